What follows belongs to an exercise in optimizing a design on an open flow for small area; a production flow would make more cautious choices. Where RTL was checked, it was by simulation tests only, not by an equivalence proof against the original. The runs stand in the order in which they began. Some may have run side by side, so a run need not build on the results above it, and the first need not be the original design. The series may have gaps, and a smaller design here may also do less where the tests do not look. For run 1, only the layout was checked, not whether the RTL still works. Power is estimated from default activity; no workload was simulated.

===== flow/config.mk =====
export PLATFORM = sky130hd
export DESIGN_NAME = clock
export DESIGN_NICKNAME = clock
export VERILOG_FILES = /design/flow/design.v
export SDC_FILE = /design/flow/constraint.sdc
export NUM_CORES = 4
export LEC_CHECK = 0
export CAP_MARGIN = 20
export CORE_MARGIN = 2
export CORE_UTILIZATION = 40
export SLEW_MARGIN = 20

===== flow/run.sh =====
#!/bin/bash
# synth_recipe.tcl (not shown) runs the flow's synth.tcl, then flattens the netlist and writes it again
# the make line also repeats each setting of config.mk as NAME=value (left out here)
make -C /OpenROAD-flow-scripts/flow DESIGN_CONFIG=/design/flow/config.mk WORK_HOME=/design/flow/orfs CLKGATE_MAP_FILE= SYNTH_SCRIPT=/design/flow/synth_recipe.tcl finish

===== flow/design.v =====
module clk_div(
    input clk,
    input rst,
    output reg tick_1hz
    );
    parameter CLK_FREQ = 1000; 
    reg [31:0] cnt; 
    always @(posedge clk or posedge rst) begin
        if (rst) begin
            cnt <= 0;
            tick_1hz <= 0;
        end 
        else begin
            if (cnt >= CLK_FREQ - 1) begin
                cnt <= 0;
                tick_1hz <= 1;
            end 
            else begin
                cnt <= cnt + 1;
                tick_1hz <= 0; 
            end
        end
    end
endmodule
module time_counter(
    input clk,
    input rst,
    input tick_1hz,
    input adjust,    
    input up,        
    input up_ten,    
    output reg [3:0] cur_h_ten, cur_h_one,
    output reg [3:0] cur_m_ten, cur_m_one,
    output reg [3:0] cur_s_ten, cur_s_one,
    output reg [1:0] adjust_mode,
    output reg led4, led6, led8
    );
    reg prev_adjust, prev_up, prev_up_ten;
    wire adjust_pulse, up_pulse, up_ten_pulse;
    always @(posedge clk) begin
        prev_adjust <= adjust;
        prev_up     <= up;
        prev_up_ten <= up_ten;
    end
    assign adjust_pulse = adjust & (~prev_adjust);
    assign up_pulse     = up & (~prev_up);
    assign up_ten_pulse = up_ten & (~prev_up_ten);
    always @(posedge clk or posedge rst) begin
        if(rst) adjust_mode <= 0;
        else if(adjust_pulse) begin
            if(adjust_mode >= 3) adjust_mode <= 0;
            else adjust_mode <= adjust_mode + 1;
        end
    end
    always @(*) begin
        case(adjust_mode)
            2'd0: {led4, led6, led8} = 3'b111;  
            2'd1: {led4, led6, led8} = 3'b001;  
            2'd2: {led4, led6, led8} = 3'b010;  
            2'd3: {led4, led6, led8} = 3'b100;  
            default: {led4, led6, led8} = 3'b111;
        endcase
    end
    always @(posedge clk or posedge rst) begin
        if(rst) begin
            {cur_h_ten, cur_h_one} <= 0;
            {cur_m_ten, cur_m_one} <= 0;
            {cur_s_ten, cur_s_one} <= 0;
        end
        else begin
            if(adjust_mode == 0 && tick_1hz) begin
                if(cur_s_one == 9) begin
                    cur_s_one <= 0;
                    if(cur_s_ten == 5) begin
                        cur_s_ten <= 0;
                        if(cur_m_one == 9) begin
                            cur_m_one <= 0;
                            if(cur_m_ten == 5) begin
                                cur_m_ten <= 0;
                                if(cur_h_ten == 2 && cur_h_one == 3) begin
                                    cur_h_ten <= 0; cur_h_one <= 0;
                                end else if(cur_h_one == 9) begin
                                    cur_h_one <= 0; cur_h_ten <= cur_h_ten + 1;
                                end else begin
                                    cur_h_one <= cur_h_one + 1;
                                end
                            end else cur_m_ten <= cur_m_ten + 1;
                        end else cur_m_one <= cur_m_one + 1;
                    end else cur_s_ten <= cur_s_ten + 1;
                end else cur_s_one <= cur_s_one + 1;
            end
            else if(up_pulse) begin
                case(adjust_mode)
                    2'd1: begin  
                        if(cur_s_one == 9) begin
                             cur_s_one <= 0;
                             if(cur_s_ten == 5) cur_s_ten <= 0;
                              else cur_s_ten <= cur_s_ten + 1;
                        end else cur_s_one <= cur_s_one + 1;
                    end
                    2'd2: begin  
                        if(cur_m_one == 9) begin
                             cur_m_one <= 0;
                             if(cur_m_ten == 5) cur_m_ten <= 0; 
                             else cur_m_ten <= cur_m_ten + 1;
                        end else cur_m_one <= cur_m_one + 1;
                    end
                    2'd3: begin  
                        if(cur_h_ten == 2 && cur_h_one == 3) begin
                            cur_h_ten <= 0; cur_h_one <= 0;
                        end else if(cur_h_one == 9) begin
                            cur_h_one <= 0; cur_h_ten <= cur_h_ten + 1;
                        end else begin
                            cur_h_one <= cur_h_one + 1;
                        end
                    end
                endcase
            end
            else if(up_ten_pulse) begin
                case(adjust_mode)
                    2'd1: begin 
                        if(cur_s_ten >= 5) cur_s_ten <= 0;
                        else cur_s_ten <= cur_s_ten + 1;
                    end
                    2'd2: begin 
                        if(cur_m_ten >= 5) cur_m_ten <= 0;
                        else cur_m_ten <= cur_m_ten + 1;
                    end
                    2'd3: begin 
                        if(cur_h_ten == 2) begin
                            cur_h_ten <= 0;
                            cur_h_one <= cur_h_one + 6;
                        end
                        else if(cur_h_ten == 1 && cur_h_one >= 4) begin
                            cur_h_ten <= 0;
                            cur_h_one <= cur_h_one - 4;
                        end
                        else begin
                            cur_h_ten <= cur_h_ten + 1;
                        end
                    end
                endcase
            end
        end
    end
endmodule
module time_converter(
    input [3:0] h_ten, h_one, 
    input world_clock, h24,
    input usa, england, spain,
    output reg [3:0] disp_h_ten, disp_h_one,
    output reg am, pm
    );
    integer k_time;  
    integer w_time;  
    always @(*) begin
        k_time = h_ten * 10 + h_one;
        w_time = k_time; 
        if (world_clock) begin
            if (usa) begin      
                w_time = k_time - 14;
                if (w_time < 0) w_time = w_time + 24; 
            end
            else if (england) begin 
                w_time = k_time - 9;
                if (w_time < 0) w_time = w_time + 24;
            end
            else if (spain) begin   
                w_time = k_time - 8;
                if (w_time < 0) w_time = w_time + 24;
            end
        end
        am = 0; 
        pm = 0;
        if (h24 || world_clock) begin
        end
        else begin
            if (w_time < 12) begin
                am = 1; pm = 0;
                if (w_time == 0) w_time = 12;
            end
            else begin
                am = 0; pm = 1;
                if (w_time > 12) w_time = w_time - 12;
            end
        end
        disp_h_ten = w_time / 10;
        disp_h_one = w_time % 10;
    end
endmodule
module stopwatch(
    input clk, rst,
    input enable_mode, 
    input btn_start,
    input btn_reset,
    output reg [3:0] m_ten, m_one,
    output reg [3:0] s_ten, s_one,
    output reg [3:0] ms_ten, ms_one,
    output reg [3:0] lap_m10, lap_m1,
    output reg [3:0] lap_s10, lap_s1,
    output reg [3:0] lap_ms10, lap_ms1
    );
reg [18:0] cnt_div;
    wire tick_10ms;
    assign tick_10ms = (cnt_div == 10 - 1);
    always @(posedge clk or posedge rst) begin
        if(rst) cnt_div <= 0;
        else if(tick_10ms) cnt_div <= 0;
        else cnt_div <= cnt_div + 1;
    end
    reg prev_start, prev_reset;
    wire start_pulse = btn_start & ~prev_start;
    wire reset_pulse = btn_reset & ~prev_reset;
    always @(posedge clk) begin
        prev_start <= btn_start;
        prev_reset <= btn_reset;
    end
    reg running; 
    always @(posedge clk or posedge rst) begin
        if(rst) begin
            {m_ten, m_one, s_ten, s_one, ms_ten, ms_one} <= 0;
            {lap_m10, lap_m1, lap_s10, lap_s1, lap_ms10, lap_ms1} <= 0;
            running <= 0;
        end
        else if(enable_mode) begin 
            if(start_pulse) begin
                running <= ~running;
                if (running) begin
                    lap_m10 <= m_ten; lap_m1 <= m_one;
                    lap_s10 <= s_ten; lap_s1 <= s_one;
                    lap_ms10 <= ms_ten; lap_ms1 <= ms_one;
                end
            end
            if(reset_pulse) begin
                running <= 0;
                {m_ten, m_one, s_ten, s_one, ms_ten, ms_one} <= 0;
                {lap_m10, lap_m1, lap_s10, lap_s1, lap_ms10, lap_ms1} <= 0;
            end
            if(running && tick_10ms) begin
                if(ms_one == 9) begin
                    ms_one <= 0;
                    if(ms_ten == 9) begin
                        ms_ten <= 0;
                        if(s_one == 9) begin
                            s_one <= 0;
                            if(s_ten == 5) begin
                                s_ten <= 0;
                                if(m_one == 9) begin
                                    m_one <= 0;
                                    if(m_ten == 5) m_ten <= 0;
                                    else m_ten <= m_ten + 1;
                                end else m_one <= m_one + 1;
                            end else s_ten <= s_ten + 1;
                        end else s_one <= s_one + 1;
                    end else ms_ten <= ms_ten + 1;
                end else ms_one <= ms_one + 1;
            end
        end
    end
endmodule
module timer(
    input clk, rst,
    input enable_mode,
    input btn_start,
    input btn_min,
    input btn_sec,
    input btn_clear,
    input btn_stop_alarm,
    output reg [3:0] tm_m10, tm_m1,
    output reg [3:0] tm_s10, tm_s1,
    output reg [3:0] set_m10, set_m1,
    output reg [3:0] set_s10, set_s1,
    output reg alarm_on
    );
    reg [31:0] cnt;
    wire tick_1hz;
    parameter CLK_FREQ = 1000;
    assign tick_1hz = (cnt == CLK_FREQ - 1);
    always @(posedge clk or posedge rst) begin
        if(rst) cnt <= 0;
        else if(cnt >= CLK_FREQ - 1) cnt <= 0; 
        else cnt <= cnt + 1;
    end
    reg prev_start, prev_min, prev_sec, prev_clear, prev_stop;
    wire start_pulse = btn_start & ~prev_start;
    wire min_pulse   = btn_min   & ~prev_min;
    wire sec_pulse   = btn_sec   & ~prev_sec;
    wire clear_pulse = btn_clear & ~prev_clear;
    wire stop_pulse  = btn_stop_alarm & ~prev_stop;
    always @(posedge clk) begin
        prev_start <= btn_start; prev_min <= btn_min; prev_sec <= btn_sec;
        prev_clear <= btn_clear; prev_stop <= btn_stop_alarm;
    end
    reg running; 
    wire is_zero = (tm_m10==0 && tm_m1==0 && tm_s10==0 && tm_s1==0);
    always @(posedge clk or posedge rst) begin
        if(rst) begin
            {tm_m10, tm_m1, tm_s10, tm_s1} <= 0;
            {set_m10, set_m1, set_s10, set_s1} <= 0;
            running <= 0; alarm_on <= 0;
        end
        else if(enable_mode) begin
            if (alarm_on && stop_pulse) begin 
                alarm_on <= 0; 
                running <= 0; 
            end
            else if (clear_pulse) begin
                {tm_m10, tm_m1, tm_s10, tm_s1} <= 0;
                {set_m10, set_m1, set_s10, set_s1} <= 0;
                running <= 0; alarm_on <= 0;
            end
            else if(!running && !alarm_on) begin
                if(min_pulse) begin 
                    if(tm_m1 == 9) begin 
                        tm_m1<=0; tm_m10<=tm_m10+1; 
                        set_m1<=0; set_m10<=set_m10+1; 
                    end 
                    else begin 
                        tm_m1 <= tm_m1 + 1;
                        set_m1 <= set_m1 + 1;          
                    end
                end
                if(sec_pulse) begin 
                    if(tm_s10 == 5) begin
                        tm_s10 <= 0; 
                        set_s10 <= 0;                  
                    end 
                    else begin
                        tm_s10 <= tm_s10 + 1;
                        set_s10 <= set_s10 + 1;        
                    end
                    tm_s1 <= 0; set_s1 <= 0; 
                end
            end
            if(start_pulse && !alarm_on && !is_zero) running <= ~running;
            if(running && tick_1hz) begin
                if(is_zero) begin 
                    running <= 0; 
                    alarm_on <= 1; 
                end
                else begin
                    if(tm_s1 == 0) begin
                        tm_s1 <= 9;
                        if(tm_s10 == 0) begin
                            tm_s10 <= 5;
                            if(tm_m1 == 0) begin
                                tm_m1 <= 9;
                                if(tm_m10 > 0) tm_m10 <= tm_m10 - 1;
                            end else tm_m1 <= tm_m1 - 1;
                        end else tm_s10 <= tm_s10 - 1;
                    end else tm_s1 <= tm_s1 - 1;
                end
            end
        end
        else begin 
            alarm_on <= 0; 
            running <= 0; 
        end
    end
endmodule
module alarm(
    input clk, rst,
    input enable_set,
    input btn_min,
    input btn_hour,
    input btn_stop,
    input btn_toggle,
    input btn_clear,
    input [3:0] cur_h_ten, cur_h_one,
    input [3:0] cur_m_ten, cur_m_one,
    input [3:0] cur_s_ten, cur_s_one,
    output reg [3:0] al_h_ten, al_h_one,
    output reg [3:0] al_m_ten, al_m_one,
    output reg alarm_trigger, 
    output reg alarm_enabled  
    );
    reg prev_min, prev_hour, prev_stop, prev_toggle, prev_clear;
    wire min_pulse    = btn_min    & ~prev_min;
    wire hour_pulse   = btn_hour   & ~prev_hour;
    wire stop_pulse   = btn_stop   & ~prev_stop;
    wire toggle_pulse = btn_toggle & ~prev_toggle;
    wire clear_pulse  = btn_clear  & ~prev_clear;
    always @(posedge clk) begin
        prev_min    <= btn_min;
        prev_hour   <= btn_hour;
        prev_stop   <= btn_stop;
        prev_toggle <= btn_toggle;
        prev_clear  <= btn_clear;
    end
    always @(posedge clk or posedge rst) begin
        if(rst) begin
            {al_h_ten, al_h_one, al_m_ten, al_m_one} <= 0;
            alarm_enabled <= 0; 
        end
        else begin
            if (toggle_pulse) alarm_enabled <= ~alarm_enabled;
            if(enable_set) begin
                if(clear_pulse) begin
                    {al_h_ten, al_h_one, al_m_ten, al_m_one} <= 0;
                end
                if(min_pulse) begin 
                    if(al_m_one == 9) begin al_m_one <= 0;
                    if(al_m_ten == 5) al_m_ten <= 0; 
                    else al_m_ten <= al_m_ten + 1; end 
                    else al_m_one <= al_m_one + 1;
                end
                if(hour_pulse) begin 
                     if(al_h_ten == 2 && al_h_one == 3) begin al_h_ten <= 0;
                     al_h_one <= 0; end 
                     else if(al_h_one == 9) begin al_h_one <= 0;
                     al_h_ten <= al_h_ten + 1; end 
                     else al_h_one <= al_h_one + 1;
                end
            end
        end
    end
    reg is_ringing; 
    always @(posedge clk or posedge rst) begin
        if (rst) is_ringing <= 0;
        else begin
            if (!alarm_enabled || (is_ringing && stop_pulse)) is_ringing <= 0;
            else if (alarm_enabled && !enable_set && !is_ringing) begin
                if ({cur_h_ten, cur_h_one, cur_m_ten, cur_m_one} == {al_h_ten, al_h_one, al_m_ten, al_m_one} &&
                    cur_s_ten == 0 && cur_s_one == 0) is_ringing <= 1; 
            end
        end
    end
    always @(*) alarm_trigger = is_ringing;
endmodule
module display_controller(
    input clk,
    input rst, 
    input [3:0] h_ten, h_one, 
    input [3:0] m_ten, m_one, 
    input [3:0] s_ten, s_one,
    input world_clock, use_alarm,
    input usa, england, spain,
    output reg [7:0] seg_com,  
    output reg [7:0] seg_data, 
    output reg [7:0] seg7
    );
    reg [19:0] seg_clk_div;
    wire seg_scan_clk;
    assign seg_scan_clk = seg_clk_div[1]; 
    always @(posedge clk or posedge rst) begin
        if (rst) seg_clk_div <= 0;
        else seg_clk_div <= seg_clk_div + 1;
    end
    reg [2:0] seg_scan_cnt;
    wire seg_scan_en = (seg_clk_div[1:0] == 2'b01);
    always @(posedge clk or posedge rst) begin
        if (rst) seg_scan_cnt <= 0;
        else if (seg_scan_en) begin
            if (seg_scan_cnt == 5) seg_scan_cnt <= 0;
            else seg_scan_cnt <= seg_scan_cnt + 1;
        end
    end
    reg [3:0] current_digit;
    always @(*) begin
        seg_data = 8'b1111_1111; 
        case (seg_scan_cnt)
            3'd0: begin
                seg_com = 8'b1101_1111; 
                current_digit = h_ten;
            end
            3'd1: begin
                seg_com = 8'b1110_1111;
                current_digit = h_one;
            end
            3'd2: begin
                seg_com = 8'b1111_0111;
                current_digit = m_ten;
            end
            3'd3: begin
                seg_com = 8'b1111_1011; 
                current_digit = m_one;
            end
            3'd4: begin
                seg_com = 8'b1111_1101; 
                current_digit = s_ten;
            end
            3'd5: begin
                seg_com = 8'b1111_1110; 
                current_digit = s_one;
            end
            default: begin
                seg_com = 8'b1111_1111;
                current_digit = 4'd0;
            end
        endcase
        case (current_digit)
            4'h0: seg_data[6:0] = ~7'b100_0000;
            4'h1: seg_data[6:0] = ~7'b111_1001;
            4'h2: seg_data[6:0] = ~7'b010_0100;
            4'h3: seg_data[6:0] = ~7'b011_0000;
            4'h4: seg_data[6:0] = ~7'b001_1001;
            4'h5: seg_data[6:0] = ~7'b001_0010;
            4'h6: seg_data[6:0] = ~7'b000_0010;
            4'h7: seg_data[6:0] = ~7'b111_1000;
            4'h8: seg_data[6:0] = ~7'b000_0000;
            4'h9: seg_data[6:0] = ~7'b001_0000;
            default: seg_data[6:0] = 7'b000_0000;
        endcase
        if (seg_scan_cnt == 3'd1 || seg_scan_cnt == 3'd3) 
             seg_data[7] = 1'b1;
        else 
             seg_data[7] = 1'b0;
    end 
    always @(posedge clk or posedge rst) begin
        if(rst) seg7 <= 8'b0000_0000; 
        else begin
            if(world_clock) begin
                if(usa)      
                    seg7 <= 8'b0011_1110; 
                else if(england) 
                    seg7 <= 8'b0111_1001; 
                else if(spain)   
                    seg7 <= 8'b0110_1101; 
                else 
                    seg7 <= 8'b0000_0000; 
            end
            else 
                seg7 <= 8'b0000_0000;
        end
    end
endmodule
module lcd_controller(
    input clk, rst,     
    input h24, world_clock,
    input sw_stopwatch, sw_timer, sw_alarm_set,
    input alarm_enabled,
    input usa, england, spain, 
    input [3:0] stp_m10, stp_m1, stp_s10, stp_s1, stp_ms10, stp_ms1,
    input [3:0] set_m10, set_m1, set_s10, set_s1,
    input [3:0] al_h10, al_h1, al_m10, al_m1,
    output reg LCD_RS, LCD_RW, LCD_E,
    output reg [7:0] LCD_DATA
    );
    reg [31:0] lcd_clk_div;
    wire lcd_tick;
    assign lcd_tick = (lcd_clk_div == 3 - 1);
    always @(posedge clk or posedge rst) begin
        if (rst) lcd_clk_div <= 0;
        else if (lcd_tick) lcd_clk_div <= 0;
        else lcd_clk_div <= lcd_clk_div + 1;
    end
    always @(posedge clk or posedge rst) begin
        if (rst) LCD_E <= 0;
        else if (lcd_clk_div < 1) LCD_E <= 1; 
        else LCD_E <= 0;
    end
    reg [7:0] lcd_state;
    reg [7:0] lcd_data_reg;
    reg lcd_rs_reg;
    reg [4:0] char_idx; 
    always @(posedge clk or posedge rst) begin
        if (rst) begin
            lcd_state <= 0;
            LCD_RW <= 0; LCD_RS <= 0; LCD_DATA <= 8'h00;
            char_idx <= 0;
            lcd_rs_reg <= 0; lcd_data_reg <= 8'h00;
        end 
        else begin
            if (lcd_tick) begin 
                case (lcd_state)
                    0:  begin lcd_rs_reg <= 0; lcd_data_reg <= 8'h38; lcd_state <= 1; end 
                    1:  begin lcd_state <= 2; end 
                    2:  begin lcd_rs_reg <= 0; lcd_data_reg <= 8'h38; lcd_state <= 3; end 
                    3:  begin lcd_state <= 4; end
                    4:  begin lcd_rs_reg <= 0; lcd_data_reg <= 8'h0C; lcd_state <= 5; end 
                    5:  begin lcd_state <= 6; end
                    6:  begin lcd_rs_reg <= 0; lcd_data_reg <= 8'h01; lcd_state <= 7; end 
                    7:  begin lcd_state <= 8; end
                    8:  begin lcd_rs_reg <= 0; lcd_data_reg <= 8'h06; lcd_state <= 9; end 
                    9:  begin lcd_state <= 10; end
                    10: begin lcd_rs_reg <= 0; lcd_data_reg <= 8'h80; char_idx <= 0; lcd_state <= 11; end 
                    11: begin 
                        lcd_rs_reg <= 1;
                        if (sw_stopwatch) begin
                            case(char_idx)
                                0: lcd_data_reg <= "M"; 1: lcd_data_reg <= "O"; 2: lcd_data_reg <= "D"; 3: lcd_data_reg <= "E";
                                4: lcd_data_reg <= " "; 5: lcd_data_reg <= ":"; 6: lcd_data_reg <= " ";
                                7: lcd_data_reg <= "S"; 8: lcd_data_reg <= "T"; 9: lcd_data_reg <= "O"; 10: lcd_data_reg <= "P"; 
                                11: lcd_data_reg <= "W"; 12: lcd_data_reg <= "A"; 13: lcd_data_reg <= "T"; 14: lcd_data_reg <= "C"; 15: lcd_data_reg <= "H";
                            endcase
                        end
                        else if (sw_timer) begin
                            case(char_idx)
                                0: lcd_data_reg <= "M"; 1: lcd_data_reg <= "O"; 2: lcd_data_reg <= "D"; 3: lcd_data_reg <= "E";
                                4: lcd_data_reg <= " "; 5: lcd_data_reg <= ":"; 6: lcd_data_reg <= " ";
                                7: lcd_data_reg <= "T"; 8: lcd_data_reg <= "I"; 9: lcd_data_reg <= "M"; 10: lcd_data_reg <= "E"; 
                                11: lcd_data_reg <= "R"; 12: lcd_data_reg <= " "; 13: lcd_data_reg <= " "; 14: lcd_data_reg <= " "; 15: lcd_data_reg <= " ";
                            endcase
                        end
                        else if (sw_alarm_set) begin
                            case(char_idx)
                                0: lcd_data_reg <= "A"; 1: lcd_data_reg <= "L"; 2: lcd_data_reg <= "A"; 3: lcd_data_reg <= "R"; 
                                4: lcd_data_reg <= "M"; 5: lcd_data_reg <= " "; 6: lcd_data_reg <= "S"; 7: lcd_data_reg <= "E"; 
                                8: lcd_data_reg <= "T"; 9: lcd_data_reg <= " "; 10: lcd_data_reg <= ":"; 11: lcd_data_reg <= " "; 
                                12: lcd_data_reg <= (alarm_enabled) ? "O" : "O";
                                13: lcd_data_reg <= (alarm_enabled) ? "N" : "F";
                                14: lcd_data_reg <= (alarm_enabled) ? " " : "F";
                                15: lcd_data_reg <= " ";
                            endcase
                        end
                        else begin
                            case(char_idx)
                                0: lcd_data_reg <= "M"; 1: lcd_data_reg <= "O"; 2: lcd_data_reg <= "D"; 3: lcd_data_reg <= "E";
                                4: lcd_data_reg <= " "; 5: lcd_data_reg <= ":"; 6: lcd_data_reg <= " ";
                                7: lcd_data_reg <= (h24) ? "2" : "1";
                                8: lcd_data_reg <= (h24) ? "4" : "2"; 
                                9: lcd_data_reg <= "H"; 
                                10: lcd_data_reg <= " "; 11: lcd_data_reg <= "T"; 12: lcd_data_reg <= "Y"; 13: lcd_data_reg <= "P"; 14: lcd_data_reg <= "E"; 15: lcd_data_reg <= " ";
                            endcase
                        end
                        if(char_idx < 15) char_idx <= char_idx + 1;
                        else lcd_state <= 12;
                    end
                    12: begin lcd_rs_reg <= 0; lcd_data_reg <= 8'hC0; char_idx <= 0; lcd_state <= 13; end 
                    13: begin
                        lcd_rs_reg <= 1;
                        if (sw_stopwatch) begin
                            case(char_idx)
                                0: lcd_data_reg <= "L"; 1: lcd_data_reg <= "A"; 2: lcd_data_reg <= "P"; 
                                3: lcd_data_reg <= " "; 4: lcd_data_reg <= ":"; 5: lcd_data_reg <= " ";
                                6: lcd_data_reg <= stp_m10 + "0"; 7: lcd_data_reg <= stp_m1 + "0";
                                8: lcd_data_reg <= ":";  
                                9: lcd_data_reg <= stp_s10 + "0"; 10: lcd_data_reg <= stp_s1 + "0";
                                11: lcd_data_reg <= ":";  
                                12: lcd_data_reg <= stp_ms10 + "0"; 13: lcd_data_reg <= stp_ms1 + "0";
                                14: lcd_data_reg <= " "; 15: lcd_data_reg <= " ";
                            endcase
                        end
                        else if (sw_timer) begin
                            case(char_idx)
                                0: lcd_data_reg <= "S"; 1: lcd_data_reg <= "E"; 2: lcd_data_reg <= "T"; 
                                3: lcd_data_reg <= " "; 4: lcd_data_reg <= ":"; 5: lcd_data_reg <= " ";
                                6: lcd_data_reg <= set_m10 + "0"; 7: lcd_data_reg <= set_m1 + "0";
                                8: lcd_data_reg <= ":";
                                9: lcd_data_reg <= set_s10 + "0"; 10: lcd_data_reg <= set_s1 + "0";
                                default: lcd_data_reg <= " "; 
                            endcase
                        end
                        else if (sw_alarm_set) begin
                            case(char_idx)
                                0: lcd_data_reg <= "T"; 1: lcd_data_reg <= "I"; 2: lcd_data_reg <= "M"; 3: lcd_data_reg <= "E"; 
                                4: lcd_data_reg <= " "; 5: lcd_data_reg <= ":"; 6: lcd_data_reg <= " ";
                                7: lcd_data_reg <= al_h10 + "0"; 8: lcd_data_reg <= al_h1 + "0";
                                9: lcd_data_reg <= ":";
                                10: lcd_data_reg <= al_m10 + "0"; 11: lcd_data_reg <= al_m1 + "0";
                                default: lcd_data_reg <= " ";
                            endcase
                        end
                        else begin
                            case(char_idx)
                                0: lcd_data_reg <= "Z"; 1: lcd_data_reg <= "O"; 2: lcd_data_reg <= "N"; 3: lcd_data_reg <= "E";
                                4: lcd_data_reg <= " "; 5: lcd_data_reg <= ":"; 6: lcd_data_reg <= " ";
                                default: begin
                                    if (world_clock && usa) begin
                                        case(char_idx)
                                            7: lcd_data_reg <= "U"; 8: lcd_data_reg <= "S"; 9: lcd_data_reg <= "A"; 10: lcd_data_reg <= " "; 
                                            11: lcd_data_reg <= "("; 12: lcd_data_reg <= "N"; 13: lcd_data_reg <= "Y"; 14: lcd_data_reg <= ")"; 15: lcd_data_reg <= " ";
                                        endcase
                                    end
                                    else if (world_clock && england) begin
                                        case(char_idx)
                                            7: lcd_data_reg <= "U"; 8: lcd_data_reg <= "K"; 9: lcd_data_reg <= " "; 10: lcd_data_reg <= "("; 
                                            11: lcd_data_reg <= "L"; 12: lcd_data_reg <= "O"; 13: lcd_data_reg <= "N"; 14: lcd_data_reg <= ")"; 15: lcd_data_reg <= " ";
                                        endcase
                                    end
                                    else if (world_clock && spain) begin
                                        case(char_idx)
                                            7: lcd_data_reg <= "S"; 8: lcd_data_reg <= "P"; 9: lcd_data_reg <= "A"; 10: lcd_data_reg <= "I"; 
                                            11: lcd_data_reg <= "N"; 12: lcd_data_reg <= " "; 13: lcd_data_reg <= " "; 14: lcd_data_reg <= " "; 15: lcd_data_reg <= " ";
                                        endcase
                                    end
                                    else begin
                                        case(char_idx)
                                            7: lcd_data_reg <= "K"; 8: lcd_data_reg <= "O"; 9: lcd_data_reg <= "R"; 10: lcd_data_reg <= "E"; 
                                            11: lcd_data_reg <= "A"; 12: lcd_data_reg <= " "; 13: lcd_data_reg <= " "; 14: lcd_data_reg <= " "; 15: lcd_data_reg <= " ";
                                        endcase
                                    end
                                end
                            endcase
                        end
                        if(char_idx < 15) char_idx <= char_idx + 1; 
                        else lcd_state <= 14; 
                    end
                    14: begin lcd_rs_reg <= 0; lcd_data_reg <= 8'h02; lcd_state <= 15; end 
                    15: begin lcd_state <= 10; end 
                    default: lcd_state <= 0;
                endcase
                LCD_RS <= lcd_rs_reg;
                LCD_DATA <= lcd_data_reg;
                LCD_RW <= 0; 
            end
        end
    end
endmodule
module clock(
    input clk,
    input rst,
    input adjust, up, up_ten,
    input h24, world_clock,
    input usa, england, spain,
    input sw_stopwatch,
    input sw_timer,
    input sw_alarm_set,
    input btn_stp_start,
    input btn_stp_reset,
    input btn_alarm_toggle,
    input btn_alarm_stop,
    output [7:0] seg_data, seg_com, seg7,
    output am, pm,
    output led4, led6, led8, 
    output LCD_RS, LCD_RW, LCD_E,
    output [7:0] LCD_DATA,
    output [3:0] rgb_r,
    output piezo_out 
    );
    wire tick_1hz;
    wire [1:0] adjust_mode;
    wire [3:0] cur_h_ten, cur_h_one, cur_m_ten, cur_m_one, cur_s_ten, cur_s_one;
    wire [3:0] disp_h_ten, disp_h_one; 
    wire [3:0] stp_m10, stp_m1, stp_s10, stp_s1, stp_ms10, stp_ms1;
    wire [3:0] stp_run_m10, stp_run_m1, stp_run_s10, stp_run_s1, stp_run_ms10, stp_run_ms1;
    wire [3:0] stp_lap_m10, stp_lap_m1, stp_lap_s10, stp_lap_s1, stp_lap_ms10, stp_lap_ms1;
    wire [3:0] tm_m10, tm_m1, tm_s10, tm_s1;
    wire [3:0] tm_set_m10, tm_set_m1, tm_set_s10, tm_set_s1;
    wire timer_alarm_on; 
    wire [3:0] al_h10, al_h1, al_m10, al_m1;
    wire real_alarm_trig; 
    wire alarm_is_on;     
    reg [3:0] final_h_ten, final_h_one, final_m_ten, final_m_one, final_s_ten, final_s_one;
    clk_div u_clk_div( .clk(clk), .rst(rst), .tick_1hz(tick_1hz) );
    time_counter u_counter(
        .clk(clk), .rst(rst), .tick_1hz(tick_1hz),
        .adjust( adjust & ~sw_stopwatch & ~sw_timer & ~sw_alarm_set ), 
        .up(     up     & ~sw_stopwatch & ~sw_timer & ~sw_alarm_set ), 
        .up_ten( up_ten & ~sw_stopwatch & ~sw_timer & ~sw_alarm_set ),
        .cur_h_ten(cur_h_ten), .cur_h_one(cur_h_one),
        .cur_m_ten(cur_m_ten), .cur_m_one(cur_m_one),
        .cur_s_ten(cur_s_ten), .cur_s_one(cur_s_one),
        .adjust_mode(adjust_mode),
        .led4(led4), .led6(led6), .led8(led8) 
    );
    time_converter u_converter(
        .h_ten(cur_h_ten), .h_one(cur_h_one),
        .world_clock(world_clock), .h24(h24),
        .usa(usa), .england(england), .spain(spain),
        .disp_h_ten(disp_h_ten), .disp_h_one(disp_h_one),
        .am(am), .pm(pm)
    );
    stopwatch u_stopwatch(
        .clk(clk), .rst(rst),
        .enable_mode(sw_stopwatch),
        .btn_start(btn_stp_start), .btn_reset(btn_stp_reset),
        .m_ten(stp_run_m10), .m_one(stp_run_m1),
        .s_ten(stp_run_s10), .s_one(stp_run_s1),
        .ms_ten(stp_run_ms10), .ms_one(stp_run_ms1),
        .lap_m10(stp_lap_m10), .lap_m1(stp_lap_m1),
        .lap_s10(stp_lap_s10), .lap_s1(stp_lap_s1),
        .lap_ms10(stp_lap_ms10), .lap_ms1(stp_lap_ms1)
    );
   timer u_timer(
        .clk(clk), .rst(rst),
        .enable_mode(sw_timer),
        .btn_start(adjust),
        .btn_min(up_ten),
        .btn_sec(up),
        .btn_clear(btn_stp_reset),
        .btn_stop_alarm(btn_alarm_stop),
        .tm_m10(tm_m10), .tm_m1(tm_m1), 
        .tm_s10(tm_s10), .tm_s1(tm_s1),
        .set_m10(tm_set_m10), .set_m1(tm_set_m1), 
        .set_s10(tm_set_s10),
        .set_s1(tm_set_s1),
        .alarm_on(timer_alarm_on)
    );
    alarm u_alarm(
        .clk(clk), .rst(rst),
        .enable_set(sw_alarm_set), 
        .btn_min(up),              
        .btn_hour(up_ten),         
        .btn_stop(btn_alarm_stop),     
        .btn_toggle(btn_alarm_toggle), 
        .btn_clear(btn_stp_reset),     
        .cur_h_ten(cur_h_ten), .cur_h_one(cur_h_one),
        .cur_m_ten(cur_m_ten), .cur_m_one(cur_m_one),
        .cur_s_ten(cur_s_ten), .cur_s_one(cur_s_one),
        .al_h_ten(al_h10), .al_h_one(al_h1),
        .al_m_ten(al_m10), .al_m_one(al_m1),
        .alarm_trigger(real_alarm_trig),
        .alarm_enabled(alarm_is_on) 
    );
    always @(*) begin
        if (sw_stopwatch) begin 
            final_h_ten = stp_run_m10;  final_h_one = stp_run_m1;
            final_m_ten = stp_run_s10;  final_m_one = stp_run_s1;
            final_s_ten = stp_run_ms10; final_s_one = stp_run_ms1;
        end
        else if (sw_timer) begin
            final_h_ten = 0;        final_h_one = 0;
            final_m_ten = tm_m10;   final_m_one = tm_m1;
            final_s_ten = tm_s10;   final_s_one = tm_s1;
        end
        else if (sw_alarm_set) begin
            final_h_ten = al_h10;   final_h_one = al_h1; 
            final_m_ten = al_m10;   final_m_one = al_m1;
            final_s_ten = 0;        final_s_one = 0;
        end
        else begin
            final_h_ten = disp_h_ten; final_h_one = disp_h_one;
            final_m_ten = cur_m_ten;  final_m_one = cur_m_one;
            final_s_ten = cur_s_ten;  final_s_one = cur_s_one;
        end
    end
    reg [15:0] piezo_cnt;
    reg piezo_wave;
    always @(posedge clk or posedge rst) begin
        if(rst) begin piezo_cnt <= 0; piezo_wave <= 0; end
        else begin
            piezo_wave <= ~piezo_wave; 
        end
    end
    assign piezo_out = (timer_alarm_on | real_alarm_trig) ? piezo_wave : 1'b0;
    reg [8:0] blink_cnt; 
    always @(posedge clk or posedge rst) begin
        if(rst) blink_cnt <= 0; else blink_cnt <= blink_cnt + 1;
    end
    wire blink_sig = blink_cnt[8]; 
    wire blink_red = (timer_alarm_on | real_alarm_trig) ? blink_sig : 1'b0; 
    assign rgb_r = {blink_red, blink_red, blink_red, blink_red}; 
    display_controller u_display(
        .clk(clk), .rst(rst),
        .h_ten(final_h_ten), .h_one(final_h_one),
        .m_ten(final_m_ten), .m_one(final_m_one),
        .s_ten(final_s_ten), .s_one(final_s_one),
        .world_clock(world_clock), .use_alarm(1'b0),
        .usa(usa), .england(england), .spain(spain),
        .seg_com(seg_com), .seg_data(seg_data), .seg7(seg7)
    );
    lcd_controller u_lcd(
        .clk(clk), .rst(rst),
        .h24(h24), .world_clock(world_clock),
        .sw_stopwatch(sw_stopwatch),
        .sw_timer(sw_timer),
        .sw_alarm_set(sw_alarm_set), 
        .alarm_enabled(alarm_is_on), 
        .usa(usa), .england(england), .spain(spain),
        .stp_m10(stp_lap_m10), .stp_m1(stp_lap_m1),
        .stp_s10(stp_lap_s10), .stp_s1(stp_lap_s1),
        .stp_ms10(stp_lap_ms10), .stp_ms1(stp_lap_ms1),
        .set_m10(tm_set_m10), .set_m1(tm_set_m1),
        .set_s10(tm_set_s10), .set_s1(tm_set_s1),
        .al_h10(al_h10), .al_h1(al_h1),
        .al_m10(al_m10), .al_m1(al_m1),
        .LCD_RS(LCD_RS), .LCD_RW(LCD_RW),
        .LCD_E(LCD_E), .LCD_DATA(LCD_DATA)
    );
endmodule

===== flow/constraint.sdc =====
create_clock -name core_clock -period 20.0 [get_ports {clk}]
set_input_delay 4.0000 -clock core_clock [delete_from_list [all_inputs] [get_ports {clk}]]
set_output_delay 4.0000 -clock core_clock [all_outputs]
set_load 0.01 [all_outputs]

==> qor.csv, run 1 <==
stage;metric;value;unit
run_status;outcome;timing/DRC/antenna clean;
detailed_routing;drt_first_iter_violations;1927;
clock_network;cts_resized;0;
grt;grt_use_total;23.80;%
worst_setup_path;slowest_delay;0.89;ns
placement;dpl.cell_count;3191;
placement;dp_hpwl;46.92;mm
die;coreArea;51410;µm²
synthesis;syn-cell-area;20880;µm²
worst_setup_path;path_buf_inv;5;
detailed_routing;vias_per_cell;5.957;
die;ios;62;
detailed_routing;vias;19396;
worst_setup_path;crit_path_top_delay_cell;clkdlybuf4s50_1;
pwr;power_density;124.4;nW/µm²
worst_setup_path;crit_type;in -> out;
synthesis;yosys_warnings;9;
clock_network;cts_sinks;297;
placement;port_buffers;57;
pwr;p_total;0.002908;W
clock_network;clk_latency;0.58;ns
die;rows;83;
run;maxCapViolCount;0;
synthesis;synthArstFlopShare;96.63;%
grt;overflow;0;
clock_network;cts_root_buf;clkbuf_16;
sta;fin_skew;0.02702;ns
synthesis;yosysSeqAreaShare;35.36;%
synthesis;synth_cell_types;118;
sta;fin_setup_tns;0;ns
grt;grt_pass1_wl;103.2;mm
sta;worst_slew_pin_slew;1.067;ns
die;die_h;232.4;µm
synthesis;synthCells;2508;
cells_and_area;reg.largest.list;u_clk_div.cnt x32, u_lcd.lcd_clk_div x32, u_timer.cnt x32;
grt;grt_max_degree;133;
synthesis;synth_ff_type;dfrtp_1;
sta;timing.final.ws_setup;1.610;ns
synthesis;syn_area_per_cell;8.323;µm²
sta;min_period_over_period;91.95;%
detailed_routing;wire_per_inst;19.69;µm
worst_setup_path;worstPathMaxFanout;19;
detailed_routing;drc;0;
worst_setup_path;cpLargestDelayFamily;compound AO/OA/AOI/OAI gates;
die;die_area;54030;µm²
worst_setup_path;worstPathArrival;14.39;ns
worst_setup_path;setup.worst_path.end_class;output pin;
synthesis;synth_edf_count;0;
synthesis;synth_top_area_cell;dfrtp_1;
sta;fmax;54.38;MHz
hold_path;holdCritPathClass;reg -> reg;
clock_network;cts_buffers;36;
worst_setup_path;crit_path_start_kind;input port;
pwr;vdd_drop_max;0.1546;mV
sta;slew_viol_final;0;
sta;grt_setup_unrepaired;no;
placement;dpl_worst_slack;1.890;ns
clock_network;cts_max_path_buffers;3;
synthesis;synth_area_leaders;dfrtp_1 (34%), nand2_1 (5.8%), ha_1 (5.0%), o21ai_0 (4.8%), nor2_1 (3.9%);
pwr;leakagePower;9.603;nW
cells_and_area;nNetsFinal;2652;
clock_network;ctsHoldBuffers;0;
sta;hold_viol;0;
sta;setup_violations;0;
clock_network;post-cts-setup-buffer-count;0;
clock_network;path_clk_slew;0.06;ns
synthesis;synth.most_common_cell;nand2_1;
grt;grt_pass1_vias;18601;
clock_network;h-tree-depth;2;
grt;antenna_found_initial;0;
cells_and_area;drive_gt1_share;6.910;%
die;initial_utilization;40.61;%
clock_network;cts_tree;yes;
die;die_w;232.4;µm
worst_setup_path;crit_required;16.00;ns
cells_and_area;n_antenna_cell;0;
detailed_routing;drtPass1Iterations;6;
cells_and_area;layout.cells.non_filler;3256;
worst_setup_path;rrSetupSlack;14.70;ns
detailed_routing;routed_wl;64.10;mm
sta;slew_headroom;28.36;%
placement;routabilityCongestion;0.9956;
cells_and_area;area_growth;12.04;%
synthesis;synth_top_area_share;34.40;%
synthesis;netlist_top_cells_count;nand2_1 (320), dfrtp_1 (287), nor2_1 (219);
synthesis;ys_ff_latch;297;
sta;fin_crit;18.39;ns
detailed_routing;ant_nets;0;
[final timing paths]
check                             startpoint                     to  cells after the start
min reg2reg                       piezo_wave             piezo_wave                      1
max in group asynchronous                rst  u_lcd.lcd_clk_div[18]                      4
min in group asynchronous                rst      u_timer.tm_s10[0]                      2
max reg2reg                u_lcd.char_idx[2]  u_lcd.lcd_data_reg[0]                     11
min                               piezo_wave             piezo_wave                      1
max                                      usa            seg_data[4]                     38
[where the power goes]
group	internal (W)	switching (W)	leakage, nW
registers	0.000646	0.0000774	3.79
logic	0.000564	0.000934	5.20
clock network	0.000418	0.000268	0.615
total	0.00163	0.00128	9.60
[logic make-up after synthesis]
group | Yosys count | share of synthesized area (%)
AND/OR/NAND/NOR | 1051 | 24.71
AO/OA/AOI/OAI | 666 | 21.84
flip-flops | 297 | 35.36
buffers and inverters | 223 | 4.357
XOR/XNOR | 132 | 5.880
adder cells (fa/ha/maj) | 86 | 5.227
multiplexers | 51 | 2.595
other | 2 | 0.03598
[area by class of cell]
class | count | area (µm²)
clock inverters | 9 | 156.4
repair buffers | 85 | 774.5
multi-input cells | 2034 | 12760
well taps | 680 | 850.8
clock buffers | 56 | 1097
flip-flops and latches | 297 | 7382
inverters | 95 | 364.1
fillers | 5099 | 28020
[stage by stage]
step / util [%] / cell area [µm²] / hold WS [ns]
floorplan: - / 21050 / 0.3828
global placement: 43.05 / 22130 / 0.3922
detailed placement: 43.05 / 22130 / 0.3918
CTS: 45.49 / 23380 / 0.4002
global route: 45.50 / 23390 / 0.4377
finish: 45.50 / 23390 / 0.3993
[metal layers]
metal / vias to the layer above / track usage (%) / share of wire (%)
li1: 9177 / - / -
met1: 9396 / 31.64 / 44
met2: 679 / 39.18 / 47
met3: 144 / 3.627 / 6.1
met4: 0 / 8.654 / 3.4
met5: - / 0 / 0
[placed cells by master (no fill, tap or decap), drive strengths merged, types with 23 or more instances in the layout]
cell / instances
dfrtp: 287
clkbuf: 56
nor4: 45
nor2b: 35
conb: 48
a21oi: 115
nand3: 121
a22oi: 29
nor3: 66
mux2i: 26
a31oi: 37
o22ai: 23
xor2: 41
buf: 30
ha: 84
o21ai: 213
o31ai: 30
and3: 31
mux2: 25
nand2: 321
nand4: 52
clkdlybuf4s50: 55
nor2: 221
xnor2: 88
and2: 36
nand2b: 30
inv: 92
==> inputs of run 2 (changes only) <==
==> flow/design.v (replaced) <==
module clock(
    input clk,
    input rst,
    input adjust, up, up_ten,
    input h24, world_clock,
    input usa, england, spain,
    input sw_stopwatch,
    input sw_timer,
    input sw_alarm_set,
    input btn_stp_start,
    input btn_stp_reset,
    input btn_alarm_toggle,
    input btn_alarm_stop,
    output [7:0] seg_data, seg_com, seg7,
    output am, pm,
    output led4, led6, led8,
    output LCD_RS, LCD_RW, LCD_E,
    output [7:0] LCD_DATA,
    output [3:0] rgb_r,
    output piezo_out
    );
    reg [8:0] b;
    reg [2:0] d0, d1, d2;
    reg [1:0] t;             
    wire d0_4 = (d0 == 3'd4);
    wire d1_4 = (d1 == 3'd4);
    wire d2_4 = (d2 == 3'd4);
    always @(posedge clk or posedge rst) begin
        if (rst) begin
            b <= 0; d0 <= 0; d1 <= 0; d2 <= 0; t <= 0;
        end else begin
            b <= b + 1'b1;
            d0 <= d0_4 ? 3'd0 : d0 + 1'b1;
            if (d0_4) d1 <= d1_4 ? 3'd0 : d1 + 1'b1;
            if (d0_4 && d1_4) d2 <= d2_4 ? 3'd0 : d2 + 1'b1;
            t <= {t[1] ^ t[0], ~t[0] | t[1]};
        end
    end
    wire tick_999 = (b[2:0] == 3'd7) && d0_4 && d1_4 && d2_4;
    wire tick_1hz = (b[2:0] == 3'd0) && (d0 == 0) && (d1 == 0) && (d2 == 0) && (t != 2'b00);
    wire tick_10ms = b[0] && d0_4;
    wire lcd_tick = (t == 2'b10);
    assign LCD_E = (t == 2'b01);
    wire nomode = ~sw_stopwatch & ~sw_timer & ~sw_alarm_set;
    reg p_adj, p_up, p_upt, p_sst, p_srs, p_atg, p_ast, p_nm;
    always @(posedge clk) begin
        p_adj <= adjust; p_up <= up; p_upt <= up_ten;
        p_sst <= btn_stp_start; p_srs <= btn_stp_reset;
        p_atg <= btn_alarm_toggle; p_ast <= btn_alarm_stop;
        p_nm <= nomode;
    end
    wire adj_p = adjust & ~p_adj;
    wire up_p = up & ~p_up;
    wire upt_p = up_ten & ~p_upt;
    wire sst_p = btn_stp_start & ~p_sst;
    wire srs_p = btn_stp_reset & ~p_srs;
    wire atg_p = btn_alarm_toggle & ~p_atg;
    wire ast_p = btn_alarm_stop & ~p_ast;
    wire tc_adj_p = adjust & nomode & ~(p_adj & p_nm);
    wire tc_up_p = up & nomode & ~(p_up & p_nm);
    wire tc_upt_p = up_ten & nomode & ~(p_upt & p_nm);
    reg [1:0] adjust_mode;
    reg [1:0] h10; reg [3:0] h1;
    reg [2:0] m10; reg [3:0] m1;
    reg [2:0] s10; reg [3:0] s1;
    always @(posedge clk or posedge rst) begin
        if (rst) adjust_mode <= 0;
        else if (tc_adj_p) adjust_mode <= adjust_mode + 1'b1;
    end
    assign {led4, led6, led8} = (adjust_mode == 2'd1) ? 3'b001 :
                                (adjust_mode == 2'd2) ? 3'b010 :
                                (adjust_mode == 2'd3) ? 3'b100 : 3'b111;
    wire h_wrap = (h10 == 2'd2) && (h1 == 4'd3);
    always @(posedge clk or posedge rst) begin
        if (rst) begin
            h10 <= 0; h1 <= 0; m10 <= 0; m1 <= 0; s10 <= 0; s1 <= 0;
        end else begin
            if (adjust_mode == 0 && tick_1hz) begin
                if (s1 == 9) begin
                    s1 <= 0;
                    if (s10 == 5) begin
                        s10 <= 0;
                        if (m1 == 9) begin
                            m1 <= 0;
                            if (m10 == 5) begin
                                m10 <= 0;
                                if (h_wrap) begin h10 <= 0; h1 <= 0; end
                                else if (h1 == 9) begin h1 <= 0; h10 <= h10 + 1'b1; end
                                else h1 <= h1 + 1'b1;
                            end else m10 <= m10 + 1'b1;
                        end else m1 <= m1 + 1'b1;
                    end else s10 <= s10 + 1'b1;
                end else s1 <= s1 + 1'b1;
            end
            else if (tc_up_p) begin
                case (adjust_mode)
                    2'd1: begin
                        if (s1 == 9) begin
                            s1 <= 0;
                            if (s10 == 5) s10 <= 0; else s10 <= s10 + 1'b1;
                        end else s1 <= s1 + 1'b1;
                    end
                    2'd2: begin
                        if (m1 == 9) begin
                            m1 <= 0;
                            if (m10 == 5) m10 <= 0; else m10 <= m10 + 1'b1;
                        end else m1 <= m1 + 1'b1;
                    end
                    2'd3: begin
                        if (h_wrap) begin h10 <= 0; h1 <= 0; end
                        else if (h1 == 9) begin h1 <= 0; h10 <= h10 + 1'b1; end
                        else h1 <= h1 + 1'b1;
                    end
                    default: ;
                endcase
            end
            else if (tc_upt_p) begin
                case (adjust_mode)
                    2'd1: if (s10 >= 5) s10 <= 0; else s10 <= s10 + 1'b1;
                    2'd2: if (m10 >= 5) m10 <= 0; else m10 <= m10 + 1'b1;
                    2'd3: begin
                        if (h10 == 2'd2) begin h10 <= 0; h1 <= h1 + 4'd6; end
                        else if (h10 == 2'd1 && h1 >= 4) begin h10 <= 0; h1 <= h1 - 4'd4; end
                        else h10 <= h10 + 1'b1;
                    end
                    default: ;
                endcase
            end
        end
    end
    reg [4:0] w;
    reg [3:0] dh10, dh1;
    reg am_r, pm_r;
    always @(*) begin
        w = h10 * 5'd10 + h1;
        if (world_clock) begin
            if (usa) w = (w < 14) ? w + 5'd10 : w - 5'd14;
            else if (england) w = (w < 9) ? w + 5'd15 : w - 5'd9;
            else if (spain) w = (w < 8) ? w + 5'd16 : w - 5'd8;
        end
        am_r = 0; pm_r = 0;
        if (!(h24 || world_clock)) begin
            if (w < 12) begin
                am_r = 1;
                if (w == 0) w = 12;
            end else begin
                pm_r = 1;
                if (w > 12) w = w - 5'd12;
            end
        end
        dh10 = (w >= 20) ? 4'd2 : (w >= 10) ? 4'd1 : 4'd0;
        dh1 = (w >= 20) ? w - 5'd20 : (w >= 10) ? w - 5'd10 : w;
    end
    assign am = am_r;
    assign pm = pm_r;
    reg sw_run;
    reg [2:0] sm10; reg [3:0] sm1; reg [2:0] ss10; reg [3:0] ss1; reg [3:0] sc10, sc1;
    reg [2:0] lm10; reg [3:0] lm1; reg [2:0] ls10; reg [3:0] ls1; reg [3:0] lc10, lc1;
    always @(posedge clk or posedge rst) begin
        if (rst) begin
            {sm10, sm1, ss10, ss1, sc10, sc1} <= 0;
            {lm10, lm1, ls10, ls1, lc10, lc1} <= 0;
            sw_run <= 0;
        end else if (sw_stopwatch) begin
            if (sst_p) begin
                sw_run <= ~sw_run;
                if (sw_run) begin
                    lm10 <= sm10; lm1 <= sm1; ls10 <= ss10; ls1 <= ss1; lc10 <= sc10; lc1 <= sc1;
                end
            end
            if (srs_p) begin
                sw_run <= 0;
                {sm10, sm1, ss10, ss1, sc10, sc1} <= 0;
                {lm10, lm1, ls10, ls1, lc10, lc1} <= 0;
            end
            if (sw_run && tick_10ms) begin
                if (sc1 == 9) begin
                    sc1 <= 0;
                    if (sc10 == 9) begin
                        sc10 <= 0;
                        if (ss1 == 9) begin
                            ss1 <= 0;
                            if (ss10 == 5) begin
                                ss10 <= 0;
                                if (sm1 == 9) begin
                                    sm1 <= 0;
                                    if (sm10 == 5) sm10 <= 0; else sm10 <= sm10 + 1'b1;
                                end else sm1 <= sm1 + 1'b1;
                            end else ss10 <= ss10 + 1'b1;
                        end else ss1 <= ss1 + 1'b1;
                    end else sc10 <= sc10 + 1'b1;
                end else sc1 <= sc1 + 1'b1;
            end
        end
    end
    reg [3:0] tm_m10, tm_m1; reg [2:0] tm_s10; reg [3:0] tm_s1;
    reg [3:0] set_m10, set_m1, set_s10;
    reg tm_run, tm_alarm;
    wire tm_zero = (tm_m10 == 0) && (tm_m1 == 0) && (tm_s10 == 0) && (tm_s1 == 0);
    always @(posedge clk or posedge rst) begin
        if (rst) begin
            {tm_m10, tm_m1, tm_s10, tm_s1} <= 0;
            {set_m10, set_m1, set_s10} <= 0;
            tm_run <= 0; tm_alarm <= 0;
        end else if (sw_timer) begin
            if (tm_alarm && ast_p) begin
                tm_alarm <= 0; tm_run <= 0;
            end else if (srs_p) begin
                {tm_m10, tm_m1, tm_s10, tm_s1} <= 0;
                {set_m10, set_m1, set_s10} <= 0;
                tm_run <= 0; tm_alarm <= 0;
            end else if (!tm_run && !tm_alarm) begin
                if (upt_p) begin
                    if (tm_m1 == 9) begin
                        tm_m1 <= 0; tm_m10 <= tm_m10 + 1'b1;
                        set_m1 <= 0; set_m10 <= set_m10 + 1'b1;
                    end else begin
                        tm_m1 <= tm_m1 + 1'b1;
                        set_m1 <= set_m1 + 1'b1;
                    end
                end
                if (up_p) begin
                    if (tm_s10 == 5) begin
                        tm_s10 <= 0; set_s10 <= 0;
                    end else begin
                        tm_s10 <= tm_s10 + 1'b1; set_s10 <= set_s10 + 1'b1;
                    end
                    tm_s1 <= 0;
                end
            end
            if (adj_p && !tm_alarm && !tm_zero) tm_run <= ~tm_run;
            if (tm_run && tick_999) begin
                if (tm_zero) begin
                    tm_run <= 0; tm_alarm <= 1;
                end else begin
                    if (tm_s1 == 0) begin
                        tm_s1 <= 9;
                        if (tm_s10 == 0) begin
                            tm_s10 <= 5;
                            if (tm_m1 == 0) begin
                                tm_m1 <= 9;
                                if (tm_m10 != 0) tm_m10 <= tm_m10 - 1'b1;
                            end else tm_m1 <= tm_m1 - 1'b1;
                        end else tm_s10 <= tm_s10 - 1'b1;
                    end else tm_s1 <= tm_s1 - 1'b1;
                end
            end
        end else begin
            tm_alarm <= 0; tm_run <= 0;
        end
    end
    reg [1:0] ah10; reg [3:0] ah1; reg [2:0] am10; reg [3:0] am1;
    reg al_en, al_ring;
    always @(posedge clk or posedge rst) begin
        if (rst) begin
            {ah10, ah1, am10, am1} <= 0;
            al_en <= 0;
        end else begin
            if (atg_p) al_en <= ~al_en;
            if (sw_alarm_set) begin
                if (srs_p) {ah10, ah1, am10, am1} <= 0;
                if (up_p) begin
                    if (am1 == 9) begin
                        am1 <= 0;
                        if (am10 == 5) am10 <= 0; else am10 <= am10 + 1'b1;
                    end else am1 <= am1 + 1'b1;
                end
                if (upt_p) begin
                    if (ah10 == 2 && ah1 == 3) begin ah10 <= 0; ah1 <= 0; end
                    else if (ah1 == 9) begin ah1 <= 0; ah10 <= ah10 + 1'b1; end
                    else ah1 <= ah1 + 1'b1;
                end
            end
        end
    end
    always @(posedge clk or posedge rst) begin
        if (rst) al_ring <= 0;
        else begin
            if (!al_en || (al_ring && ast_p)) al_ring <= 0;
            else if (!sw_alarm_set && !al_ring) begin
                if (h10 == ah10 && h1 == ah1 && m10 == am10 && m1 == am1 && s10 == 0 && s1 == 0)
                    al_ring <= 1;
            end
        end
    end
    wire ringing = tm_alarm | al_ring;
    assign piezo_out = ringing & b[0];
    assign rgb_r = {4{ringing & b[8]}};
    reg [2:0] scan;
    always @(*) begin
        case ({t, b[2:0]})
            5'b00000: scan = 3'd0;
            5'b00001: scan = 3'd2;
            5'b00010: scan = 3'd5;
            5'b00011: scan = 3'd1;
            5'b00100: scan = 3'd3;
            5'b00101: scan = 3'd5;
            5'b00110: scan = 3'd2;
            5'b00111: scan = 3'd4;
            5'b01000: scan = 3'd4;
            5'b01001: scan = 3'd0;
            5'b01010: scan = 3'd3;
            5'b01011: scan = 3'd5;
            5'b01100: scan = 3'd1;
            5'b01101: scan = 3'd3;
            5'b01110: scan = 3'd0;
            5'b01111: scan = 3'd2;
            5'b10000: scan = 3'd2;
            5'b10001: scan = 3'd4;
            5'b10010: scan = 3'd1;
            5'b10011: scan = 3'd3;
            5'b10100: scan = 3'd5;
            5'b10101: scan = 3'd1;
            5'b10110: scan = 3'd4;
            5'b10111: scan = 3'd0;
            5'b11000: scan = 3'd0;
            5'b11001: scan = 3'd2;
            5'b11010: scan = 3'd5;
            5'b11011: scan = 3'd1;
            5'b11100: scan = 3'd3;
            5'b11101: scan = 3'd5;
            5'b11110: scan = 3'd2;
            5'b11111: scan = 3'd4;
            default: scan = 3'd0;
        endcase
    end
    reg [3:0] f_h10, f_h1, f_m10, f_m1, f_s10, f_s1;
    always @(*) begin
        if (sw_stopwatch) begin
            f_h10 = sm10; f_h1 = sm1; f_m10 = ss10; f_m1 = ss1; f_s10 = sc10; f_s1 = sc1;
        end else if (sw_timer) begin
            f_h10 = 0; f_h1 = 0; f_m10 = tm_m10; f_m1 = tm_m1; f_s10 = tm_s10; f_s1 = tm_s1;
        end else if (sw_alarm_set) begin
            f_h10 = ah10; f_h1 = ah1; f_m10 = am10; f_m1 = am1; f_s10 = 0; f_s1 = 0;
        end else begin
            f_h10 = dh10; f_h1 = dh1; f_m10 = m10; f_m1 = m1; f_s10 = s10; f_s1 = s1;
        end
    end
    reg [7:0] seg_com_r, seg_data_r;
    reg [3:0] digit;
    always @(*) begin
        case (scan)
            3'd0: begin seg_com_r = 8'b1101_1111; digit = f_h10; end
            3'd1: begin seg_com_r = 8'b1110_1111; digit = f_h1; end
            3'd2: begin seg_com_r = 8'b1111_0111; digit = f_m10; end
            3'd3: begin seg_com_r = 8'b1111_1011; digit = f_m1; end
            3'd4: begin seg_com_r = 8'b1111_1101; digit = f_s10; end
            default: begin seg_com_r = 8'b1111_1110; digit = f_s1; end
        endcase
        case (digit)
            4'h0: seg_data_r[6:0] = ~7'b100_0000;
            4'h1: seg_data_r[6:0] = ~7'b111_1001;
            4'h2: seg_data_r[6:0] = ~7'b010_0100;
            4'h3: seg_data_r[6:0] = ~7'b011_0000;
            4'h4: seg_data_r[6:0] = ~7'b001_1001;
            4'h5: seg_data_r[6:0] = ~7'b001_0010;
            4'h6: seg_data_r[6:0] = ~7'b000_0010;
            4'h7: seg_data_r[6:0] = ~7'b111_1000;
            4'h8: seg_data_r[6:0] = ~7'b000_0000;
            4'h9: seg_data_r[6:0] = ~7'b001_0000;
            default: seg_data_r[6:0] = 7'b000_0000;
        endcase
        seg_data_r[7] = (scan == 3'd1) || (scan == 3'd3);
    end
    assign seg_com = seg_com_r;
    assign seg_data = seg_data_r;
    reg [1:0] z;
    always @(posedge clk or posedge rst) begin
        if (rst) z <= 0;
        else if (!world_clock) z <= 0;
        else if (usa) z <= 2'b01;
        else if (england) z <= 2'b10;
        else if (spain) z <= 2'b11;
        else z <= 0;
    end
    assign seg7 = {1'b0, z[1], z[1] | z[0], z[1] ^ z[0], z[1] | z[0], z[0], z[0] & ~z[1], z[1]};
    reg [5:0] s;
    reg [5:0] dreg;      
    reg [5:0] ld;        
    reg [7:0] ch;        
    wire [3:0] idx = s[3:0];
    always @(*) begin
        ch = 8'h00;
        if (!s[5]) begin
            case (s[3:0])
                4'd0, 4'd2: ch = 8'h38;
                4'd4: ch = 8'h0C;
                4'd6: ch = 8'h01;
                4'd8: ch = 8'h06;
                4'd10: ch = 8'h80;
                4'd12: ch = 8'hC0;
                4'd14: ch = 8'h02;
                default: ch = 8'h00;
            endcase
        end else if (!s[4]) begin
            if (sw_stopwatch) begin
                case (idx)
                    0: ch = "M"; 1: ch = "O"; 2: ch = "D"; 3: ch = "E";
                    4: ch = " "; 5: ch = ":"; 6: ch = " ";
                    7: ch = "S"; 8: ch = "T"; 9: ch = "O"; 10: ch = "P";
                    11: ch = "W"; 12: ch = "A"; 13: ch = "T"; 14: ch = "C"; 15: ch = "H";
                endcase
            end else if (sw_timer) begin
                case (idx)
                    0: ch = "M"; 1: ch = "O"; 2: ch = "D"; 3: ch = "E";
                    4: ch = " "; 5: ch = ":"; 6: ch = " ";
                    7: ch = "T"; 8: ch = "I"; 9: ch = "M"; 10: ch = "E";
                    11: ch = "R"; 12: ch = " "; 13: ch = " "; 14: ch = " "; 15: ch = " ";
                endcase
            end else if (sw_alarm_set) begin
                case (idx)
                    0: ch = "A"; 1: ch = "L"; 2: ch = "A"; 3: ch = "R";
                    4: ch = "M"; 5: ch = " "; 6: ch = "S"; 7: ch = "E";
                    8: ch = "T"; 9: ch = " "; 10: ch = ":"; 11: ch = " ";
                    12: ch = "O";
                    13: ch = al_en ? "N" : "F";
                    14: ch = al_en ? " " : "F";
                    15: ch = " ";
                endcase
            end else begin
                case (idx)
                    0: ch = "M"; 1: ch = "O"; 2: ch = "D"; 3: ch = "E";
                    4: ch = " "; 5: ch = ":"; 6: ch = " ";
                    7: ch = h24 ? "2" : "1";
                    8: ch = h24 ? "4" : "2";
                    9: ch = "H";
                    10: ch = " "; 11: ch = "T"; 12: ch = "Y"; 13: ch = "P"; 14: ch = "E"; 15: ch = " ";
                endcase
            end
        end else begin
            if (sw_stopwatch) begin
                case (idx)
                    0: ch = "L"; 1: ch = "A"; 2: ch = "P";
                    3: ch = " "; 4: ch = ":"; 5: ch = " ";
                    6: ch = {5'b00110, lm10}; 7: ch = {4'b0011, lm1};
                    8: ch = ":";
                    9: ch = {5'b00110, ls10}; 10: ch = {4'b0011, ls1};
                    11: ch = ":";
                    12: ch = {4'b0011, lc10}; 13: ch = {4'b0011, lc1};
                    14: ch = " "; 15: ch = " ";
                endcase
            end else if (sw_timer) begin
                case (idx)
                    0: ch = "S"; 1: ch = "E"; 2: ch = "T";
                    3: ch = " "; 4: ch = ":"; 5: ch = " ";
                    6: ch = {4'b0011, set_m10}; 7: ch = {4'b0011, set_m1};
                    8: ch = ":";
                    9: ch = {4'b0011, set_s10}; 10: ch = "0";
                    default: ch = " ";
                endcase
            end else if (sw_alarm_set) begin
                case (idx)
                    0: ch = "T"; 1: ch = "I"; 2: ch = "M"; 3: ch = "E";
                    4: ch = " "; 5: ch = ":"; 6: ch = " ";
                    7: ch = {6'b001100, ah10}; 8: ch = {4'b0011, ah1};
                    9: ch = ":";
                    10: ch = {5'b00110, am10}; 11: ch = {4'b0011, am1};
                    default: ch = " ";
                endcase
            end else begin
                case (idx)
                    0: ch = "Z"; 1: ch = "O"; 2: ch = "N"; 3: ch = "E";
                    4: ch = " "; 5: ch = ":"; 6: ch = " ";
                    default: begin
                        if (world_clock && usa) begin
                            case (idx)
                                7: ch = "U"; 8: ch = "S"; 9: ch = "A"; 10: ch = " ";
                                11: ch = "("; 12: ch = "N"; 13: ch = "Y"; 14: ch = ")"; default: ch = " ";
                            endcase
                        end else if (world_clock && england) begin
                            case (idx)
                                7: ch = "U"; 8: ch = "K"; 9: ch = " "; 10: ch = "(";
                                11: ch = "L"; 12: ch = "O"; 13: ch = "N"; 14: ch = ")"; default: ch = " ";
                            endcase
                        end else if (world_clock && spain) begin
                            case (idx)
                                7: ch = "S"; 8: ch = "P"; 9: ch = "A"; 10: ch = "I";
                                11: ch = "N"; default: ch = " ";
                            endcase
                        end else begin
                            case (idx)
                                7: ch = "K"; 8: ch = "O"; 9: ch = "R"; 10: ch = "E";
                                11: ch = "A"; default: ch = " ";
                            endcase
                        end
                    end
                endcase
            end
        end
    end
    wire s_wr = s[5] | ~s[0];
    always @(posedge clk or posedge rst) begin
        if (rst) begin
            s <= 0; dreg <= 0; ld <= 0;
        end else if (lcd_tick) begin
            ld <= dreg;
            if (s_wr) dreg <= ch[5:0];
            if (s[5]) begin
                if (s[3:0] != 4'd15) s <= s + 1'b1;
                else s <= s[4] ? 6'd14 : 6'd12;
            end else if (s[3:0] == 4'd10) s <= 6'd32;
            else if (s[3:0] == 4'd12) s <= 6'd48;
            else if (s[3:0] == 4'd15) s <= 6'd10;
            else s <= s + 1'b1;
        end
    end
    wire cw2 = (s[5] && s[3:0] > 4'd1) || s == 6'd12 || s == 6'd14 || s == 6'd15 || s == 6'd48;
    assign LCD_DATA = {(s == 6'd33) || (s == 6'd49), (s == 6'd49) || (cw2 && !ld[5]), ld};
    assign LCD_RS = cw2;
    assign LCD_RW = 1'b0;
endmodule
--- a/flow/config.mk
+++ b/flow/config.mk
@@ -7,5 +7,6 @@
 export LEC_CHECK = 0
+export ABC_AREA = 1
 export CAP_MARGIN = 20
 export CORE_MARGIN = 2
-export CORE_UTILIZATION = 40
+export CORE_UTILIZATION = 65
 export SLEW_MARGIN = 20
==> run 2 against run 1 <==
Against the previous run:
- design area fell by 42%
- non-clock buffer count fell by 17
- register-to-register slack improved by 0.88 ns
- clock power fell by about 50%
- synthesized cell count fell by 32%
- largest cell class unchanged
- highest routed layer unchanged
==> qor.csv, run 2 <==
stage;metric;value;unit
run_status;outcome;timing/DRC/antenna clean;
sta;grt_setup_unrepaired;no;
clock_network;post-cts-setup-buffer-count;0;
detailed_routing;wire_per_inst;19.03;µm
synthesis;ys_ff_latch;159;
die;initial_utilization;65.70;%
grt;grt_pass1_vias;11849;
synthesis;synth.most_common_cell;nand2_1;
synthesis;synth_edf_count;0;
worst_setup_path;worstPathArrival;8.65;ns
sta;hold_viol;0;
die;die_area;19830;µm²
worst_setup_path;setup.worst_path.end_class;output pin;
clock_network;clk_latency;0.45;ns
pwr;p_sw_share;44.96;%
synthesis;synthCells;1705;
cells_and_area;nNetsFinal;1846;
pwr;leakagePower;6.491;nW
synthesis;syn_area_per_cell;7.135;µm²
sta;fin_skew;0.01521;ns
synthesis;synth_ff_type;dfrtp_1;
placement;port_buffers;57;
cells_and_area;largest_reg_flops;9;
worst_setup_path;crit_path_top_delay_cell;clkdlybuf4s50_1;
pwr;switching_power;0.0006214;W
clock_network;cts_root_buf;clkbuf_16;
sta;slew_viol_final;0;
pwr;internal-power;0.0007609;W
sta;fin_setup_tns;0;ns
cells_and_area;drive_gt1_share;5.518;%
grt;grt_max_degree;84;
synthesis;synth_top_area_share;31.06;%
cells_and_area;n_antenna_cell;0;
pwr;vdd_drop_max;0.07174;mV
worst_setup_path;crit_type;in -> out;
cells_and_area;regMostFlops;b;
worst_setup_path;worstPathMaxFanout;7;
grt;antenna_found_initial;0;
clock_network;cts_tree;yes;
detailed_routing;routed_wl;37.91;mm
pwr;power_density;102.2;nW/µm²
grt;grt_use_total;38.50;%
cells_and_area;final_cell_mix;nand2_1 (314), inv_1 (255), nor2_1 (159);
clock_network;h-tree-depth;4;
detailed_routing;vias_per_cell;6.340;
sta;fin_crit;12.65;ns
clock_network;ctsHoldBuffers;0;
cells_and_area;area_growth;11.19;%
sta;whs;0.4730;ns
synthesis;yosysSeqAreaShare;32.38;%
sta;worst_slew_pin_slew;1.055;ns
run;maxCapViolCount;0;
hold_path;holdCritPathClass;reg -> reg;
cells_and_area;final_common_cell;nand2_1;
synthesis;yosys_warnings;1;
sta;min_period_over_period;63.25;%
die;rows;50;
grt;grt_pass1_wl;60.84;mm
worst_setup_path;slowest_delay;0.62;ns
detailed_routing;drc;0;
grt;overflow;0;
die;die_w;140.8;µm
cells_and_area;n_fill_cell;1513;
synthesis;syn-cell-area;12170;µm²
synthesis;synthArstFlopShare;94.97;%
clock_network;cts_resized;0;
synthesis;synth_area_leaders;dfrtp_1 (31%), nand2_1 (9.7%), ha_1 (8.5%), inv_1 (7.9%), o21ai_0 (6.1%);
synthesis;netlist_top_cells_count;nand2_1 (314), inv_1 (256), nor2_1 (160);
pwr;seqPwrFrac;31.3;%
sta;fmax;79.05;MHz
detailed_routing;drt_first_iter_violations;1496;
placement;routabilityCongestion;1.070;
pwr;power_frac_comb;43.6;%
clock_network;path_clk_slew;0.08;ns
synthesis;synth_top_area_cell;dfrtp_1;
clock_network;cts_buffers;17;
worst_setup_path;crit_required;16.00;ns
worst_setup_path;cpMostUsedCell;nand2_1;
die;coreArea;18520;µm²
sta;slew_headroom;28.90;%
die;die_h;140.8;µm
clock_network;cts_sinks;159;
placement;dp_hpwl;27.62;mm
worst_setup_path;crit_path_start_kind;input port;
synthesis;synth_cell_types;63;
detailed_routing;ant_nets;0;
clock_network;cts_max_path_buffers;2;
die;ios;62;
sta;setup_violations;0;
detailed_routing;drtPass1Iterations;9;
detailed_routing;vias;12629;
pwr;power.share.clock;25.0;%
==> run 2: power groups by stage <==
stage | Sequential, W | Combinational (W) | Clock (W)
final | 0.000433 | 0.000603 | 0.000346
after global placement | 0.000434 | 0.000569 | 0
after CTS | 0.000430 | 0.000596 | 0.000345
after detailed placement | 0.000436 | 0.000587 | 0
after floorplan | 0.000412 | 0.000452 | 0
after global routing | 0.000438 | 0.000683 | 0.000356
==> run 2: area by class of cell <==
cell class,instances,area (µm²),area share [%]
Multi-Input combinational cell,1229,6990,51.68
Sequential cell,159,3939,29.12
Inverter,270,1022,7.557
Timing Repair Buffer,68,653.1,4.828
Clock buffer,17,425.4,3.145
Tap cell,234,292.8,2.164
Clock inverter,15,203.9,1.508
==> run 2: logic make-up after synthesis <==
logic type / synth area share (%)
AND/OR/NAND/NOR: 23.83
AO/OA/AOI/OAI: 21.90
buffers and inverters: 10.24
flip-flops: 32.38
adder cells (fa/ha/maj): 8.701
XOR/XNOR: 2.808
other: 0.06173
multiplexers: 0.08228
==> run 2: worst max-delay path: cells and delay by family <==
family	cells	cell delay, ns
AND/OR/NAND/NOR	23	1.92
adder cells (fa/ha/maj)	3	0.50
buffers and inverters	9	1.67
AO/OA/AOI/OAI	3	0.55
==> run 2: final timing paths <==
| kind | slack, ns | start | endpoint | depth (start not counted) |
|---|---|---|---|---|
| min in group asynchronous | 4.05 | rst | h10[0] | 2 |
| hold reg to reg | 0.47 | ld[1] | ld[1] | 2 |
| hold / removal | 0.47 | ld[1] | ld[1] | 2 |
| setup / recovery | 7.35 | england | seg_data[0] | 38 |
| setup reg to reg | 15.58 | s[3] | dreg[0] | 16 |
| max in group asynchronous | 14.53 | rst | ld[4] | 3 |
==> run 2: through the flow <==
| step | std cells | utilization (%) | area, µm² | power [W] | setup slack, ns |
|---|---|---|---|---|---|
| after floorplan | 1707 | - | 12170 | 0.0008642 | 9.034 |
| after global placement | 1960 | 69.65 | 12900 | 0.001003 | 7.546 |
| after detailed placement | 1960 | 69.65 | 12900 | 0.001023 | 7.409 |
| after CTS | 1992 | 73.05 | 13530 | 0.001371 | 7.396 |
| after global routing | 1992 | 73.05 | 13530 | 0.001477 | 6.884 |
| final | 1992 | 73.05 | 13530 | 0.001382 | 7.350 |
==> run 2: layer usage <==
layer | up-vias | wire length (µm) | track usage (%)
li1 | 5822 | - | -
met1 | 5887 | 15300 | 51.72
met2 | 775 | 17110 | 61.21
met3 | 145 | 3552 | 5.367
met4 | 0 | 1944 | 19.89
met5 | - | 0 | 0
==> inputs of run 3 (changes only) <==
==> flow/flow/run.sh (new file) <==
#!/bin/bash
set -euo pipefail
W=$(pwd)
F="$W/flow"

# ORFS's synth.tcl with the ABC script of the logic mapping replaced
sed 's#log_cmd abc {\*}$abc_args#log_cmd abc {*}[lreplace $abc_args 1 1 $::env(MY_ABC_SCRIPT)]#' \
    "$FLOW_HOME/scripts/synth.tcl" > "$W/synth_mod.tcl"
grep -q MY_ABC_SCRIPT "$W/synth_mod.tcl"
sed "s#source \$::env(SCRIPTS_DIR)/synth.tcl#source $W/synth_mod.tcl#" \
    "$W/synth_recipe.tcl" > "$W/my_synth.tcl"
grep -q synth_mod "$W/my_synth.tcl"
# The standard flow's layout command with that synthesis script
sed "s#SYNTH_SCRIPT=[^ ]*#SYNTH_SCRIPT=$W/my_synth.tcl ADDER_MAP_FILE= 'BUFFER_PORTS_ARGS=-buffer_cell sky130_fd_sc_hd__buf_1'#" \
    "$W/standard.sh" > "$W/my_standard.sh"
grep -q my_synth "$W/my_standard.sh"

export MY_ABC_SCRIPT="$F/area.abc"
bash "$W/my_standard.sh" > "$W/flow_make.log" 2>&1
test -f "$W/out/final.def"
==> flow/flow/area.abc (new file) <==
strash
ifraig
&get -n
&deepsyn -T 60
&put
dc2
dch -f
amap
topo
==> flow/standard.sh (new file) <==
#!/bin/bash
# synth_recipe.tcl (not shown) runs the flow's synth.tcl, then flattens the netlist and writes it again
# the make line also repeats each setting of config.mk as NAME=value (left out here)
make -C /OpenROAD-flow-scripts/flow DESIGN_CONFIG=/design/flow/config.mk WORK_HOME=/design/flow/orfs CLKGATE_MAP_FILE= SYNTH_SCRIPT=/design/flow/synth_recipe.tcl "${@:-finish}"
--- a/flow/config.mk
+++ b/flow/config.mk
@@ -11,2 +11,4 @@
 export CORE_UTILIZATION = 65
+export CTS_BUF_LIST = sky130_fd_sc_hd__clkbuf_4 sky130_fd_sc_hd__clkbuf_8
+export CTS_CLUSTER_SIZE = 10
 export SLEW_MARGIN = 20
removed: flow/run.sh
==> run 3 against run 2 <==
Against the previous run:
- still clean on timing, DRC and antenna
- critical path depth fell by 11
- non-clock buffer count shrank 7
- clock skew decreased by 0.0046 ns
- die area is 23% lower
==> qor.csv, run 3 <==
stage;metric;value;unit
worst_setup_path;setup.worst_path.end_class;output pin;
pwr;power_density;93.27;nW/µm²
die;die_w;123.4;µm
die;rows;43;
clock_network;cts_buffers;17;
synthesis;synthCells;1233;
die;die_area;15230;µm²
cells_and_area;largest_reg_flops;9;
worst_setup_path;cpMostUsedCell;nor2_1;
synthesis;synth_edf_count;0;
synthesis;syn-cell-area;9268;µm²
grt;overflow;0;
sta;grt_setup_unrepaired;no;
synthesis;yosys_warnings;1;
die;ios;62;
detailed_routing;drtPass1Iterations;9;
pwr;vdd_drop_max;0.07348;mV
synthesis;synth_top_area_cell;dfrtp_1;
detailed_routing;routed_wl;30.39;mm
detailed_routing;vias;10030;
sta;slew_viol_final;0;
worst_setup_path;crit_type;in -> out;
hold_path;holdCritPathClass;reg -> reg;
placement;dp_hpwl;22.87;mm
detailed_routing;drc;0;
grt;grt_pass1_vias;9055;
die;die_h;123.4;µm
detailed_routing;ant_nets;0;
die;initial_utilization;66.77;%
worst_setup_path;worstPathArrival;9.06;ns
clock_network;post-cts-setup-buffer-count;0;
clock_network;path_clk_slew;0.09;ns
synthesis;synth_ff_type;dfrtp_1;
grt;grt_max_degree;85;
detailed_routing;drt_first_iter_violations;1714;
cells_and_area;nNetsFinal;1323;
worst_setup_path;worstPathMaxFanout;6;
worst_setup_path;crit_path_start_kind;input port;
grt;grt_use_total;41.16;%
detailed_routing;vias_per_cell;6.691;
sta;fin_crit;13.06;ns
synthesis;yosysSeqAreaShare;42.50;%
placement;port_buffers;57;
die;coreArea;13880;µm²
synthesis;synth_cell_types;49;
synthesis;synthArstFlopShare;94.97;%
sta;min_period_over_period;65.32;%
cells_and_area;final_cell_mix;nor2_1 (264), clkinv_1 (193), dfrtp_1 (151);
sta;hold_viol;0;
cells_and_area;layout.cells.non_filler;1499;
grt;grt_pass1_wl;47.38;mm
placement;dpl.cell_count;1467;
clock_network;clk_latency;0.47;ns
detailed_routing;wire_per_inst;20.27;µm
sta;slew_headroom;25.72;%
sta;fmax;76.55;MHz
worst_setup_path;crit_required;16.00;ns
worst_setup_path;crit_path_top_delay_cell;a221oi_1;
clock_network;cts_resized;0;
clock_network;h-tree-depth;4;
run_status;outcome;timing/DRC/antenna clean;
synthesis;ys_ff_latch;159;
run;maxCapViolCount;0;
cells_and_area;n_fill_cell;1141;
sta;fin_skew;0.01062;ns
clock_network;ctsHoldBuffers;0;
cells_and_area;n_antenna_cell;0;
cells_and_area;final_common_cell;nor2_1;
clock_network;cts_tree;yes;
clock_network;cts_sinks;159;
cells_and_area;area_growth;8.640;%
worst_setup_path;slowest_delay;0.38;ns
cells_and_area;drive_gt1_share;2.805;%
sta;fin_setup_tns;0;ns
synthesis;syn_area_per_cell;7.516;µm²
synthesis;synth_top_area_share;40.77;%
grt;antenna_found_initial;0;
cells_and_area;regMostFlops;b;
synthesis;synth_area_leaders;dfrtp_1 (41%), nor2_1 (11%), clkinv_1 (7.9%), nand2_1 (5.3%), o21ai_0 (4.3%);
pwr;leakagePower;3.981;nW
placement;routabilityCongestion;1.081;
sta;setup_violations;0;
sta;whs;0.4598;ns
synthesis;netlist_top_cells_count;nor2_1 (264), clkinv_1 (194), dfrtp_1 (151);
synthesis;synth.most_common_cell;nor2_1;
sta;worst_slew_pin_slew;1.110;ns
clock_network;cts_max_path_buffers;2;
clock_network;cts_root_buf;clkbuf_8;
## run 3: changes by cell type after synthesis, sizes merged, moves of 30 or more
cell	before	now
o21ai	158	80
clkbuf	33	0
nand3	99	20
ha	83	0
clkinv	5	194
nand2	339	131
inv	265	0
nor2	163	264
xor2	31	1
a21oi	118	51
## run 3: where the power goes
group	leakage [nW]	switching [W]	total, W	internal, W
Sequential	2.02	0.0000561	0.000416	0.000360
Clock	0.187	0.000135	0.000242	0.000108
Combinational	1.77	0.000187	0.000280	0.0000931
Total	3.98	0.000378	0.000939	0.000561
## run 3: area by class of cell
type	count	area [µm²]	share of cell area, %
multi-input combinational	873	4541	45.10
timing repair buffer	61	244.0	2.423
inverter	194	733.2	7.282
tap	180	225.2	2.237
sequential	159	3939	39.12
clock buffer	20	262.8	2.610
clock inverter	12	123.9	1.230
## run 3: layer usage
layer	track usage, %	share of wire, %	vias up
li1	-	-	4507
met3	10.65	12	176
met5	0	0	-
met4	18.75	5.2	0
met1	54.88	39	4603
met2	63.19	44	744
## run 3: per-stage QoR
step | setup slack (ns) | instance area (µm²) | util [%] | power (W)
after floorplan | 8.087 | 9275 | - | 0.0006114
after global placement | 7.396 | 9682 | 69.75 | 0.0006827
after detailed placement | 7.048 | 9682 | 69.75 | 0.0006925
after CTS | 7.035 | 10070 | 72.53 | 0.0009289
after global routing | 6.336 | 10070 | 72.53 | 0.0009889
final | 6.937 | 10070 | 72.53 | 0.0009391
## run 3: final timing paths
check                      slack [ns]         from           to  cells past startpoint
max                              6.94  world_clock  seg_data[3]                     27
min                              0.46         b[8]         b[8]                      1
max reg2reg                     15.41        d0[0]    tm_m10[3]                     19
min reg2reg                      0.46         b[8]         b[8]                      1
max in group asynchronous       14.95          rst      sc10[3]                      3
min in group asynchronous        3.68          rst        h1[1]                      2
## run 3: worst max-delay path, delay by kind of cell
family	cells	cell delay, ns
AOI/OAI and AO/OA	11	2.43
and+or+nand+nor	10	1.66
buffers and inverters	6	0.98
## run 3: kinds of logic (layout without fill, tap and decap cells)
logic type	count (synthesis)	count (layout)	synth area share [%]
AO/OA/AOI/OAI	345	345	24.94
buffers and inverters	203	287	8.586
flip-flops	159	159	42.50
other	2	4	0.08103
AND/OR/NAND/NOR	523	523	23.80
XOR/XNOR	1	1	0.09452
==> inputs of run 4 (changes only) <==
--- a/flow/config.mk
+++ b/flow/config.mk
@@ -11,4 +11,3 @@
 export CORE_UTILIZATION = 65
-export CTS_BUF_LIST = sky130_fd_sc_hd__clkbuf_4 sky130_fd_sc_hd__clkbuf_8
-export CTS_CLUSTER_SIZE = 10
+export CTS_BUF_LIST = sky130_fd_sc_hd__clkbuf_8
 export SLEW_MARGIN = 20
==> run 4 against run 3 <==
Against the previous run:
- critical path depth is 3 higher
- total power is 2.3% lower
- design area is 1.3% higher
- largest power group unchanged
- highest routed layer unchanged
==> qor.csv, run 4 <==
stage;metric;value;unit
clock_network;cts_sinks;159;
synthesis;synth_top_area_share;40.43;%
synthesis;netlist_top_cells_count;nor2_1 (265), clkinv_1 (204), dfrtp_1 (151);
sta;fin_setup_tns;0;ns
worst_setup_path;worstPathMaxFanout;8;
die;coreArea;13990;µm²
synthesis;syn_area_per_cell;7.452;µm²
detailed_routing;vias_per_cell;6.610;
synthesis;yosys_warnings;1;
pwr;seqPwrFrac;44.7;%
cells_and_area;drive_gt1_share;2.906;%
worst_setup_path;crit_path_top_delay_cell;o21ai_0;
pwr;power_frac_comb;27.0;%
hold_path;holdCritStartpoint;d0[0];
synthesis;synth_top_area_cell;dfrtp_1;
placement;dp_hpwl;22.49;mm
run;maxCapViolCount;0;
cells_and_area;nNetsFinal;1346;
detailed_routing;vias;10060;
sta;fin_crit;13.68;ns
worst_setup_path;worstPathArrival;9.68;ns
clock_network;cts_resized;0;
hold_path;holdCritPathClass;reg -> reg;
sta;worst_slew_pin_slew;0.9950;ns
clock_network;cts_buffers;17;
synthesis;synth_ff_type;dfrtp_1;
worst_setup_path;cp-startpoint;world_clock;
pwr;internal-power;0.0005494;W
clock_network;path_clk_slew;0.11;ns
sta;min_period_over_period;68.42;%
pwr;leakagePower;3.979;nW
clock_network;clk_latency;0.50;ns
cells_and_area;final_cell_mix;nor2_1 (265), clkinv_1 (203), dfrtp_1 (151);
cells_and_area;largest_reg_flops;9;
die;die_area;15350;µm²
sta;hold_viol;0;
worst_setup_path;crit_path_start_kind;input port;
clock_network;ctsHoldBuffers;0;
detailed_routing;drtPass1Iterations;10;
detailed_routing;routed_wl;29.85;mm
clock_network;cts_max_path_buffers;2;
placement;port_buffers;57;
die;ios;62;
synthesis;syn-cell-area;9345;µm²
worst_setup_path;crit_type;in -> out;
cells_and_area;n_fill_cell;1110;
sta;fmax;73.08;MHz
pwr;power.share.clock;28.2;%
synthesis;synth.most_common_cell;nor2_1;
cells_and_area;regMostFlops;b;
grt;grt_use_total;40.60;%
die;rows;43;
synthesis;synth_cell_types;52;
clock_network;cts_tree;yes;
die;initial_utilization;66.81;%
pwr;power_density;89.92;nW/µm²
detailed_routing;ant_nets;0;
cells_and_area;fin_util;72.93;%
sta;slew_viol_final;0;
synthesis;synth_edf_count;0;
grt;grt_pass1_vias;8865;
detailed_routing;wire_per_inst;19.61;µm
detailed_routing;drt_first_iter_violations;1455;
pwr;vdd_drop_max;0.07396;mV
grt;antenna_found_initial;0;
sta;grt_setup_unrepaired;no;
synthesis;yosysSeqAreaShare;42.15;%
pwr;p_sw_share;40.11;%
clock_network;cts_root_buf;clkbuf_8;
sta;fin_skew;0.01667;ns
synthesis;synthArstFlopShare;94.97;%
worst_setup_path;setup.worst_path.end_class;output pin;
synthesis;synthCells;1254;
grt;overflow;0;
worst_setup_path;rr_startpoint;d0[0];
worst_setup_path;slowest_delay;0.63;ns
synthesis;synth_area_leaders;dfrtp_1 (40%), nor2_1 (11%), clkinv_1 (8.2%), nand2_1 (5.2%), o21ai_0 (4.7%);
worst_setup_path;crit_required;16.00;ns
cells_and_area;final_common_cell;nor2_1;
placement;routabilityCongestion;1.071;
grt;grt_pass1_wl;46.66;mm
clock_network;h-tree-depth;4;
cells_and_area;n_antenna_cell;0;
clock_network;post-cts-setup-buffer-count;0;
run_status;outcome;timing/DRC/antenna clean;
cells_and_area;area_growth;9.171;%
detailed_routing;drc;0;
synthesis;ys_ff_latch;159;
sta;setup_violations;0;
sta;slew_headroom;31.95;%
pwr;switching_power;0.0003680;W
grt;grt_max_degree;93;
die;die_w;123.9;µm
die;die_h;123.9;µm
[run 4: path summary, 6_finish.rpt]
path,to,slack (ns),cells after the start
setup / recovery,seg_data[1],6.32,30
hold / removal,d0[0],0.45,1
setup reg to reg,sm10[1],14.98,23
hold reg to reg,d0[0],0.45,1
max in group asynchronous,sc1[1],15.10,3
min in group asynchronous,adjust_mode[0],3.67,2
[run 4: area by class of cell]
| class | instances | area (µm²) | area share [%] |
|---|---|---|---|
| timing repair buffer | 63 | 259.0 | 2.539 |
| multi-input combinational | 884 | 4581 | 44.90 |
| sequential | 159 | 3939 | 38.61 |
| clock buffer | 18 | 247.7 | 2.428 |
| inverter | 204 | 770.7 | 7.555 |
| tap | 180 | 225.2 | 2.208 |
| clock inverter | 14 | 180.2 | 1.766 |
[run 4: power groups by stage]
stage | Clock (W) | Combinational, W | Sequential (W)
2_1_floorplan | 0 | 0.000184 | 0.000396
3_3_place_gp | 0 | 0.000236 | 0.000413
3_5_place_dp | 0 | 0.000240 | 0.000413
4_1_cts | 0.000258 | 0.000241 | 0.000407
5_1_grt | 0.000273 | 0.000276 | 0.000414
6_report | 0.000259 | 0.000248 | 0.000410
[run 4: worst max-delay path, delay by kind of cell]
| kind | cells | cell delay, ns |
|---|---|---|
| AO/OA/AOI/OAI | 11 | 2.90 |
| buffers and inverters | 8 | 1.20 |
| AND/OR/NAND/NOR | 11 | 1.56 |
[run 4: per-stage QoR]
step	cells	instance area, µm²	worst slack [ns]	power [W]	hold WS [ns]
global route	1522	10200	5.463	0.0009631	0.4715
detailed placement	1490	9774	6.468	0.0006531	0.4372
floorplan	1256	9353	7.604	0.0005796	0.4182
CTS	1522	10200	6.456	0.0009054	0.4515
global placement	1490	9774	6.771	0.0006487	0.4284
finish	1522	10200	6.316	0.0009174	0.4485
[run 4: logic make-up after synthesis]
kind of cell	share of synthesized area, %
other	0.08036
buffers and inverters	8.917
AO/OA/AOI/OAI	25.52
flip-flops	42.15
AND/OR/NAND/NOR	23.34
[run 4: metal layers]
| metal | wire length, µm | up-vias | global-route usage (%) | part of all wire (%) |
|---|---|---|---|---|
| li1 | - | 4584 | - | - |
| met1 | 11760 | 4582 | 55.86 | 39 |
| met2 | 12600 | 746 | 59.68 | 42 |
| met3 | 3901 | 148 | 11.13 | 13 |
| met4 | 1589 | 0 | 19.45 | 5.3 |
| met5 | 0 | - | 0 | 0 |
==> inputs of run 5 (changes only) <==
--- a/flow/design.v
+++ b/flow/design.v
@@ -62,3 +62,4 @@
     reg [1:0] adjust_mode;
-    reg [1:0] h10; reg [3:0] h1;
+    reg [4:0] hr;            
+    reg [4:0] ahr;           
     reg [2:0] m10; reg [3:0] m1;
@@ -72,6 +73,6 @@
                                 (adjust_mode == 2'd3) ? 3'b100 : 3'b111;
-    wire h_wrap = (h10 == 2'd2) && (h1 == 4'd3);
+    wire [4:0] hr_inc = (hr == 5'd23) ? 5'd0 : hr + 5'd1;
     always @(posedge clk or posedge rst) begin
         if (rst) begin
-            h10 <= 0; h1 <= 0; m10 <= 0; m1 <= 0; s10 <= 0; s1 <= 0;
+            hr <= 0; m10 <= 0; m1 <= 0; s10 <= 0; s1 <= 0;
         end else begin
@@ -86,5 +87,3 @@
                                 m10 <= 0;
-                                if (h_wrap) begin h10 <= 0; h1 <= 0; end
-                                else if (h1 == 9) begin h1 <= 0; h10 <= h10 + 1'b1; end
-                                else h1 <= h1 + 1'b1;
+                                hr <= hr_inc;
                             end else m10 <= m10 + 1'b1;
@@ -109,5 +108,3 @@
                     2'd3: begin
-                        if (h_wrap) begin h10 <= 0; h1 <= 0; end
-                        else if (h1 == 9) begin h1 <= 0; h10 <= h10 + 1'b1; end
-                        else h1 <= h1 + 1'b1;
+                        hr <= hr_inc;
                     end
@@ -120,7 +117,3 @@
                     2'd2: if (m10 >= 5) m10 <= 0; else m10 <= m10 + 1'b1;
-                    2'd3: begin
-                        if (h10 == 2'd2) begin h10 <= 0; h1 <= h1 + 4'd6; end
-                        else if (h10 == 2'd1 && h1 >= 4) begin h10 <= 0; h1 <= h1 - 4'd4; end
-                        else h10 <= h10 + 1'b1;
-                    end
+                    2'd3: hr <= (hr >= 5'd14) ? hr - 5'd14 : hr + 5'd10;
                     default: ;
@@ -130,2 +123,4 @@
     end
+    wire al_disp = sw_alarm_set;
+    wire [4:0] hx = al_disp ? ahr : hr;
     reg [4:0] w;
@@ -134,17 +129,11 @@
     always @(*) begin
-        w = h10 * 5'd10 + h1;
-        if (world_clock) begin
-            if (usa) w = (w < 14) ? w + 5'd10 : w - 5'd14;
-            else if (england) w = (w < 9) ? w + 5'd15 : w - 5'd9;
-            else if (spain) w = (w < 8) ? w + 5'd16 : w - 5'd8;
+        w = hx;
+        if (world_clock && !al_disp) begin
+            if (usa) w = (hx < 14) ? hx + 5'd10 : hx - 5'd14;
+            else if (england) w = (hx < 9) ? hx + 5'd15 : hx - 5'd9;
+            else if (spain) w = (hx < 8) ? hx + 5'd16 : hx - 5'd8;
         end
-        am_r = 0; pm_r = 0;
-        if (!(h24 || world_clock)) begin
-            if (w < 12) begin
-                am_r = 1;
-                if (w == 0) w = 12;
-            end else begin
-                pm_r = 1;
-                if (w > 12) w = w - 5'd12;
-            end
+        if (!(h24 || world_clock || al_disp)) begin
+            if (hx == 0) w = 12;
+            else if (hx > 12) w = hx - 5'd12;
         end
@@ -152,2 +141,4 @@
         dh1 = (w >= 20) ? w - 5'd20 : (w >= 10) ? w - 5'd10 : w;
+        am_r = !(h24 || world_clock) && (hr < 12);
+        pm_r = !(h24 || world_clock) && (hr >= 12);
     end
@@ -251,3 +242,3 @@
     end
-    reg [1:0] ah10; reg [3:0] ah1; reg [2:0] am10; reg [3:0] am1;
+    reg [2:0] am10; reg [3:0] am1;
     reg al_en, al_ring;
@@ -255,3 +246,3 @@
         if (rst) begin
-            {ah10, ah1, am10, am1} <= 0;
+            {ahr, am10, am1} <= 0;
             al_en <= 0;
@@ -260,3 +251,3 @@
             if (sw_alarm_set) begin
-                if (srs_p) {ah10, ah1, am10, am1} <= 0;
+                if (srs_p) {ahr, am10, am1} <= 0;
                 if (up_p) begin
@@ -268,5 +259,5 @@
                 if (upt_p) begin
-                    if (ah10 == 2 && ah1 == 3) begin ah10 <= 0; ah1 <= 0; end
-                    else if (ah1 == 9) begin ah1 <= 0; ah10 <= ah10 + 1'b1; end
-                    else ah1 <= ah1 + 1'b1;
+                    if (ahr == 5'd23) ahr <= 5'd0;
+                    else if (srs_p && dh1 != 4'd9) ahr <= dh1[3:0] + 5'd1;
+                    else ahr <= ahr + 5'd1;
                 end
@@ -280,3 +271,3 @@
             else if (!sw_alarm_set && !al_ring) begin
-                if (h10 == ah10 && h1 == ah1 && m10 == am10 && m1 == am1 && s10 == 0 && s1 == 0)
+                if (hr == ahr && m10 == am10 && m1 == am1 && s10 == 0 && s1 == 0)
                     al_ring <= 1;
@@ -333,3 +324,3 @@
         end else if (sw_alarm_set) begin
-            f_h10 = ah10; f_h1 = ah1; f_m10 = am10; f_m1 = am1; f_s10 = 0; f_s1 = 0;
+            f_h10 = dh10; f_h1 = dh1; f_m10 = am10; f_m1 = am1; f_s10 = 0; f_s1 = 0;
         end else begin
@@ -384,11 +375,10 @@
         if (!s[5]) begin
-            case (s[3:0])
-                4'd0, 4'd2: ch = 8'h38;
-                4'd4: ch = 8'h0C;
-                4'd6: ch = 8'h01;
-                4'd8: ch = 8'h06;
-                4'd10: ch = 8'h80;
-                4'd12: ch = 8'hC0;
-                4'd14: ch = 8'h02;
-                default: ch = 8'h00;
+            case (s[3:1])
+                3'd0, 3'd1: ch = 8'h38;
+                3'd2: ch = 8'h0C;
+                3'd3: ch = 8'h01;
+                3'd4: ch = 8'h06;
+                3'd5: ch = 8'h80;
+                3'd6: ch = 8'hC0;
+                default: ch = 8'h02;
             endcase
@@ -454,3 +444,3 @@
                     4: ch = " "; 5: ch = ":"; 6: ch = " ";
-                    7: ch = {6'b001100, ah10}; 8: ch = {4'b0011, ah1};
+                    7: ch = {4'b0011, dh10}; 8: ch = {4'b0011, dh1};
                     9: ch = ":";
--- a/flow/config.mk
+++ b/flow/config.mk
@@ -11,3 +11,4 @@
 export CORE_UTILIZATION = 65
-export CTS_BUF_LIST = sky130_fd_sc_hd__clkbuf_8
+export CTS_BUF_LIST = sky130_fd_sc_hd__clkbuf_4 sky130_fd_sc_hd__clkbuf_8
+export CTS_CLUSTER_SIZE = 10
 export SLEW_MARGIN = 20
==> run 5 against run 4 <==
Against the previous run:
- still clean
- non-clock buffer count grew 1
- clock skew rose by 0.00054 ns
- sequential share of layout area is 0.79 points higher
- setup slack better by 0.063 ns
- design area decreased by 3.3%
- routed wire length decreased by 1.9%
- via count down 4.0%
- flip-flop and latch count decreased by 2
- register-to-register slack worse by 0.20 ns
- cell count is 5.0% lower
- critical path depth unchanged
- critical path type unchanged
==> qor.csv, run 5 <==
stage;metric;value;unit
sta;worst_slew_pin_slew;1.079;ns
hold_path;min_to;d0[0];
clock_network;h-tree-depth;4;
pwr;power.share.clock;29.2;%
pwr;power_frac_comb;24.5;%
pwr;seqPwrFrac;46.3;%
clock_network;ctsHoldBuffers;0;
run;maxCapViolCount;0;
placement;dpl.cell_count;1414;
detailed_routing;drc;0;
synthesis;synth_top_family_by_area;compound AO/OA/AOI/OAI gates;
pwr;p_total;0.0008838;W
grt;overflow;0;
cells_and_area;area_growth;9.509;%
die;initial_utilization;65.70;%
grt;grt_max_degree;77;
worst_setup_path;rr_startpoint;hr[0];
detailed_routing;highest_layer;met4;
clock_network;clk_latency;0.50;ns
clock_network;path_clk_slew;0.10;ns
cells_and_area;nNetsFinal;1270;
synthesis;yosysSeqAreaShare;43.14;%
pwr;vdd_drop_max;0.07447;mV
grt;grt_use_total;41.60;%
detailed_routing;routed_wl;29.29;mm
placement;routabilityCongestion;1.044;
clock_network;post-cts-setup-buffer-count;0;
synthesis;synth_edf_count;0;
sta;hold_viol;0;
synthesis;synth-simple-area-share;22.24;%
synthesis;synth_xor_area_share;0;%
die;ios;62;
pwr;leakagePower;3.891;nW
clock_network;cts_max_path_buffers;2;
sta;fin_setup_tns;0;ns
cells_and_area;largest_reg_flops;9;
worst_setup_path;crit_path_start_kind;input port;
sta;fmax;73.42;MHz
placement;dpl-instance-area;9450;µm²
run_status;outcome;timing/DRC/antenna clean;
placement;port_buffers;57;
pwr;power_density;89.54;nW/µm²
synthesis;synthCells;1177;
worst_setup_path;reg2reg_depth;24;
synthesis;ys_ff_latch;157;
grt;grt_pass1_wl;47.10;mm
grt;grt_pass1_vias;9041;
sta;slew_viol_final;0;
synthesis;syn_area_per_cell;7.658;µm²
clock_network;cts_root_buf;clkbuf_8;
detailed_routing;wire_per_inst;20.26;µm
worst_setup_path;worstPathArrival;9.62;ns
sta;fin_skew;0.01720;ns
die;rows;43;
detailed_routing;ant_nets;0;
synthesis;synth_cell_types;49;
worst_setup_path;crit_required;16.00;ns
sta;fin_crit;13.62;ns
worst_setup_path;slowest_delay;0.51;ns
placement;dp_hpwl;22.01;mm
cells_and_area;final_common_cell;nor2_1;
die;die_h;121.8;µm
die;die_area;14830;µm²
clock_network;cts_resized;0;
sta;min_period_over_period;68.10;%
sta;slew_headroom;28.05;%
detailed_routing;vias;9656;
detailed_routing;drt_first_iter_violations;1696;
synthesis;yosys_warnings;1;
worst_setup_path;crit_path_top_delay_cell;a222oi_1;
synthesis;synth.most_common_cell;nor2_1;
die;die_w;121.8;µm
detailed_routing;wl_met1;11.32;mm
hold_path;holdCritStartpoint;d0[0];
die;coreArea;13720;µm²
synthesis;netlist_top_cells_count;nor2_1 (262), clkinv_1 (182), dfrtp_1 (149);
clock_network;cts_tree;yes;
detailed_routing;wl_met3;3.227;mm
synthesis;syn-cell-area;9014;µm²
cells_and_area;regMostFlops;b;
hold_path;holdCritPathClass;reg -> reg;
sta;grt_setup_unrepaired;no;
detailed_routing;vias_per_cell;6.678;
synthesis;synth_top_area_cell;dfrtp_1;
cells_and_area;n_antenna_cell;0;
detailed_routing;drtPass1Iterations;8;
synthesis;synthMuxAreaShare;0;%
synthesis;synth_top_area_share;41.37;%
hold_path;whs_path_depth;1;
clock_network;cts_sinks;157;
synthesis;synth_compound_area_share;26.21;%
cells_and_area;final_cell_mix;nor2_1 (261), clkinv_1 (181), dfrtp_1 (149);
cells_and_area;n_fill_cell;1101;
cells_and_area;drive_gt1_share;3.239;%
pwr;p_sw_share;38.29;%
pwr;internal-power;0.0005454;W
pwr;switching_power;0.0003384;W
cells_and_area;final_area;9871;µm²
worst_setup_path;rrSetupSlack;14.78;ns
worst_setup_path;cpMostUsedCell;nor2_1;
cells_and_area;layout.cells.non_filler;1446;
synthesis;synth_area_leaders;dfrtp_1 (41%), nor2_1 (11%), clkinv_1 (7.6%), nand2_1 (4.4%), o21ai_0 (4.1%);
synthesis;synthArstFlopShare;94.90;%
synthesis;synth_fa_ha_area_share;0;%
detailed_routing;routed-wl-met2;13.01;mm
worst_setup_path;reg2reg_to;dreg[1];
synthesis;synth_ff_type;dfrtp_1;
worst_setup_path;crit_type;in -> out;
grt;antenna_found_initial;0;
worst_setup_path;worstPathMaxFanout;8;
clock_network;cts_buffers;17;
sta;setup_violations;0;
worst_setup_path;setup.worst_path.end_class;output pin;
-- run 5: logic make-up after synthesis --
logic type             after synthesis
flip-flops                         157
buffers and inverters              191
AO/OA/AOI/OAI                      346
AND/OR/NAND/NOR                    481
other                                2
-- run 5: worst max-delay path, delay by kind of cell --
kind                   cells  cell delay (ns)
AO/OA/AOI/OAI             14             3.18
AND/OR/NAND/NOR           12             1.82
buffers and inverters      4             0.60
-- run 5: layout make-up --
type | count | area [µm²] | share of cell area [%]
well taps | 180 | 225.2 | 2.282
clock inverters | 14 | 176.4 | 1.787
repair buffers | 64 | 266.5 | 2.700
multi-input cells | 831 | 4384 | 44.42
inverters | 182 | 688.2 | 6.972
flip-flops and latches | 157 | 3889 | 39.40
clock buffers | 18 | 241.5 | 2.446
-- run 5: power by group through the flow --
stage	registers (W)	clock network, W	logic [W]
after global placement	0.000412	0	0.000204
final	0.000409	0.000258	0.000217
after floorplan	0.000396	0	0.000158
after detailed placement	0.000412	0	0.000210
after global routing	0.000414	0.000271	0.000241
after CTS	0.000406	0.000256	0.000212
-- run 5: routing by layer --
layer  vias to the layer above  GRT usage (%)
met5                         -              0
met4                         0          22.20
met3                       151          9.785
met2                       668          63.23
met1                      4465          55.52
li1                       4372              -
-- run 5: per-stage QoR --
step	setup WS, ns	hold WS (ns)	util [%]
5_1_grt	5.909	0.4709	71.95
2_1_floorplan	7.641	0.4182	-
6_report	6.379	0.4562	71.95
3_5_place_dp	6.625	0.4448	68.88
3_3_place_gp	7.026	0.4348	68.88
4_1_cts	6.617	0.4564	71.93
-- run 5: worst max path at each step --
stage	start	end	slack [ns]
floorplan	usa	seg_data[1]	7.64
global placement	world_clock	seg_data[1]	7.03
detailed placement	world_clock	seg_data[1]	6.63
CTS	world_clock	seg_data[1]	6.62
global route	world_clock	seg_data[1]	5.91
finish	world_clock	seg_data[1]	6.38
==> inputs of run 6 (changes only) <==
--- a/flow/design.v
+++ b/flow/design.v
@@ -24,5 +24,5 @@
     reg [1:0] t;             
-    wire d0_4 = (d0 == 3'd4);
-    wire d1_4 = (d1 == 3'd4);
-    wire d2_4 = (d2 == 3'd4);
+    wire d0_4 = d0[2];       
+    wire d1_4 = d1[2];
+    wire d2_4 = d2[2];
     always @(posedge clk or posedge rst) begin
@@ -73,3 +73,17 @@
                                 (adjust_mode == 2'd3) ? 3'b100 : 3'b111;
-    wire [4:0] hr_inc = (hr == 5'd23) ? 5'd0 : hr + 5'd1;
+    wire s1_9 = s1[3] & s1[0];
+    wire s10_5 = s10[2] & s10[0];
+    wire m1_9 = m1[3] & m1[0];
+    wire m10_5 = m10[2] & m10[0];
+    wire hr_23 = hr[4] & hr[2] & hr[1] & hr[0];
+    wire tk = (adjust_mode == 2'd0) & tick_1hz;
+    wire md1 = (adjust_mode == 2'd1), md2 = (adjust_mode == 2'd2), md3 = (adjust_mode == 2'd3);
+    wire u_one = tc_up_p;                  
+    wire u_ten = tc_upt_p & ~tc_up_p;      
+    wire inc_s1 = tk | (u_one & md1);
+    wire inc_s10 = (inc_s1 & s1_9) | (u_ten & md1);
+    wire inc_m1 = (tk & s1_9 & s10_5) | (u_one & md2);
+    wire inc_m10 = (inc_m1 & m1_9) | (u_ten & md2);
+    wire inc_hr = (tk & s1_9 & s10_5 & m1_9 & m10_5) | (u_one & md3);
+    wire add_hr = u_ten & md3;
     always @(posedge clk or posedge rst) begin
@@ -78,45 +92,8 @@
         end else begin
-            if (adjust_mode == 0 && tick_1hz) begin
-                if (s1 == 9) begin
-                    s1 <= 0;
-                    if (s10 == 5) begin
-                        s10 <= 0;
-                        if (m1 == 9) begin
-                            m1 <= 0;
-                            if (m10 == 5) begin
-                                m10 <= 0;
-                                hr <= hr_inc;
-                            end else m10 <= m10 + 1'b1;
-                        end else m1 <= m1 + 1'b1;
-                    end else s10 <= s10 + 1'b1;
-                end else s1 <= s1 + 1'b1;
-            end
-            else if (tc_up_p) begin
-                case (adjust_mode)
-                    2'd1: begin
-                        if (s1 == 9) begin
-                            s1 <= 0;
-                            if (s10 == 5) s10 <= 0; else s10 <= s10 + 1'b1;
-                        end else s1 <= s1 + 1'b1;
-                    end
-                    2'd2: begin
-                        if (m1 == 9) begin
-                            m1 <= 0;
-                            if (m10 == 5) m10 <= 0; else m10 <= m10 + 1'b1;
-                        end else m1 <= m1 + 1'b1;
-                    end
-                    2'd3: begin
-                        hr <= hr_inc;
-                    end
-                    default: ;
-                endcase
-            end
-            else if (tc_upt_p) begin
-                case (adjust_mode)
-                    2'd1: if (s10 >= 5) s10 <= 0; else s10 <= s10 + 1'b1;
-                    2'd2: if (m10 >= 5) m10 <= 0; else m10 <= m10 + 1'b1;
-                    2'd3: hr <= (hr >= 5'd14) ? hr - 5'd14 : hr + 5'd10;
-                    default: ;
-                endcase
-            end
+            if (inc_s1) s1 <= s1_9 ? 4'd0 : s1 + 1'b1;
+            if (inc_s10) s10 <= s10_5 ? 3'd0 : s10 + 1'b1;
+            if (inc_m1) m1 <= m1_9 ? 4'd0 : m1 + 1'b1;
+            if (inc_m10) m10 <= m10_5 ? 3'd0 : m10 + 1'b1;
+            if (inc_hr) hr <= hr_23 ? 5'd0 : hr + 5'd1;
+            else if (add_hr) hr <= (hr >= 5'd14) ? hr - 5'd14 : hr + 5'd10;
         end
@@ -167,13 +144,13 @@
             if (sw_run && tick_10ms) begin
-                if (sc1 == 9) begin
+                if (sc1[3] & sc1[0]) begin
                     sc1 <= 0;
-                    if (sc10 == 9) begin
+                    if (sc10[3] & sc10[0]) begin
                         sc10 <= 0;
-                        if (ss1 == 9) begin
+                        if (ss1[3] & ss1[0]) begin
                             ss1 <= 0;
-                            if (ss10 == 5) begin
+                            if (ss10[2] & ss10[0]) begin
                                 ss10 <= 0;
-                                if (sm1 == 9) begin
+                                if (sm1[3] & sm1[0]) begin
                                     sm1 <= 0;
-                                    if (sm10 == 5) sm10 <= 0; else sm10 <= sm10 + 1'b1;
+                                    if (sm10[2] & sm10[0]) sm10 <= 0; else sm10 <= sm10 + 1'b1;
                                 end else sm1 <= sm1 + 1'b1;
@@ -204,3 +181,3 @@
                 if (upt_p) begin
-                    if (tm_m1 == 9) begin
+                    if (tm_m1[3] & tm_m1[0]) begin
                         tm_m1 <= 0; tm_m10 <= tm_m10 + 1'b1;
@@ -213,3 +190,3 @@
                 if (up_p) begin
-                    if (tm_s10 == 5) begin
+                    if (tm_s10[2] & tm_s10[0]) begin
                         tm_s10 <= 0; set_s10 <= 0;
@@ -232,3 +209,3 @@
                                 tm_m1 <= 9;
-                                if (tm_m10 != 0) tm_m10 <= tm_m10 - 1'b1;
+                                tm_m10 <= tm_m10 - 1'b1;    
                             end else tm_m1 <= tm_m1 - 1'b1;
@@ -253,5 +230,5 @@
                 if (up_p) begin
-                    if (am1 == 9) begin
+                    if (am1[3] & am1[0]) begin
                         am1 <= 0;
-                        if (am10 == 5) am10 <= 0; else am10 <= am10 + 1'b1;
+                        if (am10[2] & am10[0]) am10 <= 0; else am10 <= am10 + 1'b1;
                     end else am1 <= am1 + 1'b1;
@@ -259,4 +236,4 @@
                 if (upt_p) begin
-                    if (ahr == 5'd23) ahr <= 5'd0;
-                    else if (srs_p && dh1 != 4'd9) ahr <= dh1[3:0] + 5'd1;
+                    if (ahr[4] & ahr[2] & ahr[1] & ahr[0]) ahr <= 5'd0;
+                    else if (srs_p && !(dh1[3] & dh1[0])) ahr <= dh1[3:0] + 5'd1;
                     else ahr <= ahr + 5'd1;
==> flow/flow/run.sh (replaced) <==
#!/bin/bash
set -euo pipefail
W=$(pwd)
F="$W/flow"

# ORFS's synth.tcl with the logic mapping (abc) replaced by my_abc_best
sed 's#log_cmd abc {\*}$abc_args#my_abc_best $abc_args#' \
    "$FLOW_HOME/scripts/synth.tcl" > "$W/synth_mod.tcl"
grep -q my_abc_best "$W/synth_mod.tcl"
sed "s#source \$::env(SCRIPTS_DIR)/synth.tcl#source $F/abc_best.tcl\nsource $W/synth_mod.tcl#" \
    "$W/synth_recipe.tcl" > "$W/my_synth.tcl"
grep -q synth_mod "$W/my_synth.tcl"
# The standard flow's layout command with that synthesis script
sed "s#SYNTH_SCRIPT=[^ ]*#SYNTH_SCRIPT=$W/my_synth.tcl ADDER_MAP_FILE= 'BUFFER_PORTS_ARGS=-buffer_cell sky130_fd_sc_hd__buf_1' 'MIN_BUF_CELL_AND_PORTS=sky130_fd_sc_hd__buf_1 A X'#" \
    "$W/standard.sh" > "$W/my_standard.sh"
grep -q my_synth "$W/my_standard.sh"

# ABC scripts, one per seed
for s in 1 2 3 4 5; do
    sed "s/@SEED@/$s/" "$F/area.abc" > "$W/area_$s.abc"
done
export MY_ABC_DIR="$W"
export MY_ABC_SEEDS="1 2 3 4 5"
bash "$W/my_standard.sh" > "$W/flow_make.log" 2>&1
test -f "$W/out/final.def"
==> flow/flow/abc_best.tcl (new file) <==
# Map the logic with ABC once per seed in MY_ABC_SEEDS and keep the smallest.
proc my_abc_best {abc_args} {
  global lib_args
  set best -1
  yosys design -save my_abc_pre
  foreach s $::env(MY_ABC_SEEDS) {
    yosys design -load my_abc_pre
    yosys abc {*}[lreplace $abc_args 1 1 "$::env(MY_ABC_DIR)/area_$s.abc"]
    set f "$::env(REPORTS_DIR)/abc_stat_$s.txt"
    yosys tee -q -o $f stat {*}$lib_args
    set fh [open $f r]
    set txt [read $fh]
    close $fh
    if {![regexp {Chip area for module '[^']*': ([0-9.]+)} $txt -> area]} {
      error "no area in $f"
    }
    puts "abc seed $s: area $area"
    if {$best < 0 || $area < $best} {
      set best $area
      yosys design -save my_abc_best
    }
  }
  yosys design -load my_abc_best
  puts "abc best area $best"
}
==> flow/flow/area.abc (replaced) <==
strash
ifraig
&get -n
&deepsyn -T 40 -S @SEED@
&put
dc2
dch -f
amap
topo
==> run 6 against run 5 <==
Against the previous run:
- still clean
- hold slack improved by 0.019 ns
- synthesized cell count decreased by 1.6%
- sequential power decreased by 4%
- register-to-register slack about the same
- sequential share of layout area increased by 0.50 points
- combinational power decreased by 12%
- clock power decreased by 6%
- maximum frequency increased by 9.5%
- cell count decreased by 1.7%
- critical endpoint is now seg_data[3]
- highest routed layer unchanged
==> qor.csv, run 6 <==
stage;metric;value;unit
run_status;outcome;timing/DRC/antenna clean;
clock_network;clk_latency;0.47;ns
cells_and_area;regMostFlops;b;
sta;hold_viol;0;
worst_setup_path;worstPathMaxFanout;7;
sta;fin_setup_tns;0;ns
cells_and_area;n_antenna_cell;0;
detailed_routing;routed_wl;30.53;mm
synthesis;syn_area_per_cell;7.676;µm²
synthesis;synth_top_area_cell;dfrtp_1;
worst_setup_path;path_depth;20;
clock_network;path_clk_slew;0.09;ns
grt;grt_max_degree;76;
placement;routabilityCongestion;1.012;
sta;grt_setup_unrepaired;no;
grt;grt_use_total;42.59;%
sta;min_period_over_period;62.18;%
cells_and_area;n_fill_cell;1015;
pwr;p_sw_share;36.41;%
worst_setup_path;crit_path_top_delay_cell;o311ai_0;
worst_setup_path;reg2reg_depth;13;
synthesis;synthArstFlopShare;94.90;%
synthesis;ys_ff_latch;157;
die;die_h;120.9;µm
worst_setup_path;crit_path_start_kind;input port;
detailed_routing;drc;0;
die;rows;42;
die;coreArea;13300;µm²
hold_path;whs_path_depth;1;
cells_and_area;area_growth;9.671;%
pwr;leakagePower;3.799;nW
detailed_routing;ant_nets;0;
cells_and_area;final_common_cell;nor2_1;
synthesis;synthCells;1158;
worst_setup_path;rrSetupSlack;14.79;ns
grt;overflow;0;
clock_network;ctsHoldBuffers;0;
sta;slew_viol_final;0;
clock_network;post-cts-setup-buffer-count;0;
clock_network;cts_root_buf;clkbuf_8;
cells_and_area;nNetsFinal;1250;
pwr;switching_power;0.0003011;W
worst_setup_path;cpMostUsedCell;a21oi_1;
grt;grt_pass1_vias;9046;
worst_setup_path;crit_type;in -> out;
hold_path;holdCritPathClass;reg -> reg;
synthesis;syn-cell-area;8889;µm²
synthesis;netlist_top_cells_count;nor2_1 (254), clkinv_1 (188), dfrtp_1 (149);
worst_setup_path;cpLargestDelayFamily;compound AO/OA/AOI/OAI gates;
worst_setup_path;slowest_delay;0.95;ns
cells_and_area;final_cell_mix;nor2_1 (253), clkinv_1 (187), dfrtp_1 (149);
worst_setup_path;worstPathCellList;buf_1 -> nand2_1 -> clkinv_1 -> nor2_1 -> clkinv_1 -> nand4_1 -> a31oi_1 -> clkinv_1 -> a21oi_1 -> o21ai_0 -> o21ai_0 -> nor3_1 -> a21oi_1 -> o311ai_0 -> clkinv_1 -> a21oi_1 -> a21oi_1 -> a21oi_1 -> nor2b_1 -> buf_1;
synthesis;synth_edf_count;0;
pwr;internal-power;0.0005259;W
detailed_routing;drt_first_iter_violations;1659;
pwr;power_density;84.84;nW/µm²
synthesis;yosysSeqAreaShare;43.75;%
sta;whs;0.4756;ns
worst_setup_path;path_buf_inv;6;
placement;dp_hpwl;22.32;mm
cells_and_area;fin_util;73.32;%
clock_network;h-tree-depth;4;
pwr;vdd_drop_max;0.07283;mV
synthesis;synth_ff_type;dfrtp_1;
synthesis;yosys_warnings;1;
worst_setup_path;worstPathArrival;8.44;ns
run;maxCapViolCount;0;
cells_and_area;largest_reg_flops;9;
grt;antenna_found_initial;0;
synthesis;synth_cell_types;48;
synthesis;synth_top_area_share;41.95;%
sta;fin_crit;12.44;ns
clock_network;cts_max_path_buffers;2;
die;die_w;120.9;µm
pwr;power_frac_comb;23.0;%
synthesis;synth_area_leaders;dfrtp_1 (42%), nor2_1 (11%), clkinv_1 (7.9%), o22ai_1 (3.9%), nand2_1 (3.8%);
die;ios;62;
detailed_routing;vias;9871;
sta;fmax;80.41;MHz
worst_setup_path;crit_required;16.00;ns
die;initial_utilization;66.85;%
clock_network;cts_resized;0;
sta;worst_slew_pin_slew;1.116;ns
detailed_routing;vias_per_cell;6.942;
worst_setup_path;setup.worst_path.end_class;output pin;
placement;port_buffers;57;
sta;fin_skew;0.01394;ns
sta;setup_violations;0;
detailed_routing;wire_per_inst;21.47;µm
sta;slew_headroom;24.65;%
clock_network;cts_buffers;17;
grt;grt_pass1_wl;47.76;mm
detailed_routing;drtPass1Iterations;8;
synthesis;synth.most_common_cell;nor2_1;
cells_and_area;drive_gt1_share;3.210;%
die;die_area;14630;µm²
pwr;power.share.clock;29.3;%
clock_network;cts_tree;yes;
pwr;seqPwrFrac;47.6;%
clock_network;cts_sinks;157;
==> run 6: cell types whose count changed after synthesis, moves of 11 or more <==
cell / previous run / this run
a21oi_1: 52 / 63
o22ai_1: 41 / 56
o21ai_0: 73 / 48
nand2_1: 106 / 91
==> run 6: kinds of logic after synthesis <==
family          Yosys count  share of synthesized area (%)
compound gates          327                          25.00
buf+inv                 197                          8.319
flops                   157                          43.75
other cells               2                        0.08449
simple gates            475                          22.85
==> run 6: layout make-up <==
class | instances | area [µm²] | area share, %
multi-input cells | 806 | 4270 | 43.81
flip-flops and latches | 157 | 3889 | 39.89
inverters | 188 | 710.7 | 7.290
clock buffers | 23 | 297.8 | 3.055
repair buffers | 63 | 259.0 | 2.657
well taps | 176 | 220.2 | 2.259
clock inverters | 9 | 101.3 | 1.040
==> run 6: per-stage QoR <==
step	worst slack (ns)	std cells	instance area [µm²]	total power (W)
after floorplan	8.708	1160	8896	0.0005139
after global routing	7.143	1422	9748	0.0008604
after global placement	7.938	1390	9346	0.0005722
after CTS	7.651	1422	9746	0.0008153
after detailed placement	7.685	1390	9346	0.0005786
final	7.564	1422	9748	0.0008270
==> run 6: final timing paths <==
kind / start / endpoint
min in group asynchronous: rst / ss10[0]
max reg2reg: s[0] / dreg[1]
min reg2reg: sm10[1] / sm10[1]
min: sm10[1] / sm10[1]
max in group asynchronous: rst / m1[2]
max: world_clock / seg_data[3]
==> run 6: power by group through the flow <==
stage	Combinational, W	Sequential (W)	Clock [W]
floorplan	0.000132	0.000382	0
global placement	0.000176	0.000396	0
detailed placement	0.000182	0.000397	0
CTS	0.000184	0.000391	0.000240
global route	0.000210	0.000396	0.000255
finish	0.000190	0.000394	0.000243
==> run 6: layer usage <==
metal  routed length, µm  vias to the layer above  GRT usage [%]
li1                    -                     4299              -
met4                1709                        0          20.49
met5                   0                        -              0
met1               11150                     4586          55.55
met2               14110                      821          68.15
met3                3561                      165          8.647
==> inputs of run 7 (changes only) <==
--- a/flow/flow/run.sh
+++ b/flow/flow/run.sh
@@ -17,8 +17,13 @@
 
-# ABC scripts, one per seed
-for s in 1 2 3 4 5; do
-    sed "s/@SEED@/$s/" "$F/area.abc" > "$W/area_$s.abc"
+# ABC scripts: two variants (area_a.abc, area_b.abc), several seeds each
+RUNS=""
+for v in a b; do
+    for s in 1 2 3 4 5; do
+        [[ $v == b && $s -gt 3 ]] && continue
+        sed "s/@SEED@/$s/" "$F/area_$v.abc" > "$W/area_$v$s.abc"
+        RUNS="$RUNS $v$s"
+    done
 done
 export MY_ABC_DIR="$W"
-export MY_ABC_SEEDS="1 2 3 4 5"
+export MY_ABC_SEEDS="$RUNS"
 bash "$W/my_standard.sh" > "$W/flow_make.log" 2>&1
==> flow/flow/area_a.abc (new file) <==
strash
&get -n
&deepsyn -T 40 -S @SEED@
&put
dch -f
amap
topo
==> flow/flow/area_b.abc (new file) <==
strash
ifraig
&get -n
&deepsyn -T 40 -S @SEED@
&put
dc2
dch -f
amap
topo
removed: flow/flow/area.abc
==> run 7 against run 6 <==
Against the previous run:
- die area hardly changed
- synthesized cell count up 0.35%
- clock skew fell by 0.0011 ns
- global-route usage is 1.8 points higher
- design area rose by 0.21%
- flip-flop and latch count did not move
- critical path type unchanged
==> qor.csv, run 7 <==
stage;metric;value;unit
die;die_w;120.9;µm
sta;min_period_over_period;65.91;%
synthesis;ys_ff_latch;157;
placement;port_buffers;57;
die;die_h;120.9;µm
placement;dpl-instance-area;9355;µm²
cells_and_area;final_area;9768;µm²
die;ios;62;
worst_setup_path;worstPathArrival;9.18;ns
cells_and_area;nNetsFinal;1256;
worst_setup_path;worstPathCellList;buf_1 -> clkinv_1 -> o22ai_1 -> clkinv_1 -> nor2_1 -> a21oi_1 -> a31oi_1 -> clkinv_1 -> nor2_1 -> nand2_1 -> o21ai_0 -> nand2_1 -> a21oi_1 -> a21oi_1 -> a31oi_1 -> clkinv_1 -> o21ai_0 -> a21boi_0 -> o22ai_1 -> nor2b_1 -> buf_1;
synthesis;synthCells;1162;
pwr;power.share.clock;31.1;%
synthesis;synth_top_area_share;41.98;%
synthesis;netlist_top_cells_count;nor2_1 (251), clkinv_1 (187), dfrtp_1 (149);
detailed_routing;drc;0;
pwr;power_density;85.06;nW/µm²
synthesis;synth_area_leaders;dfrtp_1 (42%), nor2_1 (11%), clkinv_1 (7.9%), o22ai_1 (4.4%), o21ai_0 (4.4%);
synthesis;syn-cell-area;8882;µm²
worst_setup_path;reg2reg_to;dreg[2];
detailed_routing;drt_first_iter_violations;1683;
sta;whs;0.4821;ns
run_status;outcome;timing/DRC/antenna clean;
detailed_routing;vias_per_cell;6.981;
sta;fin_skew;0.01280;ns
detailed_routing;routed_wl;32.00;mm
detailed_routing;vias;9969;
sta;hold_viol;0;
sta;grt_setup_unrepaired;no;
die;initial_utilization;66.81;%
placement;dp_hpwl;23.75;mm
sta;fmax;75.86;MHz
synthesis;yosys_warnings;1;
worst_setup_path;rr_startpoint;s[2];
placement;routabilityCongestion;1.024;
synthesis;synth_cell_types;48;
synthesis;synth_edf_count;0;
clock_network;cts_resized;0;
cells_and_area;final_common_cell;nor2_1;
worst_setup_path;cpMostUsedCell;clkinv_1;
run;maxCapViolCount;0;
synthesis;synth_top_area_cell;dfrtp_1;
worst_setup_path;crit_required;16.00;ns
hold_path;whs_path_depth;1;
pwr;vdd_drop_max;0.07452;mV
clock_network;h-tree-depth;4;
pwr;p_sw_share;36.86;%
detailed_routing;ant_nets;0;
clock_network;cts_buffers;17;
worst_setup_path;crit_path_start_kind;input port;
synthesis;yosysSeqAreaShare;43.78;%
worst_setup_path;crit_type;in -> out;
worst_setup_path;rrSetupSlack;14.87;ns
synthesis;synth.most_common_cell;nor2_1;
grt;grt_use_total;44.39;%
worst_setup_path;cpLargestDelayFamily;compound AO/OA/AOI/OAI gates;
hold_path;min_to;sm10[1];
synthesis;synthArstFlopShare;94.90;%
grt;grt_max_degree;77;
sta;slew_viol_final;0;
sta;fin_setup_tns;0;ns
grt;grt_pass1_vias;9255;
clock_network;cts_max_path_buffers;2;
hold_path;holdCritStartpoint;sm10[1];
clock_network;post-cts-setup-buffer-count;0;
synthesis;synth_compound_area_share;26.05;%
synthesis;synth_ff_type;dfrtp_1;
grt;antenna_found_initial;0;
synthesis;syn_area_per_cell;7.644;µm²
worst_setup_path;setup.worst_path.end_class;output pin;
clock_network;ctsHoldBuffers;0;
cells_and_area;fin_util;73.47;%
pwr;power_frac_comb;22.1;%
pwr;seqPwrFrac;46.8;%
worst_setup_path;reg2reg_depth;12;
clock_network;cts_tree;yes;
detailed_routing;wire_per_inst;22.41;µm
synthesis;synth-simple-area-share;21.81;%
worst_setup_path;slowest_delay;0.52;ns
detailed_routing;drtPass1Iterations;6;
clock_network;clk_latency;0.47;ns
hold_path;holdCritPathClass;reg -> reg;
cells_and_area;final_cell_mix;nor2_1 (251), clkinv_1 (186), dfrtp_1 (149);
cells_and_area;n_antenna_cell;0;
synthesis;synth_xor_area_share;0;%
grt;overflow;0;
die;die_area;14620;µm²
sta;setup_violations;0;
clock_network;cts_sinks;157;
pwr;internal-power;0.0005246;W
synthesis;synth_fa_ha_area_share;0;%
cells_and_area;regMostFlops;b;
die;rows;42;
clock_network;cts_root_buf;clkbuf_8;
sta;slew_headroom;37.64;%
die;coreArea;13300;µm²
clock_network;path_clk_slew;0.10;ns
worst_setup_path;crit_path_top_delay_cell;buf_1;
grt;grt_pass1_wl;49.47;mm
worst_setup_path;path_buf_inv;6;
pwr;switching_power;0.0003062;W
pwr;leakagePower;3.854;nW
sta;fin_crit;13.18;ns
cells_and_area;area_growth;9.973;%
cells_and_area;n_fill_cell;973;
synthesis;synthMuxAreaShare;0;%
cells_and_area;largest_reg_flops;9;
cells_and_area;drive_gt1_share;3.275;%
sta;worst_slew_pin_slew;0.9355;ns
synthesis;synth_top_family_by_area;compound AO/OA/AOI/OAI gates;
worst_setup_path;worstPathMaxFanout;13;
[run 7: cell count changes after synthesis, sizes merged, moves of 5 or more]
cell,delta
o21a,+5
o22ai,+7
nor3,-5
and3,-5
a21oi,-21
o21ai,+30
a211oi,-11
o32ai,-5
nand2,+13
[run 7: power groups by stage]
stage	Sequential (W)	Combinational, W	Clock [W]
2_1_floorplan	0.000378	0.000128	0
3_3_place_gp	0.000390	0.000172	0
3_5_place_dp	0.000391	0.000177	0
4_1_cts	0.000385	0.000178	0.000254
5_1_grt	0.000391	0.000202	0.000267
6_report	0.000389	0.000184	0.000258
[run 7: worst max-delay path by stage]
stage / from / to / slack (ns) / depth (start not counted)
3_5_place_dp: sw_alarm_set / seg_data[4] / 7.14 / 21
4_1_cts: sw_alarm_set / seg_data[4] / 7.11 / 21
5_1_grt: sw_alarm_set / seg_data[4] / 6.54 / 21
3_3_place_gp: sw_alarm_set / seg_data[4] / 7.56 / 21
6_report: sw_alarm_set / seg_data[4] / 6.82 / 21
2_1_floorplan: sw_stopwatch / seg_data[4] / 8.57 / 13
[run 7: final cells by class]
| cell class | count | area [µm²] | area share, % |
|---|---|---|---|
| sequential | 157 | 3889 | 39.81 |
| tap | 176 | 220.2 | 2.254 |
| multi-input combinational | 811 | 4265 | 43.67 |
| clock buffer | 18 | 241.5 | 2.472 |
| inverter | 187 | 706.9 | 7.237 |
| clock inverter | 14 | 171.4 | 1.755 |
| timing repair buffer | 65 | 274.0 | 2.805 |
[run 7: routing by layer]
| layer | wire length (µm) | vias up | track usage [%] |
|---|---|---|---|
| met5 | 0 | - | 0 |
| met4 | 2051 | 0 | 26.02 |
| met3 | 3933 | 201 | 11.09 |
| met2 | 14600 | 837 | 69.80 |
| met1 | 11410 | 4642 | 55.68 |
| li1 | - | 4289 | - |
[run 7: worst reg2reg max path, stage by stage (launching register included)]
cell	delay (ns)
dfrtp_1	0.73
clkinv_1	0.40
nor2_1	0.58
clkinv_1	0.55
nor2_1	0.61
clkinv_1	0.41
a21oi_1	0.24
nor2_1	0.05
o311ai_0	0.73
o2111ai_1	0.33
nand3_1	0.21
o211ai_1	0.10
o21ai_0	0.10
[run 7: through the flow]
stage          std cells  setup slack, ns   power, W
2_1_floorplan       1164            8.574  0.0005064
3_3_place_gp        1396            7.556  0.0005613
3_5_place_dp        1396            7.142  0.0005681
4_1_cts             1428            7.108  0.0008171
5_1_grt             1428            6.538  0.0008591
6_report            1428            6.818  0.0008309
[run 7: cells by family (layout without fill, tap and decap cells)]
| kind of cell | count (synthesis) | count (layout) |
|---|---|---|
| buf+inv | 196 | 284 |
| simple gates | 462 | 462 |
| other cells | 2 | 4 |
| flops | 157 | 157 |
| compound gates | 345 | 345 |
==> inputs of run 8 (changes only) <==
--- a/flow/config.mk
+++ b/flow/config.mk
@@ -8,3 +8,3 @@
 export ABC_AREA = 1
-export CAP_MARGIN = 20
+export CAP_MARGIN = 0
 export CORE_MARGIN = 2
@@ -13,2 +13,2 @@
 export CTS_CLUSTER_SIZE = 10
-export SLEW_MARGIN = 20
+export SLEW_MARGIN = 0
==> run 8 against run 7 <==
Against the previous run:
- combinational power is essentially flat
- critical path type unchanged
- sequential power is essentially flat
- first-iteration DRC count is the same
- area after synthesis is the same
- still clean on timing, DRC and antenna
- critical endpoint unchanged
==> qor.csv, run 8 <==
stage;metric;value;unit
run_status;outcome;timing/DRC/antenna clean;
worst_setup_path;rrSetupSlack;14.87;ns
detailed_routing;routed_wl;32.00;mm
sta;fin_skew;0.01280;ns
detailed_routing;vias_per_cell;6.981;
detailed_routing;ant_nets;0;
synthesis;synth_cell_types;48;
synthesis;synth_ff_type;dfrtp_1;
pwr;leakagePower;3.854;nW
detailed_routing;drc;0;
synthesis;yosys_warnings;1;
worst_setup_path;crit_type;in -> out;
worst_setup_path;cpMostUsedCell;clkinv_1;
cells_and_area;final_common_cell;nor2_1;
worst_setup_path;worstPathMaxFanout;13;
sta;fin_setup_tns;0;ns
die;ios;62;
detailed_routing;drtPass1Iterations;6;
synthesis;yosysSeqAreaShare;43.78;%
clock_network;ctsHoldBuffers;0;
hold_path;holdCritPathClass;reg -> reg;
cells_and_area;final_cell_mix;nor2_1 (251), clkinv_1 (186), dfrtp_1 (149);
sta;setup_violations;0;
die;rows;42;
worst_setup_path;rr_startpoint;s[2];
worst_setup_path;setup.worst_path.end_class;output pin;
cells_and_area;regMostFlops;b;
grt;grt_max_degree;77;
grt;overflow;0;
pwr;vdd_drop_max;0.07452;mV
worst_setup_path;reg2reg_to;dreg[2];
grt;grt_use_total;44.39;%
sta;hold_viol;0;
synthesis;synth_area_leaders;dfrtp_1 (42%), nor2_1 (11%), clkinv_1 (7.9%), o22ai_1 (4.4%), o21ai_0 (4.4%);
detailed_routing;vias;9969;
sta;min_period_over_period;65.91;%
synthesis;synthCells;1162;
detailed_routing;drt_first_iter_violations;1683;
synthesis;synth_fa_ha_area_share;0;%
clock_network;clk_latency;0.47;ns
synthesis;synthMuxAreaShare;0;%
hold_path;holdCritStartpoint;sm10[1];
clock_network;cts_max_path_buffers;2;
sta;worst_slew_pin_slew;0.9355;ns
die;initial_utilization;66.81;%
synthesis;synth_top_area_cell;dfrtp_1;
placement;routabilityCongestion;1.024;
detailed_routing;wire_per_inst;22.41;µm
synthesis;ys_ff_latch;157;
run;maxCapViolCount;0;
grt;grt_pass1_vias;9255;
cells_and_area;nNetsFinal;1256;
die;die_area;14620;µm²
clock_network;cts_buffers;17;
sta;grt_setup_unrepaired;no;
synthesis;syn-cell-area;8882;µm²
hold_path;min_to;sm10[1];
clock_network;post-cts-setup-buffer-count;0;
sta;fin_crit;13.18;ns
worst_setup_path;crit_path_start_kind;input port;
placement;dp_hpwl;23.75;mm
placement;port_buffers;57;
clock_network;cts_root_buf;clkbuf_8;
pwr;p_total;0.0008309;W
die;die_w;120.9;µm
synthesis;synth.most_common_cell;nor2_1;
synthesis;netlist_top_cells_count;nor2_1 (251), clkinv_1 (187), dfrtp_1 (149);
synthesis;synth_xor_area_share;0;%
cells_and_area;n_antenna_cell;0;
worst_setup_path;worstPathArrival;9.18;ns
clock_network;cts_resized;0;
sta;fmax;75.86;MHz
sta;slew_headroom;37.64;%
grt;antenna_found_initial;0;
worst_setup_path;reg2reg_depth;12;
worst_setup_path;slowest_delay;0.52;ns
synthesis;synthArstFlopShare;94.90;%
sta;slew_viol_final;0;
synthesis;syn_area_per_cell;7.644;µm²
cells_and_area;area_growth;9.973;%
clock_network;cts_tree;yes;
clock_network;cts_sinks;157;
synthesis;synth-simple-area-share;21.81;%
pwr;power_density;85.06;nW/µm²
worst_setup_path;crit_required;16.00;ns
cells_and_area;drive_gt1_share;3.275;%
synthesis;synth_top_area_share;41.98;%
synthesis;synth_edf_count;0;
hold_path;whs_path_depth;1;
worst_setup_path;worstPathCellList;buf_1 -> clkinv_1 -> o22ai_1 -> clkinv_1 -> nor2_1 -> a21oi_1 -> a31oi_1 -> clkinv_1 -> nor2_1 -> nand2_1 -> o21ai_0 -> nand2_1 -> a21oi_1 -> a21oi_1 -> a31oi_1 -> clkinv_1 -> o21ai_0 -> a21boi_0 -> o22ai_1 -> nor2b_1 -> buf_1;
die;coreArea;13300;µm²
clock_network;h-tree-depth;4;
clock_network;path_clk_slew;0.10;ns
die;die_h;120.9;µm
synthesis;synth_top_family_by_area;compound AO/OA/AOI/OAI gates;
cells_and_area;largest_reg_flops;9;
worst_setup_path;crit_path_top_delay_cell;buf_1;
synthesis;synth_compound_area_share;26.05;%
grt;grt_pass1_wl;49.47;mm
==> run 8: power by group <==
group | internal (W) | leakage [nW] | switching [W]
combinational | 0.0000580 | 1.64 | 0.000126
clock | 0.000118 | 0.215 | 0.000140
sequential | 0.000349 | 2.00 | 0.0000400
==> run 8: critical path, delay by kind of cell <==
kind,cells,cell delay [ns]
compound gates,10,2.81
buf+inv,6,1.65
simple gates,5,0.71
==> run 8: routing by layer <==
layer  track usage, %  wire, µm  share of wire, %
met1            55.68     11410                36
met3            11.09      3933                12
met4            26.02      2051               6.4
met2            69.80     14600                46
met5                0         0                 0
==> run 8: cell families (layout without fill, tap and decap cells) <==
kind of cell / after synthesis / in the layout
AO/OA/AOI/OAI: 345 / 345
buffers and inverters: 196 / 284
flip-flops: 157 / 157
other: 2 / 4
AND/OR/NAND/NOR: 462 / 462
==> run 8: worst max-delay path by stage <==
stage	from	endpoint	slack, ns	depth (start not counted)
6_report	sw_alarm_set	seg_data[4]	6.82	21
5_1_grt	sw_alarm_set	seg_data[4]	6.54	21
4_1_cts	sw_alarm_set	seg_data[4]	7.11	21
3_5_place_dp	sw_alarm_set	seg_data[4]	7.14	21
3_3_place_gp	sw_alarm_set	seg_data[4]	7.56	21
2_1_floorplan	sw_stopwatch	seg_data[4]	8.57	13
==> run 8: area by class of cell <==
| cell class | count | area (µm²) |
|---|---|---|
| Timing Repair Buffer | 65 | 274.0 |
| Inverter | 187 | 706.9 |
| Fill cell | 973 | 3527 |
| Sequential cell | 157 | 3889 |
| Tap cell | 176 | 220.2 |
| Clock buffer | 18 | 241.5 |
| Multi-Input combinational cell | 811 | 4265 |
| Clock inverter | 14 | 171.4 |
==> run 8: metrics by stage <==
| step | cell area (µm²) | util, % | hold WS, ns | instances | setup WS (ns) |
|---|---|---|---|---|---|
| 4_1_cts | 9768 | 73.47 | 0.4812 | 1428 | 7.108 |
| 3_3_place_gp | 9355 | 70.37 | 0.4550 | 1396 | 7.556 |
| 2_1_floorplan | 8890 | - | 0.4319 | 1164 | 8.574 |
| 3_5_place_dp | 9355 | 70.37 | 0.4689 | 1396 | 7.142 |
| 6_report | 9768 | 73.47 | 0.4821 | 1428 | 6.818 |
| 5_1_grt | 9768 | 73.47 | 0.4904 | 1428 | 6.538 |
==> inputs of run 9 (changes only) <==
--- a/flow/flow/run.sh
+++ b/flow/flow/run.sh
@@ -17,7 +17,7 @@
 
-# ABC scripts: two variants (area_a.abc, area_b.abc), several seeds each
+# ABC scripts: three variants (area_a.abc, area_c.abc, area_d.abc), several seeds each
 RUNS=""
-for v in a b; do
-    for s in 1 2 3 4 5; do
-        [[ $v == b && $s -gt 3 ]] && continue
+for v in a c d; do
+    for s in 1 2 3 4; do
+        [[ $v == d && $s -gt 3 ]] && continue
         sed "s/@SEED@/$s/" "$F/area_$v.abc" > "$W/area_$v$s.abc"
==> flow/flow/area_c.abc (new file) <==
strash
&get -n
&deepsyn -T 40 -S @SEED@
&put
dch -f
amap -A 20 -F 20
topo
==> flow/flow/area_d.abc (new file) <==
strash
&get -n
&deepsyn -T 40 -S @SEED@
&dch -f
&nf -p -R 1000 -F 8 -A 8
&put
topo
--- a/flow/config.mk
+++ b/flow/config.mk
@@ -8,3 +8,3 @@
 export ABC_AREA = 1
-export CAP_MARGIN = 0
+export CAP_MARGIN = 20
 export CORE_MARGIN = 2
@@ -13,2 +13,2 @@
 export CTS_CLUSTER_SIZE = 10
-export SLEW_MARGIN = 0
+export SLEW_MARGIN = 20
removed: flow/flow/area_b.abc
==> run 9 against run 8 <==
Against the previous run:
- sequential power is 5.4% higher
- register-to-register slack better by 0.61 ns
- total power rose by 2.7%
- clock skew up 0.0031 ns
- cell count decreased by 7.4%
- sequential share of layout area down 0.056 points
- die area fell by 0.69%
- non-clock buffer count rose by 6
- global-route usage fell by 6.7 points
- setup slack improved by 0.91 ns
- clock-buffer cell count grew 2
- via count shrank 9.5%
- critical endpoint is now seg_data[3]
- largest cell class unchanged
==> qor.csv, run 9 <==
stage;metric;value;unit
die;coreArea;13240;µm²
sta;fmax;81.49;MHz
detailed_routing;wl_met1;10.76;mm
synthesis;synth.most_common_cell;nor2_1;
die;initial_utilization;66.59;%
pwr;leakagePower;4.034;nW
worst_setup_path;rrSetupSlack;15.48;ns
placement;dpl-instance-area;9336;µm²
die;ios;62;
die;rows;42;
sta;setup_violations;0;
detailed_routing;routed_wl;26.74;mm
sta;min_period_over_period;61.36;%
hold_path;min_to;d0[0];
synthesis;synth_cell_types;56;
clock_network;cts_sinks;157;
detailed_routing;vias_per_cell;6.821;
die;die_area;14510;µm²
synthesis;netlist_top_cells_count;nor2_1 (159), dfrtp_1 (149), nand2_1 (114);
synthesis;ys_ff_latch;157;
detailed_routing;drtPass1Iterations;7;
detailed_routing;vias;9017;
detailed_routing;wl_met3;2.870;mm
sta;worst_slew_pin_slew;1.024;ns
worst_setup_path;crit_required;16.00;ns
clock_network;h-tree-depth;4;
die;die_w;120.5;µm
sta;fin_setup_tns;0;ns
hold_path;holdCritPathClass;reg -> reg;
worst_setup_path;setup.worst_path.end_class;output pin;
die;die_h;120.5;µm
cells_and_area;drive_gt1_share;4.101;%
grt;grt_max_degree;98;
sta;fin_crit;12.27;ns
clock_network;cts_root_buf;clkbuf_8;
clock_network;post-cts-setup-buffer-count;0;
placement;routabilityCongestion;1.011;
synthesis;synth_top_area_cell;dfrtp_1;
cells_and_area;n_antenna_cell;0;
sta;fin_skew;0.01591;ns
worst_setup_path;worstPathMaxFanout;10;
synthesis;yosysSeqAreaShare;44.10;%
clock_network;ctsHoldBuffers;0;
sta;slew_viol_final;0;
synthesis;synthArstFlopShare;94.90;%
worst_setup_path;rr_startpoint;hr[1];
placement;dp_hpwl;19.00;mm
synthesis;syn-cell-area;8818;µm²
detailed_routing;drt_first_iter_violations;1433;
sta;slew_headroom;31.46;%
pwr;power_density;87.25;nW/µm²
cells_and_area;largest_reg_flops;9;
clock_network;cts_buffers;17;
pwr;vdd_drop_max;0.08810;mV
worst_setup_path;worstPathArrival;8.27;ns
clock_network;cts_tree;yes;
worst_setup_path;reg2reg_to;ahr[3];
clock_network;cts_max_path_buffers;2;
grt;grt_pass1_wl;42.64;mm
synthesis;synth_edf_count;0;
worst_setup_path;crit_type;in -> out;
clock_network;cts_resized;0;
synthesis;synth_top_area_share;42.28;%
detailed_routing;drc;0;
synthesis;yosys_warnings;1;
cells_and_area;n_fill_cell;1043;
worst_setup_path;crit_path_start_kind;input port;
synthesis;synth_ff_type;dfrtp_1;
hold_path;holdCritStartpoint;d0[0];
cells_and_area;area_growth;10.93;%
grt;antenna_found_initial;0;
hold_path;whs_path_depth;1;
cells_and_area;final_cell_mix;nor2_1 (159), dfrtp_1 (149), nand2_1 (114);
grt;overflow;0;
grt;grt_pass1_vias;8176;
clock_network;path_clk_slew;0.09;ns
detailed_routing;routed-wl-met2;11.91;mm
synthesis;synthCells;1050;
run;maxCapViolCount;0;
cells_and_area;final_common_cell;nor2_1;
cells_and_area;nNetsFinal;1150;
sta;grt_setup_unrepaired;no;
detailed_routing;ant_nets;0;
detailed_routing;highest_layer;met4;
run_status;outcome;timing/DRC/antenna clean;
synthesis;synth_area_leaders;dfrtp_1 (42%), nor2_1 (6.8%), a21oi_1 (5.7%), nand2_1 (4.9%), o21ai_0 (3.7%);
worst_setup_path;reg2reg_depth;17;
cells_and_area;final_area;9782;µm²
placement;port_buffers;57;
cells_and_area;regMostFlops;b;
sta;hold_viol;0;
grt;grt_use_total;37.65;%
clock_network;clk_latency;0.47;ns
synthesis;syn_area_per_cell;8.399;µm²
detailed_routing;wire_per_inst;20.23;µm
-- run 9: cell type report --
cell class	count	area [µm²]	area share (%)
Multi-Input combinational cell	845	4750	48.55
Sequential cell	157	3889	39.75
Timing Repair Buffer	71	319.1	3.262
Clock buffer	20	256.5	2.622
Tap cell	176	220.2	2.251
Clock inverter	12	188.9	1.931
Inverter	41	158.9	1.624
-- run 9: worst max path at each step --
stage             endpoint         from  depth (start not counted)  slack (ns)
6_report       seg_data[3]  world_clock                         18        7.73
5_1_grt        seg_data[3]  world_clock                         19        7.38
4_1_cts        seg_data[3]  world_clock                         18        7.86
3_5_place_dp   seg_data[3]  world_clock                         18        7.95
3_3_place_gp   seg_data[3]      england                         18        8.11
2_1_floorplan  seg_data[3]      england                         16        8.76
-- run 9: worst max-delay path: stages --
cell and delay, ns:
buf_1 0.30, o21ai_0 0.27, nor2_1 0.28, a31oi_1 0.14, o21ai_0 0.18, a21oi_1 0.06, o41ai_1 0.56, clkinv_1 0.19
o21ai_0 0.53, xnor2_1 0.25, a21oi_1 0.15, o32a_1 0.36, o21ai_0 0.20, nor2_1 0.13, and2_0 0.18, a21oi_1 0.17
nor2b_1 0.15, buf_1 0.16
-- run 9: per-layer routing --
layer / vias to the layer above / track usage (%)
met2: 614 / 56.32
met5: - / 0
met3: 113 / 8.302
li1: 4071 / -
met1: 4219 / 52.17
met4: 0 / 18.39
-- run 9: cells by family after synthesis --
| kind of cell | count (synthesis) | share of synthesized area [%] |
|---|---|---|
| AND/OR/NAND/NOR | 459 | 24.22 |
| AO/OA/AOI/OAI | 348 | 25.92 |
| flip-flops | 157 | 44.10 |
| buffers and inverters | 50 | 2.128 |
| XOR/XNOR | 27 | 2.682 |
| multiplexers | 7 | 0.8655 |
| other | 2 | 0.08516 |
-- run 9: stage by stage --
step	total power [W]	utilization, %	hold slack [ns]	setup slack [ns]	std cells
after floorplan	0.0005214	-	0.4289	8.758	1052
after global placement	0.0005780	70.50	0.4558	8.106	1290
after detailed placement	0.0005827	70.50	0.4668	7.950	1290
after CTS	0.0008474	73.87	0.4807	7.859	1322
after global routing	0.0008884	73.87	0.4993	7.382	1322
final	0.0008534	73.87	0.4845	7.729	1322
-- run 9: where the power goes --
group	internal (W)	switching (W)
combinational	0.0000685	0.000106
sequential	0.000349	0.0000606
clock	0.000142	0.000127
==> inputs of run 10 (changes only) <==
--- a/flow/flow/run.sh
+++ b/flow/flow/run.sh
@@ -17,7 +17,9 @@
 
-# ABC scripts: three variants (area_a.abc, area_c.abc, area_d.abc), several seeds each
+# ABC scripts: four variants (area_a.abc, area_c.abc, area_d.abc,
+# area_e.abc), several seeds each
 RUNS=""
-for v in a c d; do
+for v in a c d e; do
     for s in 1 2 3 4; do
-        [[ $v == d && $s -gt 3 ]] && continue
+        [[ $v == a && $s -gt 3 ]] && continue
+        [[ $v == d && $s -gt 2 ]] && continue
         sed "s/@SEED@/$s/" "$F/area_$v.abc" > "$W/area_$v$s.abc"
==> flow/flow/area_e.abc (new file) <==
strash
&get -n
&deepsyn -T 40 -S @SEED@
&put
dch -f
amap -A 50 -F 50
strash
dch -f
amap -A 50 -F 50
strash
dch -f
amap -A 50 -F 50
strash
dch -f
amap -A 50 -F 50
strash
dch -f
amap -A 50 -F 50
topo
==> run 10 against run 9 <==
Against the previous run:
- die area down 0.36%
- first-iteration DRC count grew 0.35%
- clock skew down 0.0031 ns
- via count increased by 3.7%
- area after synthesis is 0.38% lower
- non-clock buffer count is 7 lower
- clock power decreased by 8.2%
- core utilization fell by 0.96 points
- hold slack got worse by 0.0096 ns
- cell count increased by 4.8%
- total power decreased by 4.2%
==> qor.csv, run 10 <==
stage;metric;value;unit
hold_path;holdCritPathClass;reg -> reg;
pwr;vdd_drop_max;0.06254;mV
cells_and_area;area_growth;9.899;%
placement;dp_hpwl;21.20;mm
worst_setup_path;cpMostUsedCell;nor2_1;
worst_setup_path;slowest_delay;0.32;ns
run;maxCapViolCount;0;
synthesis;yosys_warnings;1;
run_status;outcome;timing/DRC/antenna clean;
worst_setup_path;worstPathArrival;8.39;ns
synthesis;synth_cell_types;49;
detailed_routing;vias_per_cell;6.749;
synthesis;synthCells;1120;
die;rows;42;
worst_setup_path;crit_required;16.00;ns
sta;fin_setup_tns;0;ns
sta;min_period_over_period;61.93;%
synthesis;syn-cell-area;8785;µm²
cells_and_area;regArea;3889;µm²
sta;grt_setup_unrepaired;no;
cells_and_area;layout.cells.non_filler;1385;
synthesis;synth_edf_count;0;
clock_network;path_clk_slew;0.09;ns
pwr;p_total;0.0008172;W
die;die_area;14460;µm²
clock_network;ctsHoldBuffers;0;
grt;grt_use_total;40.76;%
synthesis;synth.most_common_cell;nor2_1;
clock_network;h-tree-depth;4;
synthesis;yosysSeqAreaShare;44.27;%
detailed_routing;wire_per_inst;20.68;µm
cells_and_area;multi_input_area;4141;µm²
detailed_routing;drtPass1Iterations;8;
worst_setup_path;worstPathMaxFanout;5;
die;coreArea;13240;µm²
cells_and_area;nNetsFinal;1213;
clock_network;post-cts-setup-buffer-count;0;
sta;fmax;80.74;MHz
detailed_routing;routed_wl;28.65;mm
synthesis;synth_ff_type;dfrtp_1;
worst_setup_path;crit_path_top_delay_cell;o21ai_0;
synthesis;ys_ff_latch;157;
clock_network;cts_resized;0;
cells_and_area;regMostFlops;b;
sta;setup_violations;0;
synthesis;synth_top_area_share;42.44;%
sta;slew_headroom;27.30;%
synthesis;netlist_top_cells_count;nor2_1 (201), clkinv_1 (194), dfrtp_1 (149);
die;die_h;120.3;µm
worst_setup_path;setup.worst_path.end_class;output pin;
synthesis;synth_top_area_cell;dfrtp_1;
clock_network;cts_tree;yes;
detailed_routing;drt_first_iter_violations;1438;
cells_and_area;final_common_cell;nor2_1;
detailed_routing;drc;0;
grt;grt_pass1_vias;8803;
cells_and_area;n_fill_cell;1050;
die;initial_utilization;66.34;%
cells_and_area;final_cell_mix;nor2_1 (201), clkinv_1 (193), dfrtp_1 (149);
clock_network;clk_latency;0.48;ns
synthesis;synth_area_leaders;dfrtp_1 (42%), nor2_1 (8.6%), clkinv_1 (8.3%), o21ai_0 (6.6%), o22ai_1 (4.8%);
detailed_routing;vias;9348;
synthesis;synthArstFlopShare;94.90;%
grt;antenna_found_initial;0;
sta;hold_viol;0;
placement;routabilityCongestion;1.044;
sta;slew_viol_final;0;
synthesis;syn_area_per_cell;7.843;µm²
pwr;leakagePower;3.742;nW
placement;port_buffers;57;
detailed_routing;ant_nets;0;
die;die_w;120.3;µm
pwr;power_density;84.65;nW/µm²
cells_and_area;drive_gt1_share;3.309;%
die;ios;62;
sta;worst_slew_pin_slew;1.090;ns
cells_and_area;n_antenna_cell;0;
grt;grt_max_degree;89;
worst_setup_path;crit_type;in -> out;
sta;fin_skew;0.01283;ns
cells_and_area;largest_reg_flops;9;
clock_network;cts_root_buf;clkbuf_8;
sta;fin_crit;12.39;ns
sta;whs;0.4749;ns
grt;overflow;0;
worst_setup_path;crit_path_start_kind;input port;
placement;dpl.cell_count;1353;
grt;grt_pass1_wl;45.41;mm
clock_network;cts_max_path_buffers;2;
clock_network;cts_sinks;157;
clock_network;cts_buffers;17;
## run 10: logic make-up after synthesis
| group | count (synthesis) | synth area share, % |
|---|---|---|
| AND/OR/NAND/NOR | 373 | 18.19 |
| other | 2 | 0.08549 |
| flip-flops | 157 | 44.27 |
| buffers and inverters | 203 | 8.674 |
| AO/OA/AOI/OAI | 385 | 28.79 |
## run 10: report_power, final
part / switching, W / internal, W
combinational: 0.000124 / 0.0000598
sequential: 0.0000381 / 0.000348
clock: 0.000141 / 0.000106
## run 10: layout make-up
type                       instances  share of cell area [%]
multi-input combinational        762                   42.90
sequential                       157                   40.28
inverter                         194                   7.595
timing repair buffer              64                   2.761
clock buffer                      17                   2.424
tap                              176                   2.281
clock inverter                    15                   1.763
## run 10: routing by layer
layer	part of all wire [%]	GRT usage, %	up-vias
met5	0	0	-
met3	11	9.387	138
li1	-	-	4203
met1	39	53.36	4368
met2	45	64.13	639
met4	5.0	20.42	0
## run 10: worst paths after layout
| kind | start | end | slack [ns] | cells past startpoint |
|---|---|---|---|---|
| setup reg to reg | hr[1] | dreg[2] | 15.34 | 22 |
| setup / recovery | world_clock | seg_data[3] | 7.61 | 27 |
| max in group asynchronous | rst | ss10[2] | 15.07 | 3 |
| min in group asynchronous | rst | ahr[4] | 3.65 | 2 |
| hold reg to reg | sm1[2] | sm1[2] | 0.47 | 1 |
| hold / removal | sm1[2] | sm1[2] | 0.47 | 1 |
## run 10: worst max-delay path, delay by kind of cell
family,cells,cell delay [ns]
compound gates,11,2.02
simple gates,8,1.17
buf+inv,8,1.19
## run 10: stage by stage
stage / setup WS, ns / instance area [µm²] / utilization (%)
3_5_place_dp: 7.819 / 9250 / 69.85
2_1_floorplan: 8.762 / 8792 / -
6_report: 7.615 / 9654 / 72.90
3_3_place_gp: 8.016 / 9250 / 69.85
5_1_grt: 7.104 / 9654 / 72.90
4_1_cts: 7.783 / 9654 / 72.90
==> inputs of run 11 (changes only) <==
--- a/flow/flow/run.sh
+++ b/flow/flow/run.sh
@@ -17,9 +17,7 @@
 
-# ABC scripts: four variants (area_a.abc, area_c.abc, area_d.abc,
-# area_e.abc), several seeds each
+# ABC scripts: two variants (area_e.abc, area_f.abc), several seeds each
 RUNS=""
-for v in a c d e; do
-    for s in 1 2 3 4; do
-        [[ $v == a && $s -gt 3 ]] && continue
-        [[ $v == d && $s -gt 2 ]] && continue
+for v in e f; do
+    for s in 1 2 3 4 5 6; do
+        [[ $v == f && $s -gt 4 ]] && continue
         sed "s/@SEED@/$s/" "$F/area_$v.abc" > "$W/area_$v$s.abc"
==> flow/flow/area_f.abc (new file) <==
strash
&get -n
&deepsyn -T 60 -S @SEED@
&put
dch -f
amap -A 50 -F 50
strash
dch -f
amap -A 50 -F 50
strash
dch -f
amap -A 50 -F 50
strash
dch -f
amap -A 50 -F 50
strash
dch -f
amap -A 50 -F 50
strash
dch -f
amap -A 50 -F 50
strash
dch -f
amap -A 50 -F 50
strash
dch -f
amap -A 50 -F 50
topo
removed: flow/flow/area_a.abc
removed: flow/flow/area_c.abc
removed: flow/flow/area_d.abc
==> run 11 against run 10 <==
Against the previous run:
- critical path depth shrank 3
- register-to-register slack lost 0.24 ns
- maximum frequency shrank 2.8%
- cell count shrank 0.58%
- routed wire length grew 3.4%
- non-clock buffer count grew 4
- hold slack gained 0.0069 ns
- design area shrank 0.10%
- flip-flop and latch count is the same
- total power shrank 2.9%
- sequential power is essentially flat
- critical path type unchanged
- largest cell class unchanged
- highest routed layer unchanged
==> qor.csv, run 11 <==
stage;metric;value;unit
synthesis;synth_area_leaders;dfrtp_1 (43%), clkinv_1 (8.4%), nor2_1 (8.1%), o21ai_0 (5.9%), o22ai_1 (4.6%);
grt;antenna_found_initial;0;
synthesis;synth_ff_type;dfrtp_1;
synthesis;synth.most_common_cell;clkinv_1;
pwr;power.share.clock;29.9;%
worst_setup_path;crit_path_start_kind;input port;
pwr;seqPwrFrac;48.4;%
detailed_routing;drt_first_iter_violations;1743;
sta;worst_slew_pin_slew;1.218;ns
worst_setup_path;rrSetupSlack;15.10;ns
synthesis;syn-cell-area;8753;µm²
worst_setup_path;worstPathMaxFanout;6;
synthesis;synth_top_area_cell;dfrtp_1;
clock_network;path_clk_slew;0.10;ns
synthesis;ys_ff_latch;157;
sta;min_period_over_period;63.72;%
placement;port_buffers;57;
cells_and_area;regMostFlops;b;
worst_setup_path;worstPathArrival;8.74;ns
sta;setup_violations;0;
cells_and_area;final_area;9644;µm²
clock_network;cts_resized;0;
die;ios;62;
sta;grt_setup_unrepaired;no;
cells_and_area;n_fill_cell;1049;
clock_network;post-cts-setup-buffer-count;0;
pwr;switching_power;0.0002949;W
die;die_w;120.0;µm
worst_setup_path;slowest_delay;0.60;ns
cells_and_area;drive_gt1_share;3.664;%
pwr;power_frac_comb;21.6;%
synthesis;synthCells;1108;
synthesis;synth_cell_types;49;
sta;fin_setup_tns;0;ns
worst_setup_path;crit_required;16.00;ns
sta;slew_headroom;18.15;%
grt;grt_max_degree;77;
cells_and_area;final_common_cell;clkinv_1;
detailed_routing;drc;0;
clock_network;clk_latency;0.49;ns
detailed_routing;wire_per_inst;21.51;µm
grt;overflow;0;
detailed_routing;ant_nets;0;
synthesis;synth_xor_area_share;0;%
synthesis;synth_compound_area_share;29.45;%
pwr;internal-power;0.0004983;W
sta;fmax;78.47;MHz
detailed_routing;vias_per_cell;6.939;
placement;dp_hpwl;21.74;mm
synthesis;yosys_warnings;1;
synthesis;synth_fa_ha_area_share;0;%
worst_setup_path;setup.worst_path.end_class;output pin;
die;die_h;120.0;µm
cells_and_area;n_antenna_cell;0;
clock_network;ctsHoldBuffers;0;
clock_network;cts_tree;yes;
detailed_routing;drtPass1Iterations;8;
sta;fin_crit;12.74;ns
worst_setup_path;crit_type;in -> out;
placement;routabilityCongestion;1.097;
detailed_routing;routed_wl;29.61;mm
synthesis;netlist_top_cells_count;clkinv_1 (195), nor2_1 (189), dfrtp_1 (149);
clock_network;cts_root_buf;clkbuf_8;
synthesis;yosysSeqAreaShare;44.43;%
die;coreArea;13190;µm²
grt;grt_pass1_wl;46.49;mm
sta;slew_viol_final;0;
pwr;vdd_drop_max;0.06319;mV
run;maxCapViolCount;0;
clock_network;cts_buffers;17;
die;rows;42;
synthesis;syn_area_per_cell;7.900;µm²
pwr;power_density;82.25;nW/µm²
clock_network;h-tree-depth;4;
pwr;p_sw_share;37.18;%
grt;grt_pass1_vias;8693;
clock_network;cts_max_path_buffers;2;
placement;dpl-instance-area;9249;µm²
synthesis;synth-simple-area-share;17.30;%
cells_and_area;largest_reg_flops;9;
pwr;leakagePower;3.744;nW
synthesis;synthArstFlopShare;94.90;%
die;initial_utilization;66.36;%
die;die_area;14410;µm²
cells_and_area;area_growth;10.18;%
synthesis;synth_top_area_share;42.60;%
sta;hold_viol;0;
run_status;outcome;timing/DRC/antenna clean;
hold_path;holdCritPathClass;reg -> reg;
worst_setup_path;path_buf_inv;6;
worst_setup_path;cpLargestDelayFamily;compound AO/OA/AOI/OAI gates;
cells_and_area;final_cell_mix;clkinv_1 (194), nor2_1 (189), dfrtp_1 (149);
synthesis;synthMuxAreaShare;0;%
clock_network;cts_sinks;157;
cells_and_area;nNetsFinal;1205;
worst_setup_path;worstPathCellList;buf_1 -> nand2_1 -> nor2_1 -> clkinv_1 -> nor2_1 -> nand2_1 -> o21ai_0 -> a222oi_1 -> o32ai_1 -> clkinv_1 -> nand2_1 -> o22ai_1 -> nor2b_1 -> o22ai_1 -> o21ai_0 -> clkinv_1 -> o21ai_0 -> a222oi_1 -> nor2_1 -> nor2_1 -> clkinv_1 -> a21oi_1 -> o21bai_1 -> buf_1;
detailed_routing;vias;9555;
worst_setup_path;crit_path_top_delay_cell;a222oi_1;
synthesis;synth_top_family_by_area;compound AO/OA/AOI/OAI gates;
grt;grt_use_total;41.94;%
sta;fin_skew;0.01808;ns
synthesis;synth_edf_count;0;
==> run 11: cell types whose count changed after synthesis, sizes merged, moves of 6 or more <==
cell / delta
nor2: -12
o21ai: -12
a31oi: +6
nand2: +6
a222oi: +11
==> run 11: layout make-up <==
| cell class | count | area (µm²) | area share [%] |
|---|---|---|---|
| inverters | 195 | 737.0 | 7.641 |
| flip-flops and latches | 157 | 3889 | 40.32 |
| repair buffers | 68 | 296.5 | 3.075 |
| well taps | 176 | 220.2 | 2.283 |
| multi-input cells | 749 | 4106 | 42.58 |
| clock inverters | 14 | 147.6 | 1.531 |
| clock buffers | 18 | 247.7 | 2.569 |
==> run 11: power groups by stage <==
stage	registers, W	logic (W)	clock network [W]
after detailed placement	0.000388	0.000166	0
after CTS	0.000382	0.000167	0.000237
after global routing	0.000387	0.000190	0.000249
final	0.000384	0.000172	0.000237
after global placement	0.000388	0.000160	0
after floorplan	0.000376	0.000122	0
==> run 11: tightest hold or removal path: stages (launching register included) <==
cell	delay [ns]
dfrtp_1	0.35
nand2_1	0.04
o21ai_0	0.05
==> run 11: path summary, 6_finish.rpt <==
kind                        startpoint          end  depth (start not counted)
setup / recovery           world_clock  seg_data[2]                         24
hold reg to reg                  ld[3]        ld[3]                          2
max in group asynchronous          rst       sc1[1]                          3
min in group asynchronous          rst        hr[2]                          2
setup reg to reg                  s[0]      dreg[1]                         14
hold / removal                   ld[3]        ld[3]                          2
==> run 11: metrics by stage <==
step | hold WS (ns) | total power [W] | instances | utilization (%) | worst slack [ns]
floorplan | 0.4329 | 0.0004984 | 1110 | - | 8.328
global placement | 0.4512 | 0.0005481 | 1345 | 70.12 | 7.653
detailed placement | 0.4654 | 0.0005538 | 1345 | 70.12 | 7.398
CTS | 0.4791 | 0.0007856 | 1377 | 73.12 | 7.375
global route | 0.5086 | 0.0008264 | 1377 | 73.12 | 6.766
finish | 0.4818 | 0.0007932 | 1377 | 73.12 | 7.256
==> run 11: kinds of logic after synthesis <==
kind of cell | Yosys count
buf+inv | 204
flops | 157
compound gates | 388
simple gates | 357
other cells | 2
==> run 11: routing by layer <==
| metal | vias up | wire length, µm | global-route usage [%] |
|---|---|---|---|
| li1 | 4184 | - | - |
| met2 | 789 | 12460 | 61.12 |
| met4 | 0 | 2172 | 24.78 |
| met1 | 4370 | 11320 | 56.63 |
| met3 | 212 | 3658 | 10.84 |
| met5 | - | 0 | 0 |

==> port drivers added, routing unchanged <==
The flow's constraints put no driver on any port. The routed layouts listed below were extracted and timed again, unchanged, in two steps.
Step 1, drivers: a clkbuf_16 drives clk and a buf_2 each remaining input, both assumed.
Step 2 times the ports against the registers' clock, not the clock port: input delays grow and output delays shrink by t, the midpoint of the rising clock arrivals with the driver on.
Slacks: ideal ports / drivers / drivers and shift; pairs: ideal ports / drivers.
run | t (ns) | slack for setup (ns) | worst register clock-pin slew, ns | worst slew at a driven data input, ns
run 1 | 0.618 | 1.610 / 1.580 / 1.580 | 0.07 / 0.07 | 0.05
run 2 | 0.493 | 7.350 / 7.323 / 7.323 | 0.08 / 0.08 | 0.05
run 3 | 0.504 | 6.937 / 6.911 / 6.911 | 0.10 / 0.10 | 0.04
run 4 | 0.534 | 6.316 / 6.292 / 6.292 | 0.11 / 0.11 | 0.03
run 5 | 0.535 | 6.379 / 6.354 / 6.354 | 0.10 / 0.10 | 0.03
run 6 | 0.499 | 7.564 / 7.543 / 7.543 | 0.09 / 0.09 | 0.03
run 7 | 0.506 | 6.818 / 6.789 / 6.789 | 0.10 / 0.10 | 0.05
run 8 | 0.506 | 6.818 / 6.789 / 6.789 | 0.10 / 0.10 | 0.05
run 9 | 0.507 | 7.729 / 7.707 / 7.707 | 0.10 / 0.10 | 0.03
run 10 | 0.510 | 7.615 / 7.592 / 7.592 | 0.10 / 0.10 | 0.03
run 11 | 0.520 | 7.256 / 7.231 / 7.231 | 0.10 / 0.10 | 0.07
After both steps every run listed still meets setup and hold. For run 1, which loses most, drivers alone change the setup slack by -0.030 ns; drivers and shift together by -0.030 ns.
